What follows belongs to an exercise in optimizing a design on an open flow for small area; a production flow would make more cautious choices.
Where RTL was checked, it was by simulation tests only, not by an equivalence proof against the original.
Runs are listed by start time; runs that overlapped did not see each other's results, and the first one shown may already differ from the original design.
Not every run is shown, and edits may drop behaviour that the tests do not exercise.
Only the layout flow was run in runs 11 to 13; the RTL was not checked for function there.

==> flow/design.v <==
`timescale 1ns / 1ps
module counter10000_TOP (
    input        rst,
    input        clk,
    input        btn_D,
    input        btn_R,
    input        btn_L,
    input        rx,
    output       tx,
    output [3:0] fnd_com,
    output [7:0] fnd_data
);
    reg [5:0] bcnt;
    reg       btick;
    always @(posedge clk, posedge rst) begin
        if (rst) begin
            bcnt  <= 0;
            btick <= 1'b0;
        end else begin
            btick <= (bcnt == 6'd53);
            bcnt  <= (bcnt == 6'd53) ? 6'd0 : bcnt + 6'd1;
        end
    end
    reg [6:0] dcnt;
    reg       dtick;
    always @(posedge clk, posedge rst) begin
        if (rst) begin
            dcnt  <= 0;
            dtick <= 1'b0;
        end else begin
            dtick <= (dcnt == 7'd99);
            dcnt  <= (dcnt == 7'd99) ? 7'd0 : dcnt + 7'd1;
        end
    end
    wire dpost = (dcnt == 7'd1);
    localparam [1:0] S_IDLE = 2'd0, S_START = 2'd1, S_DATA = 2'd2, S_STOP = 2'd3;
    reg [1:0] rx_state;
    reg       rx_done;
    reg [6:0] rx_cnt;        
    reg [7:0] rx_sh;
    always @(posedge clk, posedge rst) begin
        if (rst) begin
            rx_state <= S_IDLE;
            rx_done  <= 1'b0;
        end else begin
            rx_done <= 1'b0;
            case (rx_state)
                S_IDLE:  if (!rx) rx_state <= S_START;
                S_START: if (btick && rx_cnt[2:0] == 3'd7) rx_state <= S_DATA;
                S_DATA:  if (btick && rx_cnt == 7'd127) rx_state <= S_STOP;
                S_STOP:  if (btick && rx_cnt[3:0] == 4'd15) begin
                    rx_state <= S_IDLE;
                    rx_done  <= 1'b1;
                end
            endcase
        end
    end
    always @(posedge clk) begin
        if (rx_state == S_IDLE)
            rx_cnt <= 7'd0;
        else if (btick)
            rx_cnt <= (rx_state == S_START && rx_cnt[2:0] == 3'd7) ? 7'd0 : rx_cnt + 7'd1;
        if (rx_state == S_DATA && btick && rx_cnt[3:0] == 4'd15)
            rx_sh <= {rx, rx_sh[7:1]};
    end
    wire [7:0] rxf_head, txf_head;
    wire       rxf_empty, rxf_full, txf_empty, txf_full;
    reg        tx_busy;
    fifo U_RXF (
        .clk(clk), .rst(rst),
        .push(rx_done), .pop(~txf_full), .wdata(rx_sh),
        .empty(rxf_empty), .full(rxf_full), .rdata(rxf_head)
    );
    fifo U_TXF (
        .clk(clk), .rst(rst),
        .push(~rxf_empty), .pop(~tx_busy), .wdata(rxf_head),
        .empty(txf_empty), .full(txf_full), .rdata(txf_head)
    );
    reg [1:0] tx_state;
    reg       tx_reg;
    reg [6:0] tx_cnt;
    reg [7:0] tx_buf;
    assign tx = tx_reg;
    always @(posedge clk, posedge rst) begin
        if (rst) begin
            tx_state <= S_IDLE;
            tx_busy  <= 1'b0;
            tx_reg   <= 1'b1;
        end else begin
            tx_busy <= (tx_state != S_IDLE);
            case (tx_state)
                S_IDLE: begin
                    tx_reg <= 1'b1;
                    if (!txf_empty) tx_state <= S_START;
                end
                S_START: begin
                    tx_reg <= 1'b0;
                    if (btick && tx_cnt[3:0] == 4'd15) tx_state <= S_DATA;
                end
                S_DATA: begin
                    tx_reg <= tx_buf[tx_cnt[6:4]];
                    if (btick && tx_cnt == 7'd127) tx_state <= S_STOP;
                end
                S_STOP: begin
                    tx_reg <= 1'b1;
                    if (btick && tx_cnt[3:0] == 4'd15) tx_state <= S_IDLE;
                end
            endcase
        end
    end
    always @(posedge clk) begin
        if (tx_state == S_IDLE)
            tx_cnt <= 7'd0;
        else if (btick)
            tx_cnt <= (tx_state == S_START && tx_cnt[3:0] == 4'd15) ? 7'd0 : tx_cnt + 7'd1;
        if (tx_state == S_IDLE && !txf_empty)
            tx_buf <= txf_head;
    end
    reg cmd_run, cmd_clear, cmd_mode;
    always @(posedge clk, posedge rst) begin
        if (rst) begin
            cmd_run   <= 1'b0;
            cmd_clear <= 1'b0;
            cmd_mode  <= 1'b0;
        end else if (txf_empty) begin
            cmd_run   <= 1'b0;
            cmd_clear <= 1'b0;
            cmd_mode  <= 1'b0;
        end else begin
            if (txf_head == "r") cmd_run <= 1'b1;
            if (txf_head == "c") cmd_clear <= 1'b1;
            if (txf_head == "m") cmd_mode <= 1'b1;
        end
    end
    wire pR, pD, pL;
    btn_db DB_R (.clk(clk), .rst(rst), .en(dtick), .post(dpost), .i_btn(btn_R), .o_btn(pR));
    btn_db DB_D (.clk(clk), .rst(rst), .en(dtick), .post(dpost), .i_btn(btn_D), .o_btn(pD));
    btn_db DB_L (.clk(clk), .rst(rst), .en(dtick), .post(dpost), .i_btn(btn_L), .o_btn(pL));
    wire c_en  = pR | cmd_run;
    wire c_clr = pL | cmd_clear;
    wire c_md  = pD | cmd_mode;
    reg cu_cmd, run, mode, clear;
    always @(posedge clk, posedge rst) begin
        if (rst) begin
            cu_cmd <= 1'b0;
            run    <= 1'b0;
            mode   <= 1'b0;
            clear  <= 1'b0;
        end else if (cu_cmd) begin
            cu_cmd <= 1'b0;
            clear  <= 1'b0;
        end else begin
            cu_cmd <= c_en | c_clr | c_md;
            clear  <= c_clr;
            if (c_en) run  <= ~run;
            if (c_md) mode <= ~mode;
        end
    end
    reg [9:0] tcnt;
    reg       ctick;
    always @(posedge clk, posedge rst) begin
        if (rst) begin
            tcnt  <= 0;
            ctick <= 1'b0;
        end else if (clear) begin
            tcnt  <= 0;
            ctick <= 1'b0;
        end else if (run) begin
            ctick <= (tcnt == 10'd999);
            tcnt  <= (tcnt == 10'd999) ? 10'd0 : tcnt + 10'd1;
        end
    end
    reg [3:0] d0, d1, d2, d3;
    wire up = ~mode;
    wire e0 = up ? (d0 == 4'd9) : (d0 == 4'd0);
    wire e1 = up ? (d1 == 4'd9) : (d1 == 4'd0);
    wire e2 = up ? (d2 == 4'd9) : (d2 == 4'd0);
    function [3:0] step(input [3:0] d, input u);
        step = u ? ((d == 4'd9) ? 4'd0 : d + 4'd1) : ((d == 4'd0) ? 4'd9 : d - 4'd1);
    endfunction
    always @(posedge clk, posedge rst) begin
        if (rst) begin
            d0 <= 0; d1 <= 0; d2 <= 0; d3 <= 0;
        end else if (clear) begin
            d0 <= 0; d1 <= 0; d2 <= 0; d3 <= 0;
        end else if (ctick) begin
            d0 <= step(d0, up);
            if (e0) d1 <= step(d1, up);
            if (e0 && e1) d2 <= step(d2, up);
            if (e0 && e1 && e2) d3 <= step(d3, up);
        end
    end
    reg [1:0] sel;
    always @(posedge clk, posedge rst) begin
        if (rst) sel <= 2'd0;
        else if (dtick) sel <= sel + 2'd1;
    end
    assign fnd_com = ~(4'b0001 << sel);
    reg [3:0] dig;
    always @(*) begin
        case (sel)
            2'd0: dig = d0;
            2'd1: dig = d1;
            2'd2: dig = d2;
            default: dig = d3;
        endcase
    end
    wire A = dig[3], B = dig[2], C = dig[1], D = dig[0];
    wire sa = A | C | (B & D) | (~B & ~D);
    wire sb = ~B | (~C & ~D) | (C & D);
    wire sc = B | ~C | D;
    wire sd = A | (~B & ~D) | (~B & C) | (C & ~D) | (B & ~C & D);
    wire se = (~B & ~D) | (C & ~D);
    wire sf = A | (~C & ~D) | (B & ~C) | (B & ~D);
    wire sg = A | (~B & C) | (B & ~C) | (C & ~D);
    wire [6:0] seg = ~{sg, sf, se, sd, sc, sb, sa};
    assign fnd_data = {1'b1, seg};
endmodule
module btn_db (
    input  clk,
    input  rst,
    input  en,
    input  post,
    input  i_btn,
    output o_btn
);
    reg [2:0] st;
    always @(posedge clk, posedge rst) begin
        if (rst) st <= 3'd0;
        else if (en) st <= !i_btn ? 3'd0 : (st == 3'd6) ? 3'd6 : st + 3'd1;
    end
    assign o_btn = post & (st == 3'd5);
endmodule
module fifo (
    input            clk,
    input            rst,
    input            push,
    input            pop,
    input      [7:0] wdata,
    output           empty,
    output           full,
    output     [7:0] rdata
);
    reg [3:0] last;          
    reg [7:0] m0, m1, m2, m3, m4, m5, m6, m7;
    assign empty = last[3];
    assign full  = (last == 4'd7);
    wire do_push = push & ~full;
    wire do_pop  = pop & ~empty;
    reg [7:0] rd;
    always @(*) begin
        case (last[2:0])
            3'd0: rd = m0;
            3'd1: rd = m1;
            3'd2: rd = m2;
            3'd3: rd = m3;
            3'd4: rd = m4;
            3'd5: rd = m5;
            3'd6: rd = m6;
            default: rd = m7;
        endcase
    end
    assign rdata = rd;
    always @(posedge clk, posedge rst) begin
        if (rst)
            last <= 4'b1111;
        else if (do_push && !do_pop)
            last <= last + 4'd1;
        else if (do_pop && !do_push)
            last <= last - 4'd1;
    end
    always @(posedge clk) begin
        if (do_push) begin
            m0 <= wdata; m1 <= m0; m2 <= m1; m3 <= m2;
            m4 <= m3;    m5 <= m4; m6 <= m5; m7 <= m6;
        end
    end
endmodule
==> flow/run.sh <==
#!/bin/bash
# synth_recipe.tcl (not shown) runs the flow's synth.tcl, then flattens the netlist and writes it again
# the make line also repeats each setting of config.mk as NAME=value (left out here)
make -C /OpenROAD-flow-scripts/flow DESIGN_CONFIG=/design/flow/config.mk WORK_HOME=/design/flow/orfs CLKGATE_MAP_FILE= SYNTH_SCRIPT=/design/flow/synth_recipe.tcl finish
==> flow/config.mk <==
export PLATFORM = sky130hd
export DESIGN_NAME = counter10000_TOP
export DESIGN_NICKNAME = counter10000_TOP
export VERILOG_FILES = /design/flow/design.v
export SDC_FILE = /design/flow/constraint.sdc
export NUM_CORES = 4
export LEC_CHECK = 0
export CAP_MARGIN = 20
export CORE_MARGIN = 2
export CORE_UTILIZATION = 40
export SLEW_MARGIN = 20
==> flow/constraint.sdc <==
create_clock -name core_clock -period 120.0 [get_ports {clk}]
set_input_delay 24.0000 -clock core_clock [delete_from_list [all_inputs] [get_ports {clk}]]
set_output_delay 24.0000 -clock core_clock [all_outputs]
set_load 0.01 [all_outputs]
==> summary.md, run 1 <==
| Metric | Value |
|---|---|
| Status | `no timing/DRC/antenna violations` |
| WL final | `18500 um` |
| Chip Width | `168 um` |
| Via density | `5.21` |
| Post-synthesis sequential area ratio | `60.1%` |
| Final hold violation count | `0` |
| Adder-Cell Fraction of Synth Area | `5.47%` |
| Critical Path Fanout Max | `6` |
| R2r setup slk | `116.26 ns` |
| Peak Freq | `0.0371 GHz` |
| Post-synth EDFFs | `144` |
| Crit end category | `output pin` |
| Final setup viols | `0` |
| Initial Util | `40.4%` |
| RSZ-0062 raised after global routing | `no` |
| Core area | `26700 sq um` |
| Crit-path cells | `inv_1 -> ha_1 -> a222oi_1 -> mux2_2 -> mux2_2 -> nor2_1 -> clkdlybuf4s50_1` |
| Synth Area in Compound Gates | `10.2%` |
| Vias after detailed routing | `6505` |
| Post-cts sizing count | `0` |
| Post-Syn Nets | `930` |
| Multiplexer share of the synthesized area | `5.70%` |
| YS warnings | `3` |
| Critical path type | `register to output pin` |
| GRT Total Usage | `13.1%` |
| Post-synth top flop | `edfxtp_1` |
| # hold bufs at CTS | `0` |
| CTS tree | `done` |
| Ports | `19` |
| Die H | `168 um` |
| Clk_skew | `0.0239 ns` |
| Synth Cell Area | `10800 sq um` |
| Row cnt | `60` |
| Clock Path Buffers | `3` |
| DRC | `0` |
| Num CTS Buffers | `26` |
| First drt pass iteration count | `5` |
| Post-Route Setup TNS | `0 ns` |
| Routed WL per cell | `14.8 um` |
| Avg Cell Area, Syn | `12.3 sq um` |
| FF+latch count, synth | `233` |
| CP arrival | `2.99 ns` |
| Hold wc startpoint | `rx_sh[0]` |
| First-pass GRT wire length | `31200 um` |
| Crit-path max cell delay | `0.55 ns` |
| Largest net degree at the start of global routing | `76` |
| Initial antenna violation count | `0` |
| Final instance area | `12000 sq um` |
| Final worst path period share | `22.5%` |
| Final nets | `940` |
| Max-cap viol count | `0` |
| Slew headroom | `37.0%` |
| Hold Path Depth | `0` |
| Async set or reset register ratio after synthesis | `32.2%` |
| Simple-gate share of the synthesized area | `11.9%` |
| Worst skew pair latency | `0.53 ns` |
| GRT overflow | `0` |
| Synth Area in XOR/XNOR | `3.41%` |
| Worst R2R Start | `U_RXF.last[2]` |
| CTS root buffer | `clkbuf_16` |
| Final worst path period need | `26.99 ns` |
| Final HPWL DP | `11800 um` |
| Max reg flops | `10` |
| HP Class | `register to register` |
| Routed Antenna Nets | `0` |
| Biggest register | `tcnt` |
| Vias in the first global route | `6224` |
| Clock sinks | `233` |
| Worst path required time | `96.00 ns` |
| CTS H-tree depth | `1` |
| Slew @ Worst Pin | `0.945 ns` |
| Largest family of logic cells by synthesized area | `simple AND/OR/NAND/NOR gates` |
| RD Place Congestion | `0.807` |
| Share of layout cells above drive strength 1 | `10.1%` |
| Layout area overhead | `11.6%` |
| WHS Endpoint | `U_RXF.m0[0]` |
| Slowest library cell on the worst path | `clkdlybuf4s50_1` |
| Yosys cell types | `74` |
| Clk pin slew, worst setup/hold paths | `0.06 ns` |
| N_diodes | `0` |
| Max Slew Vio Count | `0` |
| Initial DRC count | `354` |
| Port Buf Inserts | `17` |
| R2R depth | `12` |
| Die area | `28300 sq um` |
| DP Area | `11200 sq um` |
| Worst r2r dst | `U_RXF.last[3]` |
| Startpoint types | `register` |
| Cells after Synth | `878` |
| Crit path top cell by count | `mux2_2` |
| Post-CTS Setup Repair Bufs | `0` |
## critical path: cells and delay by family (launching register included)
family                     cells  cell delay, ns
buffers and inverters          2            0.65
muxes                          2            0.64
DFF                            1            0.43
AOI/OAI and AO/OA              1            0.40
adders and majority gates      1            0.27
and+or+nand+nor                1            0.09
## cell families (layout without fill, tap and decap cells)
kind of cell | after synthesis | after routing
and+or+nand+nor | 262 | 262
DFF | 233 | 233
AOI/OAI and AO/OA | 164 | 164
buffers and inverters | 80 | 109
muxes | 50 | 50
adders and majority gates | 46 | 46
xor gates and xnor gates | 42 | 42
other | 1 | 1
## routing by layer
layer	GRT usage (%)	vias to the layer above	wire (um)
li1	-	3216	-
met1	18.8	3177	8950
met2	21.0	83	8530
met3	2.16	29	625
met4	3.45	0	380
met5	0	-	0
## per-stage QoR
stage               util [%]  hold slack, ns  instances  setup WS, ns
floorplan                  -           0.400        878         94.10
global placement        42.0           0.405       1201         93.62
detailed placement      42.0           0.408       1201         93.53
CTS                     45.1           0.422       1248         92.97
global route            45.1           0.436       1248         92.75
finish                  45.1           0.420       1248         93.01
## area by class of cell
class                      instances  area (sq um)
clock inverter                    11          95.1
fill                            2434         14700
timing repair buffer              21           200
sequential                       233          6490
tap                              341           427
clock buffer                      36           718
multi-input combinational        565          3960
inverter                          41           155
## synth_stat cells, drive strengths merged, types with 7 or more instances
cell	instances	area share, %
a211oi	13	0.90
a21oi	41	1.9
a31oi	7	0.41
and2	7	0.41
buf	16	1.0
clkbuf	23	0.80
dfrtp	66	15
dfstp	9	2.2
dfxtp	14	2.6
edfxtp	144	40
ha	44	5.1
inv	41	1.4
mux2	12	1.3
mux2i	30	2.8
mux4	8	1.7
nand2	61	2.1
nand2b	13	0.75
nand3	25	1.2
nand3b	7	0.49
nand4	7	0.41
nor2	90	3.2
nor2b	10	0.58
nor3	11	0.51
o21ai	34	1.6
xnor2	25	2.0
xor2	17	1.4
## how the worst max path moves through the flow
| stage | startpoint | end | slack, ns | depth (start not counted) |
|---|---|---|---|---|
| final | sel[0] | fnd_data[6] | 93.01 | 7 |
| after global routing | sel[0] | fnd_data[6] | 92.75 | 8 |
| after CTS | sel[0] | fnd_data[6] | 92.97 | 8 |
| after detailed placement | sel[0] | fnd_data[6] | 93.53 | 8 |
| after global placement | sel[0] | fnd_data[3] | 93.62 | 9 |
| after floorplan | rst | DB_D.st[0] | 94.10 | 1 |
## placed cells by master (no fill, tap or decap), types with 12 or more instances in the layout
cell,instances
o21ai_0,33
nand2_1,61
dfrtp_1,66
xor2_1,17
nor2_1,88
ha_1,44
nand2b_1,13
a211oi_1,13
edfxtp_1,144
clkdlybuf4s50_1,17
dfxtp_1,14
mux2_2,12
xnor2_1,25
nand3_1,24
a21oi_1,41
mux2i_1,30
clkbuf_16,26
inv_1,39
Power of run 1 is not shown: the default activity estimate is doubtful for this run.
==> run 2, diff against run 1 <==
--- a/flow/config.mk
+++ b/flow/config.mk
@@ -10,2 +10,3 @@
 export CORE_UTILIZATION = 40
+export CTS_BUF_LIST = sky130_fd_sc_hd__clkbuf_2
 export SLEW_MARGIN = 20
==> summary.md, run 2 <==
| Metric | Value |
|---|---|
| # hold bufs at CTS | `0 (unchanged)` |
| Peak Freq | `0.0365 GHz (was 0.0371 GHz)` |
| Clk pin slew, worst setup/hold paths | `0.10 ns (was 0.06 ns)` |
| Crit end category | `output pin (unchanged)` |
| Met2 usage | `20.8% (was 21.0%)` |
| Post-synth top cells | `edfxtp_1, nor2_1, dfrtp_1 (unchanged)` |
| Slew @ Worst Pin | `0.937 ns (was 0.945 ns)` |
| Max reg flops | `10 (unchanged)` |
| Post-Route Setup TNS | `0 ns (unchanged)` |
| CP arrival | `3.36 ns (was 2.99 ns)` |
| Final setup viols | `0 (unchanged)` |
| Post-cts sizing count | `0 (unchanged)` |
| Worst path required time | `96.00 ns (about the same)` |
| Worst skew pair latency | `0.90 ns (was 0.53 ns)` |
| Final worst path period need | `27.36 ns (was 26.99 ns)` |
| M1 GR Usage | `18.7% (was 18.8%)` |
| Post-synth EDFFs | `144 (unchanged)` |
| HP Class | `register to register (unchanged)` |
| Top-count cell post-synth | `edfxtp_1 (unchanged)` |
| Max-cap viol count | `0 (unchanged)` |
| Status | `no timing/DRC/antenna violations (unchanged)` |
| Routed WL per cell | `14.3 um (was 14.8 um)` |
| Chip Width | `168 um (unchanged)` |
| Final hold violation count | `0 (unchanged)` |
| Ports | `19 (unchanged)` |
| Async set or reset register ratio after synthesis | `32.2% (unchanged)` |
| Most frequent cells in the layout | `edfxtp_1, clkbuf_2, nor2_1 (was edfxtp_1, nor2_1, dfrtp_1)` |
| Post-synthesis sequential area ratio | `60.1% (unchanged)` |
| GRT Total Usage | `13.5% (was 13.1%)` |
| Avg Cell Area, Syn | `12.3 sq um (unchanged)` |
| RD Place Congestion | `0.807 (unchanged)` |
| Biggest register | `tcnt (unchanged)` |
| DRC | `0 (unchanged)` |
| Biggest area consumer among synthesized cells | `edfxtp_1 (unchanged)` |
| Slew headroom | `37.5% (was 37.0%)` |
| Vias in the first global route | `6507 (was 6224)` |
| Post-Syn Nets | `930 (unchanged)` |
| Largest cells by area after synthesis | `edfxtp_1, dfrtp_1, ha_1 (unchanged)` |
| Fill count | `2494 (was 2434)` |
| Most common cell after layout, fill and taps aside | `edfxtp_1 (unchanged)` |
| Initial Util | `40.4% (unchanged)` |
| Initial antenna violation count | `1 (was 0)` |
| RSZ-0062 raised after global routing | `no (unchanged)` |
| Final HPWL DP | `11800 um (unchanged)` |
| CTS H-tree depth | `2 (was 1)` |
| First-pass GRT wire length | `31800 um (was 31200 um)` |
| Vias after detailed routing | `6706 (was 6505)` |
| Layout area overhead | `9.06% (was 11.6%)` |
| GR peak layer | `met2 (unchanged)` |
| Clk_skew | `0.102 ns (was 0.0239 ns)` |
| CTS tree | `done (unchanged)` |
| GRT overflow | `0 (unchanged)` |
| Post-CTS Setup Repair Bufs | `0 (unchanged)` |
| Port Buf Inserts | `17 (unchanged)` |
| Final nets | `974 (was 940)` |
| Clock Path Buffers | `3 (unchanged)` |
| Cells after Synth | `878 (unchanged)` |
| Startpoint types | `register (unchanged)` |
| Die H | `168 um (unchanged)` |
| Largest net degree at the start of global routing | `76 (unchanged)` |
| Initial DRC count | `307 (was 354)` |
| Via density | `5.13 (was 5.21)` |
| Critical path type | `register to output pin (unchanged)` |
| Row cnt | `60 (unchanged)` |
| Max Slew Vio Count | `0 (unchanged)` |
| Synth Cell Area | `10800 sq um (unchanged)` |
| Synth top area share | `40.0% (unchanged)` |
| Die area | `28300 sq um (unchanged)` |
| Routed Antenna Nets | `0 (unchanged)` |
| Post-synth top flop | `edfxtp_1 (unchanged)` |
| FF+latch count, synth | `233 (unchanged)` |
| Grt met3 use | `2.73% (was 2.16%)` |
| First drt pass iteration count | `5 (unchanged)` |
| Core area | `26700 sq um (unchanged)` |
| Yosys cell types | `74 (unchanged)` |
| Num CTS Buffers | `60 (was 26)` |
| Share of layout cells above drive strength 1 | `15.9% (was 10.1%)` |
| Critical Path Fanout Max | `8 (was 6)` |
| WL final | `18800 um (was 18500 um)` |
| YS warnings | `3 (unchanged)` |
| Clock sinks | `233 (unchanged)` |
| Final worst path period share | `22.8% (was 22.5%)` |
| CTS root buffer | `clkbuf_2 (was clkbuf_16)` |
run 2: cell count changes in the layout (fill, tap and decap cells not counted), sizes merged:
cell / change
clkinv: +1
diode: +2
clkinvlp: -3
inv: +1
bufinv: -1
clkbuf: +60
run 2: critical path: stages, from the launching register on:
cell	delay (ns)
dfrtp_1	0.45
inv_1	0.11
ha_1	0.25
a222oi_1	0.13
mux2i_1	0.51
nand2_1	0.10
mux2_2	0.28
nor2_1	0.09
clkdlybuf4s50_1	0.55
run 2: layout make-up:
type                            instances  area, sq um  area share [%]
Tap cell                              341          427            3.62
Antenna cell                            2         5.00          0.0425
Inverter                               41          155            1.32
Clock buffer                           96          480            4.08
Clock inverter                          9         57.6           0.489
Sequential cell                       233         6490            55.1
Timing Repair Buffer                   21          200            1.70
Multi-Input combinational cell        565         3960            33.6
run 2: metal layers:
layer / vias to the layer above / wire length, um
li1: 3329 / -
met1: 3246 / 9070
met2: 93 / 8680
met3: 38 / 577
met4: 0 / 425
met5: - / 0
run 2: cell families after synthesis:
family / Yosys count / synth area share [%]
AOI/OAI and AO/OA: 164 / 10.2
xor gates and xnor gates: 42 / 3.41
adders and majority gates: 46 / 5.47
buffers and inverters: 80 / 3.22
DFF: 233 / 60.1
muxes: 50 / 5.70
other: 1 / 0.0347
and+or+nand+nor: 262 / 11.9
run 2: final timing paths:
path,startpoint,endpoint,cells after the start,slack [ns]
setup / recovery,sel[0],fnd_data[6],8,92.64
setup reg to reg,U_RXF.last[2],U_RXF.last[3],12,116.28
hold / removal,U_TXF.m5[3],U_TXF.m6[3],0,0.39
min in group asynchronous,rst,DB_D.st[1],3,23.74
hold reg to reg,U_TXF.m5[3],U_TXF.m6[3],0,0.39
max in group asynchronous,rst,bcnt[2],3,95.58
run 2: through the flow:
| stage | setup slack, ns | hold WS [ns] | instance area, sq um | instances | util [%] |
|---|---|---|---|---|---|
| finish | 92.64 | 0.393 | 11800 | 1308 | 44.1 |
| floorplan | 94.10 | 0.400 | 10800 | 878 | - |
| CTS | 92.52 | 0.367 | 11800 | 1306 | 44.1 |
| global placement | 93.62 | 0.405 | 11200 | 1201 | 42.0 |
| detailed placement | 93.53 | 0.408 | 11200 | 1201 | 42.0 |
| global route | 92.29 | 0.394 | 11800 | 1308 | 44.1 |
Power of run 2 is not shown: the default activity estimate is doubtful for this run.
==> run 3, diff against run 2 <==
--- a/flow/config.mk
+++ b/flow/config.mk
@@ -10,3 +10,3 @@
 export CORE_UTILIZATION = 40
-export CTS_BUF_LIST = sky130_fd_sc_hd__clkbuf_2
+export CTS_BUF_LIST = sky130_fd_sc_hd__clkbuf_4
 export SLEW_MARGIN = 20
==> summary.md, run 3 <==
| Metric | Value |
|---|---|
| Final worst path period need | `27.13 ns (was 27.36 ns)` |
| YS warnings | `3 (unchanged)` |
| Row cnt | `60 (unchanged)` |
| Slew headroom | `37.4% (was 37.5%)` |
| DP Area | `11200 sq um (unchanged)` |
| First drt pass iteration count | `6 (was 5)` |
| Final worst path period share | `22.6% (was 22.8%)` |
| Largest cells by area after synthesis | `edfxtp_1, dfrtp_1, ha_1 (unchanged)` |
| Crit-path max cell delay | `0.55 ns (about the same)` |
| RSZ-0062 raised after global routing | `no (unchanged)` |
| Max Slew Vio Count | `0 (unchanged)` |
| Final setup viols | `0 (unchanged)` |
| Slew @ Worst Pin | `0.939 ns (was 0.937 ns)` |
| Buffers & Inverters on Critical Path | `2 (unchanged)` |
| Synth Area in XOR/XNOR | `3.41% (unchanged)` |
| Most frequent cells in the layout | `edfxtp_1, clkbuf_4, nor2_1 (was edfxtp_1, clkbuf_2, nor2_1)` |
| Largest net degree at the start of global routing | `76 (unchanged)` |
| Largest family of logic cells by synthesized area | `simple AND/OR/NAND/NOR gates (unchanged)` |
| Delay-heaviest family, CP | `buffers and inverters (was multiplexers)` |
| Post-synthesis sequential area ratio | `60.1% (unchanged)` |
| Avg Cell Area, Syn | `12.3 sq um (unchanged)` |
| Via density | `5.16 (was 5.13)` |
| Critical path type | `register to output pin (unchanged)` |
| Final hold violation count | `0 (unchanged)` |
| Max-cap viol count | `0 (unchanged)` |
| Initial Util | `40.4% (unchanged)` |
| Post-CTS Setup Repair Bufs | `0 (unchanged)` |
| GRT overflow | `0 (unchanged)` |
| Biggest register | `tcnt (unchanged)` |
| Most common cell after layout, fill and taps aside | `edfxtp_1 (unchanged)` |
| Dpl ws | `93.53 ns (unchanged)` |
| Port Buf Inserts | `17 (unchanged)` |
| Post-synth top flop | `edfxtp_1 (unchanged)` |
| RD Place Congestion | `0.807 (unchanged)` |
| Ports | `19 (unchanged)` |
| Post-synth top cells | `edfxtp_1, nor2_1, dfrtp_1 (unchanged)` |
| Final instance area | `12100 sq um (was 11800 sq um)` |
| Startpoint types | `register (unchanged)` |
| Clk pin slew, worst setup/hold paths | `0.06 ns (was 0.10 ns)` |
| # hold bufs at CTS | `0 (unchanged)` |
| Final HPWL DP | `11800 um (unchanged)` |
| First-pass GRT wire length | `31900 um (was 31800 um)` |
| Final nets | `980 (was 974)` |
| Worst skew pair latency | `0.67 ns (was 0.90 ns)` |
| Layout area overhead | `11.7% (was 9.06%)` |
| CTS tree | `done (unchanged)` |
| Clock Path Buffers | `3 (unchanged)` |
| Yosys cell types | `74 (unchanged)` |
| Vias in the first global route | `6547 (was 6507)` |
| Clk_skew | `0.0523 ns (was 0.102 ns)` |
| Setup slack after layout | `92.87 ns (was 92.64 ns)` |
| Critical Path Fanout Max | `6 (was 8)` |
| Max reg flops | `10 (unchanged)` |
| Core area | `26700 sq um (unchanged)` |
| Status | `no timing/DRC/antenna violations (unchanged)` |
| Crit end category | `output pin (unchanged)` |
| Clock sinks | `233 (unchanged)` |
| Slowest library cell on the worst path | `clkdlybuf4s50_1 (unchanged)` |
| Chip Width | `168 um (unchanged)` |
| Post-synth EDFFs | `144 (unchanged)` |
| Initial antenna violation count | `1 (unchanged)` |
| Synth Area in Compound Gates | `10.2% (unchanged)` |
| Post-Route Setup TNS | `0 ns (unchanged)` |
| Crit-path cells | `inv_1 -> ha_1 -> a222oi_1 -> mux2_2 -> mux2_2 -> nor2_1 -> clkdlybuf4s50_1 (was inv_1 -> ha_1 -> a222oi_1 -> mux2i_1 -> nand2_1 -> mux2_2 -> nor2_1 -> clkdlybuf4s50_1)` |
| GRT Total Usage | `13.7% (was 13.5%)` |
| Worst path required time | `96.00 ns (about the same)` |
| Post-Syn Nets | `930 (unchanged)` |
| CTS H-tree depth | `3 (was 2)` |
| Routed WL per cell | `14.3 um (about the same)` |
| DRC | `0 (unchanged)` |
| Die area | `28300 sq um (unchanged)` |
| HP Class | `register to register (unchanged)` |
| Adder-Cell Fraction of Synth Area | `5.47% (unchanged)` |
| Biggest area consumer among synthesized cells | `edfxtp_1 (unchanged)` |
| Synth top area share | `40.0% (unchanged)` |
| Die H | `168 um (unchanged)` |
| Synth Cell Area | `10800 sq um (unchanged)` |
| Peak Freq | `0.0369 GHz (was 0.0365 GHz)` |
| Crit path top cell by count | `mux2_2` |
| Top-count cell post-synth | `edfxtp_1 (unchanged)` |
| Simple-gate share of the synthesized area | `11.9% (unchanged)` |
| Share of layout cells above drive strength 1 | `16.7% (was 15.9%)` |
| Post-cts sizing count | `0 (unchanged)` |
| Multiplexer share of the synthesized area | `5.70% (unchanged)` |
| FF+latch count, synth | `233 (unchanged)` |
| Vias after detailed routing | `6774 (was 6706)` |
| Cells after Synth | `878 (unchanged)` |
| Initial DRC count | `295 (was 307)` |
| Num CTS Buffers | `66 (was 60)` |
| CTS root buffer | `clkbuf_4 (was clkbuf_2)` |
| Async set or reset register ratio after synthesis | `32.2% (unchanged)` |
| Routed Antenna Nets | `0 (unchanged)` |
| WL final | `18800 um (about the same)` |
| CP arrival | `3.13 ns (was 3.36 ns)` |
[run 3: cell counts after synthesis]
Identical to the previous run, type by type.
[run 3: stage by stage]
step                utilization (%)  instances  hold WS [ns]
floorplan                         -        878         0.400
global placement               42.0       1201         0.405
detailed placement             42.0       1201         0.408
CTS                            45.1       1313         0.413
global route                   45.2       1314         0.420
finish                         45.2       1314         0.424
[run 3: path summary, 6_finish.rpt]
| path | end | slack, ns | start | cells after the start |
|---|---|---|---|---|
| setup / recovery | fnd_data[6] | 92.87 | sel[0] | 7 |
| hold / removal | U_RXF.m0[0] | 0.42 | rx_sh[0] | 0 |
| setup reg to reg | U_RXF.last[3] | 116.24 | U_RXF.last[2] | 12 |
| hold reg to reg | U_RXF.m0[0] | 0.42 | rx_sh[0] | 0 |
| max in group asynchronous | d2[0] | 95.41 | rst | 3 |
| min in group asynchronous | dcnt[1] | 23.95 | rst | 3 |
[run 3: logic make-up (layout without fill, tap and decap cells)]
group           count (synthesis)  count (layout)
buf+inv                        80             174
other cells                     1               2
mux                            50              50
flops                         233             233
fa+ha+maj                      46              46
xor+xnor                       42              42
simple gates                  262             262
compound gates                164             164
[run 3: area by class of cell]
cell class / instances / area, sq um
tap: 341 / 427
clock inverter: 13 / 87.6
multi-input combinational: 565 / 3960
sequential: 233 / 6490
timing repair buffer: 21 / 200
antenna: 1 / 2.50
inverter: 41 / 155
fill: 2453 / 14700
clock buffer: 99 / 743
[run 3: per-layer routing]
layer | track usage, % | share of wire, % | wire length (um)
met1 | 18.6 | 48 | 8980
met2 | 20.6 | 45 | 8570
met3 | 3.55 | 3.9 | 742
met4 | 6.56 | 3.0 | 561
met5 | 0 | 0 | 0
Power of run 3 is not shown: the default activity estimate is doubtful for this run.
==> run 4, diff against run 3 <==
--- a/flow/config.mk
+++ b/flow/config.mk
@@ -10,3 +10,5 @@
 export CORE_UTILIZATION = 40
-export CTS_BUF_LIST = sky130_fd_sc_hd__clkbuf_4
+export CTS_BUF_LIST = sky130_fd_sc_hd__clkbuf_4 sky130_fd_sc_hd__clkbuf_8 sky130_fd_sc_hd__clkbuf_16
+export CTS_CLUSTER_DIAMETER = 40
+export CTS_CLUSTER_SIZE = 12
 export SLEW_MARGIN = 20
==> summary.md, run 4 <==
| Metric | Value |
|---|---|
| Max reg flops | `10 (unchanged)` |
| Post-synth top flop | `edfxtp_1 (unchanged)` |
| Post-Syn Nets | `930 (unchanged)` |
| Critical path type | `register to output pin (unchanged)` |
| Async set or reset register ratio after synthesis | `32.2% (unchanged)` |
| R2r setup slk | `116.20 ns (was 116.24 ns)` |
| Largest family of logic cells by synthesized area | `simple AND/OR/NAND/NOR gates (unchanged)` |
| Hold wc startpoint | `rx_sh[0] (unchanged)` |
| Post-synthesis sequential area ratio | `60.1% (unchanged)` |
| Synth Cell Area | `10800 sq um (unchanged)` |
| RSZ-0062 raised after global routing | `no (unchanged)` |
| Avg Cell Area, Syn | `12.3 sq um (unchanged)` |
| Die area | `28300 sq um (unchanged)` |
| Fill count | `2392 (was 2453)` |
| Final HPWL DP | `11800 um (unchanged)` |
| Worst path required time | `96.00 ns (about the same)` |
| First-pass GRT wire length | `32100 um (was 31900 um)` |
| Slowest library cell on the worst path | `clkdlybuf4s50_1 (unchanged)` |
| WHS Endpoint | `U_RXF.m0[0] (unchanged)` |
| Status | `no timing/DRC/antenna violations (unchanged)` |
| Vias after detailed routing | `6624 (was 6774)` |
| Via density | `5.22 (was 5.16)` |
| Simple-gate share of the synthesized area | `11.9% (unchanged)` |
| GRT Total Usage | `13.7% (about the same)` |
| Delay-heaviest family, CP | `multiplexers (was buffers and inverters)` |
| Crit. path cell count | `8 (was 7)` |
| Final nets | `952 (was 980)` |
| Crit end category | `output pin (unchanged)` |
| DRC | `0 (unchanged)` |
| Die H | `168 um (unchanged)` |
| Critical Path Fanout Max | `8 (was 6)` |
| Initial antenna violation count | `0 (was 1)` |
| CTS tree | `done (unchanged)` |
| Port Buf Inserts | `17 (unchanged)` |
| GRT overflow | `0 (unchanged)` |
| Biggest register | `tcnt (unchanged)` |
| Clock Path Buffers | `3 (unchanged)` |
| Clk_skew | `0.0233 ns (was 0.0523 ns)` |
| N_diodes | `0 (was 1)` |
| YS warnings | `3 (unchanged)` |
| Peak Freq | `0.0371 GHz (was 0.0369 GHz)` |
| Final hold violation count | `0 (unchanged)` |
| Final setup viols | `0 (unchanged)` |
| Chip Width | `168 um (unchanged)` |
| Largest cells by area after synthesis | `edfxtp_1, dfrtp_1, ha_1 (unchanged)` |
| Startpoint types | `register (unchanged)` |
| Crit-path cells | `inv_1 -> ha_1 -> a222oi_1 -> mux2i_1 -> nand2_1 -> mux2_2 -> nor2_1 -> clkdlybuf4s50_1 (was inv_1 -> ha_1 -> a222oi_1 -> mux2_2 -> mux2_2 -> nor2_1 -> clkdlybuf4s50_1)` |
| Post-cts sizing count | `0 (unchanged)` |
| Max-cap viol count | `0 (unchanged)` |
| Layout area overhead | `15.9% (was 11.7%)` |
| Multiplexer share of the synthesized area | `5.70% (unchanged)` |
| Initial DRC count | `366 (was 295)` |
| CTS root buffer | `clkbuf_16 (was clkbuf_4)` |
| Adder-Cell Fraction of Synth Area | `5.47% (unchanged)` |
| Worst R2R Start | `U_RXF.last[2] (unchanged)` |
| Synth Area in XOR/XNOR | `3.41% (unchanged)` |
| WL final | `19000 um (was 18800 um)` |
| Share of layout cells above drive strength 1 | `12.7% (was 16.7%)` |
| Register area | `6490 sq um (unchanged)` |
| Area of the multi-input gates | `3960 sq um (unchanged)` |
| Synth top area share | `40.0% (unchanged)` |
| Worst r2r dst | `U_RXF.last[3] (unchanged)` |
| Row cnt | `60 (unchanged)` |
| Cells after Synth | `878 (unchanged)` |
| Synth Area in Compound Gates | `10.2% (unchanged)` |
| Biggest area consumer among synthesized cells | `edfxtp_1 (unchanged)` |
| Most common cell after layout, fill and taps aside | `edfxtp_1 (unchanged)` |
| Crit-path max cell delay | `0.55 ns (about the same)` |
| RD Place Congestion | `0.807 (unchanged)` |
| Vias in the first global route | `6387 (was 6547)` |
| Worst skew pair latency | `0.52 ns (was 0.67 ns)` |
| Routed WL per cell | `15.0 um (was 14.3 um)` |
| Routed Antenna Nets | `0 (unchanged)` |
| Max Slew Vio Count | `0 (unchanged)` |
| CTS H-tree depth | `2 (was 3)` |
| Num CTS Buffers | `38 (was 66)` |
| Initial Util | `40.4% (unchanged)` |
| Post-synth EDFFs | `144 (unchanged)` |
| First drt pass iteration count | `5 (was 6)` |
| Core area | `26700 sq um (unchanged)` |
| Final worst path period share | `22.5% (was 22.6%)` |
| Largest net degree at the start of global routing | `76 (unchanged)` |
| Yosys cell types | `74 (unchanged)` |
| Top-count cell post-synth | `edfxtp_1 (unchanged)` |
| Post-Route Setup TNS | `0 ns (unchanged)` |
| Final worst path period need | `26.99 ns (was 27.13 ns)` |
| Hold Path Depth | `0 (unchanged)` |
| Fin util | `46.8% (was 45.2%)` |
| FF+latch count, synth | `233 (unchanged)` |
| Slew headroom | `37.1% (was 37.4%)` |
| R2R depth | `12 (unchanged)` |
| HP Class | `register to register (unchanged)` |
| Buffers & Inverters on Critical Path | `2 (unchanged)` |
| Clock sinks | `233 (unchanged)` |
| Post-CTS Setup Repair Bufs | `0 (unchanged)` |
| # hold bufs at CTS | `0 (unchanged)` |
| Slew @ Worst Pin | `0.943 ns (was 0.939 ns)` |
| Most frequent cells in the layout | `edfxtp_1, nor2_1, dfrtp_1 (was edfxtp_1, clkbuf_4, nor2_1)` |
| CP arrival | `2.99 ns (was 3.13 ns)` |
| Ports | `19 (unchanged)` |
| Clk pin slew, worst setup/hold paths | `0.06 ns (about the same)` |
| Post-synth top cells | `edfxtp_1, nor2_1, dfrtp_1 (unchanged)` |
[run 4: changes by cell type in the layout (fill, tap and decap cells not counted), sizes merged]
| cell | delta |
|---|---|
| inv | +3 |
| clkinv | +2 |
| diode | -1 |
| clkbuf | -57 |
| bufinv | +3 |
| clkinvlp | +5 |
[run 4: cells by family (layout without fill, tap and decap cells)]
group	count (synthesis)	in the layout
AO/OA/AOI/OAI	164	164
XOR/XNOR	42	42
other	1	1
flip-flops	233	233
buffers and inverters	80	130
adder cells (fa/ha/maj)	46	46
multiplexers	50	50
AND/OR/NAND/NOR	262	262
[run 4: metal layers]
layer | track usage [%] | share of wire, %
met4 | 4.61 | 2.2
met3 | 2.94 | 4.4
met2 | 21.4 | 46
met5 | 0 | 0
met1 | 19.1 | 47
[run 4: layout make-up]
cell class | instances | share of cell area, %
multi-input combinational | 565 | 31.6
clock inverter | 26 | 2.21
sequential | 233 | 51.9
tap | 341 | 3.41
clock buffer | 42 | 8.03
timing repair buffer | 21 | 1.60
inverter | 41 | 1.24
[run 4: worst max path at each step]
stage                       from           to
after detailed placement  sel[0]  fnd_data[6]
final                     sel[0]  fnd_data[6]
after global routing      sel[0]  fnd_data[6]
after CTS                 sel[0]  fnd_data[6]
after floorplan              rst   DB_D.st[0]
after global placement    sel[0]  fnd_data[3]
[run 4: through the flow]
stage | hold slack [ns] | instances | area [sq um] | setup slack [ns]
finish | 0.419 | 1269 | 12500 | 93.01
detailed placement | 0.408 | 1201 | 11200 | 93.53
global route | 0.435 | 1269 | 12500 | 92.76
global placement | 0.405 | 1201 | 11200 | 93.62
CTS | 0.422 | 1269 | 12500 | 92.98
floorplan | 0.400 | 878 | 10800 | 94.10
Power of run 4 is not shown: the default activity estimate is doubtful for this run.
==> run 5, diff against run 4 <==
--- a/flow/config.mk
+++ b/flow/config.mk
@@ -10,5 +10,5 @@
 export CORE_UTILIZATION = 40
-export CTS_BUF_LIST = sky130_fd_sc_hd__clkbuf_4 sky130_fd_sc_hd__clkbuf_8 sky130_fd_sc_hd__clkbuf_16
-export CTS_CLUSTER_DIAMETER = 40
-export CTS_CLUSTER_SIZE = 12
+export CTS_BUF_LIST = sky130_fd_sc_hd__clkbuf_8
+export CTS_CLUSTER_DIAMETER = 50
+export CTS_CLUSTER_SIZE = 16
 export SLEW_MARGIN = 20
==> summary.md, run 5 <==
| Metric | Value |
|---|---|
| FF+latch count, synth | `233 (unchanged)` |
| CTS tree | `done (unchanged)` |
| Vias after detailed routing | `6477 (was 6624)` |
| Synth Area in XOR/XNOR | `3.41% (unchanged)` |
| Via density | `5.17 (was 5.22)` |
| Final instance area | `11900 sq um (was 12500 sq um)` |
| WL final | `18500 um (was 19000 um)` |
| Final HPWL DP | `11800 um (unchanged)` |
| Initial Util | `40.4% (unchanged)` |
| Routed Antenna Nets | `0 (unchanged)` |
| First-pass GRT wire length | `31200 um (was 32100 um)` |
| Initial antenna violation count | `0 (unchanged)` |
| Dpl ws | `93.53 ns (unchanged)` |
| GRT Total Usage | `13.1% (was 13.7%)` |
| Status | `no timing/DRC/antenna violations (unchanged)` |
| Hold Path Depth | `0 (unchanged)` |
| Post-Syn Nets | `930 (unchanged)` |
| Multiplexer share of the synthesized area | `5.70% (unchanged)` |
| RD Place Congestion | `0.807 (unchanged)` |
| Buffers & Inverters on Critical Path | `2 (unchanged)` |
| Avg Cell Area, Syn | `12.3 sq um (unchanged)` |
| Row cnt | `60 (unchanged)` |
| DP Area | `11200 sq um (unchanged)` |
| Vias in the first global route | `6201 (was 6387)` |
| Final hold violation count | `0 (unchanged)` |
| DRC | `0 (unchanged)` |
| # hold bufs at CTS | `0 (unchanged)` |
| Worst skew pair latency | `0.59 ns (was 0.52 ns)` |
| Clk_skew | `0.0573 ns (was 0.0233 ns)` |
| Synth Area in Compound Gates | `10.2% (unchanged)` |
| YS warnings | `3 (unchanged)` |
| Post-synth top flop | `edfxtp_1 (unchanged)` |
| Port Buf Inserts | `17 (unchanged)` |
| Post-Route Setup TNS | `0 ns (unchanged)` |
| Peak Freq | `0.0370 GHz (was 0.0371 GHz)` |
| Delay-heaviest family, CP | `multiplexers (unchanged)` |
| HP Class | `register to register (unchanged)` |
| Chip Width | `168 um (unchanged)` |
| Slew headroom | `37.4% (was 37.1%)` |
| Largest net degree at the start of global routing | `76 (unchanged)` |
| GRT overflow | `0 (unchanged)` |
| Max Slew Vio Count | `0 (unchanged)` |
| Max reg flops | `10 (unchanged)` |
| Crit-path cells | `inv_1 -> ha_1 -> a222oi_1 -> mux2i_1 -> nand2_1 -> mux2_2 -> nor2_1 -> clkdlybuf4s50_1 (unchanged)` |
| Num CTS Buffers | `28 (was 38)` |
| CP arrival | `3.02 ns (was 2.99 ns)` |
| Synth top area share | `40.0% (unchanged)` |
| Slowest library cell on the worst path | `clkdlybuf4s50_1 (unchanged)` |
| Crit end category | `output pin (unchanged)` |
| Fill count | `2454 (was 2392)` |
| Max-cap viol count | `0 (unchanged)` |
| Async set or reset register ratio after synthesis | `32.2% (unchanged)` |
| Critical path type | `register to output pin (unchanged)` |
| Largest cells by area after synthesis | `edfxtp_1, dfrtp_1, ha_1 (unchanged)` |
| Clock Path Buffers | `3 (unchanged)` |
| Cells after Synth | `878 (unchanged)` |
| Slew @ Worst Pin | `0.939 ns (was 0.943 ns)` |
| CTS root buffer | `clkbuf_8 (was clkbuf_16)` |
| Yosys cell types | `74 (unchanged)` |
| Biggest register | `tcnt (unchanged)` |
| Post-CTS Setup Repair Bufs | `0 (unchanged)` |
| Post-synth top cells | `edfxtp_1, nor2_1, dfrtp_1 (unchanged)` |
| Share of layout cells above drive strength 1 | `11.3% (was 12.7%)` |
| Biggest area consumer among synthesized cells | `edfxtp_1 (unchanged)` |
| Core area | `26700 sq um (unchanged)` |
| Clk pin slew, worst setup/hold paths | `0.10 ns (was 0.06 ns)` |
| Simple-gate share of the synthesized area | `11.9% (unchanged)` |
| Startpoint types | `register (unchanged)` |
| Crit-path max cell delay | `0.55 ns (about the same)` |
| Post-synthesis sequential area ratio | `60.1% (unchanged)` |
| Most frequent cells in the layout | `edfxtp_1, nor2_1, dfrtp_1 (unchanged)` |
| N_diodes | `0 (unchanged)` |
| Crit. path cell count | `8 (unchanged)` |
| Layout area overhead | `9.85% (was 15.9%)` |
| Die area | `28300 sq um (unchanged)` |
| R2R depth | `12 (unchanged)` |
| Largest family of logic cells by synthesized area | `simple AND/OR/NAND/NOR gates (unchanged)` |
| Setup slack after layout | `92.98 ns (was 93.01 ns)` |
| Routed WL per cell | `14.8 um (was 15.0 um)` |
| Final worst path period share | `22.5% (about the same)` |
| Die H | `168 um (unchanged)` |
| Synth Cell Area | `10800 sq um (unchanged)` |
| RSZ-0062 raised after global routing | `no (unchanged)` |
| Critical Path Fanout Max | `8 (unchanged)` |
| Top-count cell post-synth | `edfxtp_1 (unchanged)` |
| Worst path required time | `96.00 ns (about the same)` |
| Final setup viols | `0 (unchanged)` |
| Post-cts sizing count | `0 (unchanged)` |
| Final nets | `942 (was 952)` |
| Initial DRC count | `322 (was 366)` |
| Final worst path period need | `27.02 ns (was 26.99 ns)` |
| Min Hold Slack | `0.419 ns (about the same)` |
| Most common cell after layout, fill and taps aside | `edfxtp_1 (unchanged)` |
| Ports | `19 (unchanged)` |
| First drt pass iteration count | `5 (unchanged)` |
| Post-synth EDFFs | `144 (unchanged)` |
| Adder-Cell Fraction of Synth Area | `5.47% (unchanged)` |
| Clock sinks | `233 (unchanged)` |
| CTS H-tree depth | `1 (was 2)` |
[run 5: layout make-up]
| type | instances | area (sq um) | area share, % |
|---|---|---|---|
| multi-input combinational | 565 | 3960 | 33.4 |
| clock inverter | 22 | 229 | 1.93 |
| tap | 341 | 427 | 3.60 |
| clock buffer | 29 | 399 | 3.36 |
| inverter | 41 | 155 | 1.31 |
| sequential | 233 | 6490 | 54.7 |
| timing repair buffer | 21 | 200 | 1.69 |
[run 5: path summary, 6_finish.rpt]
check,from,to,slack (ns)
max,sel[0],fnd_data[6],92.98
min,U_TXF.m4[2],U_TXF.m5[2],0.42
max reg2reg,U_RXF.last[2],U_RXF.last[3],116.28
min reg2reg,U_TXF.m4[2],U_TXF.m5[2],0.42
max in group asynchronous,rst,d2[0],95.32
min in group asynchronous,rst,DB_R.st[0],24.02
[run 5: metrics by stage]
stage	util, %	instances
floorplan	-	878
global placement	42.0	1201
detailed placement	42.0	1201
CTS	44.4	1252
global route	44.4	1252
finish	44.4	1252
[run 5: cells by family after synthesis]
kind of cell	Yosys count
buffers and inverters	80
adders and majority gates	46
AOI/OAI and AO/OA	164
xor gates and xnor gates	42
muxes	50
DFF	233
other	1
and+or+nand+nor	262
[run 5: metal layers]
layer | vias to the layer above | GRT usage, % | share of wire, %
met5 | - | 0 | 0
met4 | 0 | 3.30 | 1.8
met3 | 27 | 2.37 | 3.2
met2 | 64 | 20.8 | 46
met1 | 3158 | 18.9 | 49
li1 | 3228 | - | -
Power of run 5 is not shown: the default activity estimate is doubtful for this run.
==> run 6, diff against run 5 <==
==> flow/flow/run.sh (new file) <==
#!/bin/bash
# Standard synthesis, then an area-oriented re-mapping of the combinational
# logic (registers are kept as the standard synthesis made them), then the
# standard layout steps.
set -euo pipefail
R=orfs/results/$FLOW_PLATFORM/counter10000_TOP/base
export BUFFER_PORTS_ARGS="-buffer_cell sky130_fd_sc_hd__buf_1"

bash standard.sh synth > std_synth.log 2>&1
cp $R/1_2_yosys.v synth_standard.v

LIB=$FLOW_HOME/platforms/$FLOW_PLATFORM/lib/sky130_fd_sc_hd__tt_025C_1v80.lib
REOPT_LIB=$LIB REOPT_IN=synth_standard.v REOPT_OUT=synth_area.v REOPT_SCRIPT=flow/area.abc \
  yosys -c flow/reopt.tcl > reopt.log 2>&1
cp synth_area.v $R/1_2_yosys.v

bash standard.sh finish > std_finish.log 2>&1
==> flow/flow/area.abc (new file) <==
strash
&get -n
&deepsyn -T 60
&put
strash
dch -f
amap
mfs2
strash
dch -f
amap
==> flow/flow/reopt.tcl (new file) <==
yosys -import
if {[info exists ::env(REOPT_LIB)]} {set lib $::env(REOPT_LIB)} else {set lib /OpenROAD-flow-scripts/flow/platforms/sky130hd/lib/sky130_fd_sc_hd__tt_025C_1v80.lib}
set in $::env(REOPT_IN)
set out $::env(REOPT_OUT)
set script $::env(REOPT_SCRIPT)
set dont_use {}
set fh [open $lib r]
while {[gets $fh line] >= 0} {
  if {[regexp {^\s*cell\s*\(\s*"?([A-Za-z0-9_]+)"?\s*\)} $line -> c]} {
    if {[regexp {lpflow|probe} $c]} { lappend dont_use -dont_use $c }
  }
}
close $fh
read_liberty -ignore_miss_func $lib
read_verilog $in
hierarchy -top $::env(FLOW_TOP)
# sequential cells and tie cells are kept as they are
foreach m [split [string trim [tee -q -s result.string select -list-mod *]] "\n"] {
  if {[regexp {^\\?sky130_fd_sc_hd__(df|edf|sdf|dl|conb)} $m]} {
    setattr -mod -set blackbox 1 $m
  }
}
tee -o $out.before stat -liberty $lib
flatten
opt_clean -purge
abc -liberty $lib {*}$dont_use -script $script
opt_clean -purge
hilomap -singleton -hicell sky130_fd_sc_hd__conb_1 HI -locell sky130_fd_sc_hd__conb_1 LO
splitnets
opt_clean -purge
tee -o $out.after stat -liberty $lib
write_verilog -noattr -nohex -nodec $out
design -reset
read_liberty -lib $lib
read_verilog $out
hierarchy -top $::env(FLOW_TOP)
tee -o $out.check check -assert -mapped
==> flow/standard.sh (new file) <==
#!/bin/bash
# synth_recipe.tcl (not shown) runs the flow's synth.tcl, then flattens the netlist and writes it again
# the make line also repeats each setting of config.mk as NAME=value (left out here)
make -C /OpenROAD-flow-scripts/flow DESIGN_CONFIG=/design/flow/config.mk WORK_HOME=/design/flow/orfs CLKGATE_MAP_FILE= SYNTH_SCRIPT=/design/flow/synth_recipe.tcl "${@:-finish}"
--- a/flow/config.mk
+++ b/flow/config.mk
@@ -9,6 +9,7 @@
 export CORE_MARGIN = 2
-export CORE_UTILIZATION = 40
+export CORE_UTILIZATION = 70
 export CTS_BUF_LIST = sky130_fd_sc_hd__clkbuf_8
-export CTS_CLUSTER_DIAMETER = 50
-export CTS_CLUSTER_SIZE = 16
+export CTS_CLUSTER_DIAMETER = 40
+export CTS_CLUSTER_SIZE = 20
+export PLACE_DENSITY = 0.8
 export SLEW_MARGIN = 20
removed: flow/run.sh
==> summary.md, run 6 <==
| Metric | Value |
|---|---|
| Status | `no timing/DRC/antenna violations (unchanged)` |
| Die area | `14000 sq um (was 28300 sq um)` |
| Critical path type | `register to output pin (unchanged)` |
| Die H | `118 um (was 168 um)` |
| Synth Cell Area | `9170 sq um (was 10800 sq um)` |
| RD Place Congestion | `0.874 (was 0.807)` |
| Slowest library cell on the worst path | `dfrtp_1 (was clkdlybuf4s50_1)` |
| WL final | `17800 um (was 18500 um)` |
| First-pass GRT wire length | `29600 um (was 31200 um)` |
| Chip Width | `118 um (was 168 um)` |
| Cells after Synth | `756 (was 878)` |
| Crit path top cell by count | `clkinv_1` |
| Post-Route Setup TNS | `0 ns (unchanged)` |
| Post-cts sizing count | `0 (unchanged)` |
| Finished Layout Cells | `1002 (was 1252)` |
| Crit-path cells | `clkinv_1 -> nand2_1 -> o221ai_1 -> clkinv_1 -> nor2_1 -> o21a_1 -> nor2_1 -> o21ai_0 -> clkinv_1 -> buf_1 (was inv_1 -> ha_1 -> a222oi_1 -> mux2i_1 -> nand2_1 -> mux2_2 -> nor2_1 -> clkdlybuf4s50_1)` |
| Post-CTS Setup Repair Bufs | `0 (unchanged)` |
| Clk pin slew, worst setup/hold paths | `0.07 ns (was 0.10 ns)` |
| Routed Antenna Nets | `0 (unchanged)` |
| HP Class | `register to register (unchanged)` |
| Max reg flops | `10 (unchanged)` |
| Via density | `6.28 (was 5.17)` |
| Num CTS Buffers | `29 (was 28)` |
| CTS root buffer | `clkbuf_8 (unchanged)` |
| Worst R2R Start | `U_TXF.last[2] (was U_RXF.last[2])` |
| Initial DRC count | `725 (was 322)` |
| Final worst path period need | `26.44 ns (was 27.02 ns)` |
| Post-Syn Nets | `762 (was 930)` |
| Worst path required time | `96.00 ns (about the same)` |
| Fill count | `736 (was 2454)` |
| Largest net degree at the start of global routing | `76 (unchanged)` |
| Critical Path Fanout Max | `5 (was 8)` |
| Startpoint types | `register (unchanged)` |
| Share of layout cells above drive strength 1 | `7.95% (was 11.3%)` |
| Buffers & Inverters on Critical Path | `4 (was 2)` |
| Final worst path period share | `22.0% (was 22.5%)` |
| Core area | `12700 sq um (was 26700 sq um)` |
| Initial Util | `72.1% (was 40.4%)` |
| N_diodes | `0 (unchanged)` |
| RSZ-0062 raised after global routing | `no (unchanged)` |
| Crit end category | `output pin (unchanged)` |
| Min Hold Slack | `0.430 ns (was 0.419 ns)` |
| Clk_skew | `0.0204 ns (was 0.0573 ns)` |
| Area of the multi-input gates | `2400 sq um (was 3960 sq um)` |
| Hold wc startpoint | `rx_sh[0] (was U_TXF.m4[2])` |
| Avg Cell Area, Syn | `12.1 sq um (was 12.3 sq um)` |
| Port Buf Inserts | `17 (unchanged)` |
| Layout area overhead | `11.1% (was 9.85%)` |
| Clock Path Buffers | `3 (unchanged)` |
| Final HPWL DP | `12000 um (was 11800 um)` |
| CTS tree | `done (unchanged)` |
| First drt pass iteration count | `7 (was 5)` |
| Fin util | `80.0% (was 44.4%)` |
| Row cnt | `41 (was 60)` |
| # hold bufs at CTS | `0 (unchanged)` |
| Register area | `6490 sq um (unchanged)` |
| YS warnings | `3 (unchanged)` |
| Ports | `19 (unchanged)` |
| Most common cell after layout, fill and taps aside | `edfxtp_1 (unchanged)` |
| CTS H-tree depth | `1 (unchanged)` |
| Slew headroom | `32.0% (was 37.4%)` |
| Max-cap viol count | `0 (unchanged)` |
| Final nets | `813 (was 942)` |
| Slew @ Worst Pin | `1.01 ns (was 0.939 ns)` |
| Max Slew Vio Count | `0 (unchanged)` |
| CP arrival | `2.44 ns (was 3.02 ns)` |
| Most frequent cells in the layout | `edfxtp_1, nor2_1, clkinv_1 (was edfxtp_1, nor2_1, dfrtp_1)` |
| Peak Freq | `0.0378 GHz (was 0.0370 GHz)` |
| Vias in the first global route | `6145 (was 6201)` |
| Initial antenna violation count | `0 (unchanged)` |
| Final hold violation count | `0 (unchanged)` |
| Clock sinks | `233 (unchanged)` |
| Vias after detailed routing | `6297 (was 6477)` |
| Biggest register | `tcnt (unchanged)` |
| DRC | `0 (unchanged)` |
| GRT overflow | `0 (unchanged)` |
| # placed instances | `948 (was 1201)` |
| Routed WL per cell | `17.8 um (was 14.8 um)` |
| Worst skew pair latency | `0.57 ns (was 0.59 ns)` |
| Crit-path max cell delay | `0.40 ns (was 0.55 ns)` |
| GRT Total Usage | `26.0% (was 13.1%)` |
| Final setup viols | `0 (unchanged)` |
| Crit path from | `sel[0] (unchanged)` |
| Delay-heaviest family, CP | `compound AO/OA/AOI/OAI gates (was multiplexers)` |
==> run 6: metrics by stage <==
step                      setup slack (ns)  cell area (sq um)
after floorplan                      94.29               9170
final                                93.56              10200
after detailed placement             94.17               9490
after global placement               94.27               9490
after CTS                            93.56              10200
after global routing                 93.35              10200
==> run 6: final cells by class <==
cell class | instances | share of cell area [%]
sequential | 233 | 63.8
clock inverter | 24 | 2.74
clock buffer | 30 | 4.05
inverter | 80 | 2.95
timing repair buffer | 20 | 0.848
tap | 172 | 2.11
multi-input combinational | 443 | 23.5
==> run 6: final timing paths <==
kind	to	slack, ns	depth (start not counted)
worst max-delay path	fnd_data[3]	93.56	10
worst min-delay path	U_RXF.m0[0]	0.43	0
worst max register to register	U_RXF.last[2]	116.53	10
worst min register to register	U_RXF.m0[0]	0.43	0
max in group asynchronous	sel[0]	95.72	3
min in group asynchronous	bcnt[5]	23.68	3
==> run 6: layer usage <==
metal,share of wire [%],global-route usage [%]
met1,42,37.1
met2,49,41.8
met3,6.3,4.20
met4,2.1,8.41
met5,0,0
Power of run 6 is not shown: the default activity estimate is doubtful for this run.
==> run 7, diff against run 6 <==
--- a/flow/config.mk
+++ b/flow/config.mk
@@ -10,5 +10,5 @@
 export CORE_UTILIZATION = 70
-export CTS_BUF_LIST = sky130_fd_sc_hd__clkbuf_8
-export CTS_CLUSTER_DIAMETER = 40
-export CTS_CLUSTER_SIZE = 20
+export CTS_BUF_LIST = sky130_fd_sc_hd__clkbuf_4
+export CTS_CLUSTER_DIAMETER = 30
+export CTS_CLUSTER_SIZE = 12
 export PLACE_DENSITY = 0.8
==> summary.md, run 7 <==
| Metric | Value |
|---|---|
| Status | `no timing/DRC/antenna violations (unchanged)` |
| Most common cell after layout, fill and taps aside | `edfxtp_1 (unchanged)` |
| CP arrival | `2.53 ns (was 2.44 ns)` |
| Final worst path period need | `26.53 ns (was 26.44 ns)` |
| Crit-path cells | `clkinv_1 -> nand2_1 -> o22a_1 -> o221ai_1 -> clkinv_1 -> nor2_1 -> o21a_1 -> nor2_1 -> o21ai_0 -> clkinv_1 -> buf_1 (was clkinv_1 -> nand2_1 -> o221ai_1 -> clkinv_1 -> nor2_1 -> o21a_1 -> nor2_1 -> o21ai_0 -> clkinv_1 -> buf_1)` |
| Final HPWL DP | `12000 um (unchanged)` |
| Post-cts sizing count | `0 (unchanged)` |
| Layout area overhead | `10.6% (was 11.1%)` |
| Synth Cell Area | `9170 sq um (unchanged)` |
| Min Hold Slack | `0.437 ns (was 0.430 ns)` |
| Post-Route Setup TNS | `0 ns (unchanged)` |
| Clock sinks | `233 (unchanged)` |
| Fill count | `764 (was 736)` |
| Final nets | `823 (was 813)` |
| Setup slack after layout | `93.47 ns (was 93.56 ns)` |
| Num CTS Buffers | `39 (was 29)` |
| Grt met3 use | `5.50% (was 4.20%)` |
| Final worst path period share | `22.1% (was 22.0%)` |
| Crit path top cell by count | `clkinv_1 (unchanged)` |
| Die H | `118 um (unchanged)` |
| Ports | `19 (unchanged)` |
| CTS H-tree depth | `2 (was 1)` |
| CTS root buffer | `clkbuf_4 (was clkbuf_8)` |
| Most frequent cells in the layout | `edfxtp_1, nor2_1, clkinv_1 (unchanged)` |
| Chip Width | `118 um (unchanged)` |
| Slew headroom | `31.6% (was 32.0%)` |
| Share of layout cells above drive strength 1 | `10.0% (was 7.95%)` |
| GRT overflow | `0 (unchanged)` |
| Hold wc startpoint | `U_TXF.m2[4] (was rx_sh[0])` |
| M1 GR Usage | `37.3% (was 37.1%)` |
| Crit path from | `sel[1] (was sel[0])` |
| Biggest register | `tcnt (unchanged)` |
| Dpl ws | `94.17 ns (unchanged)` |
| Max Slew Vio Count | `0 (unchanged)` |
| Max reg flops | `10 (unchanged)` |
| Max-cap viol count | `0 (unchanged)` |
| Final hold violation count | `0 (unchanged)` |
| Core area | `12700 sq um (unchanged)` |
| Post-Syn Nets | `762 (unchanged)` |
| Routed Antenna Nets | `0 (unchanged)` |
| N_diodes | `0 (unchanged)` |
| Avg Cell Area, Syn | `12.1 sq um (unchanged)` |
| RSZ-0062 raised after global routing | `no (unchanged)` |
| Slew @ Worst Pin | `1.02 ns (was 1.01 ns)` |
| Clk pin slew, worst setup/hold paths | `0.10 ns (was 0.07 ns)` |
| HP Class | `register to register (unchanged)` |
| Via density | `6.27 (was 6.28)` |
| Worst path required time | `96.00 ns (about the same)` |
| Peak Freq | `0.0377 GHz (was 0.0378 GHz)` |
| Critical Path Fanout Max | `6 (was 5)` |
| Slowest library cell on the worst path | `dfrtp_1 (unchanged)` |
| Final setup viols | `0 (unchanged)` |
| Startpoint types | `register (unchanged)` |
| Vias in the first global route | `6245 (was 6145)` |
| Port Buf Inserts | `17 (unchanged)` |
| Vias after detailed routing | `6392 (was 6297)` |
| RD Place Congestion | `0.874 (unchanged)` |
| Post-CTS Setup Repair Bufs | `0 (unchanged)` |
| Crit-path max cell delay | `0.40 ns (about the same)` |
| Routed WL per cell | `18.1 um (was 17.8 um)` |
| DRC | `0 (unchanged)` |
| Initial DRC count | `844 (was 725)` |
| WL final | `18500 um (was 17800 um)` |
| Die area | `14000 sq um (unchanged)` |
| Worst R2R Start | `mode (was U_TXF.last[2])` |
| GR peak layer | `met2 (unchanged)` |
| Crit end category | `output pin (unchanged)` |
| First-pass GRT wire length | `30400 um (was 29600 um)` |
| CTS tree | `done (unchanged)` |
| Largest net degree at the start of global routing | `76 (unchanged)` |
| Delay-heaviest family, CP | `compound AO/OA/AOI/OAI gates (unchanged)` |
| DP Area | `9490 sq um (unchanged)` |
| Critical path type | `register to output pin (unchanged)` |
| # hold bufs at CTS | `0 (unchanged)` |
| Clk_skew | `0.0319 ns (was 0.0204 ns)` |
| Initial Util | `72.1% (unchanged)` |
| Initial antenna violation count | `0 (unchanged)` |
| Clock Path Buffers | `3 (unchanged)` |
| Met2 usage | `43.2% (was 41.8%)` |
| YS warnings | `3 (unchanged)` |
| Buffers & Inverters on Critical Path | `4 (unchanged)` |
| Worst skew pair latency | `0.65 ns (was 0.57 ns)` |
| GRT Total Usage | `27.0% (was 26.0%)` |
| Cells after Synth | `756 (unchanged)` |
| First drt pass iteration count | `6 (was 7)` |
| Final instance area | `10100 sq um (was 10200 sq um)` |
| Row cnt | `41 (unchanged)` |
run 7: area by class of cell:
class / count / area [sq um] / share of cell area, %
Clock buffer: 47 / 353 / 3.48
Clock inverter: 25 / 297 / 2.92
Inverter: 80 / 300 / 2.96
Multi-Input combinational cell: 443 / 2400 / 23.6
Sequential cell: 233 / 6490 / 64.0
Tap cell: 172 / 215 / 2.12
Timing Repair Buffer: 20 / 86.3 / 0.851
run 7: worst paths after layout:
check	to	slack (ns)	cells past startpoint
worst max-delay path	fnd_data[3]	93.47	11
worst min-delay path	U_TXF.m3[4]	0.44	0
worst max register to register	d3[1]	116.22	14
worst min register to register	U_TXF.m3[4]	0.44	0
max in group asynchronous	sel[0]	95.80	3
min in group asynchronous	bcnt[5]	23.60	3
run 7: metal layers:
metal,part of all wire [%],wire length (um),vias up
met5,0,0,-
met4,2.8,514,0
met3,6.9,1270,56
met1,42,7680,3075
li1,-,-,2971
met2,49,9020,290
run 7: stage by stage:
stage | std cells | utilization [%]
finish | 1020 | 79.7
global route | 1020 | 79.7
CTS | 1020 | 79.7
detailed placement | 948 | 74.6
global placement | 948 | 74.6
floorplan | 756 | -
Power of run 7 is not shown: the default activity estimate is doubtful for this run.
==> run 8, diff against run 7 <==
--- a/flow/design.v
+++ b/flow/design.v
@@ -12,25 +12,23 @@
 );
-    reg [5:0] bcnt;
+    reg [5:0] bs;
     reg       btick;
-    always @(posedge clk, posedge rst) begin
-        if (rst) begin
-            bcnt  <= 0;
-            btick <= 1'b0;
-        end else begin
-            btick <= (bcnt == 6'd53);
-            bcnt  <= (bcnt == 6'd53) ? 6'd0 : bcnt + 6'd1;
-        end
-    end
-    reg [6:0] dcnt;
+    wire      bterm = bs[0] & ~bs[2] & bs[3] & ~bs[4] & ~bs[5];
+    always @(posedge clk, posedge rst) begin
+        if (rst)
+            bs <= 6'd23;
+        else
+            bs <= {bs[4:2], bs[1] | bterm, bs[0], bs[0] ^ bs[5]};
+    end
+    always @(posedge clk) btick <= bterm;
+    reg [6:0] ds;
     reg       dtick;
-    always @(posedge clk, posedge rst) begin
-        if (rst) begin
-            dcnt  <= 0;
-            dtick <= 1'b0;
-        end else begin
-            dtick <= (dcnt == 7'd99);
-            dcnt  <= (dcnt == 7'd99) ? 7'd0 : dcnt + 7'd1;
-        end
-    end
-    wire dpost = (dcnt == 7'd1);
+    wire      dterm = ds[0] & ds[1] & ~ds[2] & ds[3] & ds[6];
+    always @(posedge clk, posedge rst) begin
+        if (rst)
+            ds <= 7'd18;
+        else
+            ds <= {ds[5:2], ds[1] & ~dterm, ds[0], ds[0] ^ ds[6]};
+    end
+    always @(posedge clk) dtick <= dterm;
+    wire dpost = ~ds[0] & ~ds[1] & ds[2] & ~ds[4] & ds[5];
     localparam [1:0] S_IDLE = 2'd0, S_START = 2'd1, S_DATA = 2'd2, S_STOP = 2'd3;
@@ -43,5 +41,3 @@
             rx_state <= S_IDLE;
-            rx_done  <= 1'b0;
-        end else begin
-            rx_done <= 1'b0;
+        end else begin
             case (rx_state)
@@ -50,6 +46,3 @@
                 S_DATA:  if (btick && rx_cnt == 7'd127) rx_state <= S_STOP;
-                S_STOP:  if (btick && rx_cnt[3:0] == 4'd15) begin
-                    rx_state <= S_IDLE;
-                    rx_done  <= 1'b1;
-                end
+                S_STOP:  if (btick && rx_cnt[3:0] == 4'd15) rx_state <= S_IDLE;
             endcase
@@ -57,2 +50,4 @@
     end
+    always @(posedge clk)
+        rx_done <= (rx_state == S_STOP) && btick && (rx_cnt[3:0] == 4'd15);
     always @(posedge clk) begin
@@ -86,6 +81,4 @@
             tx_state <= S_IDLE;
-            tx_busy  <= 1'b0;
             tx_reg   <= 1'b1;
         end else begin
-            tx_busy <= (tx_state != S_IDLE);
             case (tx_state)
@@ -110,2 +103,3 @@
     end
+    always @(posedge clk) tx_busy <= (tx_state != S_IDLE);
     always @(posedge clk) begin
@@ -119,8 +113,4 @@
     reg cmd_run, cmd_clear, cmd_mode;
-    always @(posedge clk, posedge rst) begin
-        if (rst) begin
-            cmd_run   <= 1'b0;
-            cmd_clear <= 1'b0;
-            cmd_mode  <= 1'b0;
-        end else if (txf_empty) begin
+    always @(posedge clk) begin
+        if (txf_empty) begin
             cmd_run   <= 1'b0;
@@ -172,22 +162,9 @@
     end
-    reg [3:0] d0, d1, d2, d3;
+    wire [3:0] d0, d1, d2, d3;
+    wire c0, c1, c2, c3;
     wire up = ~mode;
-    wire e0 = up ? (d0 == 4'd9) : (d0 == 4'd0);
-    wire e1 = up ? (d1 == 4'd9) : (d1 == 4'd0);
-    wire e2 = up ? (d2 == 4'd9) : (d2 == 4'd0);
-    function [3:0] step(input [3:0] d, input u);
-        step = u ? ((d == 4'd9) ? 4'd0 : d + 4'd1) : ((d == 4'd0) ? 4'd9 : d - 4'd1);
-    endfunction
-    always @(posedge clk, posedge rst) begin
-        if (rst) begin
-            d0 <= 0; d1 <= 0; d2 <= 0; d3 <= 0;
-        end else if (clear) begin
-            d0 <= 0; d1 <= 0; d2 <= 0; d3 <= 0;
-        end else if (ctick) begin
-            d0 <= step(d0, up);
-            if (e0) d1 <= step(d1, up);
-            if (e0 && e1) d2 <= step(d2, up);
-            if (e0 && e1 && e2) d3 <= step(d3, up);
-        end
-    end
+    bcd_digit D0 (.clk(clk), .rst(rst), .clr(clear), .t(ctick), .u(up), .q(d0), .term(c0));
+    bcd_digit D1 (.clk(clk), .rst(rst), .clr(clear), .t(ctick & c0), .u(up), .q(d1), .term(c1));
+    bcd_digit D2 (.clk(clk), .rst(rst), .clr(clear), .t(ctick & c0 & c1), .u(up), .q(d2), .term(c2));
+    bcd_digit D3 (.clk(clk), .rst(rst), .clr(clear), .t(ctick & c0 & c1 & c2), .u(up), .q(d3), .term(c3));
     reg [1:0] sel;
@@ -278 +255,19 @@
 endmodule
+module bcd_digit (
+    input            clk,
+    input            rst,
+    input            clr,
+    input            t,
+    input            u,
+    output reg [3:0] q,
+    output           term
+);
+    wire t1 = u ? (q[0] & ~q[3]) : (~q[0] & (q[1] | q[2] | q[3]));
+    wire t2 = u ? (q[1] & q[0]) : (~q[1] & ~q[0] & (q[2] | q[3]));
+    wire t3 = u ? (q[0] & (q[3] | (q[2] & q[1]))) : (~q[0] & ~q[1] & ~q[2]);
+    assign term = u ? (q[3] & q[0]) : ~(q[3] | q[2] | q[1] | q[0]);
+    always @(posedge clk, posedge rst) begin
+        if (rst) q <= 4'd0;
+        else q <= clr ? 4'd0 : q ^ ({t3, t2, t1, 1'b1} & {4{t}});
+    end
+endmodule
--- a/flow/flow/run.sh
+++ b/flow/flow/run.sh
@@ -2,4 +2,5 @@
 # Standard synthesis, then an area-oriented re-mapping of the combinational
-# logic (registers are kept as the standard synthesis made them), then the
-# standard layout steps.
+# logic (registers are kept exactly as the standard synthesis made them), then
+# the standard layout steps with smaller port buffers and a clock tree
+# without dummy loads.
 set -euo pipefail
@@ -7,2 +8,3 @@
 export BUFFER_PORTS_ARGS="-buffer_cell sky130_fd_sc_hd__buf_1"
+export CTS_ARGS="$(cat flow/cts_args.txt)"
 
==> flow/flow/cts_args.txt (new file) <==
-sink_clustering_enable -repair_clock_nets -dont_use_dummy_load -buf_list sky130_fd_sc_hd__clkbuf_8 -sink_clustering_size 24 -sink_clustering_max_diameter 40
--- a/flow/config.mk
+++ b/flow/config.mk
@@ -10,5 +10,2 @@
 export CORE_UTILIZATION = 70
-export CTS_BUF_LIST = sky130_fd_sc_hd__clkbuf_4
-export CTS_CLUSTER_DIAMETER = 30
-export CTS_CLUSTER_SIZE = 12
 export PLACE_DENSITY = 0.8
==> summary.md, run 8 <==
| Metric | Value |
|---|---|
| Slew headroom | `31.2% (was 31.6%)` |
| First drt pass iteration count | `5 (was 6)` |
| Clock sinks | `233 (unchanged)` |
| Post-Syn Nets | `724 (was 762)` |
| WL final | `16100 um (was 18500 um)` |
| RD Place Congestion | `0.940 (was 0.874)` |
| Slew @ Worst Pin | `1.03 ns (was 1.02 ns)` |
| Layout area overhead | `7.92% (was 10.6%)` |
| CTS tree | `done (unchanged)` |
| R2r setup slk | `116.75 ns (was 116.22 ns)` |
| Post-Route Setup TNS | `0 ns (unchanged)` |
| Max Slew Vio Count | `0 (unchanged)` |
| Initial antenna violation count | `0 (unchanged)` |
| Hold wc startpoint | `bs[0] (was U_TXF.m2[4])` |
| Fill count | `768 (was 764)` |
| HP Class | `register to register (unchanged)` |
| GRT Total Usage | `23.8% (was 27.0%)` |
| Vias after detailed routing | `5786 (was 6392)` |
| Critical path type | `register to output pin (unchanged)` |
| Num CTS Buffers | `28 (was 39)` |
| CTS root buffer | `clkbuf_8 (was clkbuf_4)` |
| Initial DRC count | `600 (was 844)` |
| Clk pin slew, worst setup/hold paths | `0.09 ns (was 0.10 ns)` |
| Startpoint types | `register (unchanged)` |
| Peak Freq | `0.0375 GHz (was 0.0377 GHz)` |
| Synth Cell Area | `8960 sq um (was 9170 sq um)` |
| Port Buf Inserts | `17 (unchanged)` |
| Core area | `12600 sq um (was 12700 sq um)` |
| Clk_skew | `0.0510 ns (was 0.0319 ns)` |
| R2R depth | `13 (was 14)` |
| N_diodes | `0 (unchanged)` |
| Biggest register | `tcnt (unchanged)` |
| Hold Path Depth | `0 (unchanged)` |
| Largest net degree at the start of global routing | `70 (was 76)` |
| Final worst path period share | `22.2% (was 22.1%)` |
| Cells after Synth | `718 (was 756)` |
| Worst path required time | `96.00 ns (about the same)` |
| WHS Endpoint | `bs[1] (was U_TXF.m3[4])` |
| Worst skew pair latency | `0.55 ns (was 0.65 ns)` |
| Die H | `117 um (was 118 um)` |
| DRC | `0 (unchanged)` |
| Max-cap viol count | `0 (unchanged)` |
| CP arrival | `2.64 ns (was 2.53 ns)` |
| Row cnt | `41 (unchanged)` |
| Ports | `19 (unchanged)` |
| Crit end category | `output pin (unchanged)` |
| Worst r2r dst | `cmd_mode (was d3[1])` |
| Post-cts sizing count | `0 (unchanged)` |
| # hold bufs at CTS | `0 (unchanged)` |
| Via density | `6.16 (was 6.27)` |
| Chip Width | `117 um (was 118 um)` |
| GRT overflow | `0 (unchanged)` |
| Routed Antenna Nets | `0 (unchanged)` |
| Initial Util | `71.3% (was 72.1%)` |
| YS warnings | `4 (was 3)` |
| RSZ-0062 raised after global routing | `no (unchanged)` |
| Final hold violation count | `0 (unchanged)` |
| Post-CTS Setup Repair Bufs | `0 (unchanged)` |
| CTS H-tree depth | `1 (was 2)` |
| Routed WL per cell | `17.1 um (was 18.1 um)` |
| Avg Cell Area, Syn | `12.5 sq um (was 12.1 sq um)` |
| Final worst path period need | `26.64 ns (was 26.53 ns)` |
| Final HPWL DP | `10700 um (was 12000 um)` |
| Final setup viols | `0 (unchanged)` |
| Clock Path Buffers | `3 (unchanged)` |
| First-pass GRT wire length | `25700 um (was 30400 um)` |
| Most frequent cells in the layout | `edfxtp_1, nor2_1, clkinv_1 (unchanged)` |
| Final nets | `775 (was 823)` |
| Share of layout cells above drive strength 1 | `6.52% (was 10.0%)` |
| Most common cell after layout, fill and taps aside | `edfxtp_1 (unchanged)` |
| Die area | `13700 sq um (was 14000 sq um)` |
| Vias in the first global route | `5456 (was 6245)` |
| Status | `no timing/DRC/antenna violations (unchanged)` |
| Worst R2R Start | `U_TXF.last[0] (was mode)` |
| Critical Path Fanout Max | `7 (was 6)` |
| Max reg flops | `10 (unchanged)` |
-- run 8: area by class of cell --
cell class / count / area (sq um) / area share (%)
Sequential cell: 233 / 6460 / 66.8
Clock buffer: 28 / 385 / 3.98
Inverter: 76 / 285 / 2.95
Tap cell: 172 / 215 / 2.23
Multi-Input combinational cell: 409 / 2230 / 23.0
Timing Repair Buffer: 21 / 93.8 / 0.970
-- run 8: how the worst max path moves through the flow --
stage / from / endpoint / slack [ns] / cells past startpoint
floorplan: sel[0] / fnd_data[3] / 93.88 / 9
global placement: sel[0] / fnd_data[6] / 94.12 / 13
detailed placement: sel[0] / fnd_data[6] / 93.93 / 13
CTS: sel[0] / fnd_data[6] / 93.42 / 13
global route: sel[0] / fnd_data[3] / 93.12 / 10
finish: sel[0] / fnd_data[6] / 93.36 / 13
-- run 8: routing by layer --
layer  wire [um]  share of wire, %  global-route usage, %
met5           0                 0                      0
met4         266               1.7                   7.69
met3         760               4.7                   4.43
met2        7840                49                   38.9
met1        7190                45                   33.1
-- run 8: stage by stage --
| step | setup WS [ns] | hold slack, ns | area, sq um | std cells | utilization [%] |
|---|---|---|---|---|---|
| after floorplan | 93.88 | 0.347 | 8960 | 718 | - |
| after global placement | 94.12 | 0.356 | 9290 | 911 | 73.9 |
| after detailed placement | 93.93 | 0.364 | 9290 | 911 | 73.9 |
| after CTS | 93.42 | 0.381 | 9670 | 939 | 77.0 |
| after global routing | 93.12 | 0.387 | 9670 | 939 | 77.0 |
| final | 93.36 | 0.381 | 9670 | 939 | 77.0 |
-- run 8: worst max-delay path, cell delays in order (launching register included) --
cell and delay, ns:
dfrtp_1 0.44, clkinv_1 0.16, nand2_1 0.16, o22ai_1 0.10
a31oi_1 0.13, o21ai_0 0.19, clkinv_1 0.12, nand2_1 0.07
nand2_1 0.09, o21ai_0 0.12, nor2_1 0.18, nand2_1 0.10
o31ai_1 0.10, buf_1 0.18
Power of run 8 is not shown: the default activity estimate is doubtful for this run.
==> run 9, diff against run 8 <==
==> flow/flow/cts_args.txt (replaced) <==
-sink_clustering_enable -repair_clock_nets -dont_use_dummy_load -buf_list sky130_fd_sc_hd__clkbuf_4 -sink_clustering_size 12 -sink_clustering_max_diameter 30
==> summary.md, run 9 <==
| Metric | Value |
|---|---|
| Final nets | `787 (was 775)` |
| Initial antenna violation count | `0 (unchanged)` |
| Final worst path period share | `22.3% (was 22.2%)` |
| Clock Path Buffers | `3 (unchanged)` |
| Largest net degree at the start of global routing | `70 (unchanged)` |
| Post-CTS Setup Repair Bufs | `0 (unchanged)` |
| Clk_skew | `0.0582 ns (was 0.0510 ns)` |
| Clk pin slew, worst setup/hold paths | `0.08 ns (was 0.09 ns)` |
| Num CTS Buffers | `40 (was 28)` |
| GRT Total Usage | `24.3% (was 23.8%)` |
| Max reg flops | `10 (unchanged)` |
| Die area | `13700 sq um (unchanged)` |
| Synth Cell Area | `8960 sq um (unchanged)` |
| Most common cell after layout, fill and taps aside | `edfxtp_1 (unchanged)` |
| # hold bufs at CTS | `0 (unchanged)` |
| Post-Syn Nets | `724 (unchanged)` |
| Fin util | `76.3% (was 77.0%)` |
| Share of layout cells above drive strength 1 | `7.96% (was 6.52%)` |
| Routed Antenna Nets | `0 (unchanged)` |
| WL final | `16200 um (was 16100 um)` |
| Crit end category | `output pin (unchanged)` |
| Chip Width | `117 um (unchanged)` |
| Worst path required time | `96.00 ns (about the same)` |
| Post-Route Setup TNS | `0 ns (unchanged)` |
| Worst skew pair latency | `0.62 ns (was 0.55 ns)` |
| DRC | `0 (unchanged)` |
| Final HPWL DP | `10700 um (unchanged)` |
| CTS tree | `done (unchanged)` |
| CTS root buffer | `clkbuf_4 (was clkbuf_8)` |
| Startpoint types | `register (unchanged)` |
| YS warnings | `4 (unchanged)` |
| Peak Freq | `0.0374 GHz (was 0.0375 GHz)` |
| First-pass GRT wire length | `25800 um (was 25700 um)` |
| N_diodes | `0 (unchanged)` |
| Register area | `6460 sq um (unchanged)` |
| Fill count | `787 (was 768)` |
| Avg Cell Area, Syn | `12.5 sq um (unchanged)` |
| GRT overflow | `0 (unchanged)` |
| Final setup viols | `0 (unchanged)` |
| First drt pass iteration count | `5 (unchanged)` |
| CP arrival | `2.74 ns (was 2.64 ns)` |
| Cells after Synth | `718 (unchanged)` |
| Critical Path Fanout Max | `7 (unchanged)` |
| Most frequent cells in the layout | `edfxtp_1, nor2_1, clkinv_1 (unchanged)` |
| Port Buf Inserts | `17 (unchanged)` |
| Row cnt | `41 (unchanged)` |
| Initial DRC count | `505 (was 600)` |
| R2r setup slk | `116.79 ns (was 116.75 ns)` |
| Max-cap viol count | `0 (unchanged)` |
| Status | `no timing/DRC/antenna violations (unchanged)` |
| Initial Util | `71.3% (unchanged)` |
| RSZ-0062 raised after global routing | `no (unchanged)` |
| Post-cts sizing count | `0 (unchanged)` |
| Slew @ Worst Pin | `1.06 ns (was 1.03 ns)` |
| Vias after detailed routing | `5883 (was 5786)` |
| Routed WL per cell | `17.0 um (was 17.1 um)` |
| Area of the multi-input gates | `2230 sq um (unchanged)` |
| Die H | `117 um (unchanged)` |
| Slew headroom | `29.2% (was 31.2%)` |
| Vias in the first global route | `5535 (was 5456)` |
| Max Slew Vio Count | `0 (unchanged)` |
| Layout area overhead | `6.97% (was 7.92%)` |
| Final hold violation count | `0 (unchanged)` |
| Ports | `19 (unchanged)` |
| Biggest register | `tcnt (unchanged)` |
| Via density | `6.19 (was 6.16)` |
| HP Class | `register to register (unchanged)` |
| Final worst path period need | `26.74 ns (was 26.64 ns)` |
| Clock sinks | `233 (unchanged)` |
| Core area | `12600 sq um (unchanged)` |
| RD Place Congestion | `0.940 (unchanged)` |
| Critical path type | `register to output pin (unchanged)` |
| CTS H-tree depth | `2 (was 1)` |
[run 9: cell count changes in the layout (fill, tap and decap cells not counted), sizes merged]
| cell | change |
|---|---|
| clkbuf | +12 |
[run 9: critical path, cell delays in order, from the launching register on]
cell and delay (ns):
dfrtp_1 0.45, clkinv_1 0.16, nand2_1 0.16, o22ai_1 0.10
a31oi_1 0.13, o21ai_0 0.19, clkinv_1 0.13, nand2_1 0.07
nand2_1 0.09, o21ai_0 0.11, nor2_1 0.17, nand2_1 0.11
o31ai_1 0.10, buf_1 0.18
[run 9: final timing paths]
check	from	end	cells after the start
min in group asynchronous	rst	bs[5]	3
worst min-delay path	ds[5]	ds[6]	0
max in group asynchronous	rst	ds[5]	3
worst max-delay path	sel[0]	fnd_data[6]	13
worst min register to register	ds[5]	ds[6]	0
worst max register to register	U_RXF.last[0]	U_RXF.m4[7]	6
[run 9: layer usage]
| layer | global-route usage, % | up-vias | share of wire (%) |
|---|---|---|---|
| met1 | 32.4 | 2818 | 44 |
| met4 | 8.08 | 0 | 2.1 |
| met2 | 39.5 | 211 | 48 |
| met3 | 6.64 | 46 | 5.8 |
| met5 | 0 | - | 0 |
| li1 | - | 2808 | - |
[run 9: metrics by stage]
step	hold WS [ns]	instances	instance area (sq um)	setup slack, ns
5_1_grt	0.372	951	9590	92.98
6_report	0.347	951	9590	93.26
3_5_place_dp	0.364	911	9290	93.93
2_1_floorplan	0.347	718	8960	93.88
3_3_place_gp	0.356	911	9290	94.12
4_1_cts	0.349	951	9590	93.30
[run 9: final cells by class]
cell class | count | area share [%]
sequential | 233 | 67.4
multi-input combinational | 409 | 23.2
clock buffer | 40 | 3.13
inverter | 76 | 2.98
tap | 172 | 2.24
timing repair buffer | 21 | 0.979
Power of run 9 is not shown: the default activity estimate is doubtful for this run.
==> run 10, diff against run 9 <==
==> flow/flow/cts_args.txt (replaced) <==
-sink_clustering_enable -repair_clock_nets -dont_use_dummy_load -buf_list sky130_fd_sc_hd__clkbuf_8 -sink_clustering_size 20 -sink_clustering_max_diameter 50
==> summary.md, run 10 <==
| Metric | Value |
|---|---|
| N_diodes | `0 (unchanged)` |
| Clock Path Buffers | `3 (unchanged)` |
| Post-Route Setup TNS | `0 ns (unchanged)` |
| Biggest register | `tcnt (unchanged)` |
| Final worst path period share | `22.3% (about the same)` |
| Final HPWL DP | `10700 um (unchanged)` |
| Max Slew Vio Count | `0 (unchanged)` |
| Synth Cell Area | `8960 sq um (unchanged)` |
| Final setup viols | `0 (unchanged)` |
| Peak Freq | `0.0375 GHz (was 0.0374 GHz)` |
| RSZ-0062 raised after global routing | `no (unchanged)` |
| Fill count | `782 (was 787)` |
| Final nets | `766 (was 787)` |
| Row cnt | `41 (unchanged)` |
| Die H | `117 um (unchanged)` |
| HP Class | `register to register (unchanged)` |
| RD Place Congestion | `0.940 (unchanged)` |
| Die area | `13700 sq um (unchanged)` |
| CTS H-tree depth | `1 (was 2)` |
| Clk pin slew, worst setup/hold paths | `0.09 ns (was 0.08 ns)` |
| Worst skew pair latency | `0.51 ns (was 0.62 ns)` |
| GRT overflow | `0 (unchanged)` |
| Post-cts sizing count | `0 (unchanged)` |
| Routed WL per cell | `17.0 um (about the same)` |
| Critical path type | `register to output pin (unchanged)` |
| Share of layout cells above drive strength 1 | `5.41% (was 7.96%)` |
| Worst path required time | `96.00 ns (about the same)` |
| Post-Syn Nets | `724 (unchanged)` |
| Final worst path period need | `26.70 ns (was 26.74 ns)` |
| Clk_skew | `0.0475 ns (was 0.0582 ns)` |
| Slew @ Worst Pin | `1.02 ns (was 1.06 ns)` |
| Vias in the first global route | `5352 (was 5535)` |
| Port Buf Inserts | `17 (unchanged)` |
| WL final | `15800 um (was 16200 um)` |
| DRC | `0 (unchanged)` |
| YS warnings | `4 (unchanged)` |
| Most frequent cells in the layout | `edfxtp_1, nor2_1, clkinv_1 (unchanged)` |
| Max-cap viol count | `0 (unchanged)` |
| CTS root buffer | `clkbuf_8 (was clkbuf_4)` |
| CP arrival | `2.70 ns (was 2.74 ns)` |
| Largest net degree at the start of global routing | `70 (unchanged)` |
| Crit end category | `output pin (unchanged)` |
| Metal-1 WL | `7030 um (was 7060 um)` |
| Chip Width | `117 um (unchanged)` |
| Met2 WL | `7780 um (was 7840 um)` |
| Max reg flops | `10 (unchanged)` |
| Num CTS Buffers | `19 (was 40)` |
| Critical Path Fanout Max | `7 (unchanged)` |
| Via density | `6.16 (was 6.19)` |
| Startpoint types | `register (unchanged)` |
| First-pass GRT wire length | `25200 um (was 25800 um)` |
| Slew headroom | `32.0% (was 29.2%)` |
| Cells after Synth | `718 (unchanged)` |
| Top layer in use | `met4 (unchanged)` |
| Met3 wire length | `694 um (was 942 um)` |
| Initial Util | `71.3% (unchanged)` |
| GRT Total Usage | `23.3% (was 24.3%)` |
| Vias after detailed routing | `5731 (was 5883)` |
| Final hold violation count | `0 (unchanged)` |
| Status | `no timing/DRC/antenna violations (unchanged)` |
| Layout area overhead | `6.53% (was 6.97%)` |
| Post-CTS Setup Repair Bufs | `0 (unchanged)` |
| Initial DRC count | `523 (was 505)` |
| CTS tree | `done (unchanged)` |
| Initial antenna violation count | `0 (unchanged)` |
| Core area | `12600 sq um (unchanged)` |
| # hold bufs at CTS | `0 (unchanged)` |
| Most common cell after layout, fill and taps aside | `edfxtp_1 (unchanged)` |
| Ports | `19 (unchanged)` |
| Avg Cell Area, Syn | `12.5 sq um (unchanged)` |
| Clock sinks | `233 (unchanged)` |
| Routed Antenna Nets | `0 (unchanged)` |
| First drt pass iteration count | `6 (was 5)` |
run 10: worst paths after layout:
path	startpoint	end	slack [ns]	cells after the start
max	sel[0]	fnd_data[6]	93.30	13
min	bs[3]	bs[4]	0.38	0
max reg2reg	U_TXF.last[0]	cmd_mode	116.72	13
min reg2reg	bs[3]	bs[4]	0.38	0
max in group asynchronous	rst	tx_state[0]	95.71	3
min in group asynchronous	rst	rx_state[0]	23.70	3
run 10: layout make-up:
type                    instances  area, sq um  area share, %
clock buffers                  19          262           2.74
flip-flops and latches        233         6460           67.7
inverters                      76          285           2.99
repair buffers                 21         93.8          0.983
well taps                     172          215           2.25
multi-input cells             409         2230           23.3
run 10: routing by layer:
metal	track usage, %	up-vias
li1	-	2747
met1	32.4	2772
met2	38.7	179
met3	3.81	33
met4	6.59	0
met5	0	-
run 10: worst max-delay path, stage by stage, from the launching register on:
cell and delay, ns:
dfrtp_1 0.46, clkinv_1 0.16, nand2_1 0.16, o22ai_1 0.10
a31oi_1 0.14, o21ai_0 0.19, clkinv_1 0.13, nand2_1 0.07
nand2_1 0.09, o21ai_0 0.12, nor2_1 0.19, nand2_1 0.11
o31ai_1 0.10, buf_1 0.18
run 10: through the flow:
| stage | hold WS (ns) | cell area (sq um) | std cells | setup slack, ns | util (%) |
|---|---|---|---|---|---|
| 6_report | 0.381 | 9550 | 930 | 93.30 | 76.0 |
| 3_3_place_gp | 0.356 | 9290 | 911 | 94.12 | 73.9 |
| 5_1_grt | 0.387 | 9550 | 930 | 93.08 | 76.0 |
| 3_5_place_dp | 0.364 | 9290 | 911 | 93.93 | 73.9 |
| 2_1_floorplan | 0.347 | 8960 | 718 | 93.88 | - |
| 4_1_cts | 0.381 | 9550 | 930 | 93.39 | 76.0 |
Power of run 10 is not shown: the default activity estimate is doubtful for this run.
==> run 11, diff against run 10 <==
--- a/flow/design.v
+++ b/flow/design.v
@@ -33,27 +33,23 @@
     wire dpost = ~ds[0] & ~ds[1] & ds[2] & ~ds[4] & ds[5];
-    localparam [1:0] S_IDLE = 2'd0, S_START = 2'd1, S_DATA = 2'd2, S_STOP = 2'd3;
-    reg [1:0] rx_state;
+    reg       rx_act;
     reg       rx_done;
-    reg [6:0] rx_cnt;        
+    reg [7:0] rx_c;
     reg [7:0] rx_sh;
-    always @(posedge clk, posedge rst) begin
-        if (rst) begin
-            rx_state <= S_IDLE;
-        end else begin
-            case (rx_state)
-                S_IDLE:  if (!rx) rx_state <= S_START;
-                S_START: if (btick && rx_cnt[2:0] == 3'd7) rx_state <= S_DATA;
-                S_DATA:  if (btick && rx_cnt == 7'd127) rx_state <= S_STOP;
-                S_STOP:  if (btick && rx_cnt[3:0] == 4'd15) rx_state <= S_IDLE;
-            endcase
-        end
+    wire      rx_end = btick & rx_c[7] & rx_c[4] & (rx_c[2:0] == 3'd7);    
+    always @(posedge clk, posedge rst) begin
+        if (rst)
+            rx_act <= 1'b0;
+        else if (!rx_act)
+            rx_act <= ~rx;
+        else if (rx_end)
+            rx_act <= 1'b0;
     end
     always @(posedge clk)
-        rx_done <= (rx_state == S_STOP) && btick && (rx_cnt[3:0] == 4'd15);
-    always @(posedge clk) begin
-        if (rx_state == S_IDLE)
-            rx_cnt <= 7'd0;
+        rx_done <= rx_act & rx_end;
+    always @(posedge clk) begin
+        if (!rx_act)
+            rx_c <= 8'd0;
         else if (btick)
-            rx_cnt <= (rx_state == S_START && rx_cnt[2:0] == 3'd7) ? 7'd0 : rx_cnt + 7'd1;
-        if (rx_state == S_DATA && btick && rx_cnt[3:0] == 4'd15)
+            rx_c <= rx_c + 8'd1;
+        if (rx_act && btick && rx_c[3:0] == 4'd7 && rx_c[7:4] != 4'd0 && rx_c[7:4] != 4'd9)
             rx_sh <= {rx, rx_sh[7:1]};
@@ -73,6 +69,7 @@
     );
-    reg [1:0] tx_state;
+    reg       tx_act;
     reg       tx_reg;
-    reg [6:0] tx_cnt;
-    reg [7:0] tx_buf;
+    reg [7:0] tx_c;
+    reg [7:0] tx_buf;        
+    wire      tx_end = btick & tx_c[7] & tx_c[4] & (tx_c[3:0] == 4'd15);    
     assign tx = tx_reg;
@@ -80,33 +77,25 @@
         if (rst) begin
-            tx_state <= S_IDLE;
-            tx_reg   <= 1'b1;
+            tx_act <= 1'b0;
+            tx_reg <= 1'b1;
+        end else if (!tx_act) begin
+            tx_reg <= 1'b1;
+            tx_act <= ~txf_empty;
         end else begin
-            case (tx_state)
-                S_IDLE: begin
-                    tx_reg <= 1'b1;
-                    if (!txf_empty) tx_state <= S_START;
-                end
-                S_START: begin
-                    tx_reg <= 1'b0;
-                    if (btick && tx_cnt[3:0] == 4'd15) tx_state <= S_DATA;
-                end
-                S_DATA: begin
-                    tx_reg <= tx_buf[tx_cnt[6:4]];
-                    if (btick && tx_cnt == 7'd127) tx_state <= S_STOP;
-                end
-                S_STOP: begin
-                    tx_reg <= 1'b1;
-                    if (btick && tx_cnt[3:0] == 4'd15) tx_state <= S_IDLE;
-                end
-            endcase
-        end
-    end
-    always @(posedge clk) tx_busy <= (tx_state != S_IDLE);
-    always @(posedge clk) begin
-        if (tx_state == S_IDLE)
-            tx_cnt <= 7'd0;
+            if (tx_c[7:4] == 4'd0)
+                tx_reg <= 1'b0;
+            else if (tx_c[7] & tx_c[4])
+                tx_reg <= 1'b1;
+            else
+                tx_reg <= tx_buf[tx_c[6:4]];
+            if (tx_end) tx_act <= 1'b0;
+        end
+    end
+    always @(posedge clk) tx_busy <= tx_act;
+    always @(posedge clk) begin
+        if (!tx_act)
+            tx_c <= 8'd0;
         else if (btick)
-            tx_cnt <= (tx_state == S_START && tx_cnt[3:0] == 4'd15) ? 7'd0 : tx_cnt + 7'd1;
-        if (tx_state == S_IDLE && !txf_empty)
-            tx_buf <= txf_head;
+            tx_c <= tx_c + 8'd1;
+        if (!tx_act && !txf_empty)
+            tx_buf <= {txf_head[6:0], txf_head[7]};
     end
@@ -204,7 +193,8 @@
     reg [2:0] st;
+    wire [2:0] nx = {st[2] | (st[1] & st[0]), st[0] & (st[1] | ~st[2]), ~(st[1] & st[2])};
     always @(posedge clk, posedge rst) begin
         if (rst) st <= 3'd0;
-        else if (en) st <= !i_btn ? 3'd0 : (st == 3'd6) ? 3'd6 : st + 3'd1;
-    end
-    assign o_btn = post & (st == 3'd5);
+        else if (en) st <= i_btn ? nx : 3'd0;
+    end
+    assign o_btn = post & st[2] & ~st[1] & ~st[0];
 endmodule
==> flow/flow/cts_args.txt (replaced) <==
-sink_clustering_enable -repair_clock_nets -dont_use_dummy_load -buf_list sky130_fd_sc_hd__clkbuf_4 -sink_clustering_size 10 -sink_clustering_max_diameter 50
==> summary.md, run 11 <==
| Metric | Value |
|---|---|
| CTS H-tree depth | `1 (unchanged)` |
| Worst path required time | `96.00 ns (about the same)` |
| CP arrival | `2.83 ns (was 2.70 ns)` |
| M1 GR Usage | `35.2% (was 32.4%)` |
| Area of the multi-input gates | `2230 sq um (about the same)` |
| Largest net degree at the start of global routing | `67 (was 70)` |
| DRC | `0 (unchanged)` |
| Max-cap viol count | `0 (unchanged)` |
| Vias in the first global route | `5364 (was 5352)` |
| Core area | `12500 sq um (was 12600 sq um)` |
| GRT Total Usage | `24.3% (was 23.3%)` |
| Chip Width | `117 um (about the same)` |
| N_diodes | `0 (unchanged)` |
| Initial Util | `71.2% (was 71.3%)` |
| Die area | `13600 sq um (was 13700 sq um)` |
| Clk pin slew, worst setup/hold paths | `0.11 ns (was 0.09 ns)` |
| Port Buf Inserts | `17 (unchanged)` |
| Register area | `6450 sq um (was 6460 sq um)` |
| Post-cts sizing count | `0 (unchanged)` |
| Initial antenna violation count | `0 (unchanged)` |
| Status | `no timing/DRC/antenna violations (unchanged)` |
| R2R depth | `11 (was 13)` |
| Ports | `19 (unchanged)` |
| Layout area overhead | `5.66% (was 6.53%)` |
| Clk_skew | `0.0927 ns (was 0.0475 ns)` |
| Post-Route Setup TNS | `0 ns (unchanged)` |
| Final worst path period need | `26.83 ns (was 26.70 ns)` |
| Setup slack after layout | `93.17 ns (was 93.30 ns)` |
| Final nets | `750 (was 766)` |
| Slew headroom | `33.0% (was 32.0%)` |
| First-pass GRT wire length | `26000 um (was 25200 um)` |
| CTS root buffer | `clkbuf_4 (was clkbuf_8)` |
| Hold wc startpoint | `bs[0] (was bs[3])` |
| GRT overflow | `0 (unchanged)` |
| Final worst path period share | `22.4% (was 22.3%)` |
| Final setup viols | `0 (unchanged)` |
| Worst skew pair latency | `0.66 ns (was 0.51 ns)` |
| Via density | `6.25 (was 6.16)` |
| YS warnings | `4 (unchanged)` |
| HP Class | `register to register (unchanged)` |
| Most common cell after layout, fill and taps aside | `edfxtp_1 (unchanged)` |
| Grt met3 use | `4.58% (was 3.81%)` |
| Row cnt | `41 (unchanged)` |
| Crit end category | `output pin (unchanged)` |
| Min Hold Slack | `0.380 ns (was 0.381 ns)` |
| Critical Path Fanout Max | `5 (was 7)` |
| WL final | `16100 um (was 15800 um)` |
| Dpl ws | `93.92 ns (was 93.93 ns)` |
| Die H | `117 um (about the same)` |
| Routed WL per cell | `17.6 um (was 17.0 um)` |
| Met2 usage | `38.5% (was 38.7%)` |
| Share of layout cells above drive strength 1 | `6.47% (was 5.41%)` |
| Cells after Synth | `695 (was 718)` |
| R2r setup slk | `116.09 ns (was 116.72 ns)` |
| Max Slew Vio Count | `0 (unchanged)` |
| Initial DRC count | `419 (was 523)` |
| Fill count | `847 (was 782)` |
| Post-Syn Nets | `701 (was 724)` |
| Biggest register | `tcnt (unchanged)` |
| Avg Cell Area, Syn | `12.8 sq um (was 12.5 sq um)` |
| # hold bufs at CTS | `0 (unchanged)` |
| Post-CTS Setup Repair Bufs | `0 (unchanged)` |
| Clock sinks | `233 (unchanged)` |
| CTS tree | `done (unchanged)` |
| Most frequent cells in the layout | `edfxtp_1, nor2_1, clkinv_1 (unchanged)` |
| Synth Cell Area | `8910 sq um (was 8960 sq um)` |
| Clock Path Buffers | `3 (unchanged)` |
| Final HPWL DP | `10900 um (was 10700 um)` |
| Hold Path Depth | `0 (unchanged)` |
| First drt pass iteration count | `5 (was 6)` |
| Max reg flops | `10 (unchanged)` |
| WHS Endpoint | `bs[1] (was bs[4])` |
| Worst R2R Start | `U_TXF.last[0] (unchanged)` |
| Final hold violation count | `0 (unchanged)` |
| RSZ-0062 raised after global routing | `no (unchanged)` |
| Critical path type | `register to output pin (unchanged)` |
| Vias after detailed routing | `5708 (was 5731)` |
| GR peak layer | `met2 (unchanged)` |
| Worst r2r dst | `U_TXF.last[1] (was cmd_mode)` |
| RD Place Congestion | `0.843 (was 0.940)` |
| Slew @ Worst Pin | `0.997 ns (was 1.02 ns)` |
| Num CTS Buffers | `27 (was 19)` |
| Startpoint types | `register (unchanged)` |
| Routed Antenna Nets | `0 (unchanged)` |
| Peak Freq | `0.0373 GHz (was 0.0375 GHz)` |
==> run 11: changes by cell type in the layout (fill, tap and decap cells not counted), sizes merged, moves of 7 or more <==
| cell | previous run | this run |
|---|---|---|
| clkbuf | 19 | 27 |
| o21ai | 39 | 30 |
| clkinv | 74 | 58 |
| a221oi | 1 | 8 |
| nor3 | 26 | 33 |
| a222oi | 14 | 4 |
| or3 | 3 | 10 |
| a21oi | 28 | 18 |
| nand3 | 16 | 8 |
==> run 11: critical path: stages (launching register included) <==
cell	delay (ns)
dfrtp_1	0.40
clkinv_1	0.14
nand2_1	0.17
nor2_1	0.06
a31oi_1	0.15
o221ai_1	0.23
nor2_1	0.19
a211oi_1	0.08
o21bai_1	0.20
nand2b_1	0.18
nor3_1	0.20
buf_1	0.17
==> run 11: through the flow <==
step | instances | util, % | instance area (sq um)
after global routing | 914 | 75.2 | 9410
final | 914 | 75.2 | 9410
after floorplan | 695 | - | 8910
after detailed placement | 887 | 73.6 | 9210
after global placement | 887 | 73.6 | 9210
after CTS | 914 | 75.2 | 9410
==> run 11: worst max path at each step <==
stage,startpoint,end,slack (ns),cells past startpoint
after floorplan,sel[0],fnd_data[0],94.09,10
after global placement,sel[0],fnd_data[0],94.08,11
after detailed placement,sel[0],fnd_data[0],93.92,11
after CTS,sel[0],fnd_data[0],93.16,11
after global routing,sel[0],fnd_data[0],92.92,11
final,sel[0],fnd_data[0],93.17,11
==> run 11: final cells by class <==
cell class | count | area share (%)
sequential | 233 | 68.6
multi-input combinational | 401 | 23.6
inverter | 61 | 2.43
tap | 172 | 2.29
clock buffer | 27 | 2.15
timing repair buffer | 20 | 0.917
==> run 11: metal layers <==
| layer | share of wire, % | wire, um | up-vias |
|---|---|---|---|
| met5 | 0 | 0 | - |
| met4 | 2.1 | 330 | 0 |
| met3 | 5.7 | 911 | 37 |
| met2 | 48 | 7690 | 183 |
| met1 | 44 | 7150 | 2762 |
| li1 | - | - | 2726 |
Power of run 11 is not shown: the default activity estimate is doubtful for this run.
==> run 12, diff against run 11 <==
==> flow/flow/cts_args.txt (replaced) <==
-sink_clustering_enable -repair_clock_nets -dont_use_dummy_load -buf_list sky130_fd_sc_hd__clkbuf_4 -sink_clustering_size 11 -sink_clustering_max_diameter 45
==> summary.md, run 12 <==
| Metric | Value |
|---|---|
| Port Buf Inserts | `17 (unchanged)` |
| Peak Freq | `0.0372 GHz (was 0.0373 GHz)` |
| Worst r2r dst | `U_TXF.last[1] (unchanged)` |
| Die area | `13600 sq um (unchanged)` |
| Final setup viols | `0 (unchanged)` |
| DRC | `0 (unchanged)` |
| Crit path from | `sel[0] (unchanged)` |
| Area of the multi-input gates | `2230 sq um (unchanged)` |
| Final HPWL DP | `10900 um (unchanged)` |
| HP Class | `register to register (unchanged)` |
| RSZ-0062 raised after global routing | `no (unchanged)` |
| Worst skew pair latency | `0.67 ns (was 0.66 ns)` |
| Max reg flops | `10 (unchanged)` |
| Chip Width | `117 um (unchanged)` |
| Routed Antenna Nets | `0 (unchanged)` |
| Final worst path period need | `26.85 ns (was 26.83 ns)` |
| Delay-heaviest family, CP | `simple AND/OR/NAND/NOR gates (unchanged)` |
| RD Place Congestion | `0.843 (unchanged)` |
| First drt pass iteration count | `5 (unchanged)` |
| Final nets | `749 (was 750)` |
| Max Slew Vio Count | `0 (unchanged)` |
| Largest net degree at the start of global routing | `67 (unchanged)` |
| Buffers & Inverters on Critical Path | `2 (unchanged)` |
| Final worst path period share | `22.4% (about the same)` |
| Clk pin slew, worst setup/hold paths | `0.12 ns (was 0.11 ns)` |
| Most common cell after layout, fill and taps aside | `edfxtp_1 (unchanged)` |
| Crit-path cells | `clkinv_1 -> nand2_1 -> nor2_1 -> a31oi_1 -> o221ai_1 -> nor2_1 -> a211oi_1 -> o21bai_1 -> nand2b_1 -> nor3_1 -> buf_1 (unchanged)` |
| Num CTS Buffers | `26 (was 27)` |
| Crit path top cell by count | `nor2_1 (unchanged)` |
| Final hold violation count | `0 (unchanged)` |
| Critical path type | `register to output pin (unchanged)` |
| Post-cts sizing count | `0 (unchanged)` |
| R2R depth | `11 (unchanged)` |
| Cells after Synth | `695 (unchanged)` |
| Slowest library cell on the worst path | `dfrtp_1 (unchanged)` |
| Vias in the first global route | `5391 (was 5364)` |
| Biggest register | `tcnt (unchanged)` |
| Routed WL per cell | `17.6 um (about the same)` |
| Via density | `6.23 (was 6.25)` |
| Vias after detailed routing | `5685 (was 5708)` |
| CP arrival | `2.85 ns (was 2.83 ns)` |
| Initial DRC count | `468 (was 419)` |
| CTS root buffer | `clkbuf_4 (unchanged)` |
| WHS Endpoint | `bs[1] (unchanged)` |
| Clk_skew | `0.101 ns (was 0.0927 ns)` |
| Crit end category | `output pin (unchanged)` |
| Synth Cell Area | `8910 sq um (unchanged)` |
| Initial antenna violation count | `0 (unchanged)` |
| Core area | `12500 sq um (unchanged)` |
| First-pass GRT wire length | `26100 um (was 26000 um)` |
| Fill count | `845 (was 847)` |
| Crit. path cell count | `11 (unchanged)` |
| Crit-path max cell delay | `0.41 ns (was 0.40 ns)` |
| YS warnings | `4 (unchanged)` |
| Share of layout cells above drive strength 1 | `6.34% (was 6.47%)` |
| Worst path required time | `96.00 ns (about the same)` |
| Post-Syn Nets | `701 (unchanged)` |
| Clock Path Buffers | `3 (unchanged)` |
| Post-CTS Setup Repair Bufs | `0 (unchanged)` |
| CTS H-tree depth | `1 (unchanged)` |
| Hold wc startpoint | `bs[0] (unchanged)` |
| Post-Route Setup TNS | `0 ns (unchanged)` |
| GRT overflow | `0 (unchanged)` |
| Avg Cell Area, Syn | `12.8 sq um (unchanged)` |
| Startpoint types | `register (unchanged)` |
| CTS tree | `done (unchanged)` |
| WL final | `16100 um (about the same)` |
| Initial Util | `71.2% (unchanged)` |
| Row cnt | `41 (unchanged)` |
| Slew headroom | `30.4% (was 33.0%)` |
| GRT Total Usage | `24.4% (was 24.3%)` |
| Max-cap viol count | `0 (unchanged)` |
| Die H | `117 um (unchanged)` |
| Clock sinks | `233 (unchanged)` |
| Slew @ Worst Pin | `1.04 ns (was 0.997 ns)` |
| Layout area overhead | `5.58% (was 5.66%)` |
| Status | `no timing/DRC/antenna violations (unchanged)` |
| Register area | `6450 sq um (unchanged)` |
| Critical Path Fanout Max | `5 (unchanged)` |
| R2r setup slk | `116.13 ns (was 116.09 ns)` |
| # hold bufs at CTS | `0 (unchanged)` |
| Worst R2R Start | `U_TXF.last[0] (unchanged)` |
| Ports | `19 (unchanged)` |
| Hold Path Depth | `0 (unchanged)` |
| N_diodes | `0 (unchanged)` |
| Most frequent cells in the layout | `edfxtp_1, nor2_1, clkinv_1 (unchanged)` |
==> run 12: cell type report <==
class / count / share of cell area [%]
inverter: 61 / 2.43
multi-input combinational: 401 / 23.7
tap: 172 / 2.29
clock buffer: 26 / 2.08
sequential: 233 / 68.6
timing repair buffer: 20 / 0.918
==> run 12: stage by stage <==
stage               util, %  setup slack [ns]  hold WS [ns]  instance area, sq um  std cells
floorplan                 -             94.09         0.347                  8910        695
global placement       73.6             94.08         0.354                  9210        887
detailed placement     73.6             93.92         0.363                  9210        887
CTS                    75.1             93.17         0.382                  9410        913
global route           75.1             92.93         0.386                  9410        913
finish                 75.1             93.15         0.381                  9410        913
==> run 12: worst max path at each step <==
stage / slack, ns / endpoint
after floorplan: 94.09 / fnd_data[0]
after global placement: 94.08 / fnd_data[0]
after detailed placement: 93.92 / fnd_data[0]
after CTS: 93.17 / fnd_data[0]
after global routing: 92.93 / fnd_data[0]
final: 93.15 / fnd_data[0]
==> run 12: metal layers <==
layer / wire [um] / track usage, % / share of wire, %
met4: 353 / 7.14 / 2.2
met5: 0 / 0 / 0
met2: 7720 / 38.7 / 48
met1: 7240 / 35.4 / 45
met3: 750 / 4.74 / 4.7
Power of run 12 is not shown: the default activity estimate is doubtful for this run.
==> run 13, diff against run 12 <==
--- a/flow/design.v
+++ b/flow/design.v
@@ -59,11 +59,12 @@
     reg        tx_busy;
-    fifo U_RXF (
+    wire       txf_pend;
+    ring_fifo U_RXF (
         .clk(clk), .rst(rst),
-        .push(rx_done), .pop(~txf_full), .wdata(rx_sh),
-        .empty(rxf_empty), .full(rxf_full), .rdata(rxf_head)
+        .push(rx_done), .pop(~txf_full), .back(txf_pend), .wdata(rx_sh),
+        .empty(rxf_empty), .full(rxf_full), .pend(), .rdata(rxf_head)
     );
-    fifo U_TXF (
+    ring_fifo U_TXF (
         .clk(clk), .rst(rst),
-        .push(~rxf_empty), .pop(~tx_busy), .wdata(rxf_head),
-        .empty(txf_empty), .full(txf_full), .rdata(txf_head)
+        .push(~rxf_empty), .pop(~tx_busy), .back(1'b0), .wdata(rxf_head),
+        .empty(txf_empty), .full(txf_full), .pend(txf_pend), .rdata(txf_head)
     );
@@ -200,46 +201,62 @@
 endmodule
-module fifo (
-    input            clk,
-    input            rst,
-    input            push,
-    input            pop,
-    input      [7:0] wdata,
-    output           empty,
-    output           full,
-    output     [7:0] rdata
-);
-    reg [3:0] last;          
-    reg [7:0] m0, m1, m2, m3, m4, m5, m6, m7;
-    assign empty = last[3];
-    assign full  = (last == 4'd7);
-    wire do_push = push & ~full;
-    wire do_pop  = pop & ~empty;
-    reg [7:0] rd;
+module ring_fifo (
+    input        clk,
+    input        rst,
+    input        push,
+    input        pop,
+    input        back,       
+    input  [7:0] wdata,
+    output       empty,
+    output       full,
+    output       pend,
+    output [7:0] rdata
+);
+    reg [2:0] wp, rp;
+    reg       full_r, empty_r, pend_r;
+    reg [7:0] r0, r1, r2, r3, r4, r5, r6, r7;
+    assign empty = empty_r;
+    assign full  = full_r;
+    assign pend  = pend_r;
+    wire do_push = push & ~full_r;
+    wire do_pop  = pop & ~empty_r;
+    wire we = (do_push & (wp == 3'd7)) | (pend_r & (wp == 3'd0));
+    always @(posedge clk) begin
+        r0 <= we ? wdata : r7;
+        r1 <= r0; r2 <= r1; r3 <= r2; r4 <= r3; r5 <= r4; r6 <= r5; r7 <= r6;
+    end
+    always @(posedge clk, posedge rst) begin
+        if (rst) begin
+            wp      <= 3'd0;
+            rp      <= 3'd0;
+            full_r  <= 1'b0;
+            empty_r <= 1'b1;
+            pend_r  <= 1'b0;
+        end else begin
+            wp     <= wp + {1'b0, do_push, ~do_push};
+            rp     <= rp + {1'b0, do_pop, ~do_pop};
+            pend_r <= (do_push & (wp != 3'd7)) | (pend_r & (wp != 3'd0));
+            if (do_push && !do_pop) begin
+                empty_r <= 1'b0;
+                full_r  <= (wp + 3'd1 == rp);
+            end else if (do_pop && !do_push) begin
+                full_r  <= 1'b0;
+                empty_r <= (rp + 3'd1 == wp);
+            end
+        end
+    end
+    wire [2:0] x = rp - {2'b00, back};
+    reg  [7:0] rx;
     always @(*) begin
-        case (last[2:0])
-            3'd0: rd = m0;
-            3'd1: rd = m1;
-            3'd2: rd = m2;
-            3'd3: rd = m3;
-            3'd4: rd = m4;
-            3'd5: rd = m5;
-            3'd6: rd = m6;
-            default: rd = m7;
+        case (x)
+            3'd0: rx = r0;
+            3'd1: rx = r1;
+            3'd2: rx = r2;
+            3'd3: rx = r3;
+            3'd4: rx = r4;
+            3'd5: rx = r5;
+            3'd6: rx = r6;
+            default: rx = r7;
         endcase
     end
-    assign rdata = rd;
-    always @(posedge clk, posedge rst) begin
-        if (rst)
-            last <= 4'b1111;
-        else if (do_push && !do_pop)
-            last <= last + 4'd1;
-        else if (do_pop && !do_push)
-            last <= last - 4'd1;
-    end
-    always @(posedge clk) begin
-        if (do_push) begin
-            m0 <= wdata; m1 <= m0; m2 <= m1; m3 <= m2;
-            m4 <= m3;    m5 <= m4; m6 <= m5; m7 <= m6;
-        end
-    end
+    assign rdata = (pend_r && x == wp - 3'd1) ? wdata : rx;
 endmodule
==> flow/flow/cts_args.txt (replaced) <==
-sink_clustering_enable -repair_clock_nets -dont_use_dummy_load -buf_list sky130_fd_sc_hd__clkbuf_4 -sink_clustering_size 10 -sink_clustering_max_diameter 50
==> summary.md, run 13 <==
| Metric | Value |
|---|---|
| Via density | `6.16 (was 6.23)` |
| GRT overflow | `0 (unchanged)` |
| Clock sinks | `243 (was 233)` |
| Dpl ws | `94.02 ns (was 93.92 ns)` |
| Routed WL per cell | `16.6 um (was 17.6 um)` |
| Worst skew pair latency | `0.67 ns (about the same)` |
| Hold Path Depth | `0 (unchanged)` |
| Final worst path period need | `26.61 ns (was 26.85 ns)` |
| Clk_skew | `0.0883 ns (was 0.101 ns)` |
| Clk pin slew, worst setup/hold paths | `0.10 ns (was 0.12 ns)` |
| Critical path type | `register to output pin (unchanged)` |
| Die H | `114 um (was 117 um)` |
| First drt pass iteration count | `7 (was 5)` |
| First-pass GRT wire length | `28200 um (was 26100 um)` |
| Hold wc startpoint | `U_RXF.r1[3] (was bs[0])` |
| R2R depth | `11 (unchanged)` |
| Synth Cell Area | `8430 sq um (was 8910 sq um)` |
| Vias in the first global route | `6039 (was 5391)` |
| Share of layout cells above drive strength 1 | `4.89% (was 6.34%)` |
| Slowest library cell on the worst path | `dfrtp_1 (unchanged)` |
| Worst R2R Start | `U_TXF.rp[0] (was U_TXF.last[0])` |
| Final nets | `888 (was 749)` |
| Slew @ Worst Pin | `1.08 ns (was 1.04 ns)` |
| Final setup viols | `0 (unchanged)` |
| Clock Path Buffers | `3 (unchanged)` |
| Avg Cell Area, Syn | `10.2 sq um (was 12.8 sq um)` |
| Final worst path period share | `22.2% (was 22.4%)` |
| Most common cell after layout, fill and taps aside | `dfxtp_1 (was edfxtp_1)` |
| Max reg flops | `10 (unchanged)` |
| # hold bufs at CTS | `0 (unchanged)` |
| Num CTS Buffers | `28 (was 26)` |
| Post-Syn Nets | `836 (was 701)` |
| Final HPWL DP | `11900 um (was 10900 um)` |
| Layout area overhead | `5.84% (was 5.58%)` |
| Setup slack after layout | `93.39 ns (was 93.15 ns)` |
| Crit-path max cell delay | `0.38 ns (was 0.41 ns)` |
| Max-cap viol count | `0 (unchanged)` |
| Initial antenna violation count | `0 (unchanged)` |
| Slew headroom | `27.9% (was 30.4%)` |
| Finished Layout Cells | `1027 (was 913)` |
| RSZ-0062 raised after global routing | `no (unchanged)` |
| Die area | `12900 sq um (was 13600 sq um)` |
| DRC | `0 (unchanged)` |
| Initial Util | `71.1% (was 71.2%)` |
| Peak Freq | `0.0376 GHz (was 0.0372 GHz)` |
| Crit-path cells | `clkinv_1 -> nand2_1 -> o22ai_1 -> nor2_1 -> clkinv_1 -> o21ai_0 -> nor2_1 -> nor3_1 -> nor2b_1 -> buf_1 (was clkinv_1 -> nand2_1 -> nor2_1 -> a31oi_1 -> o221ai_1 -> nor2_1 -> a211oi_1 -> o21bai_1 -> nand2b_1 -> nor3_1 -> buf_1)` |
| Post-CTS Setup Repair Bufs | `0 (unchanged)` |
| Critical Path Fanout Max | `6 (was 5)` |
| Largest net degree at the start of global routing | `77 (was 67)` |
| Crit path from | `sel[1] (was sel[0])` |
| Post-cts sizing count | `0 (unchanged)` |
| # placed instances | `999 (was 887)` |
| Post-Route Setup TNS | `0 ns (unchanged)` |
| Worst path required time | `96.00 ns (about the same)` |
| Initial DRC count | `553 (was 468)` |
| GRT Total Usage | `27.0% (was 24.4%)` |
| N_diodes | `0 (unchanged)` |
| Vias after detailed routing | `6327 (was 5685)` |
| CP arrival | `2.61 ns (was 2.85 ns)` |
| HP Class | `register to register (unchanged)` |
| Status | `no timing/DRC/antenna violations (unchanged)` |
| Startpoint types | `register (unchanged)` |
| Crit end category | `output pin (unchanged)` |
| Chip Width | `114 um (was 117 um)` |
| YS warnings | `4 (unchanged)` |
| Max Slew Vio Count | `0 (unchanged)` |
| Final hold violation count | `0 (unchanged)` |
| WL final | `17000 um (was 16100 um)` |
| Row cnt | `40 (was 41)` |
| RD Place Congestion | `0.857 (was 0.843)` |
| CTS root buffer | `clkbuf_4 (unchanged)` |
| Core area | `11900 sq um (was 12500 sq um)` |
| Biggest register | `tcnt (unchanged)` |
| Cells after Synth | `830 (was 695)` |
| CTS tree | `done (unchanged)` |
| Routed Antenna Nets | `0 (unchanged)` |
| Port Buf Inserts | `17 (unchanged)` |
| CTS H-tree depth | `1 (unchanged)` |
| Ports | `19 (unchanged)` |
| Most frequent cells in the layout | `dfxtp_1, nor2_1, clkinv_1 (was edfxtp_1, nor2_1, clkinv_1)` |
==> run 13: layer usage <==
layer  up-vias  GRT usage [%]  routed length (um)  share of wire [%]
li1       3049              -                   -                  -
met1      3062           37.6                7610                 45
met2       178           44.3                8070                 47
met3        38           4.20                1010                5.9
met4         0           8.37                 310                1.8
met5         -              0                   0                  0
==> run 13: final timing paths <==
| check | endpoint | slack [ns] |
|---|---|---|
| hold / removal | U_RXF.r2[3] | 0.30 |
| min in group asynchronous | U_RXF.rp[1] | 23.60 |
| max in group asynchronous | DB_L.st[0] | 95.74 |
| setup / recovery | fnd_data[0] | 93.39 |
| hold reg to reg | U_RXF.r2[3] | 0.30 |
| setup reg to reg | cmd_run | 115.28 |
==> run 13: cell type report <==
| class | instances | area, sq um |
|---|---|---|
| flip-flops and latches | 243 | 5420 |
| well taps | 147 | 184 |
| fillers | 856 | 2930 |
| clock buffers | 28 | 210 |
| inverters | 92 | 345 |
| multi-input cells | 495 | 2670 |
| repair buffers | 22 | 98.8 |
==> run 13: through the flow <==
step	util, %	instance area, sq um	hold slack (ns)
floorplan	-	8430	0.324
global placement	73.4	8710	0.330
detailed placement	73.5	8720	0.331
CTS	75.3	8930	0.295
global route	75.3	8930	0.280
finish	75.3	8930	0.301
==> run 13: critical path: cells and delay by family (launching register included) <==
| kind | cells | cell delay (ns) |
|---|---|---|
| AOI/OAI and AO/OA | 2 | 0.35 |
| buffers and inverters | 3 | 0.38 |
| DFF | 1 | 0.38 |
| and+or+nand+nor | 5 | 0.91 |
Power of run 13 is not shown: the default activity estimate is doubtful for this run.
==> run 14, diff against run 13 <==
--- a/flow/design.v
+++ b/flow/design.v
@@ -56,15 +56,10 @@
     end
-    wire [7:0] rxf_head, txf_head;
+    wire [7:0] txf_head;
     wire       rxf_empty, rxf_full, txf_empty, txf_full;
     reg        tx_busy;
-    wire       txf_pend;
-    ring_fifo U_RXF (
+    fifo_pair U_FIFOS (
         .clk(clk), .rst(rst),
-        .push(rx_done), .pop(~txf_full), .back(txf_pend), .wdata(rx_sh),
-        .empty(rxf_empty), .full(rxf_full), .pend(), .rdata(rxf_head)
-    );
-    ring_fifo U_TXF (
-        .clk(clk), .rst(rst),
-        .push(~rxf_empty), .pop(~tx_busy), .back(1'b0), .wdata(rxf_head),
-        .empty(txf_empty), .full(txf_full), .pend(txf_pend), .rdata(txf_head)
+        .push(rx_done), .wdata(rx_sh), .pop(~tx_busy),
+        .rx_empty(rxf_empty), .rx_full(rxf_full),
+        .tx_empty(txf_empty), .tx_full(txf_full), .tx_head(txf_head)
     );
@@ -201,3 +196,3 @@
 endmodule
-module ring_fifo (
+module fifo_pair (
     input        clk,
@@ -205,58 +200,39 @@
     input        push,
+    input  [7:0] wdata,
     input        pop,
-    input        back,       
-    input  [7:0] wdata,
-    output       empty,
-    output       full,
-    output       pend,
-    output [7:0] rdata
-);
-    reg [2:0] wp, rp;
-    reg       full_r, empty_r, pend_r;
-    reg [7:0] r0, r1, r2, r3, r4, r5, r6, r7;
-    assign empty = empty_r;
-    assign full  = full_r;
-    assign pend  = pend_r;
-    wire do_push = push & ~full_r;
-    wire do_pop  = pop & ~empty_r;
-    wire we = (do_push & (wp == 3'd7)) | (pend_r & (wp == 3'd0));
-    always @(posedge clk) begin
-        r0 <= we ? wdata : r7;
-        r1 <= r0; r2 <= r1; r3 <= r2; r4 <= r3; r5 <= r4; r6 <= r5; r7 <= r6;
-    end
-    always @(posedge clk, posedge rst) begin
-        if (rst) begin
-            wp      <= 3'd0;
-            rp      <= 3'd0;
-            full_r  <= 1'b0;
-            empty_r <= 1'b1;
-            pend_r  <= 1'b0;
-        end else begin
-            wp     <= wp + {1'b0, do_push, ~do_push};
-            rp     <= rp + {1'b0, do_pop, ~do_pop};
-            pend_r <= (do_push & (wp != 3'd7)) | (pend_r & (wp != 3'd0));
-            if (do_push && !do_pop) begin
-                empty_r <= 1'b0;
-                full_r  <= (wp + 3'd1 == rp);
-            end else if (do_pop && !do_push) begin
-                full_r  <= 1'b0;
-                empty_r <= (rp + 3'd1 == wp);
-            end
-        end
-    end
-    wire [2:0] x = rp - {2'b00, back};
-    reg  [7:0] rx;
-    always @(*) begin
-        case (x)
-            3'd0: rx = r0;
-            3'd1: rx = r1;
-            3'd2: rx = r2;
-            3'd3: rx = r3;
-            3'd4: rx = r4;
-            3'd5: rx = r5;
-            3'd6: rx = r6;
-            default: rx = r7;
-        endcase
-    end
-    assign rdata = (pend_r && x == wp - 3'd1) ? wdata : rx;
+    output       rx_empty,
+    output       rx_full,
+    output       tx_empty,
+    output       tx_full,
+    output [7:0] tx_head
+);
+    reg [3:0] n_rx, n_tx, rp, wp;
+    reg       pend;
+    reg [127:0] r;       
+    assign rx_empty = (n_rx == 4'd0);
+    assign rx_full  = n_rx[3];
+    assign tx_empty = (n_tx == 4'd0);
+    assign tx_full  = n_tx[3];
+    wire do_push = push & ~rx_full;
+    wire do_pop  = pop & ~tx_empty;
+    wire move    = ~rx_empty & ~tx_full;
+    wire we = (do_push & (wp == 4'd15)) | (pend & (wp == 4'd0));
+    always @(posedge clk)
+        r <= {r[119:0], we ? wdata : r[127:120]};
+    always @(posedge clk, posedge rst) begin
+        if (rst) begin
+            n_rx <= 4'd0;
+            n_tx <= 4'd0;
+            rp   <= 4'd0;
+            wp   <= 4'd0;
+            pend <= 1'b0;
+        end else begin
+            n_rx <= n_rx + {3'b000, do_push} - {3'b000, move};
+            n_tx <= n_tx + {3'b000, move} - {3'b000, do_pop};
+            rp   <= rp + {2'b00, do_pop, ~do_pop};
+            wp   <= wp + {2'b00, do_push, ~do_push};
+            pend <= (do_push & (wp != 4'd15)) | (pend & (wp != 4'd0));
+        end
+    end
+    assign tx_head = (pend && rp == wp - 4'd1) ? wdata : r[{rp, 3'b000} +: 8];
 endmodule
==> summary.md, run 14 <==
| Metric | Value |
|---|---|
| Initial Util | `72.0% (was 71.1%)` |
| Clk pin slew, worst setup/hold paths | `0.11 ns (was 0.10 ns)` |
| Post-Syn Nets | `814 (was 836)` |
| Die H | `113 um (was 114 um)` |
| RD Place Congestion | `0.926 (was 0.857)` |
| Routed WL per cell | `16.4 um (was 16.6 um)` |
| Crit end category | `output pin (unchanged)` |
| CTS H-tree depth | `1 (unchanged)` |
| Vias in the first global route | `5887 (was 6039)` |
| Routed Antenna Nets | `0 (unchanged)` |
| Post-Route Setup TNS | `0 ns (unchanged)` |
| Critical path type | `register to output pin (unchanged)` |
| Core area | `11500 sq um (was 11900 sq um)` |
| Max-cap viol count | `0 (unchanged)` |
| Ports | `19 (unchanged)` |
| Met3 wire length | `956 um (was 1010 um)` |
| # hold bufs at CTS | `0 (unchanged)` |
| GRT Total Usage | `26.4% (was 27.0%)` |
| GRT overflow | `0 (unchanged)` |
| DRC | `0 (unchanged)` |
| Avg Cell Area, Syn | `10.2 sq um (about the same)` |
| CTS tree | `done (unchanged)` |
| Final worst path period need | `26.80 ns (was 26.61 ns)` |
| Final worst path period share | `22.3% (was 22.2%)` |
| Buffers & Inverters on Critical Path | `3 (unchanged)` |
| HP Class | `register to register (unchanged)` |
| First drt pass iteration count | `5 (was 7)` |
| Slowest library cell on the worst path | `dfrtp_1 (unchanged)` |
| Port Buf Inserts | `17 (unchanged)` |
| Largest regs | `U_FIFOS.r (128), tcnt (10)` |
| R2R depth | `13 (was 11)` |
| Metal-1 WL | `7350 um (was 7610 um)` |
| Slew headroom | `38.2% (was 27.9%)` |
| Post-cts sizing count | `0 (unchanged)` |
| Layout area overhead | `5.91% (was 5.84%)` |
| Largest net degree at the start of global routing | `76 (was 77)` |
| Final setup viols | `0 (unchanged)` |
| Initial DRC count | `511 (was 553)` |
| Crit path from | `sel[1] (unchanged)` |
| Chip Width | `113 um (was 114 um)` |
| Worst r2r dst | `cmd_run (unchanged)` |
| Clock Path Buffers | `3 (unchanged)` |
| Peak Freq | `0.0373 GHz (was 0.0376 GHz)` |
| Final HPWL DP | `11400 um (was 11900 um)` |
| Fin util | `76.2% (was 75.3%)` |
| Crit-path cells | `clkinv_1 -> nand2_1 -> o22ai_1 -> nor2_1 -> clkinv_1 -> nor2_1 -> nor2_1 -> a211oi_1 -> o21ai_0 -> nor2_1 -> buf_1 (was clkinv_1 -> nand2_1 -> o22ai_1 -> nor2_1 -> clkinv_1 -> o21ai_0 -> nor2_1 -> nor3_1 -> nor2b_1 -> buf_1)` |
| Hold wc startpoint | `U_FIFOS.r[39] (was U_RXF.r1[3])` |
| Worst R2R Start | `U_FIFOS.rp[0] (was U_TXF.rp[0])` |
| First-pass GRT wire length | `27400 um (was 28200 um)` |
| Row cnt | `39 (was 40)` |
| Post-CTS Setup Repair Bufs | `0 (unchanged)` |
| Num CTS Buffers | `28 (unchanged)` |
| Worst skew pair latency | `0.65 ns (was 0.67 ns)` |
| Crit. path cell count | `11 (was 10)` |
| Setup slack after layout | `93.20 ns (was 93.39 ns)` |
| Top layer in use | `met4 (unchanged)` |
| Vias after detailed routing | `6102 (was 6327)` |
| Slew @ Worst Pin | `0.928 ns (was 1.08 ns)` |
| Min Hold Slack | `0.308 ns (was 0.301 ns)` |
| Met2 WL | `7840 um (was 8070 um)` |
| WL final | `16500 um (was 17000 um)` |
| Max Slew Vio Count | `0 (unchanged)` |
| Clock sinks | `242 (was 243)` |
| Worst path required time | `96.00 ns (about the same)` |
| Cells after Synth | `808 (was 830)` |
| CTS root buffer | `clkbuf_4 (unchanged)` |
| Critical Path Sink | `fnd_data[0] (unchanged)` |
| Share of layout cells above drive strength 1 | `4.78% (was 4.89%)` |
| Critical Path Fanout Max | `6 (unchanged)` |
| Status | `no timing/DRC/antenna violations (unchanged)` |
| Synth Cell Area | `8250 sq um (was 8430 sq um)` |
| R2r setup slk | `115.61 ns (was 115.28 ns)` |
| N_diodes | `0 (unchanged)` |
| Final hold violation count | `0 (unchanged)` |
| Max reg flops | `128 (was 10)` |
| Initial antenna violation count | `0 (unchanged)` |
| Via density | `6.10 (was 6.16)` |
| Final nets | `866 (was 888)` |
| Dpl ws | `93.90 ns (was 94.02 ns)` |
| Delay-heaviest family, CP | `simple AND/OR/NAND/NOR gates (unchanged)` |
| Most common cell after layout, fill and taps aside | `nor2_1 (was dfxtp_1)` |
| Crit path top cell by count | `nor2_1` |
| Die area | `12700 sq um (was 12900 sq um)` |
| Crit-path max cell delay | `0.39 ns (was 0.38 ns)` |
| Most frequent cells in the layout | `nor2_1, dfxtp_1, clkinv_1 (was dfxtp_1, nor2_1, clkinv_1)` |
| Biggest register | `U_FIFOS.r (was tcnt)` |
| RSZ-0062 raised after global routing | `no (unchanged)` |
| Clk_skew | `0.0637 ns (was 0.0883 ns)` |
| Startpoint types | `register (unchanged)` |
| CP arrival | `2.80 ns (was 2.61 ns)` |
| YS warnings | `4 (unchanged)` |
## run 14: worst min path at each step
stage                     depth (start not counted)             end
after floorplan                                   0  U_FIFOS.r[109]
after global placement                            0   U_FIFOS.r[94]
after detailed placement                          0   U_FIFOS.r[94]
after CTS                                         0   U_FIFOS.r[47]
after global routing                              0   U_FIFOS.r[94]
final                                             0   U_FIFOS.r[47]
## run 14: area by class of cell
| cell class | count | area (sq um) |
|---|---|---|
| well taps | 143 | 179 |
| inverters | 72 | 270 |
| clock buffers | 28 | 210 |
| fillers | 822 | 2730 |
| multi-input cells | 494 | 2590 |
| repair buffers | 22 | 98.8 |
| flip-flops and latches | 242 | 5390 |
## run 14: stage by stage
step,cells,instance area [sq um]
after floorplan,808,8250
after global placement,972,8530
after detailed placement,973,8530
after CTS,1001,8740
after global routing,1001,8740
final,1001,8740
## run 14: per-layer routing
layer  track usage [%]  vias to the layer above
met5                 0                        -
met4              8.46                        0
met3              3.78                       30
met2              43.3                      220
met1              36.9                     2892
li1                  -                     2960
Power of run 14 is not shown: the default activity estimate is doubtful for this run.
==> run 15, diff against run 14 <==
==> flow/flow/cts_args.txt (replaced) <==
-sink_clustering_enable -repair_clock_nets -dont_use_dummy_load -buf_list sky130_fd_sc_hd__clkbuf_8 -sink_clustering_size 20 -sink_clustering_max_diameter 50
==> summary.md, run 15 <==
| Metric | Value |
|---|---|
| Routed Antenna Nets | `0 (unchanged)` |
| Largest net degree at the start of global routing | `76 (unchanged)` |
| Clk pin slew, worst setup/hold paths | `0.10 ns (was 0.11 ns)` |
| Vias in the first global route | `5787 (was 5887)` |
| Peak Freq | `0.0375 GHz (was 0.0373 GHz)` |
| Row cnt | `39 (unchanged)` |
| Synth Cell Area | `8250 sq um (unchanged)` |
| Final instance area | `8760 sq um (was 8740 sq um)` |
| Via density | `6.02 (was 6.10)` |
| Share of layout cells above drive strength 1 | `3.54% (was 4.78%)` |
| Fin util | `76.4% (was 76.2%)` |
| Cells after Synth | `808 (unchanged)` |
| Max reg flops | `128 (unchanged)` |
| Most common cell after layout, fill and taps aside | `nor2_1 (unchanged)` |
| Largest regs | `U_FIFOS.r (128), tcnt (10) (unchanged)` |
| Fill count | `801 (was 822)` |
| Buffers & Inverters on Critical Path | `3 (unchanged)` |
| Worst path required time | `96.00 ns (about the same)` |
| Vias after detailed routing | `5961 (was 6102)` |
| GRT overflow | `0 (unchanged)` |
| WL final | `16300 um (was 16500 um)` |
| Slew headroom | `38.0% (was 38.2%)` |
| Initial Util | `72.0% (unchanged)` |
| Crit path top cell by count | `nor2_1 (unchanged)` |
| Biggest register | `U_FIFOS.r (unchanged)` |
| Slowest library cell on the worst path | `dfrtp_1 (unchanged)` |
| Port Buf Inserts | `17 (unchanged)` |
| Final HPWL DP | `11400 um (unchanged)` |
| Status | `no timing/DRC/antenna violations (unchanged)` |
| Clock sinks | `242 (unchanged)` |
| Crit-path cells | `clkinv_1 -> nand2_1 -> o22ai_1 -> nor2_1 -> clkinv_1 -> nor2_1 -> nor2_1 -> a211oi_1 -> o21ai_0 -> nor2_1 -> buf_1 (unchanged)` |
| Critical Path Fanout Max | `6 (unchanged)` |
| Die H | `113 um (unchanged)` |
| YS warnings | `4 (unchanged)` |
| Min Hold Slack | `0.339 ns (was 0.308 ns)` |
| Post-CTS Setup Repair Bufs | `0 (unchanged)` |
| HP Class | `register to register (unchanged)` |
| DRC | `0 (unchanged)` |
| Slew @ Worst Pin | `0.930 ns (was 0.928 ns)` |
| CTS root buffer | `clkbuf_8 (was clkbuf_4)` |
| Post-Syn Nets | `814 (unchanged)` |
| RSZ-0062 raised after global routing | `no (unchanged)` |
| Post-Route Setup TNS | `0 ns (unchanged)` |
| Initial antenna violation count | `0 (unchanged)` |
| Core area | `11500 sq um (unchanged)` |
| First drt pass iteration count | `5 (unchanged)` |
| CTS H-tree depth | `1 (unchanged)` |
| CP arrival | `2.68 ns (was 2.80 ns)` |
| Max-cap viol count | `0 (unchanged)` |
| Routed WL per cell | `16.4 um (about the same)` |
| N_diodes | `0 (unchanged)` |
| Worst skew pair latency | `0.49 ns (was 0.65 ns)` |
| Final hold violation count | `0 (unchanged)` |
| Clock Path Buffers | `3 (unchanged)` |
| Num CTS Buffers | `17 (was 28)` |
| First-pass GRT wire length | `27200 um (was 27400 um)` |
| Chip Width | `113 um (unchanged)` |
| DP Area | `8530 sq um (unchanged)` |
| Post-cts sizing count | `0 (unchanged)` |
| GRT Total Usage | `26.2% (was 26.4%)` |
| Most frequent cells in the layout | `nor2_1, dfxtp_1, clkinv_1 (unchanged)` |
| # hold bufs at CTS | `0 (unchanged)` |
| CTS tree | `done (unchanged)` |
| Crit-path max cell delay | `0.38 ns (was 0.39 ns)` |
| Initial DRC count | `482 (was 511)` |
| Startpoint types | `register (unchanged)` |
| Critical path type | `register to output pin (unchanged)` |
| Final nets | `855 (was 866)` |
| Layout area overhead | `6.20% (was 5.91%)` |
| Ports | `19 (unchanged)` |
| Final worst path period share | `22.2% (was 22.3%)` |
| Avg Cell Area, Syn | `10.2 sq um (unchanged)` |
| Delay-heaviest family, CP | `simple AND/OR/NAND/NOR gates (unchanged)` |
| Final setup viols | `0 (unchanged)` |
| Die area | `12700 sq um (unchanged)` |
| Crit end category | `output pin (unchanged)` |
| Final worst path period need | `26.68 ns (was 26.80 ns)` |
| RD Place Congestion | `0.926 (unchanged)` |
| Max Slew Vio Count | `0 (unchanged)` |
| Clk_skew | `0.0254 ns (was 0.0637 ns)` |
==> run 15: worst paths after layout <==
kind | endpoint | cells past startpoint | slack (ns) | start
min in group asynchronous | U_FIFOS.pend | 3 | 23.76 | rst
worst min register to register | U_FIFOS.r[107] | 0 | 0.34 | U_FIFOS.r[99]
worst max-delay path | fnd_data[0] | 11 | 93.32 | sel[1]
worst max register to register | cmd_run | 13 | 115.61 | U_FIFOS.rp[0]
max in group asynchronous | ds[3] | 3 | 95.62 | rst
worst min-delay path | U_FIFOS.r[107] | 0 | 0.34 | U_FIFOS.r[99]
==> run 15: through the flow <==
stage,std cells,worst slack [ns]
after floorplan,808,94.15
after global placement,972,94.05
after detailed placement,973,93.90
after CTS,990,93.35
after global routing,990,93.06
final,990,93.32
==> run 15: metal layers <==
layer	up-vias	track usage, %	wire length, um
li1	2932	-	-
met2	155	43.5	7720
met3	33	3.02	645
met4	0	7.72	397
met1	2841	36.9	7490
met5	-	0	0
==> run 15: final cells by class <==
cell class	instances	area (sq um)	share of cell area (%)
clock buffers	17	234	2.67
flip-flops and latches	242	5390	61.5
inverters	72	270	3.08
well taps	143	179	2.04
repair buffers	22	98.8	1.13
multi-input cells	494	2590	29.6
==> run 15: worst register-to-register path: cells and delay by family (launching register included) <==
kind	cells	cell delay, ns
AND/OR/NAND/NOR	6	1.54
buffers and inverters	3	1.16
AO/OA/AOI/OAI	4	0.95
flip-flops	1	0.67
Power of run 15 is not shown: the default activity estimate is doubtful for this run.
==> run 16, diff against run 15 <==
==> flow/flow/cts_args.txt (replaced) <==
-sink_clustering_enable -repair_clock_nets -dont_use_dummy_load -buf_list sky130_fd_sc_hd__clkbuf_4 -sink_clustering_size 10 -sink_clustering_max_diameter 50
--- a/flow/config.mk
+++ b/flow/config.mk
@@ -9,4 +9,4 @@
 export CORE_MARGIN = 2
-export CORE_UTILIZATION = 70
-export PLACE_DENSITY = 0.8
+export CORE_UTILIZATION = 80
+export PLACE_DENSITY = 0.9
 export SLEW_MARGIN = 20
==> summary.md, run 16 <==
| Metric | Value |
|---|---|
| Max-cap viol count | `0 (unchanged)` |
| Clock Path Buffers | `3 (unchanged)` |
| Share of layout cells above drive strength 1 | `4.78% (was 3.54%)` |
| CTS tree | `done (unchanged)` |
| # hold bufs at CTS | `0 (unchanged)` |
| Final HPWL DP | `12200 um (was 11400 um)` |
| YS warnings | `4 (unchanged)` |
| Worst path required time | `96.00 ns (about the same)` |
| Status | `no timing/DRC/antenna violations (unchanged)` |
| Routed WL per cell | `17.9 um (was 16.4 um)` |
| Critical path type | `register to output pin (unchanged)` |
| Cells after Synth | `808 (unchanged)` |
| Layout area overhead | `5.84% (was 6.20%)` |
| Vias in the first global route | `6224 (was 5787)` |
| Synth Cell Area | `8250 sq um (unchanged)` |
| DRC | `0 (unchanged)` |
| RD Place Congestion | `0.864 (was 0.926)` |
| Initial antenna violation count | `0 (unchanged)` |
| Avg Cell Area, Syn | `10.2 sq um (unchanged)` |
| Die H | `106 um (was 113 um)` |
| Startpoint types | `register (unchanged)` |
| GRT Total Usage | `32.5% (was 26.2%)` |
| Ports | `19 (unchanged)` |
| Most common cell after layout, fill and taps aside | `nor2_1 (unchanged)` |
| Biggest register | `U_FIFOS.r (unchanged)` |
| HP Class | `register to register (unchanged)` |
| Most frequent cells in the layout | `nor2_1, dfxtp_1, clkinv_1 (unchanged)` |
| Row cnt | `37 (was 39)` |
| Worst skew pair latency | `0.63 ns (was 0.49 ns)` |
| Post-Route Setup TNS | `0 ns (unchanged)` |
| Max Slew Vio Count | `0 (unchanged)` |
| Final hold violation count | `0 (unchanged)` |
| First-pass GRT wire length | `29500 um (was 27200 um)` |
| Final setup viols | `0 (unchanged)` |
| Initial Util | `81.0% (was 72.0%)` |
| Peak Freq | `0.0368 GHz (was 0.0375 GHz)` |
| WL final | `17800 um (was 16300 um)` |
| Max reg flops | `128 (unchanged)` |
| Final nets | `866 (was 855)` |
| Final worst path period share | `22.6% (was 22.2%)` |
| Slew @ Worst Pin | `0.923 ns (was 0.930 ns)` |
| RSZ-0062 raised after global routing | `no (unchanged)` |
| Largest regs | `U_FIFOS.r (128), tcnt (10) (unchanged)` |
| Clk_skew | `0.0664 ns (was 0.0254 ns)` |
| Routed Antenna Nets | `0 (unchanged)` |
| Via density | `6.35 (was 6.02)` |
| Critical Path Fanout Max | `6 (unchanged)` |
| Crit end category | `output pin (unchanged)` |
| Largest net degree at the start of global routing | `76 (unchanged)` |
| GRT overflow | `0 (unchanged)` |
| Initial DRC count | `644 (was 482)` |
| Die area | `11100 sq um (was 12700 sq um)` |
| Core area | `10200 sq um (was 11500 sq um)` |
| Clk pin slew, worst setup/hold paths | `0.11 ns (was 0.10 ns)` |
| Chip Width | `106 um (was 113 um)` |
| Post-cts sizing count | `0 (unchanged)` |
| Post-Syn Nets | `814 (unchanged)` |
| Clock sinks | `242 (unchanged)` |
| Slew headroom | `38.5% (was 38.0%)` |
| Vias after detailed routing | `6313 (was 5961)` |
| CTS H-tree depth | `1 (unchanged)` |
| Port Buf Inserts | `17 (unchanged)` |
| CTS root buffer | `clkbuf_4 (was clkbuf_8)` |
| Final worst path period need | `27.16 ns (was 26.68 ns)` |
| First drt pass iteration count | `5 (unchanged)` |
| N_diodes | `0 (unchanged)` |
| Num CTS Buffers | `28 (was 17)` |
| CP arrival | `3.16 ns (was 2.68 ns)` |
| Post-CTS Setup Repair Bufs | `0 (unchanged)` |
==> run 16: final timing paths <==
path | startpoint | end | slack, ns | cells past startpoint
hold reg to reg | U_FIFOS.r[94] | U_FIFOS.r[102] | 0.28 | 0
setup reg to reg | U_FIFOS.rp[0] | cmd_run | 115.52 | 13
min in group asynchronous | rst | DB_L.st[0] | 23.61 | 3
setup / recovery | sel[1] | fnd_data[0] | 92.84 | 11
max in group asynchronous | rst | bs[3] | 95.77 | 3
hold / removal | U_FIFOS.r[94] | U_FIFOS.r[102] | 0.28 | 0
==> run 16: metrics by stage <==
| step | hold WS (ns) | util (%) | area (sq um) | cells | setup WS (ns) |
|---|---|---|---|---|---|
| 2_1_floorplan | 0.324 | - | 8250 | 808 | 94.15 |
| 3_3_place_gp | 0.329 | 83.7 | 8520 | 966 | 94.06 |
| 3_5_place_dp | 0.331 | 83.7 | 8520 | 966 | 93.66 |
| 4_1_cts | 0.290 | 85.8 | 8730 | 994 | 92.98 |
| 5_1_grt | 0.288 | 85.8 | 8730 | 994 | 92.68 |
| 6_report | 0.285 | 85.8 | 8730 | 994 | 92.84 |
==> run 16: per-layer routing <==
layer / GRT usage, % / vias up / part of all wire, %
met5: 0 / - / 0
met4: 9.87 / 0 / 2.8
met3: 5.13 / 51 / 7.1
met2: 54.4 / 265 / 48
met1: 44.4 / 3049 / 42
li1: - / 2948 / -
==> run 16: worst max-delay path, stage by stage, from the launching register on <==
cell and delay, ns:
dfrtp_1 0.40, clkinv_1 0.14, nand2_1 0.24, o22ai_1 0.12, nor2_1 0.21, clkinv_1 0.18, nor2_1 0.24, nor2_1 0.09
a211oi_1 0.40, o21ai_0 0.23, nor2_1 0.13, buf_1 0.16
==> run 16: layout make-up <==
cell class	count	area [sq um]
multi-input combinational	494	2590
timing repair buffer	22	101
inverter	72	270
tap	136	170
sequential	242	5390
clock buffer	28	210
fill	562	1450
Power of run 16 is not shown: the default activity estimate is doubtful for this run.
==> run 17, diff against run 16 <==
==> flow/flow/cts_args.txt (replaced) <==
-sink_clustering_enable -repair_clock_nets -dont_use_dummy_load -buf_list sky130_fd_sc_hd__clkbuf_8 -sink_clustering_size 20 -sink_clustering_max_diameter 50
==> summary.md, run 17 <==
| Metric | Value |
|---|---|
| Status | `no timing/DRC/antenna violations (unchanged)` |
| Post-Syn Nets | `814 (unchanged)` |
| Final setup viols | `0 (unchanged)` |
| Worst skew pair latency | `0.51 ns (was 0.63 ns)` |
| Largest net degree at the start of global routing | `76 (unchanged)` |
| Num CTS Buffers | `17 (was 28)` |
| Initial antenna violation count | `0 (unchanged)` |
| Ports | `19 (unchanged)` |
| Area of the multi-input gates | `2590 sq um (unchanged)` |
| Crit path top cell by count | `nor2_1 (unchanged)` |
| Clock Path Buffers | `3 (unchanged)` |
| Peak Freq | `0.0370 GHz (was 0.0368 GHz)` |
| RD Place Congestion | `0.864 (unchanged)` |
| RSZ-0062 raised after global routing | `no (unchanged)` |
| Slew @ Worst Pin | `0.922 ns (was 0.923 ns)` |
| Core area | `10200 sq um (unchanged)` |
| Startpoint types | `register (unchanged)` |
| Worst R2R Start | `U_FIFOS.rp[0] (unchanged)` |
| DRC | `0 (unchanged)` |
| Crit path from | `sel[1] (unchanged)` |
| Buffers & Inverters on Critical Path | `3 (unchanged)` |
| Final hold violation count | `0 (unchanged)` |
| Clock sinks | `242 (unchanged)` |
| Crit-path cells | `clkinv_1 -> nand2_1 -> o22ai_1 -> nor2_1 -> clkinv_1 -> nor2_1 -> nor2_1 -> a211oi_1 -> o21ai_0 -> nor2_1 -> buf_1 (unchanged)` |
| Critical Path Sink | `fnd_data[0] (unchanged)` |
| Worst r2r dst | `cmd_run (unchanged)` |
| # hold bufs at CTS | `0 (unchanged)` |
| Initial Util | `81.0% (unchanged)` |
| Crit end category | `output pin (unchanged)` |
| Port Buf Inserts | `17 (unchanged)` |
| Via density | `6.42 (was 6.35)` |
| Crit. path cell count | `11 (unchanged)` |
| Register area | `5390 sq um (unchanged)` |
| Crit-path max cell delay | `0.38 ns (was 0.40 ns)` |
| Die H | `106 um (unchanged)` |
| YS warnings | `4 (unchanged)` |
| Worst path required time | `96.00 ns (about the same)` |
| Hold Path Depth | `0 (unchanged)` |
| First-pass GRT wire length | `29900 um (was 29500 um)` |
| GRT overflow | `0 (unchanged)` |
| Max Slew Vio Count | `0 (unchanged)` |
| Post-Route Setup TNS | `0 ns (unchanged)` |
| Synth Cell Area | `8250 sq um (unchanged)` |
| R2R depth | `13 (unchanged)` |
| Initial DRC count | `682 (was 644)` |
| GRT Total Usage | `33.0% (was 32.5%)` |
| Max reg flops | `128 (unchanged)` |
| CTS root buffer | `clkbuf_8 (was clkbuf_4)` |
| Share of layout cells above drive strength 1 | `3.54% (was 4.78%)` |
| Delay-heaviest family, CP | `simple AND/OR/NAND/NOR gates (unchanged)` |
| First drt pass iteration count | `6 (was 5)` |
| Clk_skew | `0.0601 ns (was 0.0664 ns)` |
| Biggest register | `U_FIFOS.r (unchanged)` |
| Largest regs | `U_FIFOS.r (128), tcnt (10) (unchanged)` |
| N_diodes | `0 (unchanged)` |
| CP arrival | `3.00 ns (was 3.16 ns)` |
| Critical Path Fanout Max | `6 (unchanged)` |
| R2r setup slk | `115.51 ns (was 115.52 ns)` |
| Vias after detailed routing | `6315 (was 6313)` |
| Max-cap viol count | `0 (unchanged)` |
| Final HPWL DP | `12200 um (unchanged)` |
| Vias in the first global route | `6177 (was 6224)` |
| Critical path type | `register to output pin (unchanged)` |
| Cells after Synth | `808 (unchanged)` |
| Avg Cell Area, Syn | `10.2 sq um (unchanged)` |
| CTS tree | `done (unchanged)` |
| HP Class | `register to register (unchanged)` |
| Post-CTS Setup Repair Bufs | `0 (unchanged)` |
| Layout area overhead | `6.12% (was 5.84%)` |
| Slew headroom | `38.6% (was 38.5%)` |
| Post-cts sizing count | `0 (unchanged)` |
| Final worst path period need | `27.00 ns (was 27.16 ns)` |
| Most frequent cells in the layout | `nor2_1, dfxtp_1, clkinv_1 (unchanged)` |
| Die area | `11100 sq um (unchanged)` |
| WL final | `18200 um (was 17800 um)` |
| CTS H-tree depth | `1 (unchanged)` |
| Chip Width | `106 um (unchanged)` |
| Routed WL per cell | `18.5 um (was 17.9 um)` |
| Slowest library cell on the worst path | `a211oi_1 (was dfrtp_1)` |
| Fill count | `530 (was 562)` |
| Row cnt | `37 (unchanged)` |
| Most common cell after layout, fill and taps aside | `nor2_1 (unchanged)` |
| Clk pin slew, worst setup/hold paths | `0.11 ns (about the same)` |
| Routed Antenna Nets | `0 (unchanged)` |
| Final nets | `855 (was 866)` |
| Final worst path period share | `22.5% (was 22.6%)` |
## run 17: worst register-to-register path, cell delays in order, from the launching register on
cell and delay (ns):
dfrtp_1 0.63, clkinv_1 0.42, nor2_1 0.53, clkinv_1 0.61, o22ai_1 0.36, nor3_1 0.07, o21ai_0 0.10, o41ai_1 0.13
o32ai_1 0.51, clkinv_1 0.18, or4_1 0.56, nor3_1 0.16, nor2_1 0.06, nor2_1 0.08
## run 17: metal layers
metal | vias to the layer above | wire length (um) | track usage (%) | share of wire [%]
li1 | 2918 | - | - | -
met1 | 3055 | 7570 | 45.3 | 42
met2 | 299 | 8950 | 55.8 | 49
met3 | 43 | 1290 | 5.01 | 7.1
met4 | 0 | 414 | 8.93 | 2.3
met5 | - | 0 | 0 | 0
## run 17: worst min-delay path by stage
stage,from,end,slack [ns]
2_1_floorplan,U_FIFOS.r[101],U_FIFOS.r[109],0.32
6_report,U_FIFOS.r[87],U_FIFOS.r[95],0.34
3_5_place_dp,U_FIFOS.r[101],U_FIFOS.r[109],0.33
3_3_place_gp,U_FIFOS.r[18],U_FIFOS.r[26],0.33
5_1_grt,U_FIFOS.r[102],U_FIFOS.r[110],0.34
4_1_cts,U_FIFOS.r[31],U_FIFOS.r[39],0.34
## run 17: stage by stage
step | setup WS (ns) | area (sq um) | utilization [%] | hold slack [ns] | cells
3_3_place_gp | 94.06 | 8520 | 83.7 | 0.329 | 966
2_1_floorplan | 94.15 | 8250 | - | 0.324 | 808
6_report | 93.00 | 8760 | 86.0 | 0.336 | 983
4_1_cts | 93.14 | 8760 | 86.0 | 0.339 | 983
5_1_grt | 92.89 | 8760 | 86.0 | 0.344 | 983
3_5_place_dp | 93.66 | 8520 | 83.7 | 0.331 | 966
## run 17: layout make-up
cell class	instances	area share, %
clock buffers	17	2.67
flip-flops and latches	242	61.5
well taps	136	1.94
multi-input cells	494	29.6
inverters	72	3.09
repair buffers	22	1.16
Power of run 17 is not shown: the default activity estimate is doubtful for this run.
==> run 18, diff against run 17 <==
--- a/flow/design.v
+++ b/flow/design.v
@@ -236,3 +236,3 @@
     end
-    assign tx_head = (pend && rp == wp - 4'd1) ? wdata : r[{rp, 3'b000} +: 8];
+    assign tx_head = (pend && n_rx == 4'd0 && n_tx == 4'd1) ? wdata : r[{rp, 3'b000} +: 8];
 endmodule
==> flow/flow/cts_args.txt (replaced) <==
-sink_clustering_enable -repair_clock_nets -dont_use_dummy_load -buf_list sky130_fd_sc_hd__clkbuf_4 -sink_clustering_size 10 -sink_clustering_max_diameter 50
--- a/flow/config.mk
+++ b/flow/config.mk
@@ -9,4 +9,4 @@
 export CORE_MARGIN = 2
-export CORE_UTILIZATION = 80
-export PLACE_DENSITY = 0.9
+export CORE_UTILIZATION = 70
+export PLACE_DENSITY = 0.8
 export SLEW_MARGIN = 20
==> summary.md, run 18 <==
| Metric | Value |
|---|---|
| First drt pass iteration count | `8 (was 6)` |
| Share of layout cells above drive strength 1 | `5.22% (was 3.54%)` |
| Final HPWL DP | `11000 um (was 12200 um)` |
| Post-Syn Nets | `760 (was 814)` |
| First-pass GRT wire length | `27400 um (was 29900 um)` |
| Post-cts sizing count | `0 (unchanged)` |
| Critical Path Fanout Max | `5 (was 6)` |
| GRT Total Usage | `26.5% (was 33.0%)` |
| Die area | `12500 sq um (was 11100 sq um)` |
| Synth Cell Area | `8120 sq um (was 8250 sq um)` |
| Worst skew pair latency | `0.63 ns (was 0.51 ns)` |
| Die H | `112 um (was 106 um)` |
| # hold bufs at CTS | `0 (unchanged)` |
| Initial DRC count | `460 (was 682)` |
| Num CTS Buffers | `28 (was 17)` |
| Post-Route Setup TNS | `0 ns (unchanged)` |
| Final nets | `813 (was 855)` |
| R2R depth | `10 (was 13)` |
| Startpoint types | `register (unchanged)` |
| CTS H-tree depth | `1 (unchanged)` |
| HP Class | `register to register (unchanged)` |
| Critical path type | `register to output pin (unchanged)` |
| Ports | `19 (unchanged)` |
| GRT overflow | `0 (unchanged)` |
| Peak Freq | `0.0375 GHz (was 0.0370 GHz)` |
| Clk_skew | `0.0502 ns (was 0.0601 ns)` |
| Port Buf Inserts | `17 (unchanged)` |
| Final worst path period share | `22.2% (was 22.5%)` |
| Core area | `11400 sq um (was 10200 sq um)` |
| Max reg flops | `128 (unchanged)` |
| YS warnings | `4 (unchanged)` |
| Largest regs | `U_FIFOS.r (128), tcnt (10) (unchanged)` |
| DRC | `0 (unchanged)` |
| Routed Antenna Nets | `0 (unchanged)` |
| RD Place Congestion | `0.833 (was 0.864)` |
| Clock sinks | `242 (unchanged)` |
| Hold Path Depth | `0 (unchanged)` |
| Layout area overhead | `6.13% (was 6.12%)` |
| Biggest register | `U_FIFOS.r (unchanged)` |
| RSZ-0062 raised after global routing | `no (unchanged)` |
| CTS tree | `done (unchanged)` |
| Routed WL per cell | `17.2 um (was 18.5 um)` |
| Largest net degree at the start of global routing | `76 (unchanged)` |
| CP arrival | `2.64 ns (was 3.00 ns)` |
| Final hold violation count | `0 (unchanged)` |
| Worst path required time | `96.00 ns (about the same)` |
| Slew @ Worst Pin | `1.01 ns (was 0.922 ns)` |
| Clock Path Buffers | `3 (unchanged)` |
| Initial antenna violation count | `0 (unchanged)` |
| Crit end category | `output pin (unchanged)` |
| Most frequent cells in the layout | `dfxtp_1, nor2_1, clkinv_1 (was nor2_1, dfxtp_1, clkinv_1)` |
| Vias after detailed routing | `5900 (was 6315)` |
| Fill count | `795 (was 530)` |
| CTS root buffer | `clkbuf_4 (was clkbuf_8)` |
| Most common cell after layout, fill and taps aside | `dfxtp_1 (was nor2_1)` |
| Via density | `6.22 (was 6.42)` |
| Final worst path period need | `26.64 ns (was 27.00 ns)` |
| Initial Util | `71.4% (was 81.0%)` |
| Slew headroom | `32.8% (was 38.6%)` |
| Final setup viols | `0 (unchanged)` |
| Max-cap viol count | `0 (unchanged)` |
| Post-CTS Setup Repair Bufs | `0 (unchanged)` |
| Status | `no timing/DRC/antenna violations (unchanged)` |
| Cells after Synth | `754 (was 808)` |
| Chip Width | `112 um (was 106 um)` |
| N_diodes | `0 (unchanged)` |
| WL final | `16300 um (was 18200 um)` |
| Avg Cell Area, Syn | `10.8 sq um (was 10.2 sq um)` |
| Clk pin slew, worst setup/hold paths | `0.12 ns (was 0.11 ns)` |
| Max Slew Vio Count | `0 (unchanged)` |
| Vias in the first global route | `5800 (was 6177)` |
| Row cnt | `39 (was 37)` |
[run 18: worst paths after layout]
kind / startpoint / end / slack, ns
max: sel[1] / fnd_data[3] / 93.36
min: U_FIFOS.r[46] / U_FIFOS.r[54] / 0.33
max reg2reg: U_FIFOS.rp[3] / cmd_run / 116.52
min reg2reg: U_FIFOS.r[46] / U_FIFOS.r[54] / 0.33
max in group asynchronous: rst / sel[1] / 95.75
min in group asynchronous: rst / U_FIFOS.n_tx[1] / 23.62
[run 18: final cells by class]
cell class                 count  area (sq um)  area share, %
sequential                   242          5390           62.5
tap                          143           179           2.08
clock buffer                  28           210           2.44
inverter                      80           300           3.48
multi-input combinational    432          2430           28.2
timing repair buffer          23           109           1.26
[run 18: critical path, cell delays in order (launching register included)]
cell	delay, ns
dfrtp_1	0.39
clkinv_1	0.14
nand2_1	0.19
clkinv_1	0.09
a32oi_1	0.18
o221ai_1	0.21
nor2_1	0.20
o31a_1	0.18
o21a_1	0.15
nor3_1	0.06
nand2b_1	0.14
buf_1	0.12
[run 18: layer usage]
metal	GRT usage (%)	wire length, um	up-vias
li1	-	-	2821
met1	37.5	7250	2847
met2	43.0	7690	196
met3	4.08	1010	36
met4	7.82	319	0
met5	0	0	-
[run 18: metrics by stage]
step                hold slack [ns]  instances  setup WS (ns)  instance area, sq um  utilization, %
global placement              0.329        920          94.19                  8410            74.0
global route                  0.345        948          93.18                  8620            75.8
floorplan                     0.324        754          94.06                  8120               -
CTS                           0.330        948          93.37                  8620            75.8
detailed placement            0.336        920          94.04                  8410            74.0
finish                        0.326        948          93.36                  8620            75.8
Power of run 18 is not shown: the default activity estimate is doubtful for this run.
==> run 19, diff against run 18 <==
==> flow/flow/run.sh (replaced) <==
#!/bin/bash
# Standard synthesis, then an area-oriented re-mapping of the combinational
# logic (registers are kept exactly as the standard synthesis made them; the
# smallest of a few ABC runs with different seeds is kept), then the standard
# layout steps with smaller port buffers and a clock tree without dummy loads.
set -euo pipefail
R=orfs/results/$FLOW_PLATFORM/counter10000_TOP/base
export BUFFER_PORTS_ARGS="-buffer_cell sky130_fd_sc_hd__buf_1"
export CTS_ARGS="$(cat flow/cts_args.txt)"

bash standard.sh synth > std_synth.log 2>&1
cp $R/1_2_yosys.v synth_standard.v

LIB=$FLOW_HOME/platforms/$FLOW_PLATFORM/lib/sky130_fd_sc_hd__tt_025C_1v80.lib
for S in 0 1 2 3; do
  sed "s/&deepsyn -T 60/\&deepsyn -T 60 -S $S/" flow/area.abc > area_$S.abc
  REOPT_LIB=$LIB REOPT_IN=synth_standard.v REOPT_OUT=synth_area_$S.v REOPT_SCRIPT=area_$S.abc \
    yosys -c flow/reopt.tcl > reopt_$S.log 2>&1 &
done
wait
best=""
best_area=""
for S in 0 1 2 3; do
  if [[ -s synth_area_$S.v ]] && grep -q "Found and reported 0 problems" synth_area_$S.v.check; then
    a=$(grep "Chip area for module" synth_area_$S.v.after | awk '{print $NF}')
    echo "seed $S: area $a" >> reopt_choice.log
    if [[ -z "$best" ]] || awk -v a="$a" -v b="$best_area" 'BEGIN{exit !(a < b)}'; then
      best=$S; best_area=$a
    fi
  fi
done
echo "kept seed $best ($best_area)" >> reopt_choice.log
cp synth_area_$best.v $R/1_2_yosys.v

bash standard.sh finish > std_finish.log 2>&1
==> summary.md, run 19 <==
| Metric | Value |
|---|---|
| Post-Route Setup TNS | `0 ns (unchanged)` |
| Fill count | `795 (unchanged)` |
| Die area | `12500 sq um (unchanged)` |
| CTS tree | `done (unchanged)` |
| Post-CTS Setup Repair Bufs | `0 (unchanged)` |
| Clk pin slew, worst setup/hold paths | `0.12 ns (about the same)` |
| Num CTS Buffers | `28 (unchanged)` |
| Routed WL per cell | `17.2 um (unchanged)` |
| Min Hold Slack | `0.326 ns (unchanged)` |
| Routed Antenna Nets | `0 (unchanged)` |
| Ports | `19 (unchanged)` |
| Largest net degree at the start of global routing | `76 (unchanged)` |
| Crit path top cell by count | `clkinv_1 (unchanged)` |
| HP Class | `register to register (unchanged)` |
| CP arrival | `2.64 ns (about the same)` |
| Post-Syn Nets | `760 (unchanged)` |
| DRC | `0 (unchanged)` |
| CTS root buffer | `clkbuf_4 (unchanged)` |
| N_diodes | `0 (unchanged)` |
| Critical path type | `register to output pin (unchanged)` |
| Most common cell after layout, fill and taps aside | `dfxtp_1 (unchanged)` |
| Crit end category | `output pin (unchanged)` |
| Peak Freq | `0.0375 GHz (unchanged)` |
| # hold bufs at CTS | `0 (unchanged)` |
| DP Area | `8410 sq um (unchanged)` |
| GRT Total Usage | `26.5% (unchanged)` |
| Avg Cell Area, Syn | `10.8 sq um (unchanged)` |
| Die H | `112 um (unchanged)` |
| Final nets | `813 (unchanged)` |
| Layout area overhead | `6.13% (unchanged)` |
| Final hold violation count | `0 (unchanged)` |
| Chip Width | `112 um (unchanged)` |
| Biggest register | `U_FIFOS.r (unchanged)` |
| Initial antenna violation count | `0 (unchanged)` |
| Largest regs | `U_FIFOS.r (128), tcnt (10) (unchanged)` |
| Initial DRC count | `460 (unchanged)` |
| Row cnt | `39 (unchanged)` |
| YS warnings | `4 (unchanged)` |
| Vias after detailed routing | `5900 (unchanged)` |
| CTS H-tree depth | `1 (unchanged)` |
| Clock sinks | `242 (unchanged)` |
| Critical Path Fanout Max | `5 (unchanged)` |
| Share of layout cells above drive strength 1 | `5.22% (unchanged)` |
| Clock Path Buffers | `3 (unchanged)` |
| Final setup viols | `0 (unchanged)` |
| Vias in the first global route | `5800 (unchanged)` |
| Cells after Synth | `754 (unchanged)` |
| Slew @ Worst Pin | `1.01 ns (unchanged)` |
| First-pass GRT wire length | `27400 um (unchanged)` |
| Startpoint types | `register (unchanged)` |
| Crit-path cells | `clkinv_1 -> nand2_1 -> clkinv_1 -> a32oi_1 -> o221ai_1 -> nor2_1 -> o31a_1 -> o21a_1 -> nor3_1 -> nand2b_1 -> buf_1 (unchanged)` |
| GRT overflow | `0 (unchanged)` |
| Most frequent cells in the layout | `dfxtp_1, nor2_1, clkinv_1 (unchanged)` |
| Post-cts sizing count | `0 (unchanged)` |
| Worst skew pair latency | `0.63 ns (about the same)` |
| Slew headroom | `32.8% (unchanged)` |
| Final worst path period need | `26.64 ns (unchanged)` |
| Worst path required time | `96.00 ns (about the same)` |
| Max Slew Vio Count | `0 (unchanged)` |
| Max-cap viol count | `0 (unchanged)` |
| Fin util | `75.8% (unchanged)` |
| Synth Cell Area | `8120 sq um (unchanged)` |
| Status | `no timing/DRC/antenna violations (unchanged)` |
| Core area | `11400 sq um (unchanged)` |
| Via density | `6.22 (unchanged)` |
| RD Place Congestion | `0.833 (unchanged)` |
| First drt pass iteration count | `8 (unchanged)` |
| Max reg flops | `128 (unchanged)` |
| RSZ-0062 raised after global routing | `no (unchanged)` |
| Port Buf Inserts | `17 (unchanged)` |
| Final worst path period share | `22.2% (unchanged)` |
| Slowest library cell on the worst path | `dfrtp_1 (unchanged)` |
| Clk_skew | `0.0502 ns (unchanged)` |
| Final HPWL DP | `11000 um (unchanged)` |
| Initial Util | `71.4% (unchanged)` |
| Final instance area | `8620 sq um (unchanged)` |
| Crit-path max cell delay | `0.39 ns (about the same)` |
| WL final | `16300 um (unchanged)` |
run 19: final timing paths:
kind	start	end	slack, ns	cells past startpoint
setup / recovery	sel[1]	fnd_data[3]	93.36	11
hold / removal	U_FIFOS.r[46]	U_FIFOS.r[54]	0.33	0
setup reg to reg	U_FIFOS.rp[3]	cmd_run	116.52	10
hold reg to reg	U_FIFOS.r[46]	U_FIFOS.r[54]	0.33	0
max in group asynchronous	rst	sel[1]	95.75	3
min in group asynchronous	rst	U_FIFOS.n_tx[1]	23.62	3
run 19: metrics by stage:
step                setup WS (ns)  std cells
finish                      93.36        948
global route                93.18        948
CTS                         93.37        948
detailed placement          94.04        920
global placement            94.19        920
floorplan                   94.06        754
run 19: layout make-up:
type                       count  area, sq um  area share (%)
timing repair buffer          23          109            1.26
clock buffer                  28          210            2.44
sequential                   242         5390            62.5
multi-input combinational    432         2430            28.2
inverter                      80          300            3.48
tap                          143          179            2.08
run 19: per-layer routing:
layer / GRT usage (%) / up-vias / wire length [um]
met5: 0 / - / 0
met4: 7.82 / 0 / 319
met3: 4.08 / 36 / 1010
met2: 43.0 / 196 / 7690
met1: 37.5 / 2847 / 7250
li1: - / 2821 / -
run 19: critical path, delay by kind of cell (launching register included):
family,cells,cell delay [ns]
compound gates,4,0.72
simple gates,4,0.59
flops,1,0.39
buf+inv,3,0.35
Power of run 19 is not shown: the default activity estimate is doubtful for this run.
==> run 20, diff against run 19 <==
--- a/flow/design.v
+++ b/flow/design.v
@@ -46,4 +46,3 @@
     end
-    always @(posedge clk)
-        rx_done <= rx_act & rx_end;
+    always @(*) rx_done = ~rx_act & rx_c[7];
     always @(posedge clk) begin
@@ -133,14 +132,16 @@
     end
-    reg [9:0] tcnt;
+    localparam [9:0] T_FIRST = 10'd113;
+    reg [9:0] ts;
     reg       ctick;
-    always @(posedge clk, posedge rst) begin
-        if (rst) begin
-            tcnt  <= 0;
+    wire      tterm = (ts[8:0] == 9'b000111000);
+    always @(posedge clk, posedge rst) begin
+        if (rst) begin
+            ts    <= T_FIRST;
             ctick <= 1'b0;
         end else if (clear) begin
-            tcnt  <= 0;
+            ts    <= T_FIRST;
             ctick <= 1'b0;
         end else if (run) begin
-            ctick <= (tcnt == 10'd999);
-            tcnt  <= (tcnt == 10'd999) ? 10'd0 : tcnt + 10'd1;
+            ctick <= tterm;
+            ts    <= {ts[8:0], (ts[2] ^ ts[9]) | tterm};
         end
@@ -208,4 +209,5 @@
 );
-    reg [3:0] n_rx, n_tx, rp, wp;
+    reg [3:0] n_rx, n_tx, rp;
     reg       pend;
+    wire [3:0] wp = rp + n_tx + n_rx;
     reg [127:0] r;       
@@ -226,3 +228,2 @@
             rp   <= 4'd0;
-            wp   <= 4'd0;
             pend <= 1'b0;
@@ -232,3 +233,2 @@
             rp   <= rp + {2'b00, do_pop, ~do_pop};
-            wp   <= wp + {2'b00, do_push, ~do_push};
             pend <= (do_push & (wp != 4'd15)) | (pend & (wp != 4'd0));
==> summary.md, run 20 <==
| Metric | Value |
|---|---|
| Status | `no timing/DRC/antenna violations (unchanged)` |
| GRT Total Usage | `27.8% (was 26.5%)` |
| RSZ-0062 raised after global routing | `no (unchanged)` |
| Port Buf Inserts | `17 (unchanged)` |
| Final worst path period share | `22.1% (was 22.2%)` |
| Row cnt | `39 (unchanged)` |
| Post-cts sizing count | `0 (unchanged)` |
| GRT overflow | `0 (unchanged)` |
| Die area | `12400 sq um (was 12500 sq um)` |
| Final worst path period need | `26.51 ns (was 26.64 ns)` |
| Clk pin slew, worst setup/hold paths | `0.10 ns (was 0.12 ns)` |
| Share of layout cells above drive strength 1 | `5.60% (was 5.22%)` |
| Max Slew Vio Count | `0 (unchanged)` |
| Slew @ Worst Pin | `0.879 ns (was 1.01 ns)` |
| Final nets | `829 (was 813)` |
| Max reg flops | `128 (unchanged)` |
| Clock sinks | `237 (was 242)` |
| YS warnings | `4 (unchanged)` |
| Worst path required time | `96.00 ns (about the same)` |
| Post-CTS Setup Repair Bufs | `0 (unchanged)` |
| Avg Cell Area, Syn | `10.5 sq um (was 10.8 sq um)` |
| Post-Syn Nets | `777 (was 760)` |
| Cells after Synth | `771 (was 754)` |
| First drt pass iteration count | `6 (was 8)` |
| Fill count | `798 (was 795)` |
| Vias after detailed routing | `6030 (was 5900)` |
| Post-Route Setup TNS | `0 ns (unchanged)` |
| Most common cell after layout, fill and taps aside | `dfxtp_1 (unchanged)` |
| Num CTS Buffers | `27 (was 28)` |
| RD Place Congestion | `0.913 (was 0.833)` |
| Core area | `11400 sq um (unchanged)` |
| Area of the multi-input gates | `2490 sq um (was 2430 sq um)` |
| WL final | `17000 um (was 16300 um)` |
| Initial antenna violation count | `1 (was 0)` |
| Synth Cell Area | `8100 sq um (was 8120 sq um)` |
| Critical path type | `register to output pin (unchanged)` |
| Die H | `112 um (about the same)` |
| Via density | `6.25 (was 6.22)` |
| Layout area overhead | `6.15% (was 6.13%)` |
| Initial DRC count | `466 (was 460)` |
| Startpoint types | `register (unchanged)` |
| Final hold violation count | `0 (unchanged)` |
| Biggest register | `U_FIFOS.r (unchanged)` |
| Routed Antenna Nets | `0 (unchanged)` |
| Slew headroom | `41.4% (was 32.8%)` |
| Clk_skew | `0.0712 ns (was 0.0502 ns)` |
| Largest regs | `U_FIFOS.r (128), ts (10) (was U_FIFOS.r (128), tcnt (10))` |
| DRC | `0 (unchanged)` |
| Most frequent cells in the layout | `dfxtp_1, nor2_1, clkinv_1 (unchanged)` |
| Vias in the first global route | `5995 (was 5800)` |
| Register area | `5270 sq um (was 5390 sq um)` |
| Largest net degree at the start of global routing | `72 (was 76)` |
| Ports | `19 (unchanged)` |
| Worst skew pair latency | `0.66 ns (was 0.63 ns)` |
| Fin util | `75.6% (was 75.8%)` |
| # hold bufs at CTS | `0 (unchanged)` |
| Final setup viols | `0 (unchanged)` |
| Critical Path Fanout Max | `5 (unchanged)` |
| Initial Util | `71.2% (was 71.4%)` |
| CTS tree | `done (unchanged)` |
| Peak Freq | `0.0377 GHz (was 0.0375 GHz)` |
| Crit end category | `output pin (unchanged)` |
| Chip Width | `112 um (about the same)` |
| Max-cap viol count | `0 (unchanged)` |
| CTS H-tree depth | `1 (unchanged)` |
| First-pass GRT wire length | `28600 um (was 27400 um)` |
| Clock Path Buffers | `3 (unchanged)` |
| CTS root buffer | `clkbuf_4 (unchanged)` |
| HP Class | `register to register (unchanged)` |
| Routed WL per cell | `17.6 um (was 17.2 um)` |
| CP arrival | `2.51 ns (was 2.64 ns)` |
| Final HPWL DP | `11600 um (was 11000 um)` |
run 20: critical path, stage by stage, from the launching register on:
cell      delay, ns
dfrtp_1        0.39
clkinv_1       0.13
nand2_1        0.17
o22ai_1        0.10
nor2_1         0.25
clkinv_1       0.16
nor2_1         0.16
o21a_1         0.15
nor2_1         0.04
o21ai_0        0.12
clkinv_1       0.10
buf_1          0.13
run 20: area by class of cell:
| type | count | area share [%] |
|---|---|---|
| Clock buffer | 27 | 2.36 |
| Multi-Input combinational cell | 445 | 29.0 |
| Timing Repair Buffer | 23 | 1.27 |
| Inverter | 89 | 3.89 |
| Antenna cell | 1 | 0.0291 |
| Tap cell | 143 | 2.08 |
| Sequential cell | 237 | 61.4 |
run 20: metrics by stage:
step	setup WS, ns	cell area, sq um	instances	hold WS, ns
floorplan	94.35	8100	771	0.326
global placement	94.31	8380	937	0.332
detailed placement	94.17	8380	937	0.335
CTS	93.50	8590	964	0.311
global route	93.28	8590	965	0.319
finish	93.49	8590	965	0.306
run 20: metal layers:
metal,vias up,global-route usage [%],part of all wire [%]
li1,2894,-,-
met1,2870,38.4,45
met2,222,45.4,47
met3,44,4.35,6.0
met4,0,9.63,2.5
met5,-,0,0
run 20: worst paths after layout:
| path | slack [ns] | cells after the start | to | startpoint |
|---|---|---|---|---|
| min in group asynchronous | 23.55 | 3 | bs[3] | rst |
| max reg2reg | 116.05 | 17 | D3.q[3] | mode |
| max in group asynchronous | 95.79 | 3 | U_FIFOS.rp[2] | rst |
| min | 0.31 | 0 | U_FIFOS.r[107] | U_FIFOS.r[99] |
| min reg2reg | 0.31 | 0 | U_FIFOS.r[107] | U_FIFOS.r[99] |
| max | 93.49 | 11 | fnd_data[3] | sel[0] |
Power of run 20 is not shown: the default activity estimate is doubtful for this run.

[re-timing with driven ports]
The results above use ideal ports. As a check the final layouts listed here were re-extracted and re-timed, cells and wires unchanged.
Step 1 (the two cells are an assumption about what drives the block):
set clk [get_ports {clk}]
set_driving_cell -lib_cell sky130_fd_sc_hd__clkbuf_16 $clk
set_driving_cell -lib_cell sky130_fd_sc_hd__buf_2 [delete_from_list [all_inputs] $clk]
Step 2, shift: input delay + t, output delay - t, t = (earliest + latest rising clock arrival at the registers) / 2. This alone moves slack from input paths to output paths.
Three values: ideal, step 1, step 2; two values: the first two.
run | shift t [ns] | setup slack, ns | hold WS [ns] | worst register clock-pin slew, ns
run 1 | 0.560 | 93.013 / 92.966 / 93.526 | 0.420 / 0.420 / 0.420 | 0.06 / 0.06
run 2 | 0.879 | 92.635 / 92.596 / 93.475 | 0.393 / 0.393 / 0.393 | 0.12 / 0.12
run 3 | 0.685 | 92.868 / 92.828 / 93.513 | 0.424 / 0.424 / 0.424 | 0.07 / 0.07
run 4 | 0.553 | 93.012 / 92.966 / 93.520 | 0.419 / 0.419 / 0.419 | 0.06 / 0.06
run 5 | 0.605 | 92.980 / 92.942 / 93.547 | 0.419 / 0.419 / 0.419 | 0.10 / 0.10
run 6 | 0.596 | 93.559 / 93.525 / 94.121 | 0.430 / 0.430 / 0.430 | 0.10 / 0.10
run 7 | 0.667 | 93.466 / 93.432 / 94.099 | 0.437 / 0.437 / 0.437 | 0.12 / 0.12
run 8 | 0.558 | 93.365 / 93.327 / 93.885 | 0.381 / 0.381 / 0.381 | 0.09 / 0.09
run 9 | 0.639 | 93.258 / 93.223 / 93.862 | 0.347 / 0.347 / 0.347 | 0.12 / 0.12
run 10 | 0.525 | 93.299 / 93.261 / 93.786 | 0.381 / 0.381 / 0.381 | 0.11 / 0.11
run 11 | 0.653 | 93.165 / 93.128 / 93.781 | 0.380 / 0.380 / 0.380 | 0.12 / 0.12
run 12 | 0.659 | 93.151 / 93.113 / 93.773 | 0.381 / 0.381 / 0.381 | 0.12 / 0.12
run 13 | 0.662 | 93.387 / 93.354 / 94.016 | 0.301 / 0.301 / 0.301 | 0.12 / 0.12
run 14 | 0.655 | 93.202 / 93.166 / 93.821 | 0.308 / 0.308 / 0.308 | 0.12 / 0.12
run 15 | 0.513 | 93.323 / 93.290 / 93.803 | 0.339 / 0.339 / 0.339 | 0.11 / 0.11
run 16 | 0.631 | 92.837 / 92.804 / 93.435 | 0.285 / 0.285 / 0.285 | 0.12 / 0.12
run 17 | 0.520 | 93.002 / 92.966 / 93.485 | 0.336 / 0.336 / 0.336 | 0.12 / 0.12
run 18 | 0.644 | 93.356 / 93.323 / 93.967 | 0.326 / 0.326 / 0.326 | 0.12 / 0.12
run 19 | 0.644 | 93.356 / 93.323 / 93.967 | 0.326 / 0.326 / 0.326 | 0.12 / 0.12
run 20 | 0.655 | 93.487 / 93.451 / 94.107 | 0.306 / 0.306 / 0.306 | 0.12 / 0.12
After both steps setup and hold are still met in every run listed.
